What follows belongs to an exercise in optimizing a design on an open flow for a short achievable clock period and few clock cycles; a production flow would make more cautious choices.
Function was checked by simulation only, so behaviour that the tests miss may differ from the original.
The runs stand in the order in which they began. Some may have run side by side, so a run need not build on the results above it, and the first need not be the original design.
Not every run is shown, and edits may drop behaviour that the tests do not exercise.
Power is estimated from default activity; no workload was simulated.

--- flow/design.v ---
`timescale 1ns / 1ps
module ADC32 (
	input [31:0] A,
	input [31:0] B,
	input C0,
	output [32:0] S );
	assign S = A + {C0, B} + C0;
endmodule
`timescale 1ns / 1ps
module SignalExt_32 (
	input S,
	output [31:0] So );
	assign So = {32{S}};
endmodule
`timescale 1ns / 1ps
module and32 (
	input [31:0] A,
	input [31:0] B,
	output [31:0] res );
	assign res = A & B;
endmodule
`timescale 1ns / 1ps
module or32 (
	input [31:0] A,
	input [31:0] B,
	output [31:0] res );
	assign res = A | B;
endmodule
`timescale 1ns / 1ps
module xor32 (
	input [31:0] A,
	input [31:0] B,
	output [31:0] res );
	assign res = A ^ B;
endmodule
`timescale 1ns / 1ps
module nor32 (
	input [31:0] A,
	input [31:0] B,
	output [31:0] res );
	assign res = ~ (A | B);
endmodule
`timescale 1ns / 1ps
module srl32 (
	input [31:0] A,
	input [31:0] B,
	output [31:0] res );
	assign res = B >> 1;
endmodule
`timescale 1ns / 1ps
module or_bit_32 (
	input [31:0] A,
	output o );
	assign o = | A;
endmodule
`timescale 1ns / 1ps
module mux8to1_32(
	input [31:0] x0,
	input [31:0] x1,
	input [31:0] x2,
	input [31:0] x3,
	input [31:0] x4,
	input [31:0] x5,
	input [31:0] x6,
	input [31:0] x7,
	input [2:0] sel,
	output reg[31:0] o );
	always @* begin
		case(sel)
			3'b000: o = x0;
			3'b001: o = x1;
			3'b010: o = x2;
			3'b011: o = x3;
			3'b100: o = x4;
			3'b101: o = x5;
			3'b110: o = x6;
			3'b111: o = x7;
		endcase
	end
endmodule
`timescale 1ns / 1ps
module mux4to1_32 (
	input [1:0] sel,
	input [31:0] a,
	input [31:0] b,
	input [31:0] c,
	input [31:0] d,
	output reg[31:0] o );
	always @* begin
		case(sel)
			2'b00: o = a;
			2'b01: o = b;
			2'b10: o = c;
			2'b11: o = d;
		endcase
	end
endmodule
`timescale 1ns / 1ps
module mux4to1_5 (
	input [1:0] sel,
	input [4:0] a,
	input [4:0] b,
	input [4:0] c,
	input [4:0] d,
	output reg [4:0] o );
	always @* begin
		case(sel)
			2'b00: o = a;
			2'b01: o = b;
			2'b10: o = c;
			2'b11: o = d;
		endcase
	end
endmodule
`timescale 1ns / 1ps
module mux2to1_32 (
	input [31:0] a,
	input [31:0] b,
	input sel,
	output [31:0] o );
	assign o = sel ? a : b;
endmodule
`timescale 1ns / 1ps
module Ext_32 (
	input [15:0] imm_16,
	output [31:0] Imm_32 );
	assign Imm_32 = {{16{imm_16[15]}}, imm_16};
endmodule
`timescale 1ns / 1ps
module ALU (
	input [2:0] ALU_operation,
	input [31:0] A,
	input [31:0] B,
	output overflow,
	output zero,
	output [31:0] res );
	wire or_all_bits;
	wire [32:0] S;
	wire [31:0] outand;
	wire [31:0] outor;
	wire [31:0] outxor;
	wire [31:0] outnor;
	wire [31:0] outsrl;
	wire [31:0] addnumber;
	wire [31:0] mask;
	wire [31:0] res_DUMMY;
	assign res[31:0] = res_DUMMY[31:0];
	assign zero = ~or_all_bits;
	and32 O1 (.A(A[31:0]), .B(B[31:0]), .res(outand[31:0]));	
	or32  O2 (.A(A[31:0]), .B(B[31:0]), .res(outor[31:0]));
	ADC32 O3 (.A(A[31:0]), .B(addnumber[31:0]), .C0(ALU_operation[2]), .S(S[32:0]));
	xor32 O4 (.A(A[31:0]), .B(B[31:0]), .res(outxor[31:0]));
	nor32 O5 (.A(A[31:0]), .B(B[31:0]), .res(outnor[31:0]));
	srl32 O6 (.A(A[31:0]), .B(B[31:0]), .res(outsrl[31:0]));
	xor32 O7 (.A(mask[31:0]), .B(B[31:0]), .res(addnumber[31:0]));
	mux8to1_32 muxout (
		.sel(ALU_operation[2:0]),
		.x0(outand[31:0]),
		.x1(outor[31:0]),
		.x2(S[31:0]),
		.x3(outxor[31:0]),
		.x4(outnor[31:0]),
		.x5(outsrl[31:0]),
		.x6(S[31:0]),
		.x7({31'b0, S[32]}),
		.o(res_DUMMY[31:0])
	);
	or_bit_32 Or_bit (.A(res_DUMMY[31:0]), .o(or_all_bits));
	SignalExt_32 sign (.S(ALU_operation[2]), .So(mask[31:0]));
endmodule
`timescale 1ns / 1ps
module REG32 (
	input clk,
	input CE,
	input [31:0] D,
	output [31:0] Q );
	reg [31:0] register;
	assign Q = register;
	always @(posedge clk) begin
		if(CE == 1) register <= D;
	end
endmodule
`timescale 1ns / 1ps
module REG32_with_rst (
	input clk,
	input rst,
	input CE,
	input [31:0] D,
	output [31:0] Q );
	reg [31:0] register;
	assign Q = register;
	always @(posedge clk, posedge rst) begin
		if(rst == 1) register <= 0;
		else if(CE == 1) register <= D;
	end
endmodule
`timescale 1ns / 1ps
module Regs (
	input clk, rst, L_S,
	input [4:0] R_addr_A, R_addr_B, Wt_addr,
	input [31:0] Wt_data,
	output [31:0] rdata_A, rdata_B );
	reg [31:0] register [1:31];
	integer i;
	assign rdata_A = (R_addr_A == 0)? 0: register[R_addr_A];
	assign rdata_B = (R_addr_B == 0)? 0: register[R_addr_B];
	always @(posedge clk, posedge rst) begin
		if(rst == 1) for(i = 1; i < 32; i = i + 1) register[i] <= 0;
		else if(Wt_addr != 0 && L_S == 1) register[Wt_addr] <= Wt_data;
	end
endmodule
`timescale 1ns / 1ps
module ctrl (
	input clk,
	input reset,
	input zero,
	input overflow,
	input MIO_ready,
	input [31:0] Inst_in,
	output [4:0] state_out,
	output reg MemRead,
	output reg MemWrite,
	output reg CPU_MIO,
	output reg IorD,
	output reg IRWrite,
	output reg RegWrite,
	output reg ALUSrcA,
	output reg PCWrite,
	output reg PCWriteCond,
	output reg Branch,
	output reg [1:0] RegDst,
	output reg [1:0] MemtoReg,
	output reg [1:0] ALUSrcB,
	output reg [1:0] PCSource,
	output reg [2:0] ALU_operation );
	parameter
		IF     = 5'b00000,
		ID     = 5'b00001,
		EX_R   = 5'b00010,
		EX_MEM = 5'b00011,
		EX_I   = 5'b00100,
		WB_LUI = 5'b00101,
		EX_BEQ = 5'b00110,
		EX_BNE = 5'b00111,
		EX_JR  = 5'b01000,
		EX_JAL = 5'b01001,
		EX_J   = 5'b01010,
		MEM_RD = 5'b01011,
		MEM_WD = 5'b01100,
		WB_R   = 5'b01101,
		WB_I   = 5'b01110,
		WB_LW  = 5'b01111,
		ERROR  = 5'b11111
	;
	parameter
		AND  = 3'b000,
		OR   = 3'b001,
		ADD  = 3'b010,
		XOR  = 3'b011,
		NOR  = 3'b100,
		SRL  = 3'b101,
		SUB  = 3'b110,
		SLTU = 3'b111
	;
	reg [4:0] state;
	assign state_out = state;
	always @ (posedge clk or posedge reset) begin
		if (reset == 1) begin
			{ 
		PCWrite,                
		PCWriteCond,            
		IorD,                   
		MemRead,                
		MemWrite,               
		IRWrite,                
		MemtoReg,               
		PCSource,               
		ALUSrcB,                
		ALUSrcA,                
		RegWrite,               
		RegDst,                 
		CPU_MIO                 
	} <= 17'h12821;
			ALU_operation <= ADD;
			state <= IF;
		end
		else case (state)
			IF: begin 
				if(MIO_ready) begin
					{ 
		PCWrite,                
		PCWriteCond,            
		IorD,                   
		MemRead,                
		MemWrite,               
		IRWrite,                
		MemtoReg,               
		PCSource,               
		ALUSrcB,                
		ALUSrcA,                
		RegWrite,               
		RegDst,                 
		CPU_MIO                 
	} <= 17'h00060;
					state <= ID;
					ALU_operation <= ADD;
				end
				else begin
					{ 
		PCWrite,                
		PCWriteCond,            
		IorD,                   
		MemRead,                
		MemWrite,               
		IRWrite,                
		MemtoReg,               
		PCSource,               
		ALUSrcB,                
		ALUSrcA,                
		RegWrite,               
		RegDst,                 
		CPU_MIO                 
	} <= 17'h12821;
					state <= IF;
					ALU_operation <= ADD;
				end
			end
			ID: begin
				case (Inst_in[31:26])
					6'h00: begin
						if(Inst_in[5:0] == 6'h08) begin
							{ 
		PCWrite,                
		PCWriteCond,            
		IorD,                   
		MemRead,                
		MemWrite,               
		IRWrite,                
		MemtoReg,               
		PCSource,               
		ALUSrcB,                
		ALUSrcA,                
		RegWrite,               
		RegDst,                 
		CPU_MIO                 
	} <= 17'h10010;
							state <= EX_JR;
							ALU_operation <= ADD;
						end else begin
							{ 
		PCWrite,                
		PCWriteCond,            
		IorD,                   
		MemRead,                
		MemWrite,               
		IRWrite,                
		MemtoReg,               
		PCSource,               
		ALUSrcB,                
		ALUSrcA,                
		RegWrite,               
		RegDst,                 
		CPU_MIO                 
	} <= 17'h00010;
							state <= EX_R;
							case (Inst_in[5:0])
								6'h02: ALU_operation <= SRL;
								6'h20: ALU_operation <= ADD;
								6'h22: ALU_operation <= SUB;
								6'h24: ALU_operation <= AND;
								6'h25: ALU_operation <= OR;
								6'h26: ALU_operation <= XOR;
								6'h27: ALU_operation <= NOR;
								6'h2B: ALU_operation <= SLTU;
								default: ALU_operation <= ADD;
							endcase
						end
					end
					6'h23: begin
						{ 
		PCWrite,                
		PCWriteCond,            
		IorD,                   
		MemRead,                
		MemWrite,               
		IRWrite,                
		MemtoReg,               
		PCSource,               
		ALUSrcB,                
		ALUSrcA,                
		RegWrite,               
		RegDst,                 
		CPU_MIO                 
	} <= 17'h00050;
						state <= EX_MEM;
						ALU_operation <= ADD;
					end
					6'h2B: begin
						{ 
		PCWrite,                
		PCWriteCond,            
		IorD,                   
		MemRead,                
		MemWrite,               
		IRWrite,                
		MemtoReg,               
		PCSource,               
		ALUSrcB,                
		ALUSrcA,                
		RegWrite,               
		RegDst,                 
		CPU_MIO                 
	} <= 17'h00050;
						state <= EX_MEM;
						ALU_operation <= ADD;
					end
					6'h04: begin
						{ 
		PCWrite,                
		PCWriteCond,            
		IorD,                   
		MemRead,                
		MemWrite,               
		IRWrite,                
		MemtoReg,               
		PCSource,               
		ALUSrcB,                
		ALUSrcA,                
		RegWrite,               
		RegDst,                 
		CPU_MIO                 
	} <= 17'h08090;
						state <= EX_BEQ;
						ALU_operation <= SUB;
						Branch <= 1;
					end
					6'h05: begin
						{ 
		PCWrite,                
		PCWriteCond,            
		IorD,                   
		MemRead,                
		MemWrite,               
		IRWrite,                
		MemtoReg,               
		PCSource,               
		ALUSrcB,                
		ALUSrcA,                
		RegWrite,               
		RegDst,                 
		CPU_MIO                 
	} <= 17'h08090;
						state <= EX_BNE;
						ALU_operation <= SUB;
						Branch <= 0;
					end
					6'h08: begin
						{ 
		PCWrite,                
		PCWriteCond,            
		IorD,                   
		MemRead,                
		MemWrite,               
		IRWrite,                
		MemtoReg,               
		PCSource,               
		ALUSrcB,                
		ALUSrcA,                
		RegWrite,               
		RegDst,                 
		CPU_MIO                 
	} <= 17'h00050;
						state <= EX_I;
						ALU_operation <= ADD;
					end
					6'h0C: begin
						{ 
		PCWrite,                
		PCWriteCond,            
		IorD,                   
		MemRead,                
		MemWrite,               
		IRWrite,                
		MemtoReg,               
		PCSource,               
		ALUSrcB,                
		ALUSrcA,                
		RegWrite,               
		RegDst,                 
		CPU_MIO                 
	} <= 17'h00050;
						state <= EX_I;
						ALU_operation <= AND;
					end
					6'h0D: begin
						{ 
		PCWrite,                
		PCWriteCond,            
		IorD,                   
		MemRead,                
		MemWrite,               
		IRWrite,                
		MemtoReg,               
		PCSource,               
		ALUSrcB,                
		ALUSrcA,                
		RegWrite,               
		RegDst,                 
		CPU_MIO                 
	} <= 17'h00050;
						state <= EX_I;
						ALU_operation <= OR;
					end
					6'h0E: begin
						{ 
		PCWrite,                
		PCWriteCond,            
		IorD,                   
		MemRead,                
		MemWrite,               
		IRWrite,                
		MemtoReg,               
		PCSource,               
		ALUSrcB,                
		ALUSrcA,                
		RegWrite,               
		RegDst,                 
		CPU_MIO                 
	} <= 17'h00050;
						state <= EX_I;
						ALU_operation <= XOR;
					end
					6'h0B: begin
						{ 
		PCWrite,                
		PCWriteCond,            
		IorD,                   
		MemRead,                
		MemWrite,               
		IRWrite,                
		MemtoReg,               
		PCSource,               
		ALUSrcB,                
		ALUSrcA,                
		RegWrite,               
		RegDst,                 
		CPU_MIO                 
	} <= 17'h00050;
						state <= EX_I;
						ALU_operation <= SLTU;
					end
					6'h0F:  begin
						{ 
		PCWrite,                
		PCWriteCond,            
		IorD,                   
		MemRead,                
		MemWrite,               
		IRWrite,                
		MemtoReg,               
		PCSource,               
		ALUSrcB,                
		ALUSrcA,                
		RegWrite,               
		RegDst,                 
		CPU_MIO                 
	} <= 17'h00468;
						state <= WB_LUI;
						ALU_operation <= ADD;
					end
					6'h02: begin
						{ 
		PCWrite,                
		PCWriteCond,            
		IorD,                   
		MemRead,                
		MemWrite,               
		IRWrite,                
		MemtoReg,               
		PCSource,               
		ALUSrcB,                
		ALUSrcA,                
		RegWrite,               
		RegDst,                 
		CPU_MIO                 
	} <= 17'h10160;
						state <= EX_J;
						ALU_operation <= ADD;
					end
					6'h03: begin
						{ 
		PCWrite,                
		PCWriteCond,            
		IorD,                   
		MemRead,                
		MemWrite,               
		IRWrite,                
		MemtoReg,               
		PCSource,               
		ALUSrcB,                
		ALUSrcA,                
		RegWrite,               
		RegDst,                 
		CPU_MIO                 
	} <= 17'h1076C;
						state <= EX_JAL;
						ALU_operation <= ADD;
					end
				endcase
			end
			EX_MEM: begin
				case (Inst_in[31:26])
					6'h23: begin
						{ 
		PCWrite,                
		PCWriteCond,            
		IorD,                   
		MemRead,                
		MemWrite,               
		IRWrite,                
		MemtoReg,               
		PCSource,               
		ALUSrcB,                
		ALUSrcA,                
		RegWrite,               
		RegDst,                 
		CPU_MIO                 
	} <= 17'h06051;
						state <= MEM_RD;
						ALU_operation <= ADD;
					end
					6'h2B: begin
						{ 
		PCWrite,                
		PCWriteCond,            
		IorD,                   
		MemRead,                
		MemWrite,               
		IRWrite,                
		MemtoReg,               
		PCSource,               
		ALUSrcB,                
		ALUSrcA,                
		RegWrite,               
		RegDst,                 
		CPU_MIO                 
	} <= 17'h05051;
						state <= MEM_WD;
						ALU_operation <= ADD;
					end
				endcase
			end
			EX_R: begin
				{ 
		PCWrite,                
		PCWriteCond,            
		IorD,                   
		MemRead,                
		MemWrite,               
		IRWrite,                
		MemtoReg,               
		PCSource,               
		ALUSrcB,                
		ALUSrcA,                
		RegWrite,               
		RegDst,                 
		CPU_MIO                 
	} <= 17'h0001A;
				state <= WB_R;
				ALU_operation <= ADD;
			end
			EX_I: begin
				{ 
		PCWrite,                
		PCWriteCond,            
		IorD,                   
		MemRead,                
		MemWrite,               
		IRWrite,                
		MemtoReg,               
		PCSource,               
		ALUSrcB,                
		ALUSrcA,                
		RegWrite,               
		RegDst,                 
		CPU_MIO                 
	} <= 17'h00058;
				state <= WB_I;
				ALU_operation <= ADD;
			end
			WB_LUI: begin
				{ 
		PCWrite,                
		PCWriteCond,            
		IorD,                   
		MemRead,                
		MemWrite,               
		IRWrite,                
		MemtoReg,               
		PCSource,               
		ALUSrcB,                
		ALUSrcA,                
		RegWrite,               
		RegDst,                 
		CPU_MIO                 
	} <= 17'h12821;
				state <= IF;
				ALU_operation <= ADD;
			end
			EX_BEQ: begin
				{ 
		PCWrite,                
		PCWriteCond,            
		IorD,                   
		MemRead,                
		MemWrite,               
		IRWrite,                
		MemtoReg,               
		PCSource,               
		ALUSrcB,                
		ALUSrcA,                
		RegWrite,               
		RegDst,                 
		CPU_MIO                 
	} <= 17'h12821;
				state <= IF;
				ALU_operation <= ADD;
			end
			EX_BNE: begin
				{ 
		PCWrite,                
		PCWriteCond,            
		IorD,                   
		MemRead,                
		MemWrite,               
		IRWrite,                
		MemtoReg,               
		PCSource,               
		ALUSrcB,                
		ALUSrcA,                
		RegWrite,               
		RegDst,                 
		CPU_MIO                 
	} <= 17'h12821;
				state <= IF;
				ALU_operation <= ADD;
			end
			EX_JR: begin
				{ 
		PCWrite,                
		PCWriteCond,            
		IorD,                   
		MemRead,                
		MemWrite,               
		IRWrite,                
		MemtoReg,               
		PCSource,               
		ALUSrcB,                
		ALUSrcA,                
		RegWrite,               
		RegDst,                 
		CPU_MIO                 
	} <= 17'h12821;
				state <= IF;
				ALU_operation <= ADD;
			end
			EX_JAL: begin
				{ 
		PCWrite,                
		PCWriteCond,            
		IorD,                   
		MemRead,                
		MemWrite,               
		IRWrite,                
		MemtoReg,               
		PCSource,               
		ALUSrcB,                
		ALUSrcA,                
		RegWrite,               
		RegDst,                 
		CPU_MIO                 
	} <= 17'h12821;
				state <= IF;
				ALU_operation <= ADD;
			end
			EX_J: begin
				{ 
		PCWrite,                
		PCWriteCond,            
		IorD,                   
		MemRead,                
		MemWrite,               
		IRWrite,                
		MemtoReg,               
		PCSource,               
		ALUSrcB,                
		ALUSrcA,                
		RegWrite,               
		RegDst,                 
		CPU_MIO                 
	} <= 17'h12821;
				state <= IF;
				ALU_operation <= ADD;
			end
			MEM_RD: begin
				if(MIO_ready) begin
					{ 
		PCWrite,                
		PCWriteCond,            
		IorD,                   
		MemRead,                
		MemWrite,               
		IRWrite,                
		MemtoReg,               
		PCSource,               
		ALUSrcB,                
		ALUSrcA,                
		RegWrite,               
		RegDst,                 
		CPU_MIO                 
	} <= 17'h00208;
					state <= WB_LW;
					ALU_operation <= ADD;
				end
				else begin
					{ 
		PCWrite,                
		PCWriteCond,            
		IorD,                   
		MemRead,                
		MemWrite,               
		IRWrite,                
		MemtoReg,               
		PCSource,               
		ALUSrcB,                
		ALUSrcA,                
		RegWrite,               
		RegDst,                 
		CPU_MIO                 
	} <= 17'h06051;
					state <= MEM_RD;
					ALU_operation <= ADD;
				end
			end
			MEM_WD: begin
				if(MIO_ready) begin
					{ 
		PCWrite,                
		PCWriteCond,            
		IorD,                   
		MemRead,                
		MemWrite,               
		IRWrite,                
		MemtoReg,               
		PCSource,               
		ALUSrcB,                
		ALUSrcA,                
		RegWrite,               
		RegDst,                 
		CPU_MIO                 
	} <= 17'h12821;
					state <= IF;
					ALU_operation <= ADD;
				end
				else begin
					{ 
		PCWrite,                
		PCWriteCond,            
		IorD,                   
		MemRead,                
		MemWrite,               
		IRWrite,                
		MemtoReg,               
		PCSource,               
		ALUSrcB,                
		ALUSrcA,                
		RegWrite,               
		RegDst,                 
		CPU_MIO                 
	} <= 17'h05051;
					state <= MEM_WD;
					ALU_operation <= ADD;
				end
			end
			WB_R: begin
				{ 
		PCWrite,                
		PCWriteCond,            
		IorD,                   
		MemRead,                
		MemWrite,               
		IRWrite,                
		MemtoReg,               
		PCSource,               
		ALUSrcB,                
		ALUSrcA,                
		RegWrite,               
		RegDst,                 
		CPU_MIO                 
	} <= 17'h12821;
				state <= IF;
				ALU_operation <= ADD;
			end
			WB_I: begin
				{ 
		PCWrite,                
		PCWriteCond,            
		IorD,                   
		MemRead,                
		MemWrite,               
		IRWrite,                
		MemtoReg,               
		PCSource,               
		ALUSrcB,                
		ALUSrcA,                
		RegWrite,               
		RegDst,                 
		CPU_MIO                 
	} <= 17'h12821;
				state <= IF;
				ALU_operation <= ADD;
			end
			WB_LW: begin
				{ 
		PCWrite,                
		PCWriteCond,            
		IorD,                   
		MemRead,                
		MemWrite,               
		IRWrite,                
		MemtoReg,               
		PCSource,               
		ALUSrcB,                
		ALUSrcA,                
		RegWrite,               
		RegDst,                 
		CPU_MIO                 
	} <= 17'h12821;
				state <= IF;
				ALU_operation <= ADD;
			end
		endcase
	end
endmodule
`timescale 1ns / 1ps
module M_datapath (
	input clk,
	input reset,
	input IorD,
	input ALUSrcA,
	input RegWrite,
	input IRWrite,
	input MIO_ready,
	input PCWrite,
	input PCWriteCond,
	input Branch,
	input [1:0] PCSource,
	input [1:0] RegDst,
	input [1:0] MemtoReg,
	input [1:0] ALUSrcB,
	input [2:0] ALU_operation,
	input [31:0] data2CPU,
	output zero,
	output overflow,
	output [31:0] PC_Current,
	output [31:0] M_addr,
	output [31:0] data_out,
	output [31:0] Inst );
	wire [4:0] Wt_addr;
	wire [31:0] A;
	wire [31:0] B;
	wire [31:0] res;
	wire [31:0] Wt_data;
	wire [31:0] rdata_A;
	wire [31:0] rdata_B;
	wire [31:0] MDR_data;
	wire [31:0] PC_in;
	wire [31:0] ALU_Out;
	wire [31:0] Imm_32;
	wire PC_CE;
	assign data_out = rdata_B;
	assign PC_CE = MIO_ready & (PCWrite | (PCWriteCond & (~(zero ^ Branch))));
	ALU U1 (.A(A), .B(B), .ALU_operation(ALU_operation), .zero(zero), .res(res), .overflow(overflow));
	Regs U2 (
		.clk(clk), .rst(reset), .L_S(RegWrite), .R_addr_A(Inst[25:21]), .R_addr_B(Inst[20:16]),
		.Wt_addr(Wt_addr), .Wt_data(Wt_data), .rdata_A(rdata_A), .rdata_B(rdata_B)
	);
	REG32_with_rst PC (.clk(clk), .rst(reset), .CE(PC_CE), .D(PC_in), .Q(PC_Current));
	REG32
		IR (.clk(clk), .CE(IRWrite), .D(data2CPU), .Q(Inst)),
		MDR (.clk(clk), .CE(1), .D(data2CPU), .Q(MDR_data)),
		ALUout (.clk(clk), .CE(1), .D(res), .Q(ALU_Out))
	;
	mux4to1_5 MUX1 (.a(Inst[20:16]), .b(Inst[15:11]), .c(5'b11111), .d(5'bx), .sel(RegDst), .o(Wt_addr));
	mux2to1_32 
		MUX4 (.a(rdata_A), .b(PC_Current), .o(A), .sel(ALUSrcA)),
		MUX5 (.a(ALU_Out), .b(PC_Current), .o(M_addr), .sel(IorD))
	;
	mux4to1_32
		MUX2 (.a(ALU_Out), .b(MDR_data), .c({Inst[15:0], {16{1'b0}}}), .d(PC_Current), .sel(MemtoReg), .o(Wt_data)),
		MUX3 (.a(rdata_B), .b(4), .c(Imm_32), .d({Imm_32[29:0], 2'b00}), .sel(ALUSrcB), .o(B)),
		MUX6 (.a(res), .b(ALU_Out), .c({PC_Current[31:28], Inst[25:0], 2'b00}), .d(ALU_Out), .sel(PCSource), .o(PC_in))
	;
	Ext_32 Ext_32 (.imm_16(Inst[15:0]), .Imm_32(Imm_32));
endmodule
`timescale 1ns / 1ps
module Muliti_CPU (
	input clk,
	input reset,
	input MIO_ready,
	input [31:0] Data_in,
	output mem_w,
	output CPU_MIO,
	output [31:0] Addr_out,
	output [31:0] Data_out );
	wire [31:0] PC_out;
	wire [31:0] inst_out;
	wire overflow;
	wire zero;
	wire MemRead;
	wire MemWrite;
	wire IorD;
	wire IRWrite;
	wire RegWrite;
	wire ALUSrcA;
	wire PCWrite;
	wire PCWriteCond;
	wire Branch;
	wire [1:0] RegDst;
	wire [1:0] MemtoReg;
	wire [1:0] ALUSrcB;
	wire [1:0] PCSource;
	wire [2:0] ALU_operation;
	assign mem_w = MemWrite && (~MemRead);
	ctrl m_ctrl (
		.clk(clk),
		.reset(reset),
		.Inst_in(inst_out),
		.MIO_ready(MIO_ready),
		.overflow(overflow),
		.zero(zero),
		.MemRead(MemRead),
		.MemWrite(MemWrite),
		.CPU_MIO(CPU_MIO),
		.IorD(IorD),
		.IRWrite(IRWrite),
		.RegWrite(RegWrite),
		.ALUSrcA(ALUSrcA),
		.PCWrite(PCWrite),
		.PCWriteCond(PCWriteCond),
		.Branch(Branch),
		.RegDst(RegDst),
		.MemtoReg(MemtoReg),
		.ALUSrcB(ALUSrcB),
		.PCSource(PCSource),
		.ALU_operation(ALU_operation),
		.state_out()
	);
	M_datapath m_datapath (
		.clk(clk),
		.reset(reset),
		.MIO_ready(MIO_ready),
		.IorD(IorD),
		.IRWrite(IRWrite),
		.RegWrite(RegWrite),
		.ALUSrcA(ALUSrcA),
		.PCWrite(PCWrite),
		.PCWriteCond(PCWriteCond),
		.Branch(Branch),
		.RegDst(RegDst),
		.MemtoReg(MemtoReg),
		.ALUSrcB(ALUSrcB),
		.PCSource(PCSource),
		.ALU_operation(ALU_operation),
		.data2CPU(Data_in),
		.PC_Current(PC_out),
		.Inst(inst_out),
		.data_out(Data_out),
		.M_addr(Addr_out),
		.zero(zero),
		.overflow(overflow)
	);
endmodule
--- flow/run.sh ---
#!/bin/bash
# synth_recipe.tcl (not shown) runs the flow's synth.tcl, then flattens the netlist and writes it again
# the make line also repeats each setting of config.mk as NAME=value (left out here)
make -C /OpenROAD-flow-scripts/flow DESIGN_CONFIG=/design/flow/config.mk WORK_HOME=/design/flow/orfs CLKGATE_MAP_FILE= SYNTH_SCRIPT=/design/flow/synth_recipe.tcl finish
--- flow/config.mk ---
export PLATFORM = sky130hd
export DESIGN_NAME = Muliti_CPU
export DESIGN_NICKNAME = Muliti_CPU
export VERILOG_FILES = /design/flow/design.v
export SDC_FILE = /design/flow/constraint.sdc
export NUM_CORES = 4
export LEC_CHECK = 0
export CAP_MARGIN = 20
export CORE_MARGIN = 2
export CORE_UTILIZATION = 30
export PLACE_DENSITY = 0.5
export SLEW_MARGIN = 20
--- flow/constraint.sdc ---
create_clock -name core_clock -period 11.0 [get_ports {clk}]
set_input_delay 2.2000 -clock core_clock [delete_from_list [all_inputs] [get_ports {clk}]]
set_output_delay 2.2000 -clock core_clock [all_outputs]
set_load 0.01 [all_outputs]
==> flow_metrics.env, run 1 <==
export IMPL_run_status="complete, no violations"
export IMPL_drt_total_wl_um=362200
export IMPL_cts_root_to_sink_buffers=3
export IMPL_critPathCaptureType="register"
export IMPL_report_final_slew_viol_count=0
export IMPL_critical_path_n_buffers_inverters=5
export IMPL_ir_drop_uv=145.1
export IMPL_timing_final_hold_violations=0
export IMPL_ant_nets=0
export IMPL_final_setup_violation_count=0
export IMPL_drt_pass1_iterations=9
export IMPL_drt_vias_per_instance=6.481
export IMPL_busiest_layer="met2"
export IMPL_netlist_instances=7048
export IMPL_startpoint_of_the_worst_slack_reg_to_reg_timing_path="m_datapath.IR.register[17]"
export IMPL_worst_ep_required_ns=11.72
export IMPL_hold_buffers=0
export IMPL_fin_nets=7018
export IMPL_period_share_pct=92.00
export IMPL_area_growth_synth_to_final_pct=15.85
export IMPL_use_met2_pct=48.04
export IMPL_timing_hold_worst_start="m_ctrl.MemWrite"
export IMPL_drive_gt1_share_pct=9.963
export IMPL_remaining_drc_errors=0
export IMPL_grt_util_met1_pct=44.35
export IMPL_yosys_warnings=10
export IMPL_fp_dieArea_um2=207000
export IMPL_worst_setup_path_start_kind="register"
export IMPL_die_h_um=454.9
export IMPL_cp_startpoint="m_datapath.IR.register[17]"
export IMPL_finalClockSkew_ns=0.03819
export IMPL_ctsResizeCount=0
export IMPL_initial_utilization_pct=30.18
export IMPL_cts_tree="done"
export IMPL_clk_root_buffer_cell="sky130_fd_sc_hd__clkbuf_16"
export IMPL_cp_top_family="simple AND/OR/NAND/NOR gates"
export IMPL_number_of_flops_mapped_to_enable_cells_by_yosys=33
export IMPL_htree_levels=4
export IMPL_synth_seq_area_share_pct=46.73
export IMPL_grt_pass1_wl_um=494600
export IMPL_setup_repair_after_global_routing_missed_its_margin="no"
export IMPL_syn_area_per_cell_um2=8.655
export IMPL_setup_tns_ns=0
export IMPL_width_of_the_die_um=454.9
export IMPL_async_sr_flop_fraction_pct=91.53
export IMPL_clock_pin_slew_of_the_registers_on_the_worst_case_setup_and_hold_paths_ns=0.07
export IMPL_global_route_usage_over_all_layers_pct=34.21
export IMPL_core_rowCount=165
export IMPL_total_leakage_power_uw=0.03037
export IMPL_synth_area_um2=61000
export IMPL_crit_path_max_fanout=24
export IMPL_portBuffers=100
export IMPL_tritoncts_num_buffers=141
export IMPL_sinks_on_the_clock_net=1145
export IMPL_ios=101
export IMPL_gr_usage_met3_pct=12.27
export IMPL_pwr_density_cell_nw_per_um2=322.1
export IMPL_hold_class="reg2reg"
export IMPL_cap_violations=0
export IMPL_grt_start_max_net_pins=144
export IMPL_core_um2=202100
export IMPL_final_period_minus_worst_setup_slack_ns=10.12
export IMPL_fin_ws_ns=0.8803
export IMPL_worst_endpoint_arrival_ns=10.84
export IMPL_filler_cell_count=20720
export IMPL_synth_top_flop_cell="sky130_fd_sc_hd__dfrtp_1"
export IMPL_tightestPinTransition_ns=1.216
export IMPL_ys_ff_latch=1145
export IMPL_maxClockFrequency_mhz=98.82
export IMPL_post_dp_hpwl_um=234300
export IMPL_first_global_vias=58550
export IMPL_gp_congestion=1.028
export IMPL_crit_path_top_cell_by_count="sky130_fd_sc_hd__buf_4"
export IMPL_cpPeakStageDelay_ns=0.79
export IMPL_routed_via_count=62850
export IMPL_number_of_antenna_violations_at_the_first_check_in_global_routing=34
export IMPL_slew_headroom_pct=18.91
export IMPL_critPathKind="reg2reg"
export IMPL_clk_latency_ns=0.84
export IMPL_synth_distinct_cells=80
export IMPL_synth_nets=7181
export IMPL_grt_overflow_total=0
export IMPL_post_cts_buffers=0
export IMPL_drt_iter0_markers=10660
export IMPL_placement_setup_worst_slack_ns=1.419
export IMPL_routedWlPerCell_um=37.35
export IMPL_critical_path_slowest_cell="sky130_fd_sc_hd__nor3_2"
export IMPL_final_core_util_pct=34.97
==> final cells by class <==
cell class              count  area, µm²  area share [%]
diodes                     30      75.07          0.1062
repair buffers            363       3261           4.614
flip-flops and latches   1145      28510           40.34
clock inverters            51      681.9          0.9648
inverters                 146      551.8          0.7807
clock buffers             203       4083           5.777
well taps                2672       3343           4.730
multi-input cells        5088      30170           42.68
==> layout by cell type, fill, tap and decap left out, types with 64 or more instances in the layout <==
cell,netlist,final
sky130_fd_sc_hd__a21oi_1,223,201
sky130_fd_sc_hd__a221oi_1,81,81
sky130_fd_sc_hd__a22o_1,99,99
sky130_fd_sc_hd__a22oi_1,481,481
sky130_fd_sc_hd__and3_1,135,134
sky130_fd_sc_hd__buf_4,1,240
sky130_fd_sc_hd__clkbuf_16,0,142
sky130_fd_sc_hd__clkdlybuf4s50_1,0,100
sky130_fd_sc_hd__dfrtp_1,1042,1036
sky130_fd_sc_hd__dfxtp_1,64,64
sky130_fd_sc_hd__ha_1,97,97
sky130_fd_sc_hd__inv_1,145,144
sky130_fd_sc_hd__mux2i_1,115,115
sky130_fd_sc_hd__nand2_1,1229,1226
sky130_fd_sc_hd__nand3_1,322,315
sky130_fd_sc_hd__nand4_1,165,165
sky130_fd_sc_hd__nor2_1,240,180
sky130_fd_sc_hd__o21ai_0,1141,1126
==> layer usage <==
metal  wire length [µm]  vias to the layer above
li1                   -                    25360
met1             141200                    30950
met2             146200                     5002
met3              46200                     1516
met4              28440                       22
met5                163                        -
==> where the power goes <==
group / internal (µW) / switching [µW] / leakage (µW) / total, µW
logic: 2980 / 6950 / 0.0132 / 9930
registers: 5860 / 2060 / 0.0148 / 7920
clock network: 2860 / 2060 / 0.00233 / 4910
total: 11700 / 11100 / 0.0304 / 22800
==> cell families (layout without fill, tap and decap cells) <==
kind of cell             count (synthesis)  in the layout  synth area share [%]
AO/OA/AOI/OAI                         2404           2404                 24.77
AND/OR/NAND/NOR                       2383           2383                 18.01
flip-flops                            1145           1145                 46.73
buffers and inverters                  815            763                 5.121
multiplexers                           151            151                 2.607
adder cells (fa/ha/maj)                 98             98                 2.022
XOR/XNOR                                52             52                0.7466
other                                    0             30                     0
==> registers in the layout (all words and copies together) (netlist names), 2 cells and up <==
register	flops
m_ctrl.PCSource	2
m_ctrl.ALU_operation	3
m_datapath.MDR.register	32
m_datapath.PC.register	32
m_ctrl.ALUSrcB	2
m_datapath.U2.register	992
m_datapath.IR.register	32
m_datapath.ALUout.register	32
m_ctrl.RegDst	2
m_ctrl.MemtoReg	2
m_ctrl.state	4
==> worst paths after layout <==
kind                                                        to  slack, ns  cells past startpoint
worst min register to register                 m_ctrl.MemWrite       0.48                      2
min in group asynchronous                       m_ctrl.ALUSrcA       1.81                      2
worst max-delay path                m_datapath.PC.register[13]       0.88                     27
worst min-delay path                           m_ctrl.MemWrite       0.48                      2
worst max register to register      m_datapath.PC.register[13]       0.88                     27
max in group asynchronous       m_datapath.U2.register[22][27]       7.13                      4
==> cells in the mapped netlist (10+ instances only) <==
master	number	area, µm²
sky130_fd_sc_hd__inv_1	145	544.3
sky130_fd_sc_hd__o21a_1	16	120.1
sky130_fd_sc_hd__or4_1	13	97.59
sky130_fd_sc_hd__o21ai_0	1141	5710
sky130_fd_sc_hd__o21bai_1	10	75.07
sky130_fd_sc_hd__nand2b_1	23	143.9
sky130_fd_sc_hd__mux2_2	29	326.6
sky130_fd_sc_hd__dfxtp_1	64	1281
sky130_fd_sc_hd__a21o_1	39	292.8
sky130_fd_sc_hd__a21oi_1	223	1116
sky130_fd_sc_hd__nand3b_1	25	187.7
sky130_fd_sc_hd__edfxtp_1	33	991.0
sky130_fd_sc_hd__dfrtp_1	1042	26080
sky130_fd_sc_hd__nor2b_1	21	131.4
sky130_fd_sc_hd__nor3_1	54	270.3
sky130_fd_sc_hd__nand2_1	1229	4613
sky130_fd_sc_hd__nand3_1	322	1612
sky130_fd_sc_hd__a21boi_0	28	210.2
sky130_fd_sc_hd__a22oi_1	481	3611
sky130_fd_sc_hd__o22ai_1	10	62.56
sky130_fd_sc_hd__a22o_1	99	867.1
sky130_fd_sc_hd__and2_1	12	75.07
sky130_fd_sc_hd__a221oi_1	81	709.4
sky130_fd_sc_hd__a31oi_1	25	156.4
sky130_fd_sc_hd__a222oi_1	30	300.3
sky130_fd_sc_hd__a2111oi_0	46	402.9
sky130_fd_sc_hd__buf_1	62	232.7
sky130_fd_sc_hd__nor3b_1	14	105.1
sky130_fd_sc_hd__and3_1	135	844.6
sky130_fd_sc_hd__and4_1	18	157.7
sky130_fd_sc_hd__clkbuf_1	580	2177
sky130_fd_sc_hd__o211ai_1	22	165.2
sky130_fd_sc_hd__ha_1	97	1214
sky130_fd_sc_hd__a211oi_1	36	270.3
sky130_fd_sc_hd__xnor2_1	45	394.1
sky130_fd_sc_hd__mux2i_1	115	1151
sky130_fd_sc_hd__nor2_1	240	900.9
sky130_fd_sc_hd__or2_2	19	118.9
sky130_fd_sc_hd__o221ai_1	23	201.4
sky130_fd_sc_hd__buf_2	22	110.1
sky130_fd_sc_hd__nand4_1	165	1032
sky130_fd_sc_hd__or3_1	16	100.1
sky130_fd_sc_hd__nor4_1	41	256.5
==> through the flow <==
stage	total power [µW]	hold WS (ns)	cells	area, µm²
after global routing	23600	0.5012	9673	70610
after detailed placement	17320	0.4706	9410	65730
after floorplan	12390	0.4382	7048	61010
final	22770	0.4770	9698	70680
after global placement	17260	0.4582	9407	65680
after CTS	22240	0.4850	9664	70490
==> worst min-delay path: stages, from the launching register on <==
cell and delay (ns):
sky130_fd_sc_hd__dfrtp_1 0.34, sky130_fd_sc_hd__nand2_1 0.05, sky130_fd_sc_hd__nand2_1 0.05
Testbench counts, summed over its fixed seeds: cycles 202,916.
==> inputs of run 2 (changes only) <==
==> flow/design.v (replaced) <==
`timescale 1ns / 1ps
module Muliti_CPU (
	input clk,
	input reset,
	input MIO_ready,
	input [31:0] Data_in,
	output mem_w,
	output CPU_MIO,
	output [31:0] Addr_out,
	output [31:0] Data_out );
	reg [31:0] addr_q;
	reg        memw_q;
	reg [31:0] dout_q;
	reg        mode_mem;     
	reg [31:0] pc_f;         
	reg        ld_en;        
	reg [4:0]  ld_rd;
	assign Addr_out = addr_q;
	assign mem_w    = memw_q;
	assign Data_out = dout_q;
	assign CPU_MIO  = 1'b1;
	reg        xv;
	reg [31:0] ir;
	reg [31:0] A, B;
	reg [31:0] pcx4;         
	reg [31:0] btgt;         
	reg        pred_t;       
	reg [31:0] R [1:31];
	integer i;
	wire [5:0] op = ir[31:26];
	wire [5:0] fn = ir[5:0];
	wire x_r     = (op == 6'h00);
	wire x_jr    = x_r && (fn == 6'h08);
	wire x_lw    = (op == 6'h23);
	wire x_sw    = (op == 6'h2B);
	wire x_beq   = (op == 6'h04);
	wire x_bne   = (op == 6'h05);
	wire x_jal   = (op == 6'h03);
	wire x_addi  = (op == 6'h08);
	wire x_andi  = (op == 6'h0C);
	wire x_ori   = (op == 6'h0D);
	wire x_xori  = (op == 6'h0E);
	wire x_sltiu = (op == 6'h0B);
	wire x_lui   = (op == 6'h0F);
	wire x_mem   = x_lw | x_sw;
	wire [31:0] imm32 = {{16{ir[15]}}, ir[15:0]};
	wire [31:0] op2   = x_r ? B : imm32;
	wire f_sub  = x_r && (fn == 6'h22);
	wire f_and  = x_r && (fn == 6'h24);
	wire f_or   = x_r && (fn == 6'h25);
	wire f_xor  = x_r && (fn == 6'h26);
	wire f_nor  = x_r && (fn == 6'h27);
	wire f_sltu = x_r && (fn == 6'h2B);
	wire f_srl  = x_r && (fn == 6'h02);
	wire d_and  = f_and | x_andi;
	wire d_or   = f_or | x_ori;
	wire d_xor  = f_xor | x_xori;
	wire d_sltu = f_sltu | x_sltiu;
	wire d_add  = ~(f_sub | d_and | d_or | f_xor | x_xori | f_nor | d_sltu | f_srl | x_lui | x_jal);
	wire [31:0] sum  = A + op2;
	wire [32:0] diff = {1'b0, A} + {1'b0, ~op2} + 33'd1;
	wire        ltu  = ~diff[32];
	reg [31:0] xres;
	always @* begin
		xres = 32'b0;
		if (d_add)  xres = xres | sum;
		if (f_sub)  xres = xres | diff[31:0];
		if (d_and)  xres = xres | (A & op2);
		if (d_or)   xres = xres | (A | op2);
		if (d_xor)  xres = xres | (A ^ op2);
		if (f_nor)  xres = xres | ~(A | op2);
		if (d_sltu) xres = xres | {31'b0, ltu};
		if (f_srl)  xres = xres | {1'b0, B[31:1]};
		if (x_lui)  xres = xres | {ir[15:0], 16'b0};
		if (x_jal)  xres = xres | pcx4;
	end
	wire       x_wr_rd = x_r && !x_jr;
	wire       x_wr_rt = x_addi | x_andi | x_ori | x_xori | x_sltiu | x_lui;
	wire [4:0] x_dst   = x_jal ? 5'd31 : (x_wr_rd ? ir[15:11] : ir[20:16]);
	wire       x_we    = xv && !mode_mem && (x_wr_rd | x_wr_rt | x_jal) && (x_dst != 5'd0);
	wire eq       = (A == B);
	wire taken    = (x_beq & eq) | (x_bne & ~eq);
	wire br_wrong = (x_beq | x_bne) && (taken != pred_t);
	wire jr_wrong = x_jr && !pred_t;
	wire redirect = xv && (br_wrong | jr_wrong);
	wire [31:0] rtarget = jr_wrong ? sum : (taken ? btgt : pcx4);
	wire [31:0] w    = Data_in;
	wire [5:0]  wop  = w[31:26];
	wire [4:0]  wrs  = w[25:21];
	wire [4:0]  wrt  = w[20:16];
	wire [31:0] pcf4 = addr_q + 32'd4;
	wire [31:0] rA = (wrs == 5'd0) ? 32'b0 : R[wrs];
	wire [31:0] rB = (wrt == 5'd0) ? 32'b0 : R[wrt];
	wire [31:0] A_next = (x_we && x_dst == wrs) ? xres : rA;
	wire [31:0] B_next = (x_we && x_dst == wrt) ? xres : rB;
	wire w_j   = (wop == 6'h02) | (wop == 6'h03);
	wire w_br  = (wop == 6'h04) | (wop == 6'h05);
	wire w_bb  = w_br && w[15];
	wire x_ld_hz = xv && x_lw && (ir[20:16] == wrs);
	wire w_jrp = (wop == 6'h00) && (w[5:0] == 6'h08) && (wrt == 5'd0) && !x_ld_hz;
	wire [31:0] btgt_f = pcf4 + {{14{w[15]}}, w[15:0], 2'b00};
	wire [31:0] jtgt_f = {pcf4[31:28], w[25:0], 2'b00};
	wire [31:0] pred_next = w_j ? jtgt_f : (w_bb ? btgt_f : (w_jrp ? A_next : pcf4));
	always @(posedge clk or posedge reset) begin
		if (reset) begin
			addr_q   <= 32'b0;
			memw_q   <= 1'b0;
			dout_q   <= 32'b0;
			mode_mem <= 1'b0;
			pc_f     <= 32'b0;
			ld_en    <= 1'b0;
			ld_rd    <= 5'b0;
			xv       <= 1'b0;
			ir       <= 32'b0;
			A        <= 32'b0;
			B        <= 32'b0;
			pcx4     <= 32'b0;
			btgt     <= 32'b0;
			pred_t   <= 1'b0;
		end else if (MIO_ready) begin
			if (mode_mem) begin
				mode_mem <= 1'b0;
				memw_q   <= 1'b0;
				addr_q   <= pc_f;
				if (ld_en && ld_rd != 5'd0) begin
					if (ld_rd == ir[25:21]) A <= Data_in;
					if (ld_rd == ir[20:16]) B <= Data_in;
				end
			end else begin
				if (xv && x_mem) begin
					mode_mem <= 1'b1;
					addr_q   <= sum;
					memw_q   <= x_sw;
					dout_q   <= B;
					ld_en    <= x_lw;
					ld_rd    <= ir[20:16];
					pc_f     <= pred_next;
				end else if (redirect) begin
					addr_q   <= rtarget;
				end else begin
					addr_q   <= pred_next;
				end
				if (redirect) begin
					xv <= 1'b0;
				end else begin
					xv     <= 1'b1;
					ir     <= w;
					A      <= A_next;
					B      <= B_next;
					pcx4   <= pcf4;
					btgt   <= btgt_f;
					pred_t <= w_bb | w_jrp;
				end
			end
		end
	end
	always @(posedge clk or posedge reset) begin
		if (reset) begin
			for (i = 1; i < 32; i = i + 1) R[i] <= 32'b0;
		end else if (MIO_ready) begin
			if (mode_mem) begin
				if (ld_en && ld_rd != 5'd0) R[ld_rd] <= Data_in;
			end else if (x_we) begin
				R[x_dst] <= xres;
			end
		end
	end
endmodule
--- a/flow/config.mk
+++ b/flow/config.mk
@@ -5,8 +5,10 @@
 export SDC_FILE = /design/flow/constraint.sdc
 export NUM_CORES = 4
 export LEC_CHECK = 0
+export ABC_CLOCK_PERIOD_IN_PS = 3000
 export CAP_MARGIN = 20
 export CORE_MARGIN = 2
 export CORE_UTILIZATION = 30
 export PLACE_DENSITY = 0.5
+export SETUP_SLACK_MARGIN = 5
 export SLEW_MARGIN = 20
==> run 2 against run 1 <==
  * Still clean
  * Global-route usage down 0.68 points
  * Maximum frequency is 63% higher
  * Cell count up 14%
  * Critical endpoint is now pc_f[4]
  * Largest cell class unchanged
  * Largest power group is now registers
  * Highest routed layer unchanged
==> flow_metrics.env, run 2 <==
export IMPL_grt_pass1_wl_um=560400
export IMPL_share_clk_of_total_power_pct=31.3
export IMPL_die_h_um=487.6
export IMPL_htree_levels=4
export IMPL_drt_total_wl_um=410900
export IMPL_synth_compound_area_share_pct=26.23
export IMPL_drt_pass1_iterations=15
export IMPL_critPathCaptureType="register"
export IMPL_async_sr_flop_fraction_pct=100.0
export IMPL_post_synth_fa_ha_maj_area_fraction_pct=2.332
export IMPL_cap_violations=0
export IMPL_switching_share_of_power_pct=39.88
export IMPL_post_dp_cell_area_um2=74690
export IMPL_whs_endpoint="btgt[15]"
export IMPL_tightestPinTransition_ns=1.198
export IMPL_netlist_instances=8081
export IMPL_sinks_on_the_clock_net=1256
export IMPL_gr_usage_met3_pct=11.40
export IMPL_drt_iter0_markers=12320
export IMPL_ant_nets=0
export IMPL_report_final_slew_viol_count=0
export IMPL_syn_area_per_cell_um2=8.683
export IMPL_ir_drop_uv=128.8
export IMPL_initial_utilization_pct=30.18
export IMPL_startpoint_of_the_worst_slack_reg_to_reg_timing_path="ir[29]"
export IMPL_grt_util_met1_pct=41.52
export IMPL_fin_ws_ns=4.800
export IMPL_synth_nets=8245
export IMPL_drive_gt1_share_pct=11.92
export IMPL_area_growth_synth_to_final_pct=15.08
export IMPL_first_global_vias=67600
export IMPL_intPower_uw=10050
export IMPL_clk_root_buffer_cell="sky130_fd_sc_hd__clkbuf_16"
export IMPL_hold_worst_slack_ns=0.4712
export IMPL_gp_congestion=1.019
export IMPL_routed_via_count=71970
export IMPL_finish_instance_area_um2=80750
export IMPL_ios=101
export IMPL_regToRegSetupSlack_ns=5.08
export IMPL_global_route_usage_over_all_layers_pct=33.53
export IMPL_busiest_layer="met2"
export IMPL_layout_common_cells="sky130_fd_sc_hd__nand2_1 (1584), sky130_fd_sc_hd__dfrtp_1 (1255), sky130_fd_sc_hd__o21ai_0 (1043)"
export IMPL_yosys_warnings=2
export IMPL_logic_pwr_share_pct=27.5
export IMPL_fin_nets=8017
export IMPL_clk_latency_ns=0.88
export IMPL_rr_endpoint="R[10][22]"
export IMPL_area_share_of_and_or_nand_nor_cells_after_synthesis_pct=16.23
export IMPL_hold_buffers=0
export IMPL_number_of_flops_mapped_to_enable_cells_by_yosys=0
export IMPL_critPathKind="in2reg"
export IMPL_worst_ep_required_ns=11.75
export IMPL_slew_headroom_pct=20.12
export IMPL_use_met2_pct=48.86
export IMPL_core_rowCount=177
export IMPL_timing_hold_worst_start="btgt[15]"
export IMPL_synth_top_cell_area_share_pct=44.79
export IMPL_worst_r2r_cell_count=17
export IMPL_period_share_pct=56.36
export IMPL_number_of_antenna_violations_at_the_first_check_in_global_routing=33
export IMPL_synth_area_um2=70170
export IMPL_cts_root_to_sink_buffers=3
export IMPL_yosys_cell_count_top_type="sky130_fd_sc_hd__nand2_1"
export IMPL_maxClockFrequency_mhz=161.3
export IMPL_yosys_area_share_xor_xnor_pct=1.967
export IMPL_cts_tree="done"
export IMPL_worst_setup_path_start_kind="input pin"
export IMPL_placement_setup_worst_slack_ns=3.645
export IMPL_final_period_minus_worst_setup_slack_ns=6.200
export IMPL_p_switching_uw=6671
export IMPL_core_um2=232500
export IMPL_synth_seq_area_share_pct=44.79
export IMPL_drt_vias_per_instance=6.531
export IMPL_synth_area_leaders="sky130_fd_sc_hd__dfrtp_1 (45%), sky130_fd_sc_hd__nand2_1 (8.5%), sky130_fd_sc_hd__o21ai_0 (7.6%)"
export IMPL_grt_start_max_net_pins=181
export IMPL_finalClockSkew_ns=0.09172
export IMPL_pwr_density_cell_nw_per_um2=207.1
export IMPL_synth_mux_area_fraction_pct=3.502
export IMPL_width_of_the_die_um=487.6
export IMPL_routedWlPerCell_um=37.29
export IMPL_synth_top_family_by_area="compound AO/OA/AOI/OAI gates"
export IMPL_remaining_drc_errors=0
export IMPL_synthTopCellsByCount="sky130_fd_sc_hd__nand2_1 (1588), sky130_fd_sc_hd__dfrtp_1 (1256), sky130_fd_sc_hd__o21ai_0 (1067)"
export IMPL_largest_register="R"
export IMPL_tritoncts_num_buffers=145
export IMPL_worst_endpoint_arrival_ns=6.95
export IMPL_most_common_cell_after_layout_fill_and_taps_aside="sky130_fd_sc_hd__nand2_1"
export IMPL_post_dp_hpwl_um=264400
export IMPL_largest_register_ff_count=992
export IMPL_synth_top_cell_by_area="sky130_fd_sc_hd__dfrtp_1"
export IMPL_ys_ff_latch=1256
export IMPL_clock_pin_slew_of_the_registers_on_the_worst_case_setup_and_hold_paths_ns=0.06
export IMPL_timing_final_hold_violations=0
export IMPL_total_leakage_power_uw=0.03459
export IMPL_crit_path_max_fanout=17
export IMPL_pwr_share_seq_pct=41.2
export IMPL_setup_repair_after_global_routing_missed_its_margin="yes"
export IMPL_run_status="complete, no violations"
export IMPL_synth_top_flop_cell="sky130_fd_sc_hd__dfrtp_1"
export IMPL_fp_dieArea_um2=237800
export IMPL_hold_class="reg2reg"
export IMPL_grt_overflow_total=0
export IMPL_synth_distinct_cells=105
export IMPL_setup_tns_ns=0
export IMPL_portBuffers=99
export IMPL_count_of_cells_along_the_worst_hold_path=2
export IMPL_final_setup_violation_count=0
export IMPL_filler_cell_count=23850
[run 2: cell count changes after synthesis, sizes merged, moves of 57 or more]
cell	delta
nand2	+361
dfrtp	+214
nand3	-180
a22oi	+175
mux2	+133
a21oi	+112
and3	-106
xor2	+71
nor3	+69
dfxtp	-64
mux2i	-60
a222oi	+57
[run 2: stage by stage]
stage          std cells  power (µW)  utilization (%)
2_1_floorplan       8081        8927                -
3_3_place_gp       10700       11040            32.10
3_5_place_dp       10700       11100            32.12
4_1_cts            10970       16430            34.47
5_1_grt            11010       17280            34.71
6_report           11020       16730            34.73
[run 2: kinds of logic (layout without fill, tap and decap cells)]
| kind of cell | after synthesis | after routing |
|---|---|---|
| AO/OA/AOI/OAI | 2833 | 2839 |
| AND/OR/NAND/NOR | 2596 | 2597 |
| adder cells (fa/ha/maj) | 129 | 129 |
| flip-flops | 1256 | 1256 |
| other | 1 | 18 |
| XOR/XNOR | 156 | 156 |
| buffers and inverters | 887 | 759 |
| multiplexers | 223 | 223 |
[run 2: what timing repair did]
action,in CTS,in global routing
hold endpoints to repair,0,0
resized for setup,38,48
cloned,6,1
setup endpoints to repair,541,555
setup buffers,13,27
pin swaps,11,14
[run 2: layout make-up]
| type | count | area (µm²) | share of cell area (%) |
|---|---|---|---|
| Antenna cell | 17 | 42.54 | 0.05268 |
| Clock buffer | 200 | 4156 | 5.147 |
| Clock inverter | 54 | 918.4 | 1.137 |
| Inverter | 133 | 503.0 | 0.6229 |
| Multi-Input combinational cell | 5945 | 36650 | 45.38 |
| Sequential cell | 1256 | 31430 | 38.93 |
| Tap cell | 3043 | 3807 | 4.715 |
| Timing Repair Buffer | 372 | 3241 | 4.013 |
[run 2: worst max path at each step]
stage	end	startpoint	depth (start not counted)
after floorplan	A[0]	reset	1
after global placement	R[18][20]	ir[29]	18
after detailed placement	addr_q[23]	Data_in[18]	11
after CTS	R[9][0]	ir[29]	17
after global routing	addr_q[30]	ir[29]	19
final	pc_f[4]	Data_in[24]	15
[run 2: power groups by stage]
stage	clock, µW	sequential (µW)	combinational (µW)
floorplan	0	6310	2620
finish	5240	6880	4600
CTS	5270	6820	4340
global placement	0	6890	4150
detailed placement	0	6890	4210
global route	5460	6940	4880
[run 2: worst max-delay path: stages]
cell,delay [ns]
sky130_fd_sc_hd__clkbuf_4,0.37
sky130_fd_sc_hd__buf_4,0.34
sky130_fd_sc_hd__nand2_1,0.33
sky130_fd_sc_hd__nor2_4,0.68
sky130_fd_sc_hd__buf_4,0.43
sky130_fd_sc_hd__buf_4,0.46
sky130_fd_sc_hd__a22oi_1,0.22
sky130_fd_sc_hd__nand4_1,0.15
sky130_fd_sc_hd__or3_1,0.13
sky130_fd_sc_hd__nor4_2,0.08
sky130_fd_sc_hd__nor3_1,0.64
sky130_fd_sc_hd__a21o_1,0.31
sky130_fd_sc_hd__a21oi_1,0.11
sky130_fd_sc_hd__a21oi_1,0.20
sky130_fd_sc_hd__mux2_2,0.18
[run 2: metal layers]
layer | vias to the layer above | part of all wire, %
met3 | 1900 | 13
met1 | 35240 | 37
li1 | 28970 | -
met5 | - | 0.096
met2 | 5831 | 41
met4 | 32 | 8.8
Testbench counts for the RTL of run 2, summed over its fixed seeds: cycles 66,994.
==> inputs of run 3 (changes only) <==
==> flow/design.v (replaced) <==
`timescale 1ns / 1ps
module Muliti_CPU (
	input clk,
	input reset,
	input MIO_ready,
	input [31:0] Data_in,
	output mem_w,
	output CPU_MIO,
	output [31:0] Addr_out,
	output [31:0] Data_out );
	reg [31:0] addr_q;
	reg        memw_q;
	reg [31:0] dout_q;
	reg        mode_mem;     
	reg [31:0] pc_f;         
	reg        ld_en;        
	reg [4:0]  ld_rd;
	assign Addr_out = addr_q;
	assign mem_w    = memw_q;
	assign Data_out = dout_q;
	assign CPU_MIO  = 1'b1;
	reg        rv;
	reg [31:0] ir;
	reg [31:0] pcr;          
	reg [31:0] pcr4;         
	reg        r_pt;         
	reg        r_pret;       
	reg [31:0] r_ptgt;       
	reg        bt_v   [0:7];
	reg [26:0] bt_tag [0:7];
	reg [29:0] bt_tgt [0:7];
	reg [31:0] link_q;       
	reg        bu_set, bu_clr;    
	reg [2:0]  bu_idx;
	reg [26:0] bu_tag;
	reg [29:0] bu_tgt;
	reg        xv;
	reg [31:0] A, B, O2;     
	reg [4:0]  x_rs, x_rt;
	reg        x_o2reg;      
	reg [31:0] pcx4;
	reg [31:0] btgt;
	reg [15:0] x_imm;
	reg        x_add, x_sub, x_and, x_or, x_xor, x_nor, x_sltu, x_srl, x_lui, x_jal;
	reg        x_we;         
	reg [4:0]  x_dst;
	reg        x_lw, x_sw;
	reg        x_br, x_bne, x_pred;    
	reg        x_jr;                   
	reg        x_jrp;                  
	reg [31:0] x_ptgt;                 
	reg [2:0]  x_bidx;                 
	reg [31:0] R [1:31];
	integer i;
	wire [31:0] sum  = A + O2;
	wire [32:0] diff = {1'b0, A} + {1'b0, ~O2} + 33'd1;
	reg [31:0] xres;
	always @* begin
		xres = 32'b0;
		if (x_add)  xres = xres | sum;
		if (x_sub)  xres = xres | diff[31:0];
		if (x_and)  xres = xres | (A & O2);
		if (x_or)   xres = xres | (A | O2);
		if (x_xor)  xres = xres | (A ^ O2);
		if (x_nor)  xres = xres | ~(A | O2);
		if (x_sltu) xres = xres | {31'b0, ~diff[32]};
		if (x_srl)  xres = xres | {1'b0, B[31:1]};
		if (x_lui)  xres = xres | {x_imm, 16'b0};
		if (x_jal)  xres = xres | pcx4;
	end
	wire x_act   = xv && !mode_mem;
	wire x_wr    = x_act && x_we;
	wire x_eq    = (A == B);
	wire x_taken = x_bne ? ~x_eq : x_eq;
	wire x_bad   = x_br && (x_taken != x_pred);
	wire x_rbad  = x_jrp && (A != x_ptgt);
	wire x_redir = x_act && (x_bad || x_jr || x_rbad);
	wire [31:0] x_tgt = (x_jr | x_jrp) ? sum : (x_taken ? btgt : pcx4);
	wire x_mem   = x_act && (x_lw || x_sw);
	wire [5:0] op  = ir[31:26];
	wire [5:0] fn  = ir[5:0];
	wire [4:0] rs  = ir[25:21];
	wire [4:0] rt  = ir[20:16];
	wire [4:0] rd  = ir[15:11];
	wire r_r     = (op == 6'h00);
	wire r_jr    = r_r && (fn == 6'h08);
	wire r_lw    = (op == 6'h23);
	wire r_sw    = (op == 6'h2B);
	wire r_beq   = (op == 6'h04);
	wire r_bne   = (op == 6'h05);
	wire r_jal   = (op == 6'h03);
	wire r_addi  = (op == 6'h08);
	wire r_andi  = (op == 6'h0C);
	wire r_ori   = (op == 6'h0D);
	wire r_xori  = (op == 6'h0E);
	wire r_sltiu = (op == 6'h0B);
	wire r_lui   = (op == 6'h0F);
	wire r_br    = r_beq | r_bne;
	wire f_sub  = r_r && (fn == 6'h22);
	wire f_and  = r_r && (fn == 6'h24);
	wire f_or   = r_r && (fn == 6'h25);
	wire f_xor  = r_r && (fn == 6'h26);
	wire f_nor  = r_r && (fn == 6'h27);
	wire f_sltu = r_r && (fn == 6'h2B);
	wire f_srl  = r_r && (fn == 6'h02);
	wire d_and  = f_and | r_andi;
	wire d_or   = f_or | r_ori;
	wire d_xor  = f_xor | r_xori;
	wire d_sltu = f_sltu | r_sltiu;
	wire d_add  = ~(f_sub | d_and | d_or | d_xor | f_nor | d_sltu | f_srl | r_lui | r_jal);
	wire       r_wr_rd = r_r && !r_jr;
	wire       r_wr_rt = r_addi | r_andi | r_ori | r_xori | r_sltiu | r_lui;
	wire [4:0] r_dst   = r_jal ? 5'd31 : (r_wr_rd ? rd : rt);
	wire       r_we    = (r_wr_rd | r_wr_rt | r_jal) && (r_dst != 5'd0);
	wire [31:0] imm32 = {{16{ir[15]}}, ir[15:0]};
	wire [31:0] rA = (rs == 5'd0) ? 32'b0 : R[rs];
	wire [31:0] rB = (rt == 5'd0) ? 32'b0 : R[rt];
	wire hitA = x_wr && (x_dst == rs);
	wire hitB = x_wr && (x_dst == rt);
	wire [31:0] A_next = hitA ? xres : rA;
	wire [31:0] B_next = hitB ? xres : rB;
	wire ldA  = x_act && x_lw && (x_dst == rs) && (rs != 5'd0);
	wire r_sp     = r_br && !r_pt && ir[15];                  
	wire r_predt  = r_br && (r_pt | ir[15]);                  
	wire r_jrgo   = r_jr && !r_pret && (rt == 5'd0) && !ldA;   
	wire [31:0] r_btgt = pcr4 + {imm32[29:0], 2'b00};
	wire r_act    = rv && !mode_mem && !x_redir;
	wire r_go_t   = r_sp;                                      
	wire r_go_n   = r_pt && !r_br && !r_jr;                    
	wire r_redir  = r_act && (r_go_t || r_go_n || r_jrgo);
	wire [31:0] r_tgt = r_jrgo ? A_next : (r_go_t ? r_btgt : pcr4);
	wire [31:0] w    = Data_in;
	wire [5:0]  wop  = w[31:26];
	wire [31:0] pcf4 = addr_q + 32'd4;
	wire        w_j  = (wop == 6'h02) | (wop == 6'h03);
	wire        w_jal = (wop == 6'h03);
	wire        w_ret = (wop == 6'h00) && (w[5:0] == 6'h08) && (w[25:21] == 5'd31) && (w[20:16] == 5'd0);
	wire [2:0]  f_idx = addr_q[4:2];
	wire        f_hit = bt_v[f_idx] && (bt_tag[f_idx] == addr_q[31:5]);
	wire [31:0] f_next = w_j ? {pcf4[31:28], w[25:0], 2'b00} :
	                     w_ret ? link_q :
	                     f_hit ? {bt_tgt[f_idx], 2'b00} : pcf4;
	wire [31:0] next_fetch = x_redir ? x_tgt : (r_redir ? r_tgt : f_next);
	always @(posedge clk or posedge reset) begin
		if (reset) begin
			addr_q   <= 32'b0;
			memw_q   <= 1'b0;
			dout_q   <= 32'b0;
			mode_mem <= 1'b0;
			pc_f     <= 32'b0;
			ld_en    <= 1'b0;
			ld_rd    <= 5'b0;
			rv       <= 1'b0;
			ir       <= 32'b0;
			pcr      <= 32'b0;
			pcr4     <= 32'b0;
			r_pt     <= 1'b0;
			r_pret   <= 1'b0;
			r_ptgt   <= 32'b0;
			link_q   <= 32'b0;
			xv       <= 1'b0;
			A        <= 32'b0;
			B        <= 32'b0;
			O2       <= 32'b0;
			x_rs     <= 5'b0;
			x_rt     <= 5'b0;
			x_o2reg  <= 1'b0;
			pcx4     <= 32'b0;
			btgt     <= 32'b0;
			x_imm    <= 16'b0;
			x_add    <= 1'b0;
			x_sub    <= 1'b0;
			x_and    <= 1'b0;
			x_or     <= 1'b0;
			x_xor    <= 1'b0;
			x_nor    <= 1'b0;
			x_sltu   <= 1'b0;
			x_srl    <= 1'b0;
			x_lui    <= 1'b0;
			x_jal    <= 1'b0;
			x_we     <= 1'b0;
			x_dst    <= 5'b0;
			x_lw     <= 1'b0;
			x_sw     <= 1'b0;
			x_br     <= 1'b0;
			x_bne    <= 1'b0;
			x_pred   <= 1'b0;
			x_jr     <= 1'b0;
			x_jrp    <= 1'b0;
			x_ptgt   <= 32'b0;
			x_bidx   <= 3'b0;
		end else if (MIO_ready) begin
			if (mode_mem) begin
				mode_mem <= 1'b0;
				memw_q   <= 1'b0;
				addr_q   <= pc_f;
				if (ld_en && ld_rd != 5'd0) begin
					if (ld_rd == x_rs) A <= Data_in;
					if (ld_rd == x_rt) B <= Data_in;
					if (ld_rd == x_rt && x_o2reg) O2 <= Data_in;
				end
			end else begin
				if (x_mem) begin
					mode_mem <= 1'b1;
					addr_q   <= sum;
					memw_q   <= x_sw;
					dout_q   <= B;
					ld_en    <= x_lw;
					ld_rd    <= x_dst;
					pc_f     <= next_fetch;
				end else begin
					addr_q   <= next_fetch;
				end
				rv   <= !(x_redir || r_redir);
				ir   <= w;
				pcr  <= addr_q;
				pcr4 <= pcf4;
				r_pt   <= f_hit && !w_j && !w_ret;
				r_pret <= w_ret;
				r_ptgt <= link_q;
				if (w_jal && !(x_redir || r_redir)) link_q <= pcf4;
				xv      <= rv && !x_redir;
				A       <= A_next;
				B       <= B_next;
				O2      <= r_r ? B_next : imm32;
				x_rs    <= rs;
				x_rt    <= rt;
				x_o2reg <= r_r;
				pcx4    <= pcr4;
				btgt    <= r_btgt;
				x_imm   <= ir[15:0];
				x_add   <= d_add;
				x_sub   <= f_sub;
				x_and   <= d_and;
				x_or    <= d_or;
				x_xor   <= d_xor;
				x_nor   <= f_nor;
				x_sltu  <= d_sltu;
				x_srl   <= f_srl;
				x_lui   <= r_lui;
				x_jal   <= r_jal;
				x_we    <= r_we;
				x_dst   <= r_lw ? rt : r_dst;
				x_lw    <= r_lw;
				x_sw    <= r_sw;
				x_br    <= r_br;
				x_bne   <= r_bne;
				x_pred  <= r_predt;
				x_jr    <= r_jr && !r_jrgo && !r_pret;
				x_jrp   <= r_jr && r_pret;
				x_ptgt  <= r_ptgt;
				x_bidx  <= pcr[4:2];
			end
		end
	end
	always @(posedge clk or posedge reset) begin
		if (reset) begin
			for (i = 1; i < 32; i = i + 1) R[i] <= 32'b0;
		end else if (MIO_ready) begin
			if (mode_mem) begin
				if (ld_en && ld_rd != 5'd0) R[ld_rd] <= Data_in;
			end else if (x_wr) begin
				R[x_dst] <= xres;
			end
		end
	end
	always @(posedge clk or posedge reset) begin
		if (reset) begin
			for (i = 0; i < 8; i = i + 1) begin
				bt_v[i]   <= 1'b0;
				bt_tag[i] <= 27'b0;
				bt_tgt[i] <= 30'b0;
			end
			bu_set <= 1'b0;
			bu_clr <= 1'b0;
			bu_idx <= 3'b0;
			bu_tag <= 27'b0;
			bu_tgt <= 30'b0;
		end else begin
			if (bu_set) begin
				bt_v[bu_idx]   <= 1'b1;
				bt_tag[bu_idx] <= bu_tag;
				bt_tgt[bu_idx] <= bu_tgt;
			end else if (bu_clr) begin
				bt_v[bu_idx]   <= 1'b0;
			end
			bu_set <= 1'b0;
			bu_clr <= 1'b0;
			if (MIO_ready && !mode_mem) begin
				if (x_act && x_br) begin
					bu_clr <= x_bad && !x_taken;
					bu_idx <= x_bidx;
				end else begin
					bu_set <= r_act && r_go_t;
					bu_clr <= r_act && r_go_n;
					bu_idx <= pcr[4:2];
					bu_tag <= pcr[31:5];
					bu_tgt <= r_btgt[31:2];
				end
			end
		end
	end
endmodule
==> flow/flow/run.sh (new file) <==
#!/bin/bash
set -euo pipefail
MARGIN=${MARGIN:-6.5}
bash standard.sh SETUP_SLACK_MARGIN=$MARGIN finish > standard_make.log 2>&1
==> flow/standard.sh (new file) <==
#!/bin/bash
# synth_recipe.tcl (not shown) runs the flow's synth.tcl, then flattens the netlist and writes it again
# the make line also repeats each setting of config.mk as NAME=value (left out here)
make -C /OpenROAD-flow-scripts/flow DESIGN_CONFIG=/design/flow/config.mk WORK_HOME=/design/flow/orfs CLKGATE_MAP_FILE= SYNTH_SCRIPT=/design/flow/synth_recipe.tcl "${@:-finish}"
--- a/flow/config.mk
+++ b/flow/config.mk
@@ -5,10 +5,9 @@
 export SDC_FILE = /design/flow/constraint.sdc
 export NUM_CORES = 4
 export LEC_CHECK = 0
-export ABC_CLOCK_PERIOD_IN_PS = 3000
+export ABC_CLOCK_PERIOD_IN_PS = 2500
 export CAP_MARGIN = 20
 export CORE_MARGIN = 2
 export CORE_UTILIZATION = 30
 export PLACE_DENSITY = 0.5
-export SETUP_SLACK_MARGIN = 5
 export SLEW_MARGIN = 20
removed: flow/run.sh
==> run 3 against run 2 <==
  * Now fails the layout checks on capacitance limit, slew limit
  * Critical endpoint is now O2[31]
  * Maximum frequency up 32%
  * Via count up 37%
  * Critical path depth shrank 3
  * Total power up 49%
  * Critical path type is now reg2reg
  * Register-to-register slack better by 1.2 ns
  * First-iteration DRC count rose by 28%
  * Combinational power grew 47%
  * Routed wire length increased by 37%
  * Global-route usage down 2.6 points
  * Die area grew 46%
  * Count of clock-buffer cells in the layout rose by 137
==> flow_metrics.env, run 3 <==
export IMPL_run_status="complete, but fails checks"
export IMPL_layout_failed_checks="capacitance limit, slew limit"
export IMPL_critPathKind="reg2reg"
export IMPL_synth_top_flop_cell="sky130_fd_sc_hd__dfrtp_1"
export IMPL_synth_seq_area_share_pct=49.27
export IMPL_number_of_flops_mapped_to_enable_cells_by_yosys=0
export IMPL_ant_nets=0
export IMPL_drt_iter0_markers=15800
export IMPL_syn_area_per_cell_um2=9.309
export IMPL_tritoncts_num_buffers=230
export IMPL_critical_path_slowest_cell="sky130_fd_sc_hd__a21oi_1"
export IMPL_met2RoutedLength_um=229300
export IMPL_routedWlPerCell_um=35.69
export IMPL_dr_max_layer_used="met5"
export IMPL_slew_headroom_pct=-25.65
export IMPL_crit_path_max_fanout=29
export IMPL_setup_tns_ns=0
export IMPL_die_h_um=589.8
export IMPL_final_period_minus_worst_setup_slack_ns=4.682
export IMPL_worst_endpoint_arrival_ns=5.59
export IMPL_remaining_drc_errors=0
export IMPL_fp_dieArea_um2=347900
export IMPL_width_of_the_die_um=589.8
export IMPL_first_global_vias=92200
export IMPL_synthTopCellsByCount="sky130_fd_sc_hd__nand2_1 (2230), sky130_fd_sc_hd__dfrtp_1 (2027), sky130_fd_sc_hd__o21ai_0 (1441)"
export IMPL_met3_wirelength_um=72440
export IMPL_stdcell_count=15730
export IMPL_fin_ws_ns=6.318
export IMPL_async_sr_flop_fraction_pct=100.0
export IMPL_critical_path_n_buffers_inverters=3
export IMPL_place_inst=15110
export IMPL_finalClockSkew_ns=0.1156
export IMPL_cts_tree="done"
export IMPL_cap_violations=3
export IMPL_synth_area_um2=102900
export IMPL_total_leakage_power_uw=0.05279
export IMPL_critPathCaptureType="register"
export IMPL_cp_top_family="compound AO/OA/AOI/OAI gates"
export IMPL_synth_distinct_cells=101
export IMPL_synth_nets=11230
export IMPL_worst_ep_required_ns=11.91
export IMPL_grt_overflow_total=0
export IMPL_m1WireLength_um=213300
export IMPL_filler_cell_count=34620
export IMPL_routed_via_count=98300
export IMPL_drt_total_wl_um=561400
export IMPL_ys_ff_latch=2027
export IMPL_clk_root_buffer_cell="sky130_fd_sc_hd__clkbuf_16"
export IMPL_area_growth_synth_to_final_pct=17.84
export IMPL_drt_vias_per_instance=6.249
export IMPL_reg_largest_list="R (992), bt_tgt (240), bt_tag (216)"
export IMPL_number_of_antenna_violations_at_the_first_check_in_global_routing=50
export IMPL_htree_levels=4
export IMPL_initial_utilization_pct=30.09
export IMPL_core_rowCount=215
export IMPL_largest_register="R"
export IMPL_gp_congestion=0.9872
export IMPL_grt_start_max_net_pins=166
export IMPL_report_final_slew_viol_count=6
export IMPL_largest_register_ff_count=992
export IMPL_synth_top_cell_by_area="sky130_fd_sc_hd__dfrtp_1"
export IMPL_hold_class="reg2reg"
export IMPL_setup_repair_after_global_routing_missed_its_margin="yes"
export IMPL_post_dp_hpwl_um=343800
export IMPL_cpPeakStageDelay_ns=0.81
export IMPL_hold_worst_slack_ns=0.4688
export IMPL_cp_cell_sequence="buf_6 -> or3b_2 -> nor2_4 -> buf_4 -> buf_4 -> a22oi_1 -> nand2_1 -> nor3_1 -> a21oi_1 -> a21oi_1 -> o211a_1 -> a21oi_1"
export IMPL_ir_drop_uv=166.8
export IMPL_synth_area_leaders="sky130_fd_sc_hd__dfrtp_1 (49%), sky130_fd_sc_hd__nand2_1 (8.1%), sky130_fd_sc_hd__o21ai_0 (7.0%)"
export IMPL_clk_latency_ns=1.00
export IMPL_global_route_usage_over_all_layers_pct=30.95
export IMPL_maxClockFrequency_mhz=213.6
export IMPL_period_share_pct=42.56
export IMPL_yosys_cell_count_top_type="sky130_fd_sc_hd__nand2_1"
export IMPL_core_um2=342200
export IMPL_layout_common_cells="sky130_fd_sc_hd__nand2_1 (2220), sky130_fd_sc_hd__dfrtp_1 (1986), sky130_fd_sc_hd__o21ai_0 (1391)"
export IMPL_pwr_density_cell_nw_per_um2=205.4
export IMPL_drt_pass1_iterations=10
export IMPL_portBuffers=99
export IMPL_hold_buffers=0
export IMPL_ios=101
export IMPL_tightestPinTransition_ns=1.865
export IMPL_yosys_warnings=5
export IMPL_timing_final_hold_violations=0
export IMPL_final_setup_violation_count=0
export IMPL_crit_path_top_cell_by_count="sky130_fd_sc_hd__a21oi_1"
export IMPL_drive_gt1_share_pct=16.50
export IMPL_sinks_on_the_clock_net=2027
export IMPL_grt_pass1_wl_um=762800
export IMPL_cts_root_to_sink_buffers=4
export IMPL_most_common_cell_after_layout_fill_and_taps_aside="sky130_fd_sc_hd__nand2_1"
export IMPL_worst_setup_path_start_kind="register"
export IMPL_placement_setup_worst_slack_ns=4.810
export IMPL_synth_top_cell_area_share_pct=49.27
export IMPL_fin_nets=11100
export IMPL_netlist_instances=11060
export IMPL_clock_pin_slew_of_the_registers_on_the_worst_case_setup_and_hold_paths_ns=0.06
## run 3: stage by stage
step	instance area (µm²)	total power (µW)	utilization, %
final	121300	24920	35.45
after global routing	121200	25630	35.43
after CTS	119800	24450	35.02
after detailed placement	109900	15850	32.11
after global placement	109800	15750	32.08
after floorplan	103000	12730	-
## run 3: cell families after synthesis
family,after synthesis,share of synthesized area (%)
other cells,1,0.003643
simple gates,3477,14.52
buf+inv,1069,4.016
xor+xnor,184,1.579
mux,649,6.993
flops,2027,49.27
fa+ha+maj,135,1.663
compound gates,3517,21.96
## run 3: final timing paths
| kind | from | endpoint | cells past startpoint | slack, ns |
|---|---|---|---|---|
| max in group asynchronous | reset | R[19][3] | 4 | 6.87 |
| min in group asynchronous | reset | bu_tgt[2] | 2 | 1.77 |
| setup reg to reg | ir[16] | O2[31] | 12 | 6.32 |
| setup / recovery | ir[16] | O2[31] | 12 | 6.32 |
| hold reg to reg | pcr[22] | bu_tag[17] | 1 | 0.47 |
| hold / removal | pcr[22] | bu_tag[17] | 1 | 0.47 |
## run 3: timing repair
| item | CTS | global route |
|---|---|---|
| endpoints found under the setup margin | 1185 | 831 |
| gates resized for setup | 305 | 165 |
| hold endpoints to repair | 0 | 0 |
| setup buffers | 67 | 49 |
| cloned | 15 | 8 |
| pin swaps | 47 | 31 |
## run 3: report_power, final
part           switching (µW)  total (µW)  internal (µW)  leakage [µW]
Sequential               1340        9850           8500        0.0273
Combinational            4740        6780           2040        0.0215
Clock                    3450        8300           4850       0.00393
Total                    9530       24900          15400        0.0528
## run 3: final cells by class
type | count | area [µm²] | share of cell area, %
sequential | 2027 | 50790 | 41.86
antenna | 56 | 140.1 | 0.1155
tap | 4557 | 5702 | 4.700
multi-input combinational | 7982 | 50880 | 41.94
clock buffer | 337 | 6792 | 5.598
clock inverter | 79 | 1180 | 0.9726
inverter | 152 | 594.3 | 0.4899
timing repair buffer | 539 | 5245 | 4.323
## run 3: routing by layer
| layer | track usage [%] | vias up |
|---|---|---|
| li1 | - | 39820 |
| met1 | 39.24 | 49180 |
| met2 | 44.18 | 7161 |
| met3 | 11.03 | 2095 |
| met4 | 20.21 | 40 |
| met5 | 1.190 | - |
Testbench counts for the RTL of run 3, summed over its fixed seeds: cycles 71,633.
==> inputs of run 4 (changes only) <==
==> flow/design.v (replaced) <==
`timescale 1ns / 1ps
module Muliti_CPU (
	input clk,
	input reset,
	input MIO_ready,
	input [31:0] Data_in,
	output mem_w,
	output CPU_MIO,
	output [31:0] Addr_out,
	output [31:0] Data_out );
	reg [31:0] addr_q;
	reg        memw_q;
	reg [31:0] dout_q;
	reg        mode_mem;     
	reg [31:0] pc_f;         
	reg        f_fail;       
	reg [31:0] f_ret;        
	reg        ld_en;        
	reg [4:0]  ld_rd;
	reg        wb_en;        
	reg [4:0]  wb_rd;
	reg [31:0] wbq;
	assign Addr_out = addr_q;
	assign mem_w    = memw_q;
	assign Data_out = dout_q;
	assign CPU_MIO  = 1'b1;
	reg        rv;
	reg [31:0] ir;
	reg [31:1] selA, selB;   
	reg [31:0] pcr;          
	reg [31:0] pcr4;         
	reg        r_pt;         
	reg        r_pret;       
	reg [31:0] r_ptgt;       
	reg        bt_v   [0:7];
	reg [26:0] bt_tag [0:7];
	reg [29:0] bt_tgt [0:7];
	reg [31:0] link_q;       
	reg        bu_set, bu_clr;    
	reg [2:0]  bu_idx;
	reg [26:0] bu_tag;
	reg [29:0] bu_tgt;
	reg        xv;
	reg [31:0] A, B, O2;     
	reg [4:0]  x_rs, x_rt;
	reg        x_o2reg;      
	reg [31:0] pcx4;
	reg [31:0] btgt;
	reg [15:0] x_imm;
	reg        x_add, x_sub, x_and, x_or, x_xor, x_nor, x_sltu, x_srl, x_lui, x_jal;
	reg        x_we;         
	reg [4:0]  x_dst;
	reg        x_lw, x_sw;
	reg        x_br, x_bne, x_pred;    
	reg        x_jr;                   
	reg        x_jrp;                  
	reg [31:0] x_ptgt;                 
	reg [2:0]  x_bidx;
	reg [26:0] x_btag;                 
	reg [31:0] R [1:31];
	reg [31:1] rvld;         
	integer i;
	wire [31:0] sum  = A + O2;
	wire [32:0] diff = {1'b0, A} + {1'b0, ~O2} + 33'd1;
	reg [31:0] xres;
	always @* begin
		xres = 32'b0;
		if (x_add)  xres = xres | sum;
		if (x_sub)  xres = xres | diff[31:0];
		if (x_and)  xres = xres | (A & O2);
		if (x_or)   xres = xres | (A | O2);
		if (x_xor)  xres = xres | (A ^ O2);
		if (x_nor)  xres = xres | ~(A | O2);
		if (x_sltu) xres = xres | {31'b0, ~diff[32]};
		if (x_srl)  xres = xres | {1'b0, B[31:1]};
		if (x_lui)  xres = xres | {x_imm, 16'b0};
		if (x_jal)  xres = xres | pcx4;
	end
	wire x_act   = xv && !mode_mem;
	wire x_wr    = x_act && x_we;
	wire x_eq    = (A == B);
	wire x_taken = x_bne ? ~x_eq : x_eq;
	wire x_bad   = x_br && (x_taken != x_pred);
	wire x_rbad  = x_jrp && (A != x_ptgt);
	wire x_redir = x_act && (x_bad || x_jr || x_rbad);
	wire x_mem   = x_act && (x_lw || x_sw);
	wire xs_sum  = x_act && (x_lw || x_sw || x_jr || x_rbad);
	wire xs_bt   = x_act && x_br && !x_pred && x_taken;
	wire xs_bn   = x_act && x_br && x_pred && !x_taken;
	wire [5:0] op  = ir[31:26];
	wire [5:0] fn  = ir[5:0];
	wire [4:0] rs  = ir[25:21];
	wire [4:0] rt  = ir[20:16];
	wire [4:0] rd  = ir[15:11];
	wire r_r     = (op == 6'h00);
	wire r_jr    = r_r && (fn == 6'h08);
	wire r_lw    = (op == 6'h23);
	wire r_sw    = (op == 6'h2B);
	wire r_beq   = (op == 6'h04);
	wire r_bne   = (op == 6'h05);
	wire r_jal   = (op == 6'h03);
	wire r_addi  = (op == 6'h08);
	wire r_andi  = (op == 6'h0C);
	wire r_ori   = (op == 6'h0D);
	wire r_xori  = (op == 6'h0E);
	wire r_sltiu = (op == 6'h0B);
	wire r_lui   = (op == 6'h0F);
	wire r_br    = r_beq | r_bne;
	wire f_sub  = r_r && (fn == 6'h22);
	wire f_and  = r_r && (fn == 6'h24);
	wire f_or   = r_r && (fn == 6'h25);
	wire f_xor  = r_r && (fn == 6'h26);
	wire f_nor  = r_r && (fn == 6'h27);
	wire f_sltu = r_r && (fn == 6'h2B);
	wire f_srl  = r_r && (fn == 6'h02);
	wire d_and  = f_and | r_andi;
	wire d_or   = f_or | r_ori;
	wire d_xor  = f_xor | r_xori;
	wire d_sltu = f_sltu | r_sltiu;
	wire d_add  = ~(f_sub | d_and | d_or | d_xor | f_nor | d_sltu | f_srl | r_lui | r_jal);
	wire       r_wr_rd = r_r && !r_jr;
	wire       r_wr_rt = r_addi | r_andi | r_ori | r_xori | r_sltiu | r_lui;
	wire [4:0] r_dst   = r_jal ? 5'd31 : (r_wr_rd ? rd : rt);
	wire       r_we    = (r_wr_rd | r_wr_rt | r_jal) && (r_dst != 5'd0);
	wire [31:0] imm32 = {{16{ir[15]}}, ir[15:0]};
	wire ldfA = wb_en && (wb_rd == rs);
	wire ldfB = wb_en && (wb_rd == rt);
	reg [31:0] rA_raw, rB_raw;    
	always @* begin
		rA_raw = 32'b0;
		rB_raw = 32'b0;
		for (i = 1; i < 32; i = i + 1) begin
			rA_raw = rA_raw | ((selA[i] && rvld[i]) ? R[i] : 32'b0);
			rB_raw = rB_raw | ((selB[i] && rvld[i]) ? R[i] : 32'b0);
		end
	end
	wire [31:0] rA = ldfA ? wbq : rA_raw;
	wire [31:0] rB = ldfB ? wbq : rB_raw;
	wire hitA = x_wr && (x_dst == rs);
	wire hitB = x_wr && (x_dst == rt);
	wire [31:0] A_next = hitA ? xres : rA;
	wire [31:0] B_next = hitB ? xres : rB;
	wire ldA  = x_act && x_lw && (x_dst == rs) && (rs != 5'd0);
	wire r_sp     = r_br && !r_pt && ir[15];                  
	wire r_predt  = r_br && (r_pt | ir[15]);                  
	wire r_jrgo   = r_jr && !r_pret && (rt == 5'd0) && !ldA;   
	wire [31:0] r_btgt = pcr4 + {imm32[29:0], 2'b00};
	wire r_act    = rv && !mode_mem && !x_redir;
	wire r_go_t   = r_sp;                                      
	wire r_go_n   = r_pt && !r_br && !r_jr;                    
	wire r_go     = rv && !mode_mem && (r_go_t || r_go_n || r_jrgo);
	wire r_redir  = r_go && !x_redir;
	wire [31:0] r_tgt = r_jrgo ? A_next : (r_go_t ? r_btgt : pcr4);
	wire [31:0] w    = Data_in;
	wire [5:0]  wop  = w[31:26];
	wire [31:0] pcf4 = addr_q + 32'd4;
	wire        w_j  = (wop == 6'h02) | (wop == 6'h03);
	wire        w_jal = (wop == 6'h03);
	wire        w_ret = (wop == 6'h00) && (w[5:0] == 6'h08) && (w[25:21] == 5'd31) && (w[20:16] == 5'd0);
	wire [2:0]  f_idx = addr_q[4:2];
	wire        f_hit = bt_v[f_idx] && (bt_tag[f_idx] == addr_q[31:5]);
	wire [31:0] f_next = w_j ? {pcf4[31:28], w[25:0], 2'b00} :
	                     w_ret ? link_q :
	                     f_hit ? {bt_tgt[f_idx], 2'b00} : pcf4;
	wire [31:0] pcf_next = r_go ? r_tgt : (f_fail ? f_ret : f_next);
	wire [31:0] addr_next = xs_sum ? sum : (xs_bt ? btgt : (xs_bn ? pcx4 : pcf_next));
	reg  [31:1] selA_f, selB_f;
	always @* begin
		for (i = 1; i < 32; i = i + 1) begin
			selA_f[i] = (w[25:21] == i);
			selB_f[i] = (w[20:16] == i);
		end
	end
	always @(posedge clk or posedge reset) begin
		if (reset) begin
			addr_q   <= 32'b0;
			memw_q   <= 1'b0;
			mode_mem <= 1'b0;
			wb_en    <= 1'b0;
			f_fail   <= 1'b0;
			rv       <= 1'b0;
			xv       <= 1'b0;
			link_q   <= 32'b0;
		end else begin
			if (mode_mem) begin
				wb_en <= MIO_ready && ld_en && (ld_rd != 5'd0);
				if (MIO_ready) begin
					mode_mem <= 1'b0;
					memw_q   <= 1'b0;
					addr_q   <= pc_f;
				end
			end else begin
				wb_en  <= x_wr;
				addr_q <= addr_next;
				if (x_mem) begin
					mode_mem <= 1'b1;
					memw_q   <= x_sw;
				end
				rv <= MIO_ready && !f_fail && !(x_redir || r_redir);
				if (f_fail)
					f_fail <= 1'b0;
				else if (!MIO_ready && !x_redir && !r_go)
					f_fail <= 1'b1;
				if (MIO_ready && !f_fail && w_jal && !(x_redir || r_redir)) link_q <= pcf4;
				xv <= rv && !x_redir;
			end
		end
	end
	always @(posedge clk) begin
		if (mode_mem) begin
			wb_rd <= ld_rd;
			wbq   <= Data_in;
			if (ld_en && ld_rd != 5'd0) begin
				if (ld_rd == x_rs) A <= Data_in;
				if (ld_rd == x_rt) B <= Data_in;
				if (ld_rd == x_rt && x_o2reg) O2 <= Data_in;
			end
		end else begin
			wb_rd <= x_dst;
			wbq   <= xres;
			pc_f  <= pcf_next;
			if (x_mem) begin
				dout_q <= B;
				ld_en  <= x_lw;
				ld_rd  <= x_dst;
			end
			if (!f_fail) f_ret <= addr_q;
			ir     <= w;
			selA   <= selA_f;
			selB   <= selB_f;
			pcr    <= addr_q;
			pcr4   <= pcf4;
			r_pt   <= f_hit && !w_j && !w_ret;
			r_pret <= w_ret;
			r_ptgt <= link_q;
			A       <= A_next;
			B       <= B_next;
			O2      <= r_r ? B_next : imm32;
			x_rs    <= rs;
			x_rt    <= rt;
			x_o2reg <= r_r;
			pcx4    <= pcr4;
			btgt    <= r_btgt;
			x_imm   <= ir[15:0];
			x_add   <= d_add;
			x_sub   <= f_sub;
			x_and   <= d_and;
			x_or    <= d_or;
			x_xor   <= d_xor;
			x_nor   <= f_nor;
			x_sltu  <= d_sltu;
			x_srl   <= f_srl;
			x_lui   <= r_lui;
			x_jal   <= r_jal;
			x_we    <= r_we;
			x_dst   <= r_lw ? rt : r_dst;
			x_lw    <= r_lw;
			x_sw    <= r_sw;
			x_br    <= r_br;
			x_bne   <= r_bne;
			x_pred  <= r_predt;
			x_jr    <= r_jr && !r_jrgo && !r_pret;
			x_jrp   <= r_jr && r_pret;
			x_ptgt  <= r_ptgt;
			x_bidx  <= pcr[4:2];
			x_btag  <= pcr[31:5];
		end
	end
	always @(posedge clk or posedge reset) begin
		if (reset) begin
			rvld <= 31'b0;
		end else begin
			for (i = 1; i < 32; i = i + 1)
				if (wb_en && wb_rd == i) rvld[i] <= 1'b1;
		end
	end
	always @(posedge clk) begin
		for (i = 1; i < 32; i = i + 1)
			if (wb_en && wb_rd == i) R[i] <= wbq;
	end
	always @(posedge clk or posedge reset) begin
		if (reset) begin
			for (i = 0; i < 8; i = i + 1) bt_v[i] <= 1'b0;
			bu_set <= 1'b0;
			bu_clr <= 1'b0;
		end else begin
			if (bu_set) bt_v[bu_idx] <= 1'b1;
			else if (bu_clr) bt_v[bu_idx] <= 1'b0;
			bu_set <= 1'b0;
			bu_clr <= 1'b0;
			if (!mode_mem) begin
				if (x_act && x_br) begin
					bu_clr <= x_bad && !x_taken;
					bu_set <= x_bad && x_taken;
				end else begin
					bu_set <= r_act && r_go_t;
					bu_clr <= r_act && r_go_n;
				end
			end
		end
	end
	always @(posedge clk) begin
		if (bu_set) begin
			bt_tag[bu_idx] <= bu_tag;
			bt_tgt[bu_idx] <= bu_tgt;
		end
		if (!mode_mem) begin
			if (x_act && x_br) begin
				bu_idx <= x_bidx;
				bu_tag <= x_btag;
				bu_tgt <= btgt[31:2];
			end else begin
				bu_idx <= pcr[4:2];
				bu_tag <= pcr[31:5];
				bu_tgt <= r_btgt[31:2];
			end
		end
	end
endmodule
==> flow/flow/run.sh (replaced) <==
#!/bin/bash
# The standard layout (standard.sh: standard synthesis and the ORFS
# steps) with changes to how it is made only; constraints and clock period
# are unchanged:
#  - the port buffers that buffer_ports inserts are buf_6 cells rather than
#    the smallest buffer (a slow delay cell).
set -euo pipefail
MARGIN=${MARGIN:-6.8}
bash standard.sh SETUP_SLACK_MARGIN=$MARGIN SKIP_GATE_CLONING=1 \
  "BUFFER_PORTS_ARGS=-buffer_cell sky130_fd_sc_hd__buf_6" \
  finish > standard_make.log 2>&1
--- a/flow/config.mk
+++ b/flow/config.mk
@@ -6,8 +6,8 @@
 export NUM_CORES = 4
 export LEC_CHECK = 0
 export ABC_CLOCK_PERIOD_IN_PS = 2500
-export CAP_MARGIN = 20
+export CAP_MARGIN = 30
 export CORE_MARGIN = 2
 export CORE_UTILIZATION = 30
 export PLACE_DENSITY = 0.5
-export SLEW_MARGIN = 20
+export SLEW_MARGIN = 30
==> run 4 against run 3 <==
  * Now clean on timing, DRC and antenna
  * Via count shrank 25%
  * Global-route usage fell by 3.6 points
  * Synthesized area shrank 5.0%
  * Final area is 4.5% lower
  * Count of clock-buffer cells in the layout shrank 52
  * Maximum frequency is 9.2% higher
  * Register-to-register slack better by 0.40 ns
  * Critical path type unchanged
  * Critical endpoint is now addr_q[9]
==> flow_metrics.env, run 4 <==
export IMPL_ant_nets=0
export IMPL_grt_pass1_wl_um=622500
export IMPL_sinks_on_the_clock_net=2218
export IMPL_final_core_util_pct=35.72
export IMPL_routed_via_count=74180
export IMPL_width_of_the_die_um=575.0
export IMPL_timing_hold_worst_start="r_ptgt[11]"
export IMPL_critPathKind="reg2reg"
export IMPL_htree_levels=4
export IMPL_whs_endpoint="x_ptgt[11]"
export IMPL_regToRegSetupSlack_ns=6.71
export IMPL_clk_latency_ns=1.03
export IMPL_synth_distinct_cells=84
export IMPL_logic_pwr_share_pct=37.4
export IMPL_area_growth_synth_to_final_pct=18.43
export IMPL_ir_drop_uv=181.2
export IMPL_switching_share_of_power_pct=40.90
export IMPL_yosys_cell_count_top_type="sky130_fd_sc_hd__edfxtp_1"
export IMPL_tritoncts_num_buffers=241
export IMPL_pwr_share_seq_pct=38.3
export IMPL_drt_vias_per_instance=6.327
export IMPL_setup_repair_after_global_routing_missed_its_margin="yes"
export IMPL_drt_iter0_markers=13570
export IMPL_synth_top_cell_area_share_pct=63.55
export IMPL_most_common_cell_after_layout_fill_and_taps_aside="sky130_fd_sc_hd__edfxtp_1"
export IMPL_synthTopCellsByCount="sky130_fd_sc_hd__edfxtp_1 (2070), sky130_fd_sc_hd__a22oi_1 (562), sky130_fd_sc_hd__clkbuf_1 (406)"
export IMPL_report_final_slew_viol_count=0
export IMPL_gp_congestion=0.9950
export IMPL_fp_dieArea_um2=330600
export IMPL_synth_top_flop_cell="sky130_fd_sc_hd__edfxtp_1"
export IMPL_largest_register="R"
export IMPL_rr_endpoint="addr_q[9]"
export IMPL_finalClockSkew_ns=0.2013
export IMPL_final_period_minus_worst_setup_slack_ns=4.287
export IMPL_core_rowCount=209
export IMPL_yosys_warnings=3
export IMPL_remaining_drc_errors=0
export IMPL_p_switching_uw=14800
export IMPL_netlist_instances=6970
export IMPL_worst_r2r_cell_count=12
export IMPL_drt_pass1_iterations=10
export IMPL_count_of_cells_along_the_worst_hold_path=0
export IMPL_critPathCaptureType="register"
export IMPL_routedWlPerCell_um=40.19
export IMPL_slew_headroom_pct=23.21
export IMPL_place_inst=11160
export IMPL_hold_class="reg2reg"
export IMPL_fin_nets=7341
export IMPL_pwr_density_cell_nw_per_um2=312.5
export IMPL_core_um2=324300
export IMPL_total_leakage_power_uw=0.03978
export IMPL_ios=101
export IMPL_stdcell_count=11720
export IMPL_worst_setup_path_start_kind="register"
export IMPL_final_seq_area_um2=65720
export IMPL_synth_top_cell_by_area="sky130_fd_sc_hd__edfxtp_1"
export IMPL_hold_buffers=0
export IMPL_run_status="complete, no violations"
export IMPL_clk_root_buffer_cell="sky130_fd_sc_hd__clkbuf_16"
export IMPL_first_global_vias=69680
export IMPL_grt_start_max_net_pins=144
export IMPL_placement_setup_worst_slack_ns=5.622
export IMPL_worst_endpoint_arrival_ns=4.99
export IMPL_post_dp_hpwl_um=287000
export IMPL_portBuffers=99
export IMPL_startpoint_of_the_worst_slack_reg_to_reg_timing_path="selA[10]"
export IMPL_final_setup_violation_count=0
export IMPL_synth_area_um2=97810
export IMPL_synth_area_leaders="sky130_fd_sc_hd__edfxtp_1 (64%), sky130_fd_sc_hd__a22oi_1 (4.3%), sky130_fd_sc_hd__dfrtp_1 (2.8%)"
export IMPL_die_h_um=575.0
export IMPL_cts_root_to_sink_buffers=4
export IMPL_setup_tns_ns=0
export IMPL_tightestPinTransition_ns=1.152
export IMPL_grt_overflow_total=0
export IMPL_worst_ep_required_ns=11.70
export IMPL_cts_tree="done"
export IMPL_async_sr_flop_fraction_pct=5.005
export IMPL_filler_cell_count=30980
export IMPL_fin_ws_ns=6.713
export IMPL_ys_ff_latch=2218
export IMPL_number_of_antenna_violations_at_the_first_check_in_global_routing=40
export IMPL_syn_area_per_cell_um2=14.03
export IMPL_crit_path_max_fanout=21
export IMPL_drive_gt1_share_pct=18.46
export IMPL_intPower_uw=21390
export IMPL_timing_final_hold_violations=0
export IMPL_multiInputGateArea_um2=31110
export IMPL_layout_common_cells="sky130_fd_sc_hd__edfxtp_1 (2070), sky130_fd_sc_hd__a22oi_1 (559), sky130_fd_sc_hd__nand2_1 (390)"
export IMPL_maxClockFrequency_mhz=233.3
export IMPL_initial_utilization_pct=30.16
export IMPL_clock_pin_slew_of_the_registers_on_the_worst_case_setup_and_hold_paths_ns=0.06
export IMPL_synth_seq_area_share_pct=67.15
export IMPL_number_of_flops_mapped_to_enable_cells_by_yosys=2070
export IMPL_reg_largest_list="R (992), bt_tgt (240), bt_tag (216)"
export IMPL_global_route_usage_over_all_layers_pct=27.37
export IMPL_largest_register_ff_count=992
export IMPL_synth_nets=7139
export IMPL_period_share_pct=38.97
export IMPL_share_clk_of_total_power_pct=24.3
export IMPL_drt_total_wl_um=471200
export IMPL_cap_violations=0
## run 4: changes by cell type after synthesis, sizes merged, moves of 141 or more
cell / delta
a221oi: +141
clkbuf: -352
mux2: -486
dfrtp: -1916
a21oi: -195
a22oi: -324
edfxtp: +2070
a22o: +141
nand2: -1833
o21ai: -1248
## run 4: kinds of logic (layout without fill, tap and decap cells)
logic type / after synthesis / after routing / synth area share (%)
AO/OA/AOI/OAI: 1904 / 1904 / 14.52
AND/OR/NAND/NOR: 1541 / 1541 / 7.578
other: 1 / 23 / 0.003834
adder cells (fa/ha/maj): 134 / 134 / 1.737
flip-flops: 2218 / 2218 / 67.15
XOR/XNOR: 225 / 225 / 2.015
buffers and inverters: 642 / 1049 / 2.519
multiplexers: 305 / 305 / 4.472
## run 4: final cells by class
type | instances | share of cell area, %
diodes | 22 | 0.04753
inverters | 148 | 0.5001
flip-flops and latches | 2218 | 56.74
clock buffers | 285 | 5.524
repair buffers | 453 | 3.874
well taps | 4325 | 4.672
clock inverters | 163 | 1.781
multi-input cells | 4110 | 26.86
## run 4: routing by layer
layer / track usage, % / wire length, µm / part of all wire (%)
met2: 40.17 / 199700 / 42
met4: 17.07 / 36040 / 7.6
met1: 34.39 / 170700 / 36
met5: 0.1004 / 204 / 0.043
met3: 9.611 / 64530 / 14
## run 4: what timing repair did
| action | CTS | global route |
|---|---|---|
| setup buffers | 49 | 40 |
| gates resized for setup | 138 | 91 |
| endpoints found under the setup margin | 193 | 117 |
| pin swaps | 15 | 27 |
## run 4: metrics by stage
stage	total power, µW	cell area, µm²	hold WS [ns]
final	36200	115800	0.4183
after global routing	36920	115800	0.4257
after CTS	35240	114800	0.4175
after detailed placement	26020	105200	0.4045
after global placement	25990	104900	0.4005
after floorplan	19300	97880	0.4003
## run 4: power by group through the flow
| stage | registers [µW] | clock network (µW) | logic, µW |
|---|---|---|---|
| 2_1_floorplan | 13000 | 0 | 6250 |
| 3_3_place_gp | 14000 | 0 | 12000 |
| 3_5_place_dp | 14000 | 0 | 12000 |
| 4_1_cts | 13800 | 8860 | 12600 |
| 5_1_grt | 13900 | 9170 | 13800 |
| 6_report | 13800 | 8800 | 13500 |
## run 4: how the worst max path moves through the flow
stage,startpoint,endpoint,slack [ns],cells after the start
finish,selA[10],addr_q[9],6.71,12
global route,addr_q[3],Addr_out[3],6.72,3
CTS,addr_q[2],addr_q[25],6.79,14
detailed placement,addr_q[2],addr_q[25],5.62,13
global placement,Data_in[0],addr_q[17],4.62,15
floorplan,Data_in[24],addr_q[22],6.80,11
## run 4: critical path: stages, from the launching register on
cell and delay, ns:
sky130_fd_sc_hd__edfxtp_1 0.46, sky130_fd_sc_hd__and2_2 0.53, sky130_fd_sc_hd__buf_4 0.49, sky130_fd_sc_hd__a22o_1 0.26, sky130_fd_sc_hd__a221oi_1 0.27, sky130_fd_sc_hd__nand3_1 0.12, sky130_fd_sc_hd__nor3_1 0.22, sky130_fd_sc_hd__nand4_1 0.24
sky130_fd_sc_hd__o211ai_1 0.43, sky130_fd_sc_hd__a21boi_1 0.44, sky130_fd_sc_hd__a21o_1 0.32, sky130_fd_sc_hd__nand4_1 0.11, sky130_fd_sc_hd__o2bb2ai_1 0.16
Testbench counts for the RTL of run 4, summed over its fixed seeds: cycles 69,748.
==> inputs of run 5 (changes only) <==
--- a/flow/design.v
+++ b/flow/design.v
@@ -55,8 +55,7 @@
 	reg        x_jr;                   
 	reg        x_jrp;                  
 	reg [31:0] x_ptgt;                 
-	reg [2:0]  x_bidx;
-	reg [26:0] x_btag;                 
+	reg [2:0]  x_bidx;                 
 	reg [31:0] R [1:31];
 	reg [31:1] rvld;         
 	integer i;
@@ -125,17 +124,15 @@
 	wire [31:0] imm32 = {{16{ir[15]}}, ir[15:0]};
 	wire ldfA = wb_en && (wb_rd == rs);
 	wire ldfB = wb_en && (wb_rd == rt);
-	reg [31:0] rA_raw, rB_raw;    
+	reg [31:0] rA, rB;
 	always @* begin
-		rA_raw = 32'b0;
-		rB_raw = 32'b0;
+		rA = ldfA ? wbq : 32'b0;
+		rB = ldfB ? wbq : 32'b0;
 		for (i = 1; i < 32; i = i + 1) begin
-			rA_raw = rA_raw | ((selA[i] && rvld[i]) ? R[i] : 32'b0);
-			rB_raw = rB_raw | ((selB[i] && rvld[i]) ? R[i] : 32'b0);
+			rA = rA | ((selA[i] && rvld[i] && !ldfA) ? R[i] : 32'b0);
+			rB = rB | ((selB[i] && rvld[i] && !ldfB) ? R[i] : 32'b0);
 		end
 	end
-	wire [31:0] rA = ldfA ? wbq : rA_raw;
-	wire [31:0] rB = ldfB ? wbq : rB_raw;
 	wire hitA = x_wr && (x_dst == rs);
 	wire hitB = x_wr && (x_dst == rt);
 	wire [31:0] A_next = hitA ? xres : rA;
@@ -263,7 +260,6 @@
 			x_jrp   <= r_jr && r_pret;
 			x_ptgt  <= r_ptgt;
 			x_bidx  <= pcr[4:2];
-			x_btag  <= pcr[31:5];
 		end
 	end
 	always @(posedge clk or posedge reset) begin
@@ -291,7 +287,6 @@
 			if (!mode_mem) begin
 				if (x_act && x_br) begin
 					bu_clr <= x_bad && !x_taken;
-					bu_set <= x_bad && x_taken;
 				end else begin
 					bu_set <= r_act && r_go_t;
 					bu_clr <= r_act && r_go_n;
@@ -307,8 +302,6 @@
 		if (!mode_mem) begin
 			if (x_act && x_br) begin
 				bu_idx <= x_bidx;
-				bu_tag <= x_btag;
-				bu_tgt <= btgt[31:2];
 			end else begin
 				bu_idx <= pcr[4:2];
 				bu_tag <= pcr[31:5];
==> run 5 against run 4 <==
  * Largest cell class unchanged
  * Combinational power about the same
  * Register-to-register slack about the same
  * Final area increased by 0.20%
  * Die area decreased by 1.6%
==> flow_metrics.env, run 5 <==
export IMPL_grt_start_max_net_pins=114
export IMPL_cap_violations=0
export IMPL_clk_latency_ns=0.96
export IMPL_drt_pass1_iterations=9
export IMPL_routed_via_count=74460
export IMPL_cp_cell_sequence="xor2_1 -> nor4_2 -> bufbuf_16 -> buf_12 -> buf_16 -> a21boi_4 -> buf_6 -> buf_12 -> a22o_1 -> a221oi_2 -> nand4_1 -> o21ai_2 -> a21o_1 -> o21ai_0 -> a221o_1"
export IMPL_ir_drop_uv=153.2
export IMPL_number_of_flops_mapped_to_enable_cells_by_yosys=2043
export IMPL_critPathCaptureType="register"
export IMPL_async_sr_flop_fraction_pct=5.066
export IMPL_critPathKind="reg2reg"
export IMPL_drt_total_wl_um=469700
export IMPL_crit_path_max_fanout=18
export IMPL_worst_endpoint_arrival_ns=5.05
export IMPL_synth_top_flop_cell="sky130_fd_sc_hd__edfxtp_1"
export IMPL_maxClockFrequency_mhz=233.8
export IMPL_grt_pass1_wl_um=616300
export IMPL_ant_nets=0
export IMPL_synthTopCellsByCount="sky130_fd_sc_hd__edfxtp_1 (2043), sky130_fd_sc_hd__a22oi_1 (927), sky130_fd_sc_hd__clkbuf_1 (339)"
export IMPL_yosys_warnings=3
export IMPL_synth_top_family_by_area="compound AO/OA/AOI/OAI gates"
export IMPL_total_leakage_power_uw=0.03943
export IMPL_run_status="complete, no violations"
export IMPL_ios=101
export IMPL_area_share_of_and_or_nand_nor_cells_after_synthesis_pct=7.429
export IMPL_synth_area_um2=96260
export IMPL_worst_ep_required_ns=11.78
export IMPL_final_core_util_pct=36.43
export IMPL_setup_repair_after_global_routing_missed_its_margin="yes"
export IMPL_reg_largest_list="R (992), bt_tgt (240), bt_tag (216)"
export IMPL_synth_seq_area_share_pct=67.38
export IMPL_finalClockSkew_ns=0.07407
export IMPL_critical_path_slowest_cell="sky130_fd_sc_hd__nand4_1"
export IMPL_number_of_antenna_violations_at_the_first_check_in_global_routing=40
export IMPL_sinks_on_the_clock_net=2191
export IMPL_grt_overflow_total=0
export IMPL_tightestPinTransition_ns=1.195
export IMPL_multiInputGateArea_um2=31230
export IMPL_drt_vias_per_instance=6.452
export IMPL_clk_root_buffer_cell="sky130_fd_sc_hd__clkbuf_16"
export IMPL_post_synth_fa_ha_maj_area_fraction_pct=1.765
export IMPL_clock_pin_slew_of_the_registers_on_the_worst_case_setup_and_hold_paths_ns=0.06
export IMPL_hold_class="reg2reg"
export IMPL_hold_worst_slack_ns=0.4002
export IMPL_hold_buffers=0
export IMPL_synth_nets=6960
export IMPL_post_dp_hpwl_um=278900
export IMPL_synth_top_cell_area_share_pct=63.73
export IMPL_synth_top_cell_by_area="sky130_fd_sc_hd__edfxtp_1"
export IMPL_final_seq_area_um2=64910
export IMPL_netlist_instances=6791
export IMPL_crit_path_top_cell_by_count="sky130_fd_sc_hd__buf_12"
export IMPL_core_rowCount=207
export IMPL_layout_common_cells="sky130_fd_sc_hd__edfxtp_1 (2043), sky130_fd_sc_hd__a22oi_1 (913), sky130_fd_sc_hd__nand2_1 (323)"
export IMPL_synth_area_leaders="sky130_fd_sc_hd__edfxtp_1 (64%), sky130_fd_sc_hd__a22oi_1 (7.2%), sky130_fd_sc_hd__dfrtp_1 (2.9%)"
export IMPL_report_final_slew_viol_count=0
export IMPL_synth_distinct_cells=93
export IMPL_initial_utilization_pct=30.22
export IMPL_filler_cell_count=30060
export IMPL_width_of_the_die_um=570.5
export IMPL_slew_headroom_pct=19.76
export IMPL_first_global_vias=69340
export IMPL_ys_ff_latch=2191
export IMPL_worst_setup_path_start_kind="register"
export IMPL_syn_area_per_cell_um2=14.18
export IMPL_gp_congestion=0.9320
export IMPL_fp_dieArea_um2=325400
export IMPL_fin_nets=7289
export IMPL_global_route_usage_over_all_layers_pct=27.60
export IMPL_period_share_pct=38.89
export IMPL_largest_register="R"
export IMPL_portBuffers=99
export IMPL_routedWlPerCell_um=40.70
export IMPL_final_setup_violation_count=0
export IMPL_cts_root_to_sink_buffers=4
export IMPL_area_growth_synth_to_final_pct=20.56
export IMPL_yosys_cell_count_top_type="sky130_fd_sc_hd__edfxtp_1"
export IMPL_core_um2=318600
export IMPL_synth_mux_area_fraction_pct=4.280
export IMPL_remaining_drc_errors=0
export IMPL_most_common_cell_after_layout_fill_and_taps_aside="sky130_fd_sc_hd__edfxtp_1"
export IMPL_largest_register_ff_count=992
export IMPL_tritoncts_num_buffers=235
export IMPL_drt_iter0_markers=13640
export IMPL_pwr_density_cell_nw_per_um2=303.3
export IMPL_cpPeakStageDelay_ns=0.65
export IMPL_setup_tns_ns=0
export IMPL_final_period_minus_worst_setup_slack_ns=4.278
export IMPL_drive_gt1_share_pct=20.39
export IMPL_cts_tree="done"
export IMPL_die_h_um=570.5
export IMPL_synth_compound_area_share_pct=14.73
export IMPL_timing_final_hold_violations=0
export IMPL_yosys_area_share_xor_xnor_pct=2.011
export IMPL_htree_levels=4
-- run 5: per-stage QoR --
stage	worst slack, ns	cell area, µm²	total power [µW]	instances
2_1_floorplan	6.810	96360	18620	6791
3_3_place_gp	5.247	103700	25090	10870
3_5_place_dp	5.338	104000	25160	10880
4_1_cts	6.675	113800	34130	11390
5_1_grt	6.645	116000	35880	11510
6_report	6.722	116100	35200	11540
-- run 5: power by group --
part           switching [µW]  internal, µW  total [µW]
logic                    9150          4170       13300
clock network            3540          4800        8340
registers                1780         11800       13500
total                   14500         20700       35200
-- run 5: cell families after synthesis --
logic type	after synthesis
adder cells (fa/ha/maj)	134
XOR/XNOR	221
multiplexers	287
other	1
buffers and inverters	592
AND/OR/NAND/NOR	1404
AO/OA/AOI/OAI	1961
flip-flops	2191
-- run 5: final cells by class --
class	instances	area share (%)
well taps	4180	4.506
clock inverters	151	1.525
diodes	37	0.07978
repair buffers	546	5.248
multi-input cells	4008	26.91
flip-flops and latches	2191	55.93
clock buffers	289	5.337
inverters	138	0.4657
-- run 5: metal layers --
| metal | share of wire [%] | vias to the layer above | GRT usage, % | wire length [µm] |
|---|---|---|---|---|
| met3 | 13 | 1974 | 9.787 | 63270 |
| met5 | 0.042 | - | 0 | 196 |
| met4 | 8.5 | 21 | 18.02 | 39840 |
| met1 | 36 | 37410 | 33.72 | 167300 |
| met2 | 42 | 6814 | 41.18 | 199100 |
| li1 | - | 28240 | - | - |
-- run 5: path summary, 6_finish.rpt --
path,cells past startpoint,to,slack (ns),startpoint
hold / removal,0,x_ptgt[11],0.40,r_ptgt[11]
min in group asynchronous,2,rvld[5],1.37,reset
setup reg to reg,15,addr_q[18],6.72,ir[22]
setup / recovery,15,addr_q[18],6.72,ir[22]
max in group asynchronous,4,mode_mem,7.53,reset
hold reg to reg,0,x_ptgt[11],0.40,r_ptgt[11]
-- run 5: repair_timing --
action | CTS | global route
endpoints found under the setup margin | 217 | 135
gates resized for setup | 237 | 231
pin swaps | 21 | 61
cloned | 0 | 0
buffers inserted | 69 | 113
endpoints found under the hold margin | 0 | 0
-- run 5: worst max-delay path: cells and delay by family, from the launching register on --
| family | cells | cell delay (ns) |
|---|---|---|
| AO/OA/AOI/OAI | 7 | 1.46 |
| XOR/XNOR | 1 | 0.19 |
| buffers and inverters | 5 | 1.04 |
| flip-flops | 1 | 0.41 |
| AND/OR/NAND/NOR | 2 | 0.97 |
Testbench counts for the RTL of run 5, summed over its fixed seeds: cycles 71,639.
==> inputs of run 6 (changes only) <==
--- a/flow/design.v
+++ b/flow/design.v
@@ -55,7 +55,8 @@
 	reg        x_jr;                   
 	reg        x_jrp;                  
 	reg [31:0] x_ptgt;                 
-	reg [2:0]  x_bidx;                 
+	reg [2:0]  x_bidx;
+	reg [26:0] x_btag;                 
 	reg [31:0] R [1:31];
 	reg [31:1] rvld;         
 	integer i;
@@ -124,15 +125,17 @@
 	wire [31:0] imm32 = {{16{ir[15]}}, ir[15:0]};
 	wire ldfA = wb_en && (wb_rd == rs);
 	wire ldfB = wb_en && (wb_rd == rt);
-	reg [31:0] rA, rB;
+	reg [31:0] rA_raw, rB_raw;    
 	always @* begin
-		rA = ldfA ? wbq : 32'b0;
-		rB = ldfB ? wbq : 32'b0;
+		rA_raw = 32'b0;
+		rB_raw = 32'b0;
 		for (i = 1; i < 32; i = i + 1) begin
-			rA = rA | ((selA[i] && rvld[i] && !ldfA) ? R[i] : 32'b0);
-			rB = rB | ((selB[i] && rvld[i] && !ldfB) ? R[i] : 32'b0);
+			rA_raw = rA_raw | ((selA[i] && rvld[i]) ? R[i] : 32'b0);
+			rB_raw = rB_raw | ((selB[i] && rvld[i]) ? R[i] : 32'b0);
 		end
 	end
+	wire [31:0] rA = ldfA ? wbq : rA_raw;
+	wire [31:0] rB = ldfB ? wbq : rB_raw;
 	wire hitA = x_wr && (x_dst == rs);
 	wire hitB = x_wr && (x_dst == rt);
 	wire [31:0] A_next = hitA ? xres : rA;
@@ -260,6 +263,7 @@
 			x_jrp   <= r_jr && r_pret;
 			x_ptgt  <= r_ptgt;
 			x_bidx  <= pcr[4:2];
+			x_btag  <= pcr[31:5];
 		end
 	end
 	always @(posedge clk or posedge reset) begin
@@ -287,6 +291,7 @@
 			if (!mode_mem) begin
 				if (x_act && x_br) begin
 					bu_clr <= x_bad && !x_taken;
+					bu_set <= x_bad && x_taken;
 				end else begin
 					bu_set <= r_act && r_go_t;
 					bu_clr <= r_act && r_go_n;
@@ -302,6 +307,8 @@
 		if (!mode_mem) begin
 			if (x_act && x_br) begin
 				bu_idx <= x_bidx;
+				bu_tag <= x_btag;
+				bu_tgt <= btgt[31:2];
 			end else begin
 				bu_idx <= pcr[4:2];
 				bu_tag <= pcr[31:5];
--- a/flow/flow/run.sh
+++ b/flow/flow/run.sh
@@ -5,7 +5,7 @@
 #  - the port buffers that buffer_ports inserts are buf_6 cells rather than
 #    the smallest buffer (a slow delay cell).
 set -euo pipefail
-MARGIN=${MARGIN:-6.8}
+MARGIN=${MARGIN:-7.3}
 bash standard.sh SETUP_SLACK_MARGIN=$MARGIN SKIP_GATE_CLONING=1 \
   "BUFFER_PORTS_ARGS=-buffer_cell sky130_fd_sc_hd__buf_6" \
   finish > standard_make.log 2>&1
==> run 6 against run 5 <==
  * Count of clock-buffer cells in the layout rose by 20
  * Synthesized cell count grew 2.6%
  * Combinational power rose by 19%
  * Synthesized area is 1.6% higher
  * Hold slack gained 0.018 ns
  * Critical path type unchanged
  * Worst setup slack gained 0.034 ns
  * Sequential power about the same
  * Clock power shrank 2%
  * Maximum frequency rose by 0.81%
  * Final area is 2.6% higher
  * Largest cell class unchanged
==> flow_metrics.env, run 6 <==
export IMPL_timing_final_hold_violations=0
export IMPL_drt_pass1_iterations=9
export IMPL_drive_gt1_share_pct=23.21
export IMPL_largest_register="R"
export IMPL_synth_area_um2=97810
export IMPL_cap_violations=0
export IMPL_slew_headroom_pct=16.13
export IMPL_width_of_the_die_um=575.0
export IMPL_clock_pin_slew_of_the_registers_on_the_worst_case_setup_and_hold_paths_ns=0.06
export IMPL_most_common_cell_after_layout_fill_and_taps_aside="sky130_fd_sc_hd__edfxtp_1"
export IMPL_number_of_antenna_violations_at_the_first_check_in_global_routing=35
export IMPL_multiInputGateArea_um2=32660
export IMPL_cp_startpoint="A[0]"
export IMPL_ys_ff_latch=2218
export IMPL_syn_area_per_cell_um2=14.03
export IMPL_worst_setup_path_start_kind="register"
export IMPL_regToRegSetupSlack_ns=6.76
export IMPL_ir_drop_uv=184.7
export IMPL_number_of_flops_mapped_to_enable_cells_by_yosys=2070
export IMPL_clk_root_buffer_cell="sky130_fd_sc_hd__clkbuf_16"
export IMPL_ios=101
export IMPL_critPathKind="reg2reg"
export IMPL_htree_levels=4
export IMPL_drt_iter0_markers=13880
export IMPL_critPathCaptureType="register"
export IMPL_cts_tree="done"
export IMPL_core_um2=324300
export IMPL_drt_total_wl_um=480300
export IMPL_synth_seq_area_share_pct=67.15
export IMPL_synth_top_cell_by_area="sky130_fd_sc_hd__edfxtp_1"
export IMPL_gp_congestion=0.9594
export IMPL_cts_root_to_sink_buffers=4
export IMPL_rr_endpoint="addr_q[8]"
export IMPL_report_final_slew_viol_count=0
export IMPL_area_growth_synth_to_final_pct=21.76
export IMPL_startpoint_of_the_worst_slack_reg_to_reg_timing_path="A[0]"
export IMPL_layout_common_cells="sky130_fd_sc_hd__edfxtp_1 (2070), sky130_fd_sc_hd__a22oi_1 (560), sky130_fd_sc_hd__buf_4 (408)"
export IMPL_grt_overflow_total=0
export IMPL_grt_start_max_net_pins=130
export IMPL_post_dp_hpwl_um=287000
export IMPL_remaining_drc_errors=0
export IMPL_netlist_instances=6970
export IMPL_synth_area_leaders="sky130_fd_sc_hd__edfxtp_1 (64%), sky130_fd_sc_hd__a22oi_1 (4.3%), sky130_fd_sc_hd__dfrtp_1 (2.8%)"
export IMPL_tritoncts_num_buffers=238
export IMPL_routed_via_count=75710
export IMPL_routedWlPerCell_um=40.25
export IMPL_stdcell_count=11930
export IMPL_yosys_warnings=3
export IMPL_filler_cell_count=30730
export IMPL_grt_util_met1_pct=35.06
export IMPL_largest_register_ff_count=992
export IMPL_period_share_pct=38.58
export IMPL_total_leakage_power_uw=0.04107
export IMPL_final_period_minus_worst_setup_slack_ns=4.244
export IMPL_initial_utilization_pct=30.16
export IMPL_tightestPinTransition_ns=1.255
export IMPL_ant_nets=0
export IMPL_sinks_on_the_clock_net=2218
export IMPL_fin_nets=7548
export IMPL_synth_distinct_cells=84
export IMPL_synth_nets=7139
export IMPL_synth_top_flop_cell="sky130_fd_sc_hd__edfxtp_1"
export IMPL_use_met2_pct=40.99
export IMPL_setup_repair_after_global_routing_missed_its_margin="yes"
export IMPL_final_core_util_pct=36.73
export IMPL_grt_pass1_wl_um=633500
export IMPL_worst_endpoint_arrival_ns=4.95
export IMPL_fp_dieArea_um2=330600
export IMPL_synth_top_cell_area_share_pct=63.55
export IMPL_worst_ep_required_ns=11.71
export IMPL_maxClockFrequency_mhz=235.7
export IMPL_worst_r2r_cell_count=13
export IMPL_run_status="complete, no violations"
export IMPL_count_of_cells_along_the_worst_hold_path=0
export IMPL_pwr_density_cell_nw_per_um2=316.0
export IMPL_critical_path_endpoint="addr_q[8]"
export IMPL_crit_path_max_fanout=39
export IMPL_async_sr_flop_fraction_pct=5.005
export IMPL_drt_vias_per_instance=6.345
export IMPL_hold_class="reg2reg"
export IMPL_place_inst=11170
export IMPL_final_setup_violation_count=0
export IMPL_core_rowCount=209
export IMPL_synthTopCellsByCount="sky130_fd_sc_hd__edfxtp_1 (2070), sky130_fd_sc_hd__a22oi_1 (562), sky130_fd_sc_hd__clkbuf_1 (406)"
export IMPL_clk_latency_ns=1.01
export IMPL_final_seq_area_um2=65750
export IMPL_portBuffers=99
export IMPL_setup_tns_ns=0
export IMPL_busiest_layer="met2"
export IMPL_finalClockSkew_ns=0.1603
export IMPL_yosys_cell_count_top_type="sky130_fd_sc_hd__edfxtp_1"
export IMPL_die_h_um=575.0
export IMPL_reg_largest_list="R (992), bt_tgt (240), bt_tag (216)"
export IMPL_first_global_vias=70710
export IMPL_gr_usage_met3_pct=9.588
export IMPL_global_route_usage_over_all_layers_pct=27.88
## run 6: critical path, stage by stage (launching register included)
cell                         delay, ns
sky130_fd_sc_hd__edfxtp_1         0.43
sky130_fd_sc_hd__buf_4            0.17
sky130_fd_sc_hd__xnor2_1          0.42
sky130_fd_sc_hd__nand4_1          0.17
sky130_fd_sc_hd__nor4_2           0.41
sky130_fd_sc_hd__a21boi_0         0.28
sky130_fd_sc_hd__o21a_1           0.36
sky130_fd_sc_hd__or2_2            0.31
sky130_fd_sc_hd__buf_4            0.30
sky130_fd_sc_hd__nor2_1           0.26
sky130_fd_sc_hd__clkinvlp_4       0.14
sky130_fd_sc_hd__buf_12           0.17
sky130_fd_sc_hd__o211ai_1         0.45
sky130_fd_sc_hd__o22ai_1          0.16
## run 6: worst min path at each step
stage / to / slack (ns) / from
finish: x_ptgt[23] / 0.42 / r_ptgt[23]
global route: x_ptgt[16] / 0.42 / r_ptgt[16]
CTS: x_ptgt[9] / 0.42 / r_ptgt[9]
detailed placement: x_ptgt[18] / 0.40 / r_ptgt[18]
global placement: x_ptgt[18] / 0.40 / r_ptgt[18]
floorplan: x_ptgt[0] / 0.40 / r_ptgt[0]
## run 6: logic make-up after synthesis
group	Yosys count	synth area share, %
AOI/OAI and AO/OA	1904	14.52
adders and majority gates	134	1.737
xor gates and xnor gates	225	2.015
muxes	305	4.472
buffers and inverters	642	2.519
and+or+nand+nor	1541	7.578
other	1	0.003834
DFF	2218	67.15
## run 6: cell type report
| cell class | instances | area share (%) |
|---|---|---|
| timing repair buffer | 663 | 5.694 |
| tap | 4325 | 4.544 |
| antenna | 22 | 0.04623 |
| sequential | 2218 | 55.21 |
| clock inverter | 138 | 1.224 |
| inverter | 148 | 0.4969 |
| multi-input combinational | 4110 | 27.42 |
| clock buffer | 309 | 5.360 |
## run 6: per-layer routing
metal  part of all wire, %  routed length, µm
met3                    14              65990
met1                    36             173700
met2                    42             202300
met4                   7.9              37940
met5                 0.076                367
## run 6: timing repair
item / 4_1_cts / 5_1_grt
cloned: 0 / 0
hold buffers: 0 / 0
pin swaps: 80 / 132
resized for setup: 460 / 254
setup buffers: 205 / 87
setup endpoints to repair: 298 / 276
## run 6: report_power, final
group / total, µW / switching, µW / internal, µW
Clock: 8190 / 3600 / 4580
Combinational: 15800 / 10400 / 5420
Sequential: 13700 / 1710 / 11900
Total: 37600 / 15700 / 21900
## run 6: stage by stage
stage / hold WS, ns / total power (µW) / worst slack, ns / cell area (µm²)
finish: 0.4183 / 37640 / 6.757 / 119100
global placement: 0.4036 / 26070 / 4.624 / 105000
detailed placement: 0.4045 / 26090 / 5.069 / 105300
floorplan: 0.4003 / 19320 / 6.861 / 98080
CTS: 0.4179 / 36040 / 6.876 / 117000
global route: 0.4228 / 38370 / 6.748 / 119100
Testbench counts for the RTL of run 6, summed over its fixed seeds: cycles 69,748.
==> inputs of run 7 (changes only) <==
--- a/flow/config.mk
+++ b/flow/config.mk
@@ -9,5 +9,5 @@
 export CAP_MARGIN = 30
 export CORE_MARGIN = 2
 export CORE_UTILIZATION = 30
-export PLACE_DENSITY = 0.5
+export PLACE_DENSITY = 0.62
 export SLEW_MARGIN = 30
==> run 7 against run 6 <==
  * Count of clock-buffer cells in the layout decreased by 23
  * Critical path type unchanged
  * Final area decreased by 0.66%
  * Sequential cell count unchanged
  * Cell count decreased by 0.91%
  * Worst setup slack got worse by 0.015 ns
  * Sequential power about the same
  * Via count increased by 0.97%
  * Hold slack got worse by 0.028 ns
  * Routed wire length decreased by 4.8%
  * Die area unchanged
  * Synthesized area unchanged
  * Register-to-register slack got worse by 0.02 ns
==> flow_metrics.env, run 7 <==
export IMPL_run_status="complete, no violations"
export IMPL_setup_repair_after_global_routing_missed_its_margin="yes"
export IMPL_most_common_cell_after_layout_fill_and_taps_aside="sky130_fd_sc_hd__edfxtp_1"
export IMPL_syn_area_per_cell_um2=14.03
export IMPL_drive_gt1_share_pct=22.51
export IMPL_number_of_antenna_violations_at_the_first_check_in_global_routing=33
export IMPL_reg_largest_list="R (992), bt_tgt (240), bt_tag (216)"
export IMPL_yosys_warnings=3
export IMPL_worst_setup_path_start_kind="register"
export IMPL_synth_top_cell_by_area="sky130_fd_sc_hd__edfxtp_1"
export IMPL_total_leakage_power_uw=0.04065
export IMPL_synth_area_leaders="sky130_fd_sc_hd__edfxtp_1 (64%), sky130_fd_sc_hd__a22oi_1 (4.3%), sky130_fd_sc_hd__dfrtp_1 (2.8%)"
export IMPL_crit_path_top_cell_by_count="sky130_fd_sc_hd__nand4_1"
export IMPL_critPathKind="reg2reg"
export IMPL_global_route_usage_over_all_layers_pct=26.41
export IMPL_remaining_drc_errors=0
export IMPL_drt_total_wl_um=457400
export IMPL_core_rowCount=209
export IMPL_largest_register_ff_count=992
export IMPL_final_period_minus_worst_setup_slack_ns=4.259
export IMPL_synth_area_um2=97810
export IMPL_die_h_um=575.0
export IMPL_grt_start_max_net_pins=145
export IMPL_period_share_pct=38.71
export IMPL_critical_path_slowest_cell="sky130_fd_sc_hd__and2_2"
export IMPL_ys_ff_latch=2218
export IMPL_hold_class="reg2reg"
export IMPL_ir_drop_uv=152.1
export IMPL_first_global_vias=71110
export IMPL_initial_utilization_pct=30.16
export IMPL_final_seq_area_um2=65770
export IMPL_finalClockSkew_ns=0.09213
export IMPL_grt_overflow_total=0
export IMPL_layout_common_cells="sky130_fd_sc_hd__edfxtp_1 (2070), sky130_fd_sc_hd__a22oi_1 (559), sky130_fd_sc_hd__nand2_1 (378)"
export IMPL_fin_nets=7464
export IMPL_synth_top_flop_cell="sky130_fd_sc_hd__edfxtp_1"
export IMPL_area_growth_synth_to_final_pct=20.96
export IMPL_post_synth_fa_ha_maj_area_fraction_pct=1.737
export IMPL_area_share_of_and_or_nand_nor_cells_after_synthesis_pct=7.578
export IMPL_yosys_area_share_xor_xnor_pct=2.015
export IMPL_cts_tree="done"
export IMPL_netlist_instances=6970
export IMPL_clock_pin_slew_of_the_registers_on_the_worst_case_setup_and_hold_paths_ns=0.06
export IMPL_synth_top_cell_area_share_pct=63.55
export IMPL_cp_cell_sequence="and2_2 -> buf_4 -> a22o_1 -> a221oi_1 -> nand4_1 -> nor3_1 -> nand4_1 -> o211ai_1 -> o21ai_1 -> o21ai_0 -> nand4_1 -> o2bb2ai_1"
export IMPL_timing_final_hold_violations=0
export IMPL_report_final_slew_viol_count=0
export IMPL_async_sr_flop_fraction_pct=5.005
export IMPL_filler_cell_count=30400
export IMPL_grt_pass1_wl_um=606100
export IMPL_ios=101
export IMPL_synth_nets=7139
export IMPL_largest_register="R"
export IMPL_pwr_density_cell_nw_per_um2=314.5
export IMPL_hold_worst_slack_ns=0.3904
export IMPL_worst_endpoint_arrival_ns=5.00
export IMPL_gp_congestion=0.9950
export IMPL_multiInputGateArea_um2=32750
export IMPL_cts_root_to_sink_buffers=4
export IMPL_synth_seq_area_share_pct=67.15
export IMPL_core_um2=324300
export IMPL_synth_distinct_cells=84
export IMPL_yosys_cell_count_top_type="sky130_fd_sc_hd__edfxtp_1"
export IMPL_portBuffers=99
export IMPL_synth_mux_area_fraction_pct=4.472
export IMPL_setup_tns_ns=0
export IMPL_routed_via_count=76440
export IMPL_critPathCaptureType="register"
export IMPL_drt_iter0_markers=15820
export IMPL_cpPeakStageDelay_ns=0.51
export IMPL_placement_setup_worst_slack_ns=5.351
export IMPL_crit_path_max_fanout=18
export IMPL_drt_pass1_iterations=14
export IMPL_maxClockFrequency_mhz=234.8
export IMPL_clk_root_buffer_cell="sky130_fd_sc_hd__clkbuf_16"
export IMPL_number_of_flops_mapped_to_enable_cells_by_yosys=2070
export IMPL_tightestPinTransition_ns=1.213
export IMPL_synth_compound_area_share_pct=14.52
export IMPL_htree_levels=4
export IMPL_drt_vias_per_instance=6.465
export IMPL_synth_top_family_by_area="compound AO/OA/AOI/OAI gates"
export IMPL_fin_ws_ns=6.741
export IMPL_worst_ep_required_ns=11.74
export IMPL_synthTopCellsByCount="sky130_fd_sc_hd__edfxtp_1 (2070), sky130_fd_sc_hd__a22oi_1 (562), sky130_fd_sc_hd__clkbuf_1 (406)"
export IMPL_routedWlPerCell_um=38.68
export IMPL_width_of_the_die_um=575.0
export IMPL_hold_buffers=0
export IMPL_post_dp_hpwl_um=270100
export IMPL_tritoncts_num_buffers=226
export IMPL_clk_latency_ns=0.94
export IMPL_final_setup_violation_count=0
export IMPL_sinks_on_the_clock_net=2218
export IMPL_cap_violations=0
export IMPL_fp_dieArea_um2=330600
export IMPL_slew_headroom_pct=18.77
export IMPL_ant_nets=0
-- run 7: cell counts after synthesis --
No cell type changed its count.
-- run 7: cell families (layout without fill, tap and decap cells) --
kind of cell / after synthesis / after routing
simple gates: 1541 / 1541
fa+ha+maj: 134 / 134
flops: 2218 / 2218
other cells: 1 / 20
xor+xnor: 225 / 225
buf+inv: 642 / 1153
mux: 305 / 305
compound gates: 1904 / 1904
-- run 7: area by class of cell --
| class | count | share of cell area (%) |
|---|---|---|
| sequential | 2218 | 55.59 |
| antenna | 19 | 0.04019 |
| inverter | 148 | 0.4960 |
| timing repair buffer | 591 | 5.318 |
| clock inverter | 128 | 1.186 |
| multi-input combinational | 4110 | 27.68 |
| tap | 4325 | 4.574 |
| clock buffer | 286 | 5.114 |
-- run 7: report_power, final --
| part | total [µW] | switching (µW) | internal [µW] |
|---|---|---|---|
| Combinational | 15400 | 10200 | 5240 |
| Clock | 7940 | 3430 | 4500 |
| Sequential | 13800 | 1890 | 12000 |
| Total | 37200 | 15500 | 21700 |
-- run 7: path summary, 6_finish.rpt --
path	from	end	depth (start not counted)	slack, ns
worst min register to register	pcr[19]	x_btag[14]	0	0.39
worst max-delay path	selA[4]	addr_q[13]	12	6.74
worst max register to register	selA[4]	addr_q[13]	12	6.74
max in group asynchronous	reset	addr_q[2]	5	7.92
worst min-delay path	pcr[19]	x_btag[14]	0	0.39
min in group asynchronous	reset	wb_en	3	1.43
-- run 7: through the flow --
stage / util, % / total power, µW / cells / area, µm²
floorplan: - / 19320 / 6970 / 98080
global placement: 32.26 / 25760 / 11100 / 104600
detailed placement: 32.33 / 25870 / 11110 / 104800
CTS: 35.79 / 35250 / 11710 / 116100
global route: 36.48 / 37730 / 11810 / 118300
finish: 36.49 / 37200 / 11830 / 118300
-- run 7: repair_timing --
action / CTS / global route
resized for setup: 474 / 262
gates cloned: 0 / 0
hold endpoints to repair: 0 / 0
buffers inserted: 190 / 84
pin swaps: 66 / 152
setup endpoints to repair: 353 / 230
-- run 7: critical path, delay by kind of cell (launching register included) --
kind,cells,cell delay [ns]
compound gates,6,2.00
buf+inv,1,0.47
flops,1,0.41
simple gates,5,1.17
-- run 7: routing by layer --
| layer | part of all wire, % | GRT usage [%] | vias to the layer above |
|---|---|---|---|
| met5 | 0.23 | 0.5595 | - |
| met4 | 9.0 | 18.03 | 46 |
| met3 | 17 | 12.45 | 2310 |
| met2 | 40 | 37.45 | 7754 |
| met1 | 34 | 31.59 | 37740 |
| li1 | - | - | 28600 |
==> inputs of run 8 (changes only) <==
--- a/flow/flow/run.sh
+++ b/flow/flow/run.sh
@@ -5,7 +5,7 @@
 #  - the port buffers that buffer_ports inserts are buf_6 cells rather than
 #    the smallest buffer (a slow delay cell).
 set -euo pipefail
-MARGIN=${MARGIN:-7.3}
+MARGIN=${MARGIN:-8}
 bash standard.sh SETUP_SLACK_MARGIN=$MARGIN SKIP_GATE_CLONING=1 \
   "BUFFER_PORTS_ARGS=-buffer_cell sky130_fd_sc_hd__buf_6" \
   finish > standard_make.log 2>&1
--- a/flow/config.mk
+++ b/flow/config.mk
@@ -9,5 +9,5 @@
 export CAP_MARGIN = 30
 export CORE_MARGIN = 2
 export CORE_UTILIZATION = 30
-export PLACE_DENSITY = 0.62
+export PLACE_DENSITY = 0.5
 export SLEW_MARGIN = 30
==> run 8 against run 7 <==
  * Still clean
  * Routed wire length is 6.7% higher
  * Count of clock-buffer cells in the layout increased by 7
  * Global-route usage increased by 1.8 points
  * Final area grew 5.3%
  * Sequential cell count unchanged
  * Die area is the same
  * Register-to-register slack improved by 0.23 ns
  * Via count grew 1.0%
  * Maximum frequency grew 2.9%
==> flow_metrics.env, run 8 <==
export IMPL_run_status="complete, no violations"
export IMPL_stdcell_count=12180
export IMPL_syn_area_per_cell_um2=14.03
export IMPL_synth_distinct_cells=84
export IMPL_ys_ff_latch=2218
export IMPL_largest_register="R"
export IMPL_yosys_warnings=3
export IMPL_htree_levels=4
export IMPL_worst_r2r_cell_count=19
export IMPL_final_period_minus_worst_setup_slack_ns=4.137
export IMPL_timing_hold_worst_start="pcr[22]"
export IMPL_routedWlPerCell_um=40.08
export IMPL_drt_total_wl_um=488100
export IMPL_number_of_antenna_violations_at_the_first_check_in_global_routing=26
export IMPL_synth_top_cell_area_share_pct=63.55
export IMPL_period_share_pct=37.61
export IMPL_drt_iter0_markers=13830
export IMPL_synthTopCellsByCount="sky130_fd_sc_hd__edfxtp_1 (2070), sky130_fd_sc_hd__a22oi_1 (562), sky130_fd_sc_hd__clkbuf_1 (406)"
export IMPL_yosys_cell_count_top_type="sky130_fd_sc_hd__edfxtp_1"
export IMPL_critPathKind="in2reg"
export IMPL_post_dp_hpwl_um=283800
export IMPL_global_route_usage_over_all_layers_pct=28.25
export IMPL_hold_class="reg2reg"
export IMPL_critPathCaptureType="register"
export IMPL_whs_endpoint="x_btag[17]"
export IMPL_rr_endpoint="addr_q[20]"
export IMPL_tightestPinTransition_ns=1.225
export IMPL_final_core_util_pct=38.43
export IMPL_layout_common_cells="sky130_fd_sc_hd__edfxtp_1 (2070), sky130_fd_sc_hd__a22oi_1 (556), sky130_fd_sc_hd__buf_4 (478)"
export IMPL_most_common_cell_after_layout_fill_and_taps_aside="sky130_fd_sc_hd__edfxtp_1"
export IMPL_remaining_drc_errors=0
export IMPL_core_um2=324300
export IMPL_cts_tree="done"
export IMPL_async_sr_flop_fraction_pct=5.005
export IMPL_synth_seq_area_share_pct=67.15
export IMPL_ios=101
export IMPL_worst_endpoint_arrival_ns=4.90
export IMPL_die_h_um=575.0
export IMPL_setup_tns_ns=0
export IMPL_initial_utilization_pct=30.16
export IMPL_tritoncts_num_buffers=237
export IMPL_largest_register_ff_count=992
export IMPL_cap_violations=0
export IMPL_report_final_slew_viol_count=0
export IMPL_final_setup_violation_count=0
export IMPL_fp_dieArea_um2=330600
export IMPL_synth_nets=7139
export IMPL_drt_pass1_iterations=13
export IMPL_worst_ep_required_ns=11.76
export IMPL_ant_nets=0
export IMPL_clk_latency_ns=0.97
export IMPL_maxClockFrequency_mhz=241.7
export IMPL_synth_top_cell_by_area="sky130_fd_sc_hd__edfxtp_1"
export IMPL_grt_overflow_total=0
export IMPL_clk_root_buffer_cell="sky130_fd_sc_hd__clkbuf_16"
export IMPL_sinks_on_the_clock_net=2218
export IMPL_routed_via_count=77210
export IMPL_ir_drop_uv=191.9
export IMPL_gp_congestion=0.9929
export IMPL_synth_area_leaders="sky130_fd_sc_hd__edfxtp_1 (64%), sky130_fd_sc_hd__a22oi_1 (4.3%), sky130_fd_sc_hd__dfrtp_1 (2.8%)"
export IMPL_hold_buffers=0
export IMPL_grt_pass1_wl_um=641300
export IMPL_number_of_flops_mapped_to_enable_cells_by_yosys=2070
export IMPL_count_of_cells_along_the_worst_hold_path=0
export IMPL_reg_largest_list="R (992), bt_tgt (240), bt_tag (216)"
export IMPL_slew_headroom_pct=17.97
export IMPL_regToRegSetupSlack_ns=6.97
export IMPL_fin_nets=7790
export IMPL_portBuffers=99
export IMPL_finalClockSkew_ns=0.1643
export IMPL_synth_top_flop_cell="sky130_fd_sc_hd__edfxtp_1"
export IMPL_crit_path_max_fanout=33
export IMPL_netlist_instances=6970
export IMPL_startpoint_of_the_worst_slack_reg_to_reg_timing_path="addr_q[2]"
export IMPL_cts_root_to_sink_buffers=4
export IMPL_drt_vias_per_instance=6.340
export IMPL_width_of_the_die_um=575.0
export IMPL_pwr_density_cell_nw_per_um2=321.5
export IMPL_core_rowCount=209
export IMPL_filler_cell_count=30230
export IMPL_setup_repair_after_global_routing_missed_its_margin="yes"
export IMPL_drive_gt1_share_pct=29.03
export IMPL_place_inst=11160
export IMPL_synth_area_um2=97810
export IMPL_grt_start_max_net_pins=130
export IMPL_worst_setup_path_start_kind="input pin"
export IMPL_clock_pin_slew_of_the_registers_on_the_worst_case_setup_and_hold_paths_ns=0.06
export IMPL_cp_startpoint="Data_in[28]"
export IMPL_area_growth_synth_to_final_pct=27.40
export IMPL_timing_final_hold_violations=0
export IMPL_first_global_vias=71730
export IMPL_total_leakage_power_uw=0.04335
[run 8: cells by family (layout without fill, tap and decap cells)]
logic type	count (synthesis)	in the layout	share of synthesized area, %
fa+ha+maj	134	134	1.737
flops	2218	2218	67.15
simple gates	1541	1541	7.578
compound gates	1904	1904	14.52
other cells	1	27	0.003834
xor+xnor	225	225	2.015
mux	305	305	4.472
buf+inv	642	1498	2.519
[run 8: how the worst max path moves through the flow]
| stage | to | slack [ns] | depth (start not counted) |
|---|---|---|---|
| 2_1_floorplan | addr_q[31] | 6.92 | 11 |
| 3_3_place_gp | addr_q[29] | 4.52 | 12 |
| 3_5_place_dp | link_q[10] | 5.42 | 8 |
| 4_1_cts | addr_q[10] | 6.92 | 12 |
| 5_1_grt | addr_q[14] | 6.86 | 18 |
| 6_report | addr_q[23] | 6.86 | 9 |
[run 8: layer usage]
layer | wire, µm | GRT usage (%)
met1 | 172600 | 34.89
met2 | 206600 | 41.80
met3 | 67230 | 9.686
met4 | 41350 | 18.83
met5 | 299 | 0.1435
[run 8: power breakdown]
group,switching [µW],internal (µW),total [µW],leakage [µW]
clock network,3590,4900,8490,0.00392
registers,1800,11900,13700,0.0215
logic,11200,6670,17800,0.0180
[run 8: layout make-up]
cell class / instances / area (µm²) / area share, %
inverter: 148 / 616.8 / 0.4951
clock buffer: 293 / 6305 / 5.060
multi-input combinational: 4110 / 34660 / 27.82
timing repair buffer: 906 / 9977 / 8.007
clock inverter: 151 / 1800 / 1.445
tap: 4325 / 5411 / 4.343
antenna: 26 / 65.06 / 0.05222
sequential: 2218 / 65760 / 52.78
[run 8: stage by stage]
| stage | hold WS [ns] | worst slack (ns) | cell area (µm²) | total power [µW] |
|---|---|---|---|---|
| final | 0.3925 | 6.863 | 124600 | 40060 |
| after global placement | 0.4020 | 4.519 | 105000 | 25970 |
| after global routing | 0.4043 | 6.860 | 124500 | 40770 |
| after detailed placement | 0.4054 | 5.424 | 105200 | 26040 |
| after floorplan | 0.4003 | 6.918 | 98200 | 19370 |
| after CTS | 0.3869 | 6.921 | 121300 | 37960 |
[run 8: what timing repair did]
action                                  4_1_cts  5_1_grt
endpoints found under the hold margin         0        0
cloned                                        0        0
endpoints found under the setup margin      615      419
buffers inserted                            353      187
pin swaps                                   253      230
resized for setup                          1113      333
[run 8: worst max-delay path, stage by stage]
cell and delay [ns]:
sky130_fd_sc_hd__buf_6 0.11, sky130_fd_sc_hd__nor4_4 0.60, sky130_fd_sc_hd__nand2_1 0.11, sky130_fd_sc_hd__buf_4 0.34, sky130_fd_sc_hd__o22ai_1 0.87, sky130_fd_sc_hd__a211oi_1 0.10
sky130_fd_sc_hd__a21oi_1 0.24, sky130_fd_sc_hd__a31o_2 0.20, sky130_fd_sc_hd__o221ai_2 0.08
==> inputs of run 9 (changes only) <==
--- a/flow/flow/run.sh
+++ b/flow/flow/run.sh
@@ -5,7 +5,7 @@
 #  - the port buffers that buffer_ports inserts are buf_6 cells rather than
 #    the smallest buffer (a slow delay cell).
 set -euo pipefail
-MARGIN=${MARGIN:-8}
+MARGIN=${MARGIN:-7.3}
 bash standard.sh SETUP_SLACK_MARGIN=$MARGIN SKIP_GATE_CLONING=1 \
   "BUFFER_PORTS_ARGS=-buffer_cell sky130_fd_sc_hd__buf_6" \
   finish > standard_make.log 2>&1
--- a/flow/config.mk
+++ b/flow/config.mk
@@ -5,7 +5,7 @@
 export SDC_FILE = /design/flow/constraint.sdc
 export NUM_CORES = 4
 export LEC_CHECK = 0
-export ABC_CLOCK_PERIOD_IN_PS = 2500
+export ABC_CLOCK_PERIOD_IN_PS = 1800
 export CAP_MARGIN = 30
 export CORE_MARGIN = 2
 export CORE_UTILIZATION = 30
==> run 9 against run 8 <==
  * Cell count is 2.0% lower
  * Final area down 4.4%
  * Via count shrank 1.9%
  * Highest routed layer unchanged
  * Routed wire length is 1.6% lower
  * Maximum frequency decreased by 2.5%
  * Count of clock-buffer cells in the layout rose by 16
==> flow_metrics.env, run 9 <==
export IMPL_dr_max_layer_used="met5"
export IMPL_tritoncts_num_buffers=238
export IMPL_finalClockSkew_ns=0.1603
export IMPL_first_global_vias=70710
export IMPL_yosys_cell_count_top_type="sky130_fd_sc_hd__edfxtp_1"
export IMPL_async_sr_flop_fraction_pct=5.005
export IMPL_grt_overflow_total=0
export IMPL_worst_endpoint_arrival_ns=4.95
export IMPL_routed_via_count=75710
export IMPL_cts_root_to_sink_buffers=4
export IMPL_sinks_on_the_clock_net=2218
export IMPL_width_of_the_die_um=575.0
export IMPL_drt_iter0_markers=13880
export IMPL_routedWlPerCell_um=40.25
export IMPL_drive_gt1_share_pct=23.21
export IMPL_power_total_uw=37640
export IMPL_slew_headroom_pct=16.13
export IMPL_timing_final_hold_violations=0
export IMPL_largest_register="R"
export IMPL_ios=101
export IMPL_clock_pin_slew_of_the_registers_on_the_worst_case_setup_and_hold_paths_ns=0.06
export IMPL_number_of_flops_mapped_to_enable_cells_by_yosys=2070
export IMPL_met3_wirelength_um=65990
export IMPL_yosys_warnings=3
export IMPL_grt_pass1_wl_um=633500
export IMPL_setup_tns_ns=0
export IMPL_whs_endpoint="x_ptgt[23]"
export IMPL_tightestPinTransition_ns=1.255
export IMPL_timing_hold_worst_start="r_ptgt[23]"
export IMPL_total_leakage_power_uw=0.04107
export IMPL_rr_endpoint="addr_q[8]"
export IMPL_synth_top_cell_area_share_pct=63.55
export IMPL_remaining_drc_errors=0
export IMPL_synth_seq_area_share_pct=67.15
export IMPL_worst_r2r_cell_count=13
export IMPL_synth_distinct_cells=84
export IMPL_grt_start_max_net_pins=130
export IMPL_post_dp_hpwl_um=287000
export IMPL_drt_vias_per_instance=6.345
export IMPL_finish_instance_area_um2=119100
export IMPL_clk_root_buffer_cell="sky130_fd_sc_hd__clkbuf_16"
export IMPL_number_of_antenna_violations_at_the_first_check_in_global_routing=35
export IMPL_count_of_cells_along_the_worst_hold_path=0
export IMPL_place_inst=11170
export IMPL_crit_path_max_fanout=39
export IMPL_period_share_pct=38.58
export IMPL_netlist_instances=6970
export IMPL_synth_area_leaders="sky130_fd_sc_hd__edfxtp_1 (64%), sky130_fd_sc_hd__a22oi_1 (4.3%), sky130_fd_sc_hd__dfrtp_1 (2.8%)"
export IMPL_layout_common_cells="sky130_fd_sc_hd__edfxtp_1 (2070), sky130_fd_sc_hd__a22oi_1 (560), sky130_fd_sc_hd__buf_4 (408)"
export IMPL_die_h_um=575.0
export IMPL_portBuffers=99
export IMPL_worst_setup_path_start_kind="register"
export IMPL_ys_ff_latch=2218
export IMPL_synthTopCellsByCount="sky130_fd_sc_hd__edfxtp_1 (2070), sky130_fd_sc_hd__a22oi_1 (562), sky130_fd_sc_hd__clkbuf_1 (406)"
export IMPL_final_setup_violation_count=0
export IMPL_gp_congestion=0.9594
export IMPL_core_rowCount=209
export IMPL_post_dp_cell_area_um2=105300
export IMPL_syn_area_per_cell_um2=14.03
export IMPL_critPathKind="reg2reg"
export IMPL_maxClockFrequency_mhz=235.7
export IMPL_synth_top_cell_by_area="sky130_fd_sc_hd__edfxtp_1"
export IMPL_hold_class="reg2reg"
export IMPL_cap_violations=0
export IMPL_m1WireLength_um=173700
export IMPL_cts_tree="done"
export IMPL_htree_levels=4
export IMPL_stdcell_count=11930
export IMPL_ant_nets=0
export IMPL_critPathCaptureType="register"
export IMPL_synth_top_flop_cell="sky130_fd_sc_hd__edfxtp_1"
export IMPL_fp_dieArea_um2=330600
export IMPL_worst_ep_required_ns=11.71
export IMPL_hold_worst_slack_ns=0.4183
export IMPL_most_common_cell_after_layout_fill_and_taps_aside="sky130_fd_sc_hd__edfxtp_1"
export IMPL_reg_largest_list="R (992), bt_tgt (240), bt_tag (216)"
export IMPL_startpoint_of_the_worst_slack_reg_to_reg_timing_path="A[0]"
export IMPL_synth_area_um2=97810
export IMPL_hold_buffers=0
export IMPL_drt_total_wl_um=480300
export IMPL_synth_nets=7139
export IMPL_report_final_slew_viol_count=0
export IMPL_final_period_minus_worst_setup_slack_ns=4.244
export IMPL_largest_register_ff_count=992
export IMPL_met2RoutedLength_um=202300
export IMPL_ir_drop_uv=184.7
export IMPL_area_growth_synth_to_final_pct=21.76
export IMPL_clk_latency_ns=1.01
export IMPL_core_um2=324300
export IMPL_run_status="complete, no violations"
export IMPL_pwr_density_cell_nw_per_um2=316.0
export IMPL_fin_nets=7548
export IMPL_regToRegSetupSlack_ns=6.76
export IMPL_initial_utilization_pct=30.16
export IMPL_drt_pass1_iterations=9
export IMPL_global_route_usage_over_all_layers_pct=27.88
export IMPL_setup_repair_after_global_routing_missed_its_margin="yes"
run 9: cell counts after synthesis:
No cell type changed its count.
run 9: kinds of logic after synthesis:
| family | count (synthesis) | synth area share, % |
|---|---|---|
| other | 1 | 0.003834 |
| multiplexers | 305 | 4.472 |
| adder cells (fa/ha/maj) | 134 | 1.737 |
| AO/OA/AOI/OAI | 1904 | 14.52 |
| AND/OR/NAND/NOR | 1541 | 7.578 |
| XOR/XNOR | 225 | 2.015 |
| flip-flops | 2218 | 67.15 |
| buffers and inverters | 642 | 2.519 |
run 9: worst max path at each step:
stage | start | endpoint | slack (ns)
2_1_floorplan | Data_in[25] | addr_q[31] | 6.86
3_3_place_gp | Data_in[26] | addr_q[17] | 4.62
3_5_place_dp | Data_in[0] | addr_q[17] | 5.07
4_1_cts | addr_q[2] | Addr_out[2] | 6.88
5_1_grt | addr_q[2] | addr_q[13] | 6.75
6_report | A[0] | addr_q[8] | 6.76
run 9: area by class of cell:
cell class              count  area [µm²]
multi-input cells        4110       32660
flip-flops and latches   2218       65750
repair buffers            663        6782
well taps                4325        5411
clock buffers             309        6384
diodes                     22       55.05
fillers                 30730      205200
clock inverters           138        1458
inverters                 148       591.8
run 9: power breakdown:
part	switching [µW]	internal, µW	total [µW]
Sequential	1710	11900	13700
Combinational	10400	5420	15800
Clock	3600	4580	8190
run 9: worst max-delay path: stages, from the launching register on:
cell and delay, ns:
sky130_fd_sc_hd__edfxtp_1 0.43, sky130_fd_sc_hd__buf_4 0.17, sky130_fd_sc_hd__xnor2_1 0.42, sky130_fd_sc_hd__nand4_1 0.17
sky130_fd_sc_hd__nor4_2 0.41, sky130_fd_sc_hd__a21boi_0 0.28, sky130_fd_sc_hd__o21a_1 0.36, sky130_fd_sc_hd__or2_2 0.31
sky130_fd_sc_hd__buf_4 0.30, sky130_fd_sc_hd__nor2_1 0.26, sky130_fd_sc_hd__clkinvlp_4 0.14, sky130_fd_sc_hd__buf_12 0.17
sky130_fd_sc_hd__o211ai_1 0.45, sky130_fd_sc_hd__o22ai_1 0.16
run 9: per-stage QoR:
step / util [%] / setup slack, ns
finish: 36.73 / 6.757
global route: 36.71 / 6.748
CTS: 36.08 / 6.876
detailed placement: 32.47 / 5.069
global placement: 32.38 / 4.624
floorplan: - / 6.861
run 9: timing repair:
item / 4_1_cts / 5_1_grt
setup endpoints to repair: 298 / 276
setup buffers: 205 / 87
pin swaps: 80 / 132
resized for setup: 460 / 254
run 9: routing by layer:
metal | vias to the layer above | global-route usage (%)
li1 | 28790 | -
met1 | 38400 | 35.06
met2 | 6728 | 40.99
met3 | 1752 | 9.588
met4 | 34 | 17.43
met5 | - | 0.1435
==> inputs of run 10 (changes only) <==
--- a/flow/flow/run.sh
+++ b/flow/flow/run.sh
@@ -5,7 +5,7 @@
 #  - the port buffers that buffer_ports inserts are buf_6 cells rather than
 #    the smallest buffer (a slow delay cell).
 set -euo pipefail
-MARGIN=${MARGIN:-7.3}
+MARGIN=${MARGIN:-9}
 bash standard.sh SETUP_SLACK_MARGIN=$MARGIN SKIP_GATE_CLONING=1 \
   "BUFFER_PORTS_ARGS=-buffer_cell sky130_fd_sc_hd__buf_6" \
   finish > standard_make.log 2>&1
--- a/flow/config.mk
+++ b/flow/config.mk
@@ -5,7 +5,7 @@
 export SDC_FILE = /design/flow/constraint.sdc
 export NUM_CORES = 4
 export LEC_CHECK = 0
-export ABC_CLOCK_PERIOD_IN_PS = 1800
+export ABC_CLOCK_PERIOD_IN_PS = 2500
 export CAP_MARGIN = 30
 export CORE_MARGIN = 2
 export CORE_UTILIZATION = 30
==> run 10 against run 9 <==
  * Still clean on timing, DRC and antenna
  * Die area unchanged
  * Core utilization increased by 4.9 points
  * Non-clock buffer count increased by 771
  * Routed wire length increased by 11%
  * Synthesized area unchanged
  * Sequential cell count unchanged
  * Via count increased by 8.1%
  * Critical path type is now in2reg
  * Highest routed layer unchanged
==> flow_metrics.env, run 10 <==
export IMPL_global_route_usage_over_all_layers_pct=30.62
export IMPL_cap_violations=0
export IMPL_worst_ep_required_ns=11.75
export IMPL_sinks_on_the_clock_net=2218
export IMPL_grt_start_max_net_pins=72
export IMPL_post_dp_hpwl_um=286700
export IMPL_critPathKind="in2reg"
export IMPL_total_leakage_power_uw=0.04817
export IMPL_drt_total_wl_um=534800
export IMPL_rr_endpoint="addr_q[20]"
export IMPL_drt_iter0_markers=16180
export IMPL_p_switching_uw=17370
export IMPL_fin_ws_ns=6.663
export IMPL_finish_instance_area_um2=134800
export IMPL_timing_final_hold_violations=0
export IMPL_yosys_warnings=3
export IMPL_netlist_instances=6970
export IMPL_synth_top_cell_by_area="sky130_fd_sc_hd__edfxtp_1"
export IMPL_intPower_uw=24220
export IMPL_synthTopCellsByCount="sky130_fd_sc_hd__edfxtp_1 (2070), sky130_fd_sc_hd__a22oi_1 (562), sky130_fd_sc_hd__clkbuf_1 (406)"
export IMPL_synth_top_flop_cell="sky130_fd_sc_hd__edfxtp_1"
export IMPL_startpoint_of_the_worst_slack_reg_to_reg_timing_path="addr_q[2]"
export IMPL_drt_vias_per_instance=6.446
export IMPL_clock_pin_slew_of_the_registers_on_the_worst_case_setup_and_hold_paths_ns=0.06
export IMPL_most_common_cell_after_layout_fill_and_taps_aside="sky130_fd_sc_hd__edfxtp_1"
export IMPL_core_um2=324300
export IMPL_clk_latency_ns=1.00
export IMPL_report_final_slew_viol_count=0
export IMPL_worst_setup_path_start_kind="input pin"
export IMPL_die_h_um=575.0
export IMPL_layout_common_cells="sky130_fd_sc_hd__edfxtp_1 (2070), sky130_fd_sc_hd__buf_4 (599), sky130_fd_sc_hd__a22oi_1 (555)"
export IMPL_reg_largest_list="R (992), bt_tgt (240), bt_tag (216)"
export IMPL_number_of_antenna_violations_at_the_first_check_in_global_routing=31
export IMPL_setup_tns_ns=0
export IMPL_htree_levels=4
export IMPL_synth_nets=7139
export IMPL_placement_setup_worst_slack_ns=5.080
export IMPL_power_total_uw=41590
export IMPL_yosys_cell_count_top_type="sky130_fd_sc_hd__edfxtp_1"
export IMPL_count_of_cells_along_the_worst_hold_path=0
export IMPL_cts_root_to_sink_buffers=4
export IMPL_finalClockSkew_ns=0.1818
export IMPL_slew_headroom_pct=20.89
export IMPL_first_global_vias=75620
export IMPL_ios=101
export IMPL_synth_distinct_cells=84
export IMPL_ys_ff_latch=2218
export IMPL_period_share_pct=39.43
export IMPL_routedWlPerCell_um=42.12
export IMPL_cts_tree="done"
export IMPL_number_of_flops_mapped_to_enable_cells_by_yosys=2070
export IMPL_syn_area_per_cell_um2=14.03
export IMPL_core_rowCount=209
export IMPL_grt_overflow_total=0
export IMPL_regToRegSetupSlack_ns=6.78
export IMPL_fin_nets=8318
export IMPL_setup_repair_after_global_routing_missed_its_margin="yes"
export IMPL_largest_register="R"
export IMPL_largest_register_ff_count=992
export IMPL_maxClockFrequency_mhz=230.6
export IMPL_ant_nets=0
export IMPL_ir_drop_uv=209.9
export IMPL_grt_pass1_wl_um=689400
export IMPL_worst_r2r_cell_count=20
export IMPL_post_dp_cell_area_um2=105400
export IMPL_routed_via_count=81830
export IMPL_drive_gt1_share_pct=35.49
export IMPL_hold_buffers=0
export IMPL_crit_path_max_fanout=20
export IMPL_pwr_share_seq_pct=33.4
export IMPL_timing_hold_worst_start="pcr[24]"
export IMPL_worst_endpoint_arrival_ns=5.09
export IMPL_hold_class="reg2reg"
export IMPL_width_of_the_die_um=575.0
export IMPL_pwr_density_cell_nw_per_um2=308.4
export IMPL_remaining_drc_errors=0
export IMPL_switching_share_of_power_pct=41.77
export IMPL_initial_utilization_pct=30.16
export IMPL_run_status="complete, no violations"
export IMPL_logic_pwr_share_pct=47.1
export IMPL_area_growth_synth_to_final_pct=37.87
export IMPL_clk_root_buffer_cell="sky130_fd_sc_hd__clkbuf_16"
export IMPL_async_sr_flop_fraction_pct=5.005
export IMPL_tritoncts_num_buffers=237
export IMPL_fp_dieArea_um2=330600
export IMPL_synth_area_leaders="sky130_fd_sc_hd__edfxtp_1 (64%), sky130_fd_sc_hd__a22oi_1 (4.3%), sky130_fd_sc_hd__dfrtp_1 (2.8%)"
export IMPL_portBuffers=99
export IMPL_synth_top_cell_area_share_pct=63.55
export IMPL_share_clk_of_total_power_pct=19.6
export IMPL_gp_congestion=0.9823
export IMPL_tightestPinTransition_ns=1.187
export IMPL_synth_seq_area_share_pct=67.15
export IMPL_whs_endpoint="x_btag[19]"
export IMPL_final_setup_violation_count=0
export IMPL_drt_pass1_iterations=14
export IMPL_final_period_minus_worst_setup_slack_ns=4.337
export IMPL_synth_area_um2=97810
export IMPL_critPathCaptureType="register"
run 10: metrics by stage:
step,util [%],instances,hold slack [ns]
6_report,41.59,12700,0.3882
5_1_grt,41.57,12680,0.4118
4_1_cts,40.07,12420,0.3796
3_5_place_dp,32.49,11160,0.4045
3_3_place_gp,32.40,11150,0.4012
2_1_floorplan,-,6970,0.4003
run 10: critical path, cell delays in order:
cell and delay (ns):
sky130_fd_sc_hd__buf_6 0.13, sky130_fd_sc_hd__nor4b_4 0.54, sky130_fd_sc_hd__and3_1 0.23, sky130_fd_sc_hd__nand4_1 0.26
sky130_fd_sc_hd__bufinv_8 0.43, sky130_fd_sc_hd__nor2_2 0.06, sky130_fd_sc_hd__buf_4 0.23, sky130_fd_sc_hd__and3_1 0.18
sky130_fd_sc_hd__mux2_2 0.26, sky130_fd_sc_hd__nor3_1 0.17, sky130_fd_sc_hd__a21oi_1 0.09, sky130_fd_sc_hd__a21o_1 0.20
sky130_fd_sc_hd__o221ai_1 0.07
run 10: cells by family (layout without fill, tap and decap cells):
family	Yosys count	after routing	synth area share, %
AO/OA/AOI/OAI	1904	1904	14.52
XOR/XNOR	225	225	2.015
adder cells (fa/ha/maj)	134	134	1.737
buffers and inverters	642	2023	2.519
flip-flops	2218	2218	67.15
multiplexers	305	305	4.472
other	1	21	0.003834
AND/OR/NAND/NOR	1541	1541	7.578
run 10: worst max-delay path by stage:
stage | start | end | slack [ns] | depth (start not counted)
2_1_floorplan | Data_in[23] | addr_q[31] | 6.92 | 11
3_3_place_gp | Data_in[0] | addr_q[17] | 4.56 | 13
3_5_place_dp | addr_q[2] | addr_q[25] | 5.08 | 13
4_1_cts | addr_q[2] | addr_q[20] | 6.84 | 19
5_1_grt | addr_q[2] | addr_q[20] | 6.66 | 19
6_report | Data_in[0] | addr_q[17] | 6.66 | 13
run 10: repair_timing:
| item | in CTS | in global routing |
|---|---|---|
| buffers inserted | 821 | 254 |
| resized for setup | 1801 | 485 |
| pin swaps | 393 | 250 |
| endpoints found under the setup margin | 2512 | 1218 |
run 10: area by class of cell:
type / instances / area, µm²
Timing Repair Buffer: 1434 / 19240
Inverter: 148 / 629.4
Multi-Input combinational cell: 4110 / 36030
Fill cell: 29090 / 189400
Tap cell: 4325 / 5411
Clock buffer: 303 / 6380
Antenna cell: 20 / 50.05
Sequential cell: 2218 / 65780
Clock inverter: 138 / 1321
run 10: power by group through the flow:
stage,combinational [µW],sequential (µW),clock (µW)
after global routing,19700,13900,8460
final,19600,13900,8140
after detailed placement,12100,14000,0
after CTS,17000,13700,8140
after floorplan,6410,13000,0
after global placement,12100,14000,0
run 10: metal layers:
layer	share of wire [%]	track usage [%]
met5	0.063	0.2009
met4	10	22.81
met3	15	11.66
met2	41	44.47
met1	34	36.84

## what the ideal ports hide
No port has a modelled driver above. Below, the same layouts with a new extraction and two added sets of constraints.
Step 1, drivers: a clkbuf_16 drives clk and a buf_2 each remaining input, both assumed.
Step 2 also shifts input and output timing later by t, the mid clock arrival at the registers, as if the neighbouring blocks saw the same clock.
Three values: ideal ports, drivers, drivers and shift; two values: the first two.
run	t, ns	slack for setup (ns)	worst hold slack (ns)	clock arrival spread, ns	slew at the worst register clock pin (ns)
run 1	0.909	0.880 / 0.880 / 0.880	0.477 / 0.477 / 0.477	0.040 / 0.039	0.07 / 0.07
run 2	0.925	4.800 / 4.859 / 3.934	0.471 / 0.471 / 0.471	0.099 / 0.099	0.07 / 0.07
run 3	1.042	6.318 / 6.318 / 5.479	0.469 / 0.469 / 0.469	0.116 / 0.116	0.07 / 0.07
run 4	1.039	6.713 / 6.640 / 5.858	0.418 / 0.418 / 0.418	0.218 / 0.218	0.07 / 0.07
run 5	1.021	6.722 / 6.722 / 5.862	0.400 / 0.400 / 0.400	0.087 / 0.086	0.07 / 0.07
run 6	1.032	6.757 / 6.757 / 5.911	0.418 / 0.418 / 0.418	0.200 / 0.200	0.07 / 0.07
run 7	0.993	6.741 / 6.731 / 5.897	0.390 / 0.390 / 0.390	0.094 / 0.094	0.07 / 0.07
run 8	0.977	6.863 / 6.875 / 5.934	0.393 / 0.393 / 0.393	0.175 / 0.175	0.07 / 0.07
run 9	1.032	6.757 / 6.757 / 5.911	0.418 / 0.418 / 0.418	0.200 / 0.200	0.07 / 0.07
run 10	0.998	6.663 / 6.708 / 5.710	0.388 / 0.388 / 0.388	0.192 / 0.192	0.07 / 0.07
The setup slack of run 10, which loses most, moves by +0.045 ns with the drivers and by -0.953 ns with both steps.
